What follows belongs to an exercise in optimizing a design on an open flow for small area; a production flow would make more cautious choices.
Where RTL was checked, it was by simulation tests only, not by an equivalence proof against the original.
Runs are listed by start time; runs that overlapped did not see each other's results, and the first one shown may already differ from the original design.
The series may have gaps, and a smaller design here may also do less where the tests do not look.
No functional check of the RTL was part of runs 2, 3, 5 to 10, 17 and 18.
The clock cells of runs 14 and 16 to 19 come from the design's own scripts or RTL, not from TritonCTS.
The clock input has no modelled driver; a real chip could not lean on it and would need a root buffer or a full tree.
Power is estimated from default activity; no workload was simulated.

`design/flow/design.v`:
```
`timescale 1ns / 1ps
module ROBA(
    input [15:0] x,
    input [15:0] y,
    output [31:0] p
    );
wire [15:0] x_abs;
wire [15:0] y_abs;
wire x_sign;
wire y_sign;
assign x_sign = x[15];
assign y_sign = y[15];
sec_complement_w16 abs_X
        (
         .data_in(x),
         .sign(x[15]),
         .data_out(x_abs)
         );
sec_complement_w16 abs_Y
        (
         .data_in(y),
         .sign(y[15]),
         .data_out(y_abs)
         ); 
wire [15:0] x_round;
rounding_mod RoundX(x_abs,x_round);
wire [15:0] y_round;
rounding_mod RoundY(y_abs,y_round);
wire [3:0] x_enc;
PriorityEncoder_16 EncX(x_round,x_enc);
wire [3:0] y_enc;
PriorityEncoder_16 EncY(y_round,y_enc);
wire [31:0] xr_Y;
Barrel32L XRtimesY( y_abs, x_enc, xr_Y);
wire [31:0] yr_X;
Barrel32L YRtimesX( x_abs, y_enc, yr_X);
wire [31:0] yr_yx;
Barrel32L YRtimesXR( x_round, y_enc, yr_yx);
wire [31:0] P;
assign P = xr_Y + yr_X;
wire [31:0] prod_abs;
wire [31:0] Z;
assign Z = yr_yx;
wire [31:0] tmp;
wire [31:0] tmp1;
wire [31:0] tmp2;
assign tmp = (P ^ Z);
assign tmp1 = (P << 1);
assign tmp2 = ( P & Z) << 1;
wire zero_op;
assign zero_op = ~(|x) | ~(|y);
assign prod_abs = zero_op ? 32'd0 : (P - Z);
wire prod_sign;
assign prod_sign = x_sign ^ y_sign;
sec_complement_w32 sign_P
        (
         .data_in(prod_abs),
         .sign(prod_sign),
         .data_out(p)
         );
endmodule
module rounding_mod(
    input [15:0] data_in,
    output [15:0] data_out
);
    wire [15:0] tmp;
    genvar i;
    generate
    for (i=3; i<14; i=i+1) 
      begin
        assign tmp[i] = &(~data_in[15:i+1]);
        assign data_out[i] = ((~(data_in[i]) & data_in[i-1] & data_in[i-2]) | (data_in[i] & ~data_in[i-1])) & tmp[i];
      end
    endgenerate
    assign data_out[15] = (~data_in[15] & data_in[14] & data_in[13]) | (data_in[15] & ~data_in[14]);
    assign data_out[14] = ((~data_in[14] & data_in[13] & data_in[12]) | (data_in[14] & ~data_in[13])) & ~data_in[15];
    assign data_out[2] = data_in[2] & ~data_in[1] & (&(~data_in[15:3]));
    assign data_out[1] = data_in[1] & (&(~data_in[15:2]));
    assign data_out[0] = data_in[0] & (&(~data_in[15:1]));
endmodule
module PriorityEncoder_16(
    input [15:0] data_i,
    output reg [3:0] code_o
    );
	always @*
		case (data_i)
	     16'b0000000000000001 : code_o = 4'b0000;
         16'b0000000000000010 : code_o = 4'b0001;
         16'b0000000000000100 : code_o = 4'b0010;
         16'b0000000000001000 : code_o = 4'b0011;
         16'b0000000000010000 : code_o = 4'b0100;
         16'b0000000000100000 : code_o = 4'b0101;
         16'b0000000001000000 : code_o = 4'b0110;
         16'b0000000010000000 : code_o = 4'b0111;
		 16'b0000000100000000 : code_o = 4'b1000;
         16'b0000001000000000 : code_o = 4'b1001;
         16'b0000010000000000 : code_o = 4'b1010;
         16'b0000100000000000 : code_o = 4'b1011;
         16'b0001000000000000 : code_o = 4'b1100;
         16'b0010000000000000 : code_o = 4'b1101;
         16'b0100000000000000 : code_o = 4'b1110;
         16'b1000000000000000 : code_o = 4'b1111;
			default     : code_o = 4'b0000;
		endcase
endmodule
module Barrel32L(
    input [15:0] data_i,
    input [3:0] shift_i,
    output reg [31:0] data_o
    );
   always @*
      case (shift_i)
         4'b0000: data_o = data_i;
         4'b0001: data_o = data_i << 1;
         4'b0010: data_o = data_i << 2;
         4'b0011: data_o = data_i << 3;
         4'b0100: data_o = data_i << 4;
         4'b0101: data_o = data_i << 5;
         4'b0110: data_o = data_i << 6;
         4'b0111: data_o = data_i << 7;
         4'b1000: data_o = data_i << 8;
         4'b1001: data_o = data_i << 9;
         4'b1010: data_o = data_i << 10;
         4'b1011: data_o = data_i << 11;
         4'b1100: data_o = data_i << 12;
         4'b1101: data_o = data_i << 13;
         4'b1110: data_o = data_i << 14;
         default: data_o = data_i << 15;
      endcase
endmodule
module sec_complement_w16
  (
   input [15:0] data_in,
   input sign,
   output [15:0] data_out
   );
  wire [15:0]     w_C;
  genvar  ii;
  generate
    for (ii=1; ii<16; ii=ii+1) 
      begin: pc
         assign data_out[ii] = data_in[ii] ^ (sign & w_C[ii-1]);
      end
  endgenerate
 genvar jj;
  generate
    for (jj=1; jj<16; jj=jj+1) 
      begin: kk
        assign w_C[jj] = (data_in[jj] | w_C[jj-1]);
      end
  endgenerate
  assign w_C[0] =  data_in[0];  
  assign data_out[0] = data_in[0];    
endmodule  
module sec_complement_w32
  (
   input [31:0] data_in,
   input sign,
   output [31:0] data_out
   );
  wire [31:0]     w_C;
  genvar  ii;
  generate
    for (ii=1; ii<32; ii=ii+1) 
      begin: pc
         assign data_out[ii] = data_in[ii] ^ (sign & w_C[ii-1]);
      end
  endgenerate
 genvar jj;
  generate
    for (jj=1; jj<32; jj=jj+1) 
      begin: kk
        assign w_C[jj] = (data_in[jj] | w_C[jj-1]);
      end
  endgenerate
  assign w_C[0] =  data_in[0];  
  assign data_out[0] = data_in[0];    
endmodule  
`timescale 1ns / 1ps
module mult_top(
    input clk,
    input  [15:0] x,
    input  [15:0] y,
    output reg [31:0] p_out
    );
    wire [31:0] P_vec;
    reg [15:0] X_vec;
    reg [15:0] Y_vec;
    ROBA mult(X_vec,Y_vec,P_vec); 
    always @(posedge clk) 
    begin
        p_out <= P_vec;
        X_vec <= x;
        Y_vec <= y;
    end
endmodule 
```
`design/flow/constraint.sdc`:
```
create_clock -name core_clock -period 10.0 [get_ports {clk}]
set_input_delay 2.0000 -clock core_clock [delete_from_list [all_inputs] [get_ports {clk}]]
set_output_delay 2.0000 -clock core_clock [all_outputs]
set_load 0.01 [all_outputs]
```
`design/flow/config.mk`:
```
export PLATFORM = sky130hd
export DESIGN_NAME = mult_top
export DESIGN_NICKNAME = mult_top
export VERILOG_FILES = /design/flow/design.v
export SDC_FILE = /design/flow/constraint.sdc
export NUM_CORES = 4
export LEC_CHECK = 0
export CAP_MARGIN = 20
export CELL_PAD_IN_SITES_DETAIL_PLACEMENT = 1
export CELL_PAD_IN_SITES_GLOBAL_PLACEMENT = 2
export CORE_MARGIN = 2
export CORE_UTILIZATION = 30
export SLEW_MARGIN = 20
```
`design/flow/run.sh`:
```
#!/bin/bash
# synth_recipe.tcl (not shown) runs the flow's synth.tcl, then flattens the netlist and writes it again
# the make line also repeats each setting of config.mk as NAME=value (left out here)
make -C /OpenROAD-flow-scripts/flow DESIGN_CONFIG=/design/flow/config.mk WORK_HOME=/design/flow/orfs CLKGATE_MAP_FILE= SYNTH_SCRIPT=/design/flow/synth_recipe.tcl finish
```
==> results.py, run 1 <==
metrics = {
    "timing": {
        "worst_slew_pin_slew_ns": 1.07,
        "finalCritPeriodShare_pct": 87.1,
        "max_slew_margin_pct": 28.8,
        "hold_viol_final": 0,
        "drv_slew": 0,
        "min_period_ns": 8.71,
        "fmax_mhz": 115,
        "rsz0062_at_grt": "false",
        "hold_slack_ns": 1.14,
        "fin_skew_ns": 0.00519,
        "finalSetupViolCount": 0,
        "finalSetupTns_ns": 0,
    },
    "pwr": {
        "p_leak_nw": 4.62,
        "power_density_mw_per_mm2": 163,
        "vdd_drop_max_uv": 142,
        "power_w": 0.00201,
    },
    "synthesis": {
        "yosys.area.top_type": "dfxtp_1",
        "yosysMostFrequentCell": "o22ai_1",
        "avgSynthCellArea_um2": 7.06,
        "synthTopCellsByArea": "dfxtp_1, o22ai_1, fa_1, nor2_1, o21ai_0",
        "yosysWarnings": 3,
        "syn-num-nets": 1619,
        "synthTopCellsByCount": "o22ai_1, nor2_1, clkbuf_1, o21ai_0, nand2_1",
        "synth_area_mm2": 0.0108,
        "synth_seq_cells": 64,
        "ys_seq_area_share_pct": 11.9,
        "synth.distinct_cells": 94,
        "post-synth-top-area-fraction_pct": 11.9,
        "syn_inst": 1523,
        "synthArstFlopShare_pct": 0,
        "synth-edff-count": 0,
        "synth_flop_cell": "dfxtp_1",
    },
    "setup_path": {
        "critPathBufInv": 1,
        "required_ns": 10.27,
        "startpoint": "Y_vec[0]$_DFF_P_",
        "crit_arrival_ns": 8.98,
        "reg2reg_slack_ns": 1.29,
        "path_class": "reg -> reg",
        "startpoint_type": "flop",
        "max_stage_delay_ns": 0.81,
        "rr_startpoint": "Y_vec[0]$_DFF_P_",
        "timing.critical_path.fanout_max": 15,
        "end_kind": "flop",
        "critical-path-top-delay-family": "simple AND/OR/NAND/NOR gates",
        "path_cells": "or4_1 -> o41a_1 -> xor2_1 -> nor2_2 -> and4_1 -> nand3_1 -> or3_1 -> o22ai_1 -> a221o_1 -> or4_1 -> fa_1 -> inv_1 -> ha_1 -> a21o_1 -> a21oi_1 -> o21ai_0 -> or2_2 -> o211a_1 -> o41a_1 -> a311o_1 -> xor2_1 -> o21ai_0 -> or3_1 -> a32o_1",
        "cpMaxStageDelayCell": "or4_1",
    },
    "global_routing": {
        "grt_pass1_wl_um": 82200,
        "grt_pass1_vias": 13211,
        "overflow": 0,
        "grt_max_degree": 36,
        "antenna_found_initial": 0,
        "grt_usage_pct": 28.1,
    },
    "clock_tree": {
        "cts_root_buf": "clkbuf_16",
        "cts_sinks": 64,
        "cts.htree.levels": 3,
        "postCtsSetupBuffers": 0,
        "clockBufferDepth": 2,
        "cts_buffers": 9,
        "cts_hold_buffers": 0,
        "cts_tree": "yes",
        "clk_latency_ns": 0.37,
        "path_clk_slew_ns": 0.06,
        "cts_resized": 0,
    },
    "floorplanning": {
        "die_y_um": 193,
        "coreArea_mm2": 0.0354,
        "dieArea_mm2": 0.0374,
        "initial_core_util_pct": 30.4,
        "rows": 69,
        "fp.dieW_um": 193,
        "io_pins": 65,
    },
    "cells_and_area": {
        "fin_cells": 1987,
        "n_antenna_cell": 0,
        "area_growth_pct": 15.1,
        "drive_above_1_share_pct": 10.9,
        "nNetsFinal": 1617,
    },
    "placement": {
        "dp_cells": 1971,
        "dp_hpwl_um": 37700,
        "place_congestion": 0.864,
        "port-buffer-count": 64,
    },
    "flow_run": {
        "maxCapViolCount": 0,
    },
    "routing": {
        "postRouteWirelength_um": 53100,
        "post_drt_wl_per_cell_um": 26.7,
        "drc": 0,
        "via_per_inst": 6.56,
        "drt_iter0_markers": 1283,
        "detail_route.first_pass.iterations": 6,
        "antenna_left": 0,
        "vias": 13041,
    },
    "hold_path": {
        "min_path_type": "reg -> reg",
        "worstHoldStart": "X_vec[15]$_DFF_P_",
    },
    "outcome": {
        "status": "finished clean",
    },
}
-- path summary, 6_finish.rpt --
path	endpoint	cells past startpoint
max	p_out[31]$_DFF_P_	24
min	p_out[27]$_DFF_P_	5
max reg2reg	p_out[31]$_DFF_P_	24
min reg2reg	p_out[27]$_DFF_P_	5
-- state kept, by name (all words and copies together), names as in the netlist --
name / count
X_vec: 16
p_out: 32
Y_vec: 16
-- stage by stage --
stage	area, um2	utilization, %	worst slack, ns
finish	12400	35.0	1.29
global route	12400	35.0	0.773
CTS	12400	35.0	1.34
detailed placement	12100	34.1	1.36
global placement	12100	34.1	1.55
floorplan	10800	-	2.81
-- metal layers --
layer | GRT usage [%] | vias up | share of wire, %
li1 | - | 5813 | -
met1 | 37.3 | 6486 | 43
met2 | 43.4 | 626 | 44
met3 | 4.79 | 116 | 7.6
met4 | 15.4 | 0 | 5.5
met5 | 0 | - | 0
-- final cells by class --
type / count / area, um2
clock buffer: 11 / 253
clock inverter: 5 / 62.6
fill: 4391 / 23000
inverter: 75 / 282
multi-input combinational: 1220 / 8620
sequential: 64 / 1280
tap: 461 / 577
timing repair buffer: 151 / 1310
-- placed cells by master (no fill, tap or decap), types with 32 or more instances in the layout --
cell,n
a21oi_1,85
ha_1,32
buf_4,86
nor3_1,42
clkdlybuf4s50_1,64
xnor2_1,45
nand2_1,88
xor2_1,46
nor2_1,135
o221ai_1,39
a222oi_1,32
o21ai_0,96
inv_1,75
dfxtp_1,64
o22ai_1,153
-- tightest hold or removal path: stages, from the launching register on --
cell and delay (ns):
dfxtp_1 0.30, buf_4 0.24, xor2_1 0.20, buf_4 0.19
nand2_1 0.09, xnor2_1 0.07
-- power breakdown --
part	internal (W)	total, W	switching [W]
clock	0.000208	0.000349	0.000141
sequential	0.000317	0.000347	0.0000293
combinational	0.000538	0.00132	0.000779
-- logic make-up (layout without fill, tap and decap cells) --
family                     after synthesis  after routing  synth area share [%]
xor gates and xnor gates               101            101                  8.44
buffers and inverters                  239            242                  8.84
DFF                                     64             64                  11.9
AOI/OAI and AO/OA                      629            629                  41.0
adders and majority gates               63             63                  9.50
and+or+nand+nor                        419            419                  19.6
muxes                                    8              8                 0.756
==> inputs of run 2 (changes only) <==
==> design/flow/design.v (replaced) <==
`timescale 1ns / 1ps
module ROBA(
    input [15:0] x,
    input [15:0] y,
    output [31:0] p
    );
wire [15:0] a = x[15] ? -x : x;
wire [15:0] b = y[15] ? -y : y;
function [4:0] rexp;   
    input [15:0] v;
    integer i;
    reg [3:0] e;
    reg up;
    begin
        e = 4'd0; up = 1'b0;
        for (i = 1; i < 16; i = i + 1)
            if (v[i]) begin
                e = i;
                up = (i >= 2) ? v[i-1] : 1'b0;
            end
        rexp = {up, e + up};
    end
endfunction
wire [4:0] ra = rexp(a);
wire [4:0] rb = rexp(b);
wire [3:0] ea = ra[3:0];
wire [3:0] eb = rb[3:0];
wire [16:0] d;
genvar i;
generate
    for (i = 0; i < 15; i = i + 1) begin : g_d
        assign d[i] = (|b[15:i+1]) ? b[i] : rb[4];
    end
endgenerate
assign d[15] = rb[4];
assign d[16] = rb[4];
wire nza = |x;
wire nzb = |y;
wire [31:0] t1 = {16'd0, a & {16{nzb}}} << eb;
wire [16:0] dm = d & {17{nza}};
wire [31:0] t2 = {{15{dm[16]}}, dm} << ea;
wire [31:0] pa = t1 + t2;
assign p = (x[15] ^ y[15]) ? -pa : pa;
endmodule
`timescale 1ns / 1ps
module mult_top(
    input clk,
    input  [15:0] x,
    input  [15:0] y,
    output reg [31:0] p_out
    );
    wire [31:0] P_vec;
    reg [15:0] X_vec;
    reg [15:0] Y_vec;
    ROBA mult(X_vec,Y_vec,P_vec);
    always @(posedge clk)
    begin
        p_out <= P_vec;
        X_vec <= x;
        Y_vec <= y;
    end
endmodule
==> design/flow/flow/run.sh (new file) <==
#!/bin/bash
# Own area-oriented synthesis (flow/synth.tcl), then the standard layout
# with single-strength port buffers. Full tool output goes to flow.log here;
# ORFS's per-step logs are under orfs/logs/.
set -euo pipefail
HERE=$(pwd)
export MY_FA=0
export MY_ABC_SCRIPT=$HERE/flow/abc_area.script
bash standard.sh SYNTH_SCRIPT=$HERE/flow/synth.tcl \
  "BUFFER_PORTS_ARGS=-buffer_cell sky130_fd_sc_hd__buf_1" finish > $HERE/flow.log 2>&1
==> design/flow/flow/abc_area.script (new file) <==
strash
dch -f
amap
topo
==> design/flow/flow/synth.tcl (new file) <==
# Area-oriented synthesis: ORFS's synth.tcl without the Kogge-Stone adder map
# and (optionally) without full-adder extraction, with an area ABC script.
proc synth {args} { yosys synth -nofsm -noshare {*}$args }
source $::env(SCRIPTS_DIR)/synth_preamble.tcl
read_checkpoint $::env(RESULTS_DIR)/1_1_yosys_canonicalize.rtlil
hierarchy -check -top $::env(DESIGN_NAME)
synth -flatten -run :fine
synth -top $::env(DESIGN_NAME) -run fine:
chformal -remove
delete t:\$print
renames -wire
opt -purge
if { [env_var_equals MY_FA 1] } {
  extract_fa
  techmap -map $::env(ADDER_MAP_FILE)
  techmap
  opt -fast -purge
}
dfflibmap {*}$lib_args {*}$lib_dont_use_args
opt
setundef -zero
set my_abc_args [list -script $::env(MY_ABC_SCRIPT) {*}$lib_args {*}$lib_dont_use_args]
abc {*}$my_abc_args
splitnets
opt_clean -purge
hilomap -singleton -hicell {*}$::env(TIEHI_CELL_AND_PORT) -locell {*}$::env(TIELO_CELL_AND_PORT)
insbuf -buf {*}$::env(MIN_BUF_CELL_AND_PORTS)
tee -o $::env(REPORTS_DIR)/synth_stat.txt stat {*}$lib_args
check -assert -mapped
# left out here: clear keep_hierarchy, flatten, clean up, hide names made inside functions, write 1_2_yosys.v
log_cmd exec cp $::env(SDC_FILE) $::env(RESULTS_DIR)/1_synth.sdc
==> design/flow/standard.sh (new file) <==
#!/bin/bash
# synth_recipe.tcl (not shown) runs the flow's synth.tcl, then flattens the netlist and writes it again
# the make line also repeats each setting of config.mk as NAME=value (left out here)
make -C /OpenROAD-flow-scripts/flow DESIGN_CONFIG=/design/flow/config.mk WORK_HOME=/design/flow/orfs CLKGATE_MAP_FILE= SYNTH_SCRIPT=/design/flow/synth_recipe.tcl "${@:-finish}"
removed: design/flow/run.sh
==> results.py, run 2 <==
metrics = {
    "timing": {
        "drv_slew": 0,
        "finalCritPeriodShare_pct": 92.7,
        "hold_viol_final": 0,
        "worst_slew_pin_slew_ns": 0.644,
        "finalSetupTns_ns": 0,
        "min_period_ns": 9.27,
        "fmax_mhz": 108,
        "hold_slack_ns": 0.957,
        "finalSetupViolCount": 0,
        "fin_skew_ns": 0.00674,
        "max_slew_margin_pct": 57.1,
    },
    "pwr": {
        "power_density_mw_per_mm2": 192,
        "swShare_pct": 41.6,
        "p_leak_nw": 2.42,
        "power.internal_w": 0.000759,
        "clockPowerShare_pct": 27.1,
        "p_switching_w": 0.000540,
        "p_comb_share_pct": 48.2,
        "p_seq_share_pct": 24.7,
        "vdd_drop_max_uv": 102,
    },
    "synthesis": {
        "synth_top_family_by_area": "compound AO/OA/AOI/OAI gates",
        "yosysWarnings": 2,
        "ys_seq_area_share_pct": 24.7,
        "synth-xor-area-share_pct": 0,
        "synth-simple-area-share_pct": 26.3,
        "synth_area_mm2": 0.00519,
        "yosys.area.top_type": "dfxtp_1",
        "synth_flop_cell": "dfxtp_1",
        "synth_fa_ha_area_share_pct": 0,
        "synthMuxAreaShare_pct": 0,
        "synth_seq_cells": 64,
        "post-synth-top-area-fraction_pct": 24.7,
        "yosysMostFrequentCell": "nor2_1",
        "synthTopCellsByArea": "dfxtp_1, nor2_1, o22a_1, o21ai_0, a21oi_1",
        "avgSynthCellArea_um2": 6.32,
        "syn_inst": 821,
        "synth_compound_area_share_pct": 44.3,
        "synth.distinct_cells": 32,
        "synthArstFlopShare_pct": 0,
        "syn-num-nets": 854,
        "synth-edff-count": 0,
        "synthTopCellsByCount": "nor2_1, o21ai_0, a21oi_1, nand2_1, clkinv_1",
    },
    "flow_run": {
        "maxCapViolCount": 0,
    },
    "floorplanning": {
        "coreArea_mm2": 0.0171,
        "dieArea_mm2": 0.0184,
        "rows": 48,
        "die_y_um": 136,
        "fp.dieW_um": 136,
        "io_pins": 65,
        "initial_core_util_pct": 30.3,
    },
    "setup_path": {
        "crit_arrival_ns": 9.50,
        "end_kind": "flop",
        "timing.critical_path.fanout_max": 3,
        "startpoint_type": "flop",
        "crit_path_frequent_cell": "nor2_1",
        "max_stage_delay_ns": 0.41,
        "path_class": "reg -> reg",
        "reg2reg_slack_ns": 0.73,
        "required_ns": 10.23,
        "cpMaxStageDelayCell": "or3_1",
    },
    "global_routing": {
        "grt_pass1_vias": 6243,
        "grt_usage_pct": 20.4,
        "grt_pass1_wl_um": 30200,
        "grt_max_degree": 26,
        "antenna_found_initial": 0,
        "overflow": 0,
    },
    "cells_and_area": {
        "regArea_mm2": 0.00128,
        "drive_above_1_share_pct": 13.6,
        "final_cell_mix": "nor2_1, o21ai_0, nand2_1, a21oi_1, buf_4",
        "area_growth_pct": 30.5,
        "n_antenna_cell": 0,
        "top_register": "p_out",
        "reg_top3": "p_out: 32 flops, X_vec: 16 flops, Y_vec: 16 flops",
        "layout_commonest_cell": "nor2_1",
        "largest_reg_flops": 32,
        "multiInputGateArea_mm2": 0.00388,
        "nNetsFinal": 998,
        "fillCellCount": 2306,
        "finish.utilization_pct": 39.6,
    },
    "routing": {
        "drt_iter0_markers": 371,
        "antenna_left": 0,
        "postRouteWirelength_um": 18400,
        "post_drt_wl_per_cell_um": 15.4,
        "vias": 6393,
        "via_per_inst": 5.35,
        "detail_route.first_pass.iterations": 4,
        "drc": 0,
    },
    "clock_tree": {
        "cts_buffers": 9,
        "cts_sinks": 64,
        "cts.htree.levels": 3,
        "clk_latency_ns": 0.35,
        "clockBufferDepth": 2,
        "cts_root_buf": "clkbuf_16",
        "cts_tree": "yes",
        "path_clk_slew_ns": 0.06,
    },
    "hold_path": {
        "min_path_type": "reg -> reg",
    },
    "placement": {
        "place_congestion": 0.854,
        "port-buffer-count": 64,
        "dp_hpwl_um": 14300,
    },
    "outcome": {
        "status": "finished clean",
    },
}
-- run 2: cell type report --
class / instances / share of cell area (%)
Clock inverter: 5 / 1.18
Sequential cell: 64 / 18.9
Inverter: 66 / 3.71
Tap cell: 225 / 4.16
Multi-Input combinational cell: 691 / 57.3
Clock buffer: 11 / 3.58
Timing Repair Buffer: 133 / 11.2
-- run 2: final timing paths --
kind	startpoint	depth (start not counted)	endpoint
max	Y_vec[1]$_DFF_P_	52	p_out[30]$_DFF_P_
min	X_vec[14]$_DFF_P_	3	p_out[30]$_DFF_P_
max reg2reg	Y_vec[1]$_DFF_P_	52	p_out[30]$_DFF_P_
min reg2reg	X_vec[14]$_DFF_P_	3	p_out[30]$_DFF_P_
-- run 2: timing repair --
item                                    in CTS  in global routing
pin swaps                                    0                  9
endpoints found under the setup margin       4                 13
resized for setup                            3                 56
setup buffers                                0                 11
hold buffers                                 0                  0
gates cloned                                 0                  0
-- run 2: logic make-up (layout without fill, tap and decap cells) --
family,count (synthesis),count (layout)
AOI/OAI and AO/OA,369,369
and+or+nand+nor,322,322
buffers and inverters,66,215
DFF,64,64
-- run 2: metal layers --
metal  track usage (%)  vias up  part of all wire (%)
li1                  -     3320                     -
met1              26.7     2997                    49
met2              35.0       61                    47
met3              2.99       15                   2.4
met4              5.67        0                   1.3
met5                 0        -                     0
-- run 2: power groups by stage --
| stage | Combinational, W | Sequential (W) | Clock (W) |
|---|---|---|---|
| 2_1_floorplan | 0.000396 | 0.000347 | 0 |
| 3_3_place_gp | 0.000584 | 0.000324 | 0 |
| 3_5_place_dp | 0.000596 | 0.000325 | 0 |
| 4_1_cts | 0.000602 | 0.000321 | 0.000365 |
| 5_1_grt | 0.000710 | 0.000326 | 0.000369 |
| 6_report | 0.000625 | 0.000321 | 0.000352 |
-- run 2: critical path: cells and delay by family, from the launching register on --
family	cells	cell delay, ns
AO/OA/AOI/OAI	11	1.79
flip-flops	1	0.32
buffers and inverters	5	0.58
AND/OR/NAND/NOR	36	6.50
-- run 2: per-stage QoR --
step	instances	power (W)	instance area [um2]	setup WS, ns
after floorplan	821	0.000743	5200	0.0588
after CTS	1184	0.00129	6510	0.0185
after global placement	1168	0.000908	6160	0.172
after detailed placement	1168	0.000921	6160	-0.138
after global routing	1195	0.00140	6770	-0.0751
final	1195	0.00130	6770	0.728
==> inputs of run 3 (changes only) <==
==> design/flow/flow/run.sh (replaced) <==
#!/bin/bash
# Own area-oriented synthesis (flow/synth.tcl), then the standard layout
# with single-strength port buffers and a small clock tree. Full tool output
# goes to flow.log here; ORFS's per-step logs are under orfs/logs/.
set -euo pipefail
HERE=$(pwd)
export MY_FA=0
export MY_ABC_SCRIPT=$HERE/flow/abc_area.script
bash standard.sh SYNTH_SCRIPT=$HERE/flow/synth.tcl \
  "BUFFER_PORTS_ARGS=-buffer_cell sky130_fd_sc_hd__buf_1" \
  "CTS_ARGS=-sink_clustering_enable -repair_clock_nets -dont_use_dummy_load -root_buf sky130_fd_sc_hd__clkbuf_8 -buf_list sky130_fd_sc_hd__clkbuf_4 -sink_clustering_size 16" \
  finish > $HERE/flow.log 2>&1
==> design/flow/config.mk (replaced) <==
export PLATFORM = sky130hd
export DESIGN_NAME = mult_top
export DESIGN_NICKNAME = mult_top
export VERILOG_FILES = /design/flow/design.v
export SDC_FILE = /design/flow/constraint.sdc
export NUM_CORES = 4
export LEC_CHECK = 0
export CAP_MARGIN = 20
export CELL_PAD_IN_SITES_DETAIL_PLACEMENT = 0
export CELL_PAD_IN_SITES_GLOBAL_PLACEMENT = 0
export CORE_MARGIN = 2
export CORE_UTILIZATION = 50
export GPL_TIMING_DRIVEN = 0
export SLEW_MARGIN = 20
==> results.py, run 3 <==
metrics = {
    "clock_tree": {
        "cts_buffers": 9,
        "path_clk_slew_ns": 0.07,
        "clockBufferDepth": 2,
        "cts_tree": "yes",
        "cts_sinks": 64,
        "clk_latency_ns": 0.36,
        "cts.htree.levels": 3,
        "cts_root_buf": "clkbuf_8",
    },
    "timing": {
        "drv_slew": 0,
        "fin_skew_ns": 0.00962,
        "hold_viol_final": 0,
        "worst_slew_pin_slew_ns": 0.849,
        "hold_slack_ns": 0.932,
        "finalCritPeriodShare_pct": 93.7,
        "fmax_mhz": 107,
        "min_period_ns": 9.37,
        "max_slew_margin_pct": 42.8,
        "finalSetupViolCount": 0,
        "finalSetupTns_ns": 0,
    },
    "hold_path": {
        "worstHoldStart": "X_vec[15]$_DFF_P_",
        "hold_end": "p_out[31]$_DFF_P_",
        "hold_depth": 3,
        "min_path_type": "reg -> reg",
    },
    "synthesis": {
        "synth_area_mm2": 0.00519,
        "yosys.area.top_type": "dfxtp_1",
        "post-synth-top-area-fraction_pct": 24.7,
        "synthArstFlopShare_pct": 0,
        "yosysWarnings": 2,
        "synth.distinct_cells": 32,
        "synthTopCellsByCount": "nor2_1, o21ai_0, a21oi_1, nand2_1, clkinv_1",
        "syn_inst": 821,
        "avgSynthCellArea_um2": 6.32,
        "yosysMostFrequentCell": "nor2_1",
        "synth_flop_cell": "dfxtp_1",
        "syn-num-nets": 854,
        "synth_seq_cells": 64,
        "synthTopCellsByArea": "dfxtp_1, nor2_1, o22a_1, o21ai_0, a21oi_1",
        "ys_seq_area_share_pct": 24.7,
        "synth-edff-count": 0,
    },
    "routing": {
        "postRouteWirelength_um": 15900,
        "antenna_left": 0,
        "drc": 0,
        "drt_iter0_markers": 432,
        "vias": 6255,
        "detail_route.first_pass.iterations": 5,
        "post_drt_wl_per_cell_um": 15.1,
        "via_per_inst": 5.92,
    },
    "cells_and_area": {
        "area_growth_pct": 22.5,
        "final_area_mm2": 0.00636,
        "layout_commonest_cell": "nor2_1",
        "reg_top3": "p_out: 32 flops, X_vec: 16 flops, Y_vec: 16 flops",
        "top_register": "p_out",
        "finish.utilization_pct": 62.4,
        "nNetsFinal": 956,
        "n_antenna_cell": 0,
        "largest_reg_flops": 32,
        "drive_above_1_share_pct": 11.8,
        "final_cell_mix": "nor2_1, o21ai_0, nand2_1, a21oi_1",
    },
    "pwr": {
        "power_w": 0.00110,
        "power_density_mw_per_mm2": 174,
        "p_leak_nw": 2.17,
        "vdd_drop_max_uv": 177,
    },
    "global_routing": {
        "grt_usage_pct": 27.4,
        "grt_pass1_vias": 5410,
        "grt_max_degree": 25,
        "met2_usage_pct": 46.9,
        "use_met1_pct": 34.0,
        "grt_pass1_wl_um": 24800,
        "overflow": 0,
        "antenna_found_initial": 0,
        "met3_usage_pct": 4.76,
        "busiest_layer": "met2",
    },
    "placement": {
        "port-buffer-count": 64,
        "place_congestion": 0.902,
        "dp_hpwl_um": 11500,
        "dpl_cell_area_mm2": 0.00567,
    },
    "floorplanning": {
        "coreArea_mm2": 0.0102,
        "die_y_um": 106,
        "rows": 37,
        "initial_core_util_pct": 51.0,
        "io_pins": 65,
        "dieArea_mm2": 0.0112,
        "fp.dieW_um": 106,
    },
    "setup_path": {
        "max_stage_delay_ns": 0.40,
        "end_kind": "flop",
        "reg2reg_slack_ns": 0.63,
        "rr_worst_depth": 51,
        "rr_startpoint": "Y_vec[1]$_DFF_P_",
        "cpMaxStageDelayCell": "or3_4",
        "crit_arrival_ns": 9.60,
        "startpoint_type": "flop",
        "worstReg2RegEnd": "p_out[30]$_DFF_P_",
        "required_ns": 10.23,
        "crit_path_frequent_cell": "nor2_1",
        "timing.critical_path.fanout_max": 4,
        "path_class": "reg -> reg",
    },
    "flow_run": {
        "maxCapViolCount": 0,
    },
    "outcome": {
        "status": "finished clean",
    },
}
-- run 3: final cells by class --
cell class	instances	area [um2]
multi-input cells	694	4070
fillers	966	3830
flip-flops and latches	64	1290
repair buffers	87	420
inverters	66	279
well taps	136	170
clock buffers	9	124
repair inverters	1	5.00
-- run 3: worst max-delay path by stage --
stage | startpoint | to | slack [ns] | cells past startpoint
CTS | Y_vec[15]$_DFF_P_ | p_out[30]$_DFF_P_ | 0.02 | 54
global placement | Y_vec[15]$_DFF_P_ | p_out[30]$_DFF_P_ | -1.99 | 53
floorplan | Y_vec[15]$_DFF_P_ | p_out[30]$_DFF_P_ | 0.06 | 53
finish | Y_vec[1]$_DFF_P_ | p_out[30]$_DFF_P_ | 0.63 | 51
global route | Y_vec[0]$_DFF_P_ | p_out[30]$_DFF_P_ | -0.19 | 51
detailed placement | Y_vec[15]$_DFF_P_ | p_out[30]$_DFF_P_ | -1.91 | 54
-- run 3: what timing repair did --
item,CTS,global route
cloned,2,2
buffers inserted,2,18
pin swaps,4,17
gates resized for setup,35,68
hold buffers,0,0
endpoints found under the setup margin,16,12
hold endpoints to repair,0,0
-- run 3: through the flow --
stage,instances,worst slack (ns)
final,1057,0.628
after floorplan,821,0.0588
after CTS,1037,0.0176
after global placement,1021,-1.99
after detailed placement,1024,-1.91
after global routing,1057,-0.190
-- run 3: per-layer routing --
layer	wire length, um	share of wire (%)
met2	7660	48
met5	0	0
met4	420	2.6
met1	7100	45
met3	732	4.6
-- run 3: logic make-up after synthesis --
| logic type | Yosys count | synth area share (%) |
|---|---|---|
| and+or+nand+nor | 322 | 26.3 |
| buffers and inverters | 66 | 4.77 |
| DFF | 64 | 24.7 |
| AOI/OAI and AO/OA | 369 | 44.3 |
-- run 3: power breakdown --
| group | switching, W | total [W] | internal [W] |
|---|---|---|---|
| Clock | 0.0000927 | 0.000173 | 0.0000800 |
| Sequential | 0.0000170 | 0.000321 | 0.000304 |
| Combinational | 0.000389 | 0.000611 | 0.000222 |
| Total | 0.000498 | 0.00110 | 0.000606 |
-- run 3: critical path, delay by kind of cell (launching register included) --
kind | cells | cell delay (ns)
and+or+nand+nor | 38 | 6.98
AOI/OAI and AO/OA | 10 | 1.60
DFF | 1 | 0.31
buffers and inverters | 3 | 0.30
==> inputs of run 4 (changes only) <==
==> design/flow/design.v (replaced) <==
`timescale 1ns / 1ps
module ROBA(
    input [15:0] a,
    input [15:0] b,
    input        s,
    output [31:0] p
    );
function [4:0] rexp;
    input [15:0] v;
    integer i;
    reg [3:0] e;
    reg up;
    begin
        e = 4'd0; up = 1'b0;
        for (i = 1; i < 16; i = i + 1)
            if (v[i]) begin
                e = i;
                up = (i >= 2) ? v[i-1] : 1'b0;
            end
        rexp = {up, e + up};
    end
endfunction
wire [4:0] ra = rexp(a);
wire [4:0] rb = rexp(b);
wire [3:0] ea = ra[3:0];
wire [3:0] eb = rb[3:0];
wire nza = |a;
wire nzb = |b;
wire se = s & nza & nzb;
wire [16:0] d;
genvar i;
generate
    for (i = 0; i < 15; i = i + 1) begin : g_d
        assign d[i] = (|b[15:i+1]) ? b[i] : rb[4];
    end
endgenerate
assign d[15] = rb[4];
assign d[16] = rb[4];
wire [16:0] dm = d & {17{nza}};
wire [15:0] am = (a - se) & {16{nzb}};
wire [46:0] t1w = {16'd0, am, {15{se}}} << eb;
wire [31:0] t1 = t1w[46:15];
wire [31:0] t2 = {{15{dm[16]}}, dm} << ea;
assign p = {32{se}} ^ (t1 + t2);
endmodule
`timescale 1ns / 1ps
module mult_top(
    input clk,
    input  [15:0] x,
    input  [15:0] y,
    output reg [31:0] p_out
    );
    reg [15:0] X_abs;
    reg [15:0] Y_abs;
    reg        P_sign;
    wire [31:0] P_vec;
    ROBA mult(X_abs, Y_abs, P_sign, P_vec);
    always @(posedge clk)
    begin
        p_out  <= P_vec;
        X_abs  <= x[15] ? -x : x;
        Y_abs  <= y[15] ? -y : y;
        P_sign <= x[15] ^ y[15];
    end
endmodule
==> design/flow/flow/abc_area.script (replaced) <==
strash
dch -f
amap
topo
stime -c
upsize -c -D 8000
dnsize -c -D 8000
--- a/design/flow/flow/synth.tcl
+++ b/design/flow/flow/synth.tcl
@@ -21,4 +21,7 @@
 setundef -zero
 set my_abc_args [list -script $::env(MY_ABC_SCRIPT) {*}$lib_args {*}$lib_dont_use_args]
+if { [env_var_exists_and_non_empty MY_ABC_D] } {
+  lappend my_abc_args -D $::env(MY_ABC_D) -constr $::env(OBJECTS_DIR)/abc.constr
+}
 abc {*}$my_abc_args
 splitnets
==> results.py, run 4 <==
metrics = {
    "global_routing": {
        "overflow": 0,
        "antenna_found_initial": 0,
        "grt_pass1_wl_um": 24500,
        "grt_usage_pct": 25.9,
        "grt_pass1_vias": 5437,
        "grt_max_degree": 49,
    },
    "synthesis": {
        "yosysMostFrequentCell": "nor2_1",
        "synthArstFlopShare_pct": 0,
        "avgSynthCellArea_um2": 6.35,
        "synth_top_family_by_area": "compound AO/OA/AOI/OAI gates",
        "synth_seq_cells": 65,
        "synth-simple-area-share_pct": 25.8,
        "syn_inst": 847,
        "synth_compound_area_share_pct": 45.5,
        "synth-edff-count": 0,
        "synth-xor-area-share_pct": 0,
        "yosys.area.top_type": "dfxtp_1",
        "synthTopCellsByCount": "nor2_1, o21ai_0, nand2_1, a21oi_1, o22a_1",
        "synth_flop_cell": "dfxtp_1",
        "synth_fa_ha_area_share_pct": 0,
        "synth_area_mm2": 0.00538,
        "yosysWarnings": 2,
        "post-synth-top-area-fraction_pct": 24.2,
        "synthTopCellsByArea": "dfxtp_1, nor2_1, o21ai_0, o22a_1, a21oi_1",
        "synth.distinct_cells": 31,
        "syn-num-nets": 880,
        "ys_seq_area_share_pct": 24.2,
        "synthMuxAreaShare_pct": 0,
    },
    "clock_tree": {
        "path_clk_slew_ns": 0.07,
        "cts_root_buf": "clkbuf_8",
        "clockBufferDepth": 2,
        "cts_buffers": 9,
        "clk_latency_ns": 0.35,
        "cts_hold_buffers": 0,
        "cts_tree": "yes",
        "cts_sinks": 65,
        "cts.htree.levels": 3,
    },
    "setup_path": {
        "cpMaxStageDelayCell": "a2111oi_2",
        "timing.critical_path.fanout_max": 48,
        "path_class": "reg -> reg",
        "end_kind": "flop",
        "required_ns": 10.22,
        "crit_arrival_ns": 9.06,
        "reg2reg_slack_ns": 1.16,
        "crit_path_frequent_cell": "nand2_1",
        "max_stage_delay_ns": 0.42,
        "startpoint_type": "flop",
    },
    "cells_and_area": {
        "area_growth_pct": 12.5,
        "layout_commonest_cell": "nor2_1",
        "final_cell_mix": "nor2_1, o21ai_0, nand2_1, a21oi_1, o22a_1",
        "reg_top3": "p_out: 32 flops, X_abs: 16 flops, Y_abs: 16 flops",
        "largest_reg_flops": 32,
        "n_antenna_cell": 0,
        "drive_above_1_share_pct": 3.99,
        "finish.utilization_pct": 58.4,
        "fillCellCount": 1050,
        "top_register": "p_out",
        "nNetsFinal": 963,
    },
    "flow_run": {
        "maxCapViolCount": 0,
    },
    "placement": {
        "port-buffer-count": 64,
        "dp_hpwl_um": 11200,
        "dp_slack_ns": 0.675,
        "place_congestion": 0.980,
    },
    "floorplanning": {
        "io_pins": 65,
        "initial_core_util_pct": 51.9,
        "die_y_um": 108,
        "coreArea_mm2": 0.0104,
        "rows": 37,
        "dieArea_mm2": 0.0116,
        "fp.dieW_um": 108,
    },
    "outcome": {
        "status": "finished clean",
    },
    "routing": {
        "antenna_left": 0,
        "drc": 0,
        "post_drt_wl_per_cell_um": 13.9,
        "drt_iter0_markers": 453,
        "via_per_inst": 5.88,
        "detail_route.first_pass.iterations": 5,
        "postRouteWirelength_um": 14800,
        "vias": 6257,
    },
    "timing": {
        "drv_slew": 0,
        "min_period_ns": 8.84,
        "finalSetupTns_ns": 0,
        "fmax_mhz": 113,
        "hold_slack_ns": 0.666,
        "worst_slew_pin_slew_ns": 0.980,
        "finalSetupViolCount": 0,
        "max_slew_margin_pct": 34.3,
        "finalCritPeriodShare_pct": 88.4,
        "hold_viol_final": 0,
        "fin_ws_ns": 1.16,
        "fin_skew_ns": 0.0119,
    },
    "hold_path": {
        "min_path_type": "reg -> reg",
    },
    "pwr": {
        "power_density_mw_per_mm2": 184,
        "power_w": 0.00112,
        "vdd_drop_max_uv": 89.8,
        "p_leak_nw": 2.08,
    },
}
run 4: stage by stage:
stage          area [um2]  std cells
3_3_place_gp         5790       1047
3_5_place_dp         5880       1053
6_report             6050       1064
5_1_grt              6050       1064
4_1_cts              6000       1062
2_1_floorplan        5380        847
run 4: where the power goes:
group | leakage [nW] | total (W) | internal (W) | switching [W]
Sequential | 0.547 | 0.000340 | 0.000319 | 0.0000210
Clock | 0.0647 | 0.000175 | 0.0000802 | 0.0000952
Combinational | 1.47 | 0.000601 | 0.000223 | 0.000378
run 4: path summary, 6_finish.rpt:
path                        startpoint                end  depth (start not counted)
setup reg to reg  Y_abs[15]$_SDFF_PN0_  p_out[31]$_DFF_P_                         47
hold / removal          P_sign$_DFF_P_  p_out[30]$_DFF_P_                          4
hold reg to reg         P_sign$_DFF_P_  p_out[30]$_DFF_P_                          4
setup / recovery  Y_abs[15]$_SDFF_PN0_  p_out[31]$_DFF_P_                         47
run 4: logic make-up after synthesis:
family,after synthesis
AOI/OAI and AO/OA,391
and+or+nand+nor,326
DFF,65
buffers and inverters,65
run 4: per-layer routing:
metal / up-vias / track usage (%) / part of all wire (%)
met5: - / 0 / 0
li1: 3289 / - / -
met3: 18 / 4.90 / 6.0
met2: 168 / 44.6 / 46
met4: 0 / 6.23 / 1.1
met1: 2782 / 33.4 / 47
run 4: timing repair:
action	in CTS	in global routing
setup endpoints to repair	0	5
endpoints found under the hold margin	0	0
setup buffers	0	0
gates resized for setup	0	11
run 4: final cells by class:
type,count,area (um2),share of cell area (%)
Clock buffer,9,124,2.05
Timing Repair inverter,2,10.0,0.165
Tap cell,136,170,2.81
Multi-Input combinational cell,717,3880,64.2
Inverter,65,264,4.36
Sequential cell,65,1300,21.5
Timing Repair Buffer,70,300,4.96
run 4: worst max-delay path, delay by kind of cell, from the launching register on:
family | cells | cell delay, ns
compound gates | 13 | 2.74
buf+inv | 4 | 0.76
simple gates | 30 | 4.79
flops | 1 | 0.34
==> inputs of run 5 (changes only) <==
--- a/design/flow/design.v
+++ b/design/flow/design.v
@@ -25,7 +25,4 @@
 wire [3:0] ea = ra[3:0];
 wire [3:0] eb = rb[3:0];
-wire nza = |a;
-wire nzb = |b;
-wire se = s & nza & nzb;
 wire [16:0] d;
 genvar i;
@@ -37,10 +34,9 @@
 assign d[15] = rb[4];
 assign d[16] = rb[4];
-wire [16:0] dm = d & {17{nza}};
-wire [15:0] am = (a - se) & {16{nzb}};
-wire [46:0] t1w = {16'd0, am, {15{se}}} << eb;
-wire [31:0] t1 = t1w[46:15];
-wire [31:0] t2 = {{15{dm[16]}}, dm} << ea;
-assign p = {32{se}} ^ (t1 + t2);
+wire [15:0] am = a - s;
+wire [45:0] t1w = {15'd0, am, {15{s}}} << eb;
+wire [30:0] t1 = t1w[45:15];
+wire [30:0] t2 = {{14{d[16]}}, d} << ea;
+assign p = {s, {31{s}} ^ (t1 + t2)};
 endmodule
 `timescale 1ns / 1ps
@@ -55,11 +51,14 @@
     reg        P_sign;
     wire [31:0] P_vec;
+    wire nz = (|x) & (|y);
+    wire [15:0] xa = x[15] ? -x : x;
+    wire [15:0] ya = y[15] ? -y : y;
     ROBA mult(X_abs, Y_abs, P_sign, P_vec);
     always @(posedge clk)
     begin
         p_out  <= P_vec;
-        X_abs  <= x[15] ? -x : x;
-        Y_abs  <= y[15] ? -y : y;
-        P_sign <= x[15] ^ y[15];
+        X_abs  <= xa & {16{nz}};
+        Y_abs  <= ya & {16{nz}};
+        P_sign <= (x[15] ^ y[15]) & nz;
     end
 endmodule
--- a/design/flow/flow/run.sh
+++ b/design/flow/flow/run.sh
@@ -9,4 +9,4 @@
 bash standard.sh SYNTH_SCRIPT=$HERE/flow/synth.tcl \
   "BUFFER_PORTS_ARGS=-buffer_cell sky130_fd_sc_hd__buf_1" \
-  "CTS_ARGS=-sink_clustering_enable -repair_clock_nets -dont_use_dummy_load -root_buf sky130_fd_sc_hd__clkbuf_8 -buf_list sky130_fd_sc_hd__clkbuf_4 -sink_clustering_size 16" \
+  "CTS_ARGS=-sink_clustering_enable -repair_clock_nets -dont_use_dummy_load -root_buf sky130_fd_sc_hd__clkbuf_8 -buf_list sky130_fd_sc_hd__clkbuf_8 -sink_clustering_size 32" \
   finish > $HERE/flow.log 2>&1
--- a/design/flow/config.mk
+++ b/design/flow/config.mk
@@ -6,5 +6,5 @@
 export NUM_CORES = 4
 export LEC_CHECK = 0
-export CAP_MARGIN = 20
+export CAP_MARGIN = 0
 export CELL_PAD_IN_SITES_DETAIL_PLACEMENT = 0
 export CELL_PAD_IN_SITES_GLOBAL_PLACEMENT = 0
@@ -12,3 +12,3 @@
 export CORE_UTILIZATION = 50
 export GPL_TIMING_DRIVEN = 0
-export SLEW_MARGIN = 20
+export SLEW_MARGIN = 0
==> results.py, run 5 <==
metrics = {
    "routing": {
        "postRouteWirelength_um": 14100,
        "detail_route.first_pass.iterations": 5,
        "via_per_inst": 5.87,
        "drc": 0,
        "drt_iter0_markers": 401,
        "vias": 6073,
        "post_drt_wl_per_cell_um": 13.6,
        "antenna_left": 0,
    },
    "timing": {
        "drv_slew": 0,
        "worst_slew_pin_slew_ns": 1.23,
        "max_slew_margin_pct": 17.8,
        "hold_slack_ns": 0.711,
        "min_period_ns": 8.83,
        "finalSetupViolCount": 0,
        "fmax_mhz": 113,
        "finalCritPeriodShare_pct": 88.3,
        "hold_viol_final": 0,
        "fin_skew_ns": 0.0108,
        "finalSetupTns_ns": 0,
        "fin_ws_ns": 1.17,
    },
    "cells_and_area": {
        "layout_commonest_cell": "nor2_1",
        "area_growth_pct": 12.4,
        "largest_reg_flops": 32,
        "top_register": "p_out",
        "nNetsFinal": 933,
        "fillCellCount": 1086,
        "reg_top3": "p_out: 32 flops, X_abs: 16 flops, Y_abs: 16 flops",
        "drive_above_1_share_pct": 3.01,
        "final_area_mm2": 0.00594,
        "n_antenna_cell": 0,
        "final_cell_mix": "nor2_1, nand2_1, o21ai_0, clkinv_1, o22a_1",
    },
    "synthesis": {
        "ys_seq_area_share_pct": 24.6,
        "synthTopCellsByCount": "nor2_1, nand2_1, o21ai_0, clkinv_1, o22a_1",
        "avgSynthCellArea_um2": 6.49,
        "synth-edff-count": 0,
        "syn_inst": 815,
        "yosysMostFrequentCell": "nor2_1",
        "synth-simple-area-share_pct": 20.7,
        "yosys.area.top_type": "dfxtp_1",
        "synth_flop_cell": "dfxtp_1",
        "synth_top_family_by_area": "compound AO/OA/AOI/OAI gates",
        "post-synth-top-area-fraction_pct": 24.6,
        "synthTopCellsByArea": "dfxtp_1, o22a_1, nor2_1, o21ai_0, nand2_1",
        "synth_area_mm2": 0.00529,
        "synthArstFlopShare_pct": 0,
        "synth-xor-area-share_pct": 0,
        "synth_fa_ha_area_share_pct": 0,
        "synth_seq_cells": 65,
        "synthMuxAreaShare_pct": 0,
        "synth_compound_area_share_pct": 48.2,
        "yosysWarnings": 2,
        "synth.distinct_cells": 31,
        "syn-num-nets": 848,
    },
    "clock_tree": {
        "path_clk_slew_ns": 0.06,
        "cts_buffers": 9,
        "clk_latency_ns": 0.34,
        "cts_hold_buffers": 0,
        "cts_tree": "yes",
        "cts_sinks": 65,
        "clockBufferDepth": 2,
        "cts_root_buf": "clkbuf_8",
        "cts.htree.levels": 3,
    },
    "setup_path": {
        "crit_arrival_ns": 9.02,
        "worstReg2RegEnd": "p_out[28]$_DFF_P_",
        "end_kind": "flop",
        "rr_startpoint": "Y_abs[3]$_DFF_P_",
        "cpMaxStageDelayCell": "o21ai_2",
        "timing.critical_path.fanout_max": 24,
        "path_class": "reg -> reg",
        "critical-path-top-delay-family": "compound AO/OA/AOI/OAI gates",
        "reg2reg_slack_ns": 1.17,
        "critPathBufInv": 6,
        "max_stage_delay_ns": 0.75,
        "rr_worst_depth": 53,
        "required_ns": 10.19,
        "startpoint_type": "flop",
    },
    "pwr": {
        "power_w": 0.00108,
        "p_leak_nw": 2.02,
        "power_density_mw_per_mm2": 183,
        "vdd_drop_max_uv": 110,
    },
    "flow_run": {
        "maxCapViolCount": 0,
    },
    "floorplanning": {
        "fp.dieW_um": 107,
        "initial_core_util_pct": 51.4,
        "rows": 37,
        "coreArea_mm2": 0.0103,
        "io_pins": 65,
        "die_y_um": 107,
        "dieArea_mm2": 0.0114,
    },
    "hold_path": {
        "hold_end": "p_out[31]$_DFF_P_",
        "hold_depth": 0,
        "worstHoldStart": "P_sign$_DFF_P_",
        "min_path_type": "reg -> reg",
    },
    "placement": {
        "place_congestion": 0.941,
        "port-buffer-count": 64,
        "dpl_cell_area_mm2": 0.00573,
        "dp_slack_ns": 0.471,
        "dp_hpwl_um": 10900,
    },
    "global_routing": {
        "antenna_found_initial": 0,
        "grt_pass1_wl_um": 23500,
        "grt_usage_pct": 25.3,
        "grt_pass1_vias": 5271,
        "overflow": 0,
        "grt_max_degree": 41,
    },
    "outcome": {
        "status": "finished clean",
    },
}
==> run 5: cell families after synthesis <==
logic type,after synthesis
flops,65
buf+inv,92
simple gates,272
compound gates,386
==> run 5: power breakdown <==
group	switching (W)	internal, W
sequential	0.0000255	0.000318
combinational	0.000360	0.000214
clock	0.0000865	0.0000801
==> run 5: area by class of cell <==
class,count,area (um2),area share (%)
clock buffers,9,124,2.09
inverters,92,349,5.88
multi-input cells,658,3670,61.8
flip-flops and latches,65,1300,21.9
well taps,136,170,2.86
repair buffers,74,323,5.43
==> run 5: timing repair <==
action | CTS | global route
setup endpoints to repair | 0 | 13
resized for setup | 0 | 5
hold endpoints to repair | 0 | 0
setup buffers | 0 | 8
==> run 5: per-stage QoR <==
stage	util, %	instances
2_1_floorplan	-	815
3_3_place_gp	55.4	1015
3_5_place_dp	55.7	1017
4_1_cts	56.9	1026
5_1_grt	57.8	1034
6_report	57.8	1034
==> run 5: worst register-to-register path, delay by kind of cell, from the launching register on <==
family | cells | cell delay (ns)
buffers and inverters | 6 | 1.03
AND/OR/NAND/NOR | 21 | 2.51
AO/OA/AOI/OAI | 26 | 4.77
flip-flops | 1 | 0.40
==> run 5: layer usage <==
metal | wire length (um) | GRT usage, %
met5 | 0 | 0
met4 | 196 | 7.33
met3 | 674 | 4.44
met2 | 6500 | 42.6
met1 | 6740 | 33.1
==> run 5: how the worst max path moves through the flow <==
stage,start,to,slack [ns],cells after the start
floorplan,Y_abs[3]$_DFF_P_,p_out[28]$_DFF_P_,2.10,52
global placement,Y_abs[3]$_DFF_P_,p_out[28]$_DFF_P_,0.52,51
detailed placement,Y_abs[3]$_DFF_P_,p_out[28]$_DFF_P_,0.47,52
CTS,Y_abs[3]$_DFF_P_,p_out[28]$_DFF_P_,0.42,52
global route,Y_abs[3]$_DFF_P_,p_out[28]$_DFF_P_,-0.005,53
finish,Y_abs[3]$_DFF_P_,p_out[28]$_DFF_P_,1.17,53
==> inputs of run 6 (changes only) <==
--- a/design/flow/flow/run.sh
+++ b/design/flow/flow/run.sh
@@ -9,4 +9,4 @@
 bash standard.sh SYNTH_SCRIPT=$HERE/flow/synth.tcl \
   "BUFFER_PORTS_ARGS=-buffer_cell sky130_fd_sc_hd__buf_1" \
-  "CTS_ARGS=-sink_clustering_enable -repair_clock_nets -dont_use_dummy_load -root_buf sky130_fd_sc_hd__clkbuf_8 -buf_list sky130_fd_sc_hd__clkbuf_8 -sink_clustering_size 32" \
+  "CTS_ARGS=-sink_clustering_enable -repair_clock_nets -dont_use_dummy_load -root_buf sky130_fd_sc_hd__clkbuf_16 -buf_list sky130_fd_sc_hd__clkbuf_16 -sink_clustering_size 64" \
   finish > $HERE/flow.log 2>&1
==> results.py, run 6 <==
metrics = {
    "outcome": {
        "status": "finished clean",
    },
    "routing": {
        "antenna_left": 0,
        "postRouteWirelength_um": 14100,
        "post_drt_wl_per_cell_um": 13.6,
        "drt_iter0_markers": 421,
        "via_per_inst": 5.89,
        "vias": 6090,
        "detail_route.first_pass.iterations": 5,
        "drc": 0,
    },
    "floorplanning": {
        "die_y_um": 107,
        "fp.dieW_um": 107,
        "io_pins": 65,
        "coreArea_mm2": 0.0103,
        "rows": 37,
        "dieArea_mm2": 0.0114,
        "initial_core_util_pct": 51.4,
    },
    "clock_tree": {
        "cts_sinks": 65,
        "clk_latency_ns": 0.33,
        "cts.htree.levels": 3,
        "cts_tree": "yes",
        "clockBufferDepth": 2,
        "cts_buffers": 9,
        "path_clk_slew_ns": 0.05,
        "cts_hold_buffers": 0,
        "cts_root_buf": "clkbuf_16",
    },
    "setup_path": {
        "cpMaxStageDelayCell": "o21ai_2",
        "max_stage_delay_ns": 0.75,
        "startpoint_type": "flop",
        "path_class": "reg -> reg",
        "end_kind": "flop",
        "timing.critical_path.fanout_max": 24,
        "reg2reg_slack_ns": 1.16,
        "required_ns": 10.18,
        "crit_arrival_ns": 9.02,
    },
    "synthesis": {
        "synthTopCellsByCount": "nor2_1, nand2_1, o21ai_0, clkinv_1, o22a_1",
        "synth-edff-count": 0,
        "yosysMostFrequentCell": "nor2_1",
        "post-synth-top-area-fraction_pct": 24.6,
        "yosysWarnings": 2,
        "syn-num-nets": 848,
        "syn_inst": 815,
        "yosys.area.top_type": "dfxtp_1",
        "avgSynthCellArea_um2": 6.49,
        "synth_flop_cell": "dfxtp_1",
        "synth_area_mm2": 0.00529,
        "synthTopCellsByArea": "dfxtp_1, o22a_1, nor2_1, o21ai_0, nand2_1",
        "synthArstFlopShare_pct": 0,
        "ys_seq_area_share_pct": 24.6,
        "synth.distinct_cells": 31,
        "synth_seq_cells": 65,
    },
    "cells_and_area": {
        "area_growth_pct": 14.3,
        "nNetsFinal": 933,
        "final_area_mm2": 0.00604,
        "reg_top3": "p_out: 32 flops, X_abs: 16 flops, Y_abs: 16 flops",
        "n_antenna_cell": 0,
        "layout_commonest_cell": "nor2_1",
        "largest_reg_flops": 32,
        "drive_above_1_share_pct": 3.01,
        "top_register": "p_out",
        "final_cell_mix": "nor2_1, nand2_1, o21ai_0, clkinv_1, o22a_1",
    },
    "timing": {
        "max_slew_margin_pct": 20.0,
        "fin_skew_ns": 0.0106,
        "drv_slew": 0,
        "finalSetupTns_ns": 0,
        "min_period_ns": 8.84,
        "worst_slew_pin_slew_ns": 1.20,
        "finalCritPeriodShare_pct": 88.4,
        "fmax_mhz": 113,
        "fin_ws_ns": 1.16,
        "hold_viol_final": 0,
        "finalSetupViolCount": 0,
    },
    "placement": {
        "dp_hpwl_um": 10900,
        "place_congestion": 0.941,
        "port-buffer-count": 64,
        "dp_slack_ns": 0.471,
        "dpl_cell_area_mm2": 0.00573,
    },
    "pwr": {
        "p_leak_nw": 2.06,
        "power_density_mw_per_mm2": 194,
        "vdd_drop_max_uv": 113,
    },
    "global_routing": {
        "grt_max_degree": 41,
        "antenna_found_initial": 0,
        "grt_pass1_wl_um": 23700,
        "grt_pass1_vias": 5262,
        "overflow": 0,
        "grt_usage_pct": 25.5,
    },
    "hold_path": {
        "min_path_type": "reg -> reg",
    },
    "flow_run": {
        "maxCapViolCount": 0,
    },
}
-- run 6: changes by cell type in the layout (fill, tap and decap cells not counted) --
cell	previous run	this run
clkbuf_16	0	9
clkbuf_8	9	0
-- run 6: layer usage --
layer | GRT usage, % | share of wire [%]
met2 | 43.3 | 46
met5 | 0 | 0
met3 | 4.44 | 5.0
met4 | 7.24 | 1.2
met1 | 33.2 | 47
-- run 6: cell type report --
cell class	instances	area, um2
Clock buffer	9	225
Fill cell	1059	4240
Inverter	92	349
Multi-Input combinational cell	658	3670
Sequential cell	65	1300
Tap cell	136	170
Timing Repair Buffer	74	323
-- run 6: cells by family (layout without fill, tap and decap cells) --
family / count (synthesis) / in the layout / share of synthesized area, %
simple gates: 272 / 272 / 20.7
buf+inv: 92 / 175 / 6.53
compound gates: 386 / 386 / 48.2
flops: 65 / 65 / 24.6
-- run 6: worst paths after layout --
check	end	cells after the start	start
max	p_out[28]$_DFF_P_	53	Y_abs[3]$_DFF_P_
min	p_out[31]$_DFF_P_	0	P_sign$_DFF_P_
max reg2reg	p_out[28]$_DFF_P_	53	Y_abs[3]$_DFF_P_
min reg2reg	p_out[31]$_DFF_P_	0	P_sign$_DFF_P_
-- run 6: metrics by stage --
| step | power [W] | std cells | util (%) | hold slack (ns) |
|---|---|---|---|---|
| global route | 0.00127 | 1034 | 58.8 | 0.779 |
| finish | 0.00117 | 1034 | 58.8 | 0.713 |
| floorplan | 0.000765 | 815 | - | 0.756 |
| global placement | 0.000892 | 1015 | 55.4 | 1.07 |
| detailed placement | 0.000906 | 1017 | 55.7 | 1.06 |
| CTS | 0.00117 | 1026 | 57.9 | 1.06 |
-- run 6: report_power, final --
part | switching, W | internal (W) | total (W)
Combinational | 0.000359 | 0.000214 | 0.000573
Sequential | 0.0000255 | 0.000319 | 0.000345
Clock | 0.0000989 | 0.000157 | 0.000256
-- run 6: critical path, delay by kind of cell (launching register included) --
family	cells	cell delay [ns]
buffers and inverters	6	1.01
AND/OR/NAND/NOR	21	2.49
AO/OA/AOI/OAI	26	4.76
flip-flops	1	0.39
-- run 6: repair_timing --
item | in CTS | in global routing
setup buffers | 0 | 8
endpoints found under the setup margin | 0 | 13
gates resized for setup | 0 | 5
hold endpoints to repair | 0 | 0
==> inputs of run 7 (changes only) <==
--- a/design/flow/flow/run.sh
+++ b/design/flow/flow/run.sh
@@ -9,4 +9,4 @@
 bash standard.sh SYNTH_SCRIPT=$HERE/flow/synth.tcl \
   "BUFFER_PORTS_ARGS=-buffer_cell sky130_fd_sc_hd__buf_1" \
-  "CTS_ARGS=-sink_clustering_enable -repair_clock_nets -dont_use_dummy_load -root_buf sky130_fd_sc_hd__clkbuf_16 -buf_list sky130_fd_sc_hd__clkbuf_16 -sink_clustering_size 64" \
+  "CTS_ARGS=-sink_clustering_enable -repair_clock_nets -dont_use_dummy_load -root_buf sky130_fd_sc_hd__clkbuf_4 -buf_list sky130_fd_sc_hd__clkbuf_4" \
   finish > $HERE/flow.log 2>&1
==> design/flow/flow/abc_area.script (replaced) <==
strash
dc2
dch -f
amap
strash
dc2
dch -f
amap
topo
stime -c
upsize -c -D 9000
dnsize -c -D 9000
==> results.py, run 7 <==
metrics = {
    "outcome": {
        "status": "finished clean",
    },
    "synthesis": {
        "yosysMostFrequentCell": "nor2_1",
        "ys_seq_area_share_pct": 25.7,
        "post-synth-top-area-fraction_pct": 25.7,
        "synthTopCellsByArea": "dfxtp_1, nor2_1, o22a_1, o21ai_0, nand2_1",
        "yosysWarnings": 2,
        "synth.distinct_cells": 27,
        "yosys.area.top_type": "dfxtp_1",
        "avgSynthCellArea_um2": 6.29,
        "syn-num-nets": 839,
        "synth_seq_cells": 65,
        "synthArstFlopShare_pct": 0,
        "synthTopCellsByCount": "nor2_1, nand2_1, o21ai_0, o22a_1, a21oi_1",
        "synth_area_mm2": 0.00507,
        "syn_inst": 806,
        "synth_flop_cell": "dfxtp_1",
        "synth-edff-count": 0,
    },
    "timing": {
        "hold_slack_ns": 0.669,
        "finalSetupViolCount": 0,
        "fin_skew_ns": 0.0331,
        "worst_slew_pin_slew_ns": 0.748,
        "hold_viol_final": 0,
        "finalCritPeriodShare_pct": 89.1,
        "finalSetupTns_ns": 0,
        "max_slew_margin_pct": 49.9,
        "fmax_mhz": 112,
        "min_period_ns": 8.91,
        "drv_slew": 0,
    },
    "global_routing": {
        "overflow": 0,
        "grt_pass1_vias": 5221,
        "grt_max_degree": 40,
        "antenna_found_initial": 0,
        "grt_pass1_wl_um": 23600,
        "grt_usage_pct": 26.3,
    },
    "setup_path": {
        "crit_path_frequent_cell": "nor2_1",
        "max_stage_delay_ns": 0.35,
        "startpoint_type": "flop",
        "crit_arrival_ns": 9.27,
        "rr_startpoint": "Y_abs[5]$_DFF_P_",
        "startpoint": "Y_abs[5]$_DFF_P_",
        "timing.critical_path.fanout_max": 10,
        "cpMaxStageDelayCell": "dfxtp_1",
        "required_ns": 10.36,
        "end_kind": "flop",
        "path_class": "reg -> reg",
    },
    "floorplanning": {
        "die_y_um": 105,
        "coreArea_mm2": 0.00982,
        "rows": 36,
        "dieArea_mm2": 0.0110,
        "fp.dieW_um": 105,
        "initial_core_util_pct": 51.6,
        "io_pins": 65,
    },
    "cells_and_area": {
        "final_cell_mix": "nor2_1, nand2_1, o21ai_0, o22a_1, a21oi_1",
        "largest_reg_flops": 32,
        "area_growth_pct": 20.5,
        "top_register": "p_out",
        "nNetsFinal": 958,
        "n_antenna_cell": 0,
        "drive_above_1_share_pct": 10.1,
        "reg_top3": "p_out: 32 flops, X_abs: 16 flops, Y_abs: 16 flops",
        "layout_commonest_cell": "nor2_1",
    },
    "pwr": {
        "vdd_drop_max_uv": 122,
        "p_leak_nw": 2.25,
        "power_density_mw_per_mm2": 186,
    },
    "clock_tree": {
        "clockBufferDepth": 2,
        "cts_hold_buffers": 0,
        "cts_buffers": 9,
        "cts_root_buf": "clkbuf_4",
        "cts_tree": "yes",
        "path_clk_slew_ns": 0.11,
        "cts.htree.levels": 3,
        "cts_sinks": 65,
        "clk_latency_ns": 0.46,
    },
    "routing": {
        "antenna_left": 0,
        "postRouteWirelength_um": 15200,
        "detail_route.first_pass.iterations": 5,
        "drc": 0,
        "post_drt_wl_per_cell_um": 14.4,
        "vias": 6055,
        "drt_iter0_markers": 409,
        "via_per_inst": 5.73,
    },
    "placement": {
        "place_congestion": 0.935,
        "port-buffer-count": 64,
        "dp_hpwl_um": 11000,
    },
    "flow_run": {
        "maxCapViolCount": 0,
    },
    "hold_path": {
        "worstHoldStart": "P_sign$_DFF_P_",
        "min_path_type": "reg -> reg",
    },
}
run 7: final timing paths:
check	endpoint	slack (ns)	cells past startpoint
worst min register to register	p_out[31]$_DFF_P_	0.67	0
worst min-delay path	p_out[31]$_DFF_P_	0.67	0
worst max-delay path	p_out[30]$_DFF_P_	1.09	69
worst max register to register	p_out[30]$_DFF_P_	1.09	69
run 7: kinds of logic (layout without fill, tap and decap cells):
group / Yosys count / after routing / share of synthesized area, %
simple gates: 342 / 342 / 26.8
xor+xnor: 1 / 1 / 0.173
flops: 65 / 65 / 25.7
compound gates: 345 / 347 / 43.4
buf+inv: 53 / 168 / 3.92
run 7: metrics by stage:
stage	instances	cell area [um2]	utilization (%)	power, W	setup WS [ns]
6_report	1056	6110	62.2	0.00114	1.09
5_1_grt	1056	6110	62.2	0.00124	-0.102
4_1_cts	1014	5630	57.3	0.00108	0.0869
3_5_place_dp	1005	5510	56.1	0.000945	-1.01
3_3_place_gp	1003	5480	55.8	0.000930	-1.01
2_1_floorplan	806	5070	-	0.000793	1.30
run 7: timing repair:
item / CTS / global route
cloned: 0 / 4
setup endpoints to repair: 7 / 7
pin swaps: 0 / 9
buffers inserted: 0 / 38
gates resized for setup: 16 / 45
run 7: worst max-delay path, delay by kind of cell (launching register included):
family          cells  cell delay (ns)
buf+inv             3             0.52
flops               1             0.35
simple gates       36             3.46
compound gates     30             4.48
run 7: power breakdown:
group | internal [W] | switching [W] | total [W]
clock | 0.0000416 | 0.0000858 | 0.000127
combinational | 0.000256 | 0.000409 | 0.000665
sequential | 0.000322 | 0.0000248 | 0.000347
run 7: final cells by class:
cell class | instances | area, um2
Fill cell | 993 | 3710
Multi-Input combinational cell | 690 | 3770
Timing Repair Buffer | 104 | 548
Sequential cell | 65 | 1310
Tap cell | 133 | 166
Inverter | 53 | 240
Clock buffer | 9 | 67.6
Timing Repair inverter | 2 | 13.8
run 7: routing by layer:
layer	up-vias	wire length (um)	share of wire, %	track usage, %
met1	2656	6910	45	33.8
met5	-	0	0	0
met2	194	7050	46	44.9
met4	0	255	1.7	7.81
li1	3177	-	-	-
met3	28	1010	6.6	4.93
==> inputs of run 8 (changes only) <==
==> design/flow/flow/abc_area.script (replaced) <==
strash
dc2
dch -f
amap
strash
dc2
dch -f
amap
topo
stime -c
upsize -c -D 8000
dnsize -c -D 8000
--- a/design/flow/config.mk
+++ b/design/flow/config.mk
@@ -10,5 +10,6 @@
 export CELL_PAD_IN_SITES_GLOBAL_PLACEMENT = 0
 export CORE_MARGIN = 2
-export CORE_UTILIZATION = 50
+export CORE_UTILIZATION = 70
 export GPL_TIMING_DRIVEN = 0
+export PLACE_DENSITY = 0.75
 export SLEW_MARGIN = 0
==> results.py, run 8 <==
metrics = {
    "placement": {
        "dp_hpwl_um": 10500,
        "dpl_cell_area_mm2": 0.00554,
        "port-buffer-count": 64,
        "place_congestion": 1.04,
        "dp_slack_ns": 0.264,
    },
    "timing": {
        "min_period_ns": 9.09,
        "fin_skew_ns": 0.0307,
        "finalSetupTns_ns": 0,
        "hold_slack_ns": 0.689,
        "fin_ws_ns": 0.912,
        "finalSetupViolCount": 0,
        "fmax_mhz": 110,
        "finalCritPeriodShare_pct": 90.9,
        "max_slew_margin_pct": 48.6,
        "drv_slew": 0,
        "worst_slew_pin_slew_ns": 0.767,
        "hold_viol_final": 0,
    },
    "synthesis": {
        "yosysWarnings": 2,
        "synthTopCellsByArea": "dfxtp_1, nor2_1, o22a_1, o21ai_0, nand2_1",
        "yosysMostFrequentCell": "nor2_1",
        "synth-edff-count": 0,
        "synthArstFlopShare_pct": 0,
        "ys_seq_area_share_pct": 25.3,
        "synth_flop_cell": "dfxtp_1",
        "syn-num-nets": 839,
        "post-synth-top-area-fraction_pct": 25.3,
        "synth_seq_cells": 65,
        "synth.distinct_cells": 33,
        "syn_inst": 806,
        "avgSynthCellArea_um2": 6.38,
        "yosys.area.top_type": "dfxtp_1",
        "synth_area_mm2": 0.00514,
        "synthTopCellsByCount": "nor2_1, nand2_1, o21ai_0, o22a_1, a21oi_1",
    },
    "setup_path": {
        "critical-path-top-delay-family": "simple AND/OR/NAND/NOR gates",
        "max_stage_delay_ns": 0.38,
        "critPathBufInv": 3,
        "crit_path_frequent_cell": "nor2_1",
        "cpMaxStageDelayCell": "dfxtp_1",
        "startpoint_type": "flop",
        "timing.critical_path.fanout_max": 10,
        "required_ns": 10.37,
        "path_class": "reg -> reg",
        "crit_arrival_ns": 9.46,
        "end_kind": "flop",
    },
    "clock_tree": {
        "cts_sinks": 65,
        "clk_latency_ns": 0.45,
        "path_clk_slew_ns": 0.11,
        "cts_root_buf": "clkbuf_4",
        "clockBufferDepth": 2,
        "cts_tree": "yes",
        "cts_buffers": 9,
        "cts.htree.levels": 3,
    },
    "pwr": {
        "power_density_mw_per_mm2": 191,
        "p_leak_nw": 2.15,
        "vdd_drop_max_uv": 125,
    },
    "routing": {
        "postRouteWirelength_um": 15000,
        "detail_route.first_pass.iterations": 6,
        "drt_iter0_markers": 707,
        "via_per_inst": 6.33,
        "vias": 6368,
        "post_drt_wl_per_cell_um": 14.9,
        "drc": 0,
        "antenna_left": 0,
    },
    "floorplanning": {
        "io_pins": 65,
        "die_y_um": 89.7,
        "coreArea_mm2": 0.00718,
        "initial_core_util_pct": 71.6,
        "fp.dieW_um": 89.7,
        "dieArea_mm2": 0.00805,
        "rows": 31,
    },
    "cells_and_area": {
        "multiInputGateArea_mm2": 0.00371,
        "final_cell_mix": "nor2_1, nand2_1, o21ai_0, o22a_1, a21oi_1",
        "fillCellCount": 513,
        "reg_top3": "p_out: 32 flops, X_abs: 16 flops, Y_abs: 16 flops",
        "drive_above_1_share_pct": 7.39,
        "layout_commonest_cell": "nor2_1",
        "largest_reg_flops": 32,
        "regArea_mm2": 0.00130,
        "top_register": "p_out",
        "area_growth_pct": 14.2,
        "final_area_mm2": 0.00587,
        "n_antenna_cell": 0,
        "nNetsFinal": 942,
    },
    "global_routing": {
        "grt_max_degree": 40,
        "grt_usage_pct": 34.1,
        "overflow": 0,
        "grt_pass1_wl_um": 23100,
        "grt_pass1_vias": 5360,
        "antenna_found_initial": 0,
    },
    "flow_run": {
        "maxCapViolCount": 0,
    },
    "hold_path": {
        "min_path_type": "reg -> reg",
    },
    "outcome": {
        "status": "finished clean",
    },
}
[run 8: kinds of logic (layout without fill, tap and decap cells)]
family	Yosys count	count (layout)	synth area share, %
AOI/OAI and AO/OA	345	346	44.0
and+or+nand+nor	342	342	26.4
xor gates and xnor gates	1	1	0.170
DFF	65	65	25.3
buffers and inverters	53	153	4.14
[run 8: repair_timing]
action	in CTS	in global routing
gates resized for setup	0	18
buffers inserted	0	20
endpoints found under the setup margin	0	7
hold buffers	0	0
[run 8: final cells by class]
type	instances	share of cell area, %
timing repair inverter	4	0.341
inverter	53	3.94
sequential	65	22.2
tap	99	2.11
timing repair buffer	87	7.05
clock buffer	9	1.15
multi-input combinational	689	63.2
[run 8: final timing paths]
kind | endpoint | slack (ns) | cells after the start | startpoint
worst min-delay path | p_out[31]$_DFF_P_ | 0.69 | 0 | P_sign$_DFF_P_
worst min register to register | p_out[31]$_DFF_P_ | 0.69 | 0 | P_sign$_DFF_P_
worst max register to register | p_out[30]$_DFF_P_ | 0.91 | 73 | Y_abs[3]$_DFF_P_
worst max-delay path | p_out[30]$_DFF_P_ | 0.91 | 73 | Y_abs[3]$_DFF_P_
[run 8: per-stage QoR]
stage	power, W	cells	utilization (%)
after floorplan	0.000806	806	-
after global placement	0.000922	969	76.7
final	0.00112	1006	81.8
after global routing	0.00120	1006	81.8
after CTS	0.00107	981	78.1
after detailed placement	0.000948	972	77.1
[run 8: metal layers]
layer / vias up / global-route usage (%) / share of wire (%)
li1: 3148 / - / -
met1: 2775 / 40.9 / 40
met2: 367 / 60.7 / 47
met3: 78 / 6.45 / 9.7
met4: 0 / 12.7 / 3.5
met5: - / 0 / 0
[run 8: report_power, final]
| part | total (W) | switching, W | internal, W |
|---|---|---|---|
| logic | 0.000643 | 0.000402 | 0.000241 |
| registers | 0.000347 | 0.0000254 | 0.000322 |
| clock network | 0.000129 | 0.0000876 | 0.0000416 |
| total | 0.00112 | 0.000515 | 0.000604 |
==> inputs of run 9 (changes only) <==
==> design/flow/flow/abc_area.script (replaced) <==
strash
dch -f
amap
topo
stime -c
upsize -c -D 8000
dnsize -c -D 8000
==> results.py, run 9 <==
metrics = {
    "setup_path": {
        "timing.critical_path.fanout_max": 20,
        "cpMaxStageDelayCell": "o21ai_2",
        "critPathBufInv": 4,
        "end_kind": "flop",
        "max_stage_delay_ns": 0.65,
        "required_ns": 10.26,
        "crit_arrival_ns": 9.18,
        "critical-path-top-delay-family": "compound AO/OA/AOI/OAI gates",
        "startpoint_type": "flop",
        "path_class": "reg -> reg",
    },
    "timing": {
        "finalSetupTns_ns": 0,
        "fin_skew_ns": 0.0218,
        "hold_viol_final": 0,
        "drv_slew": 0,
        "fmax_mhz": 112,
        "fin_ws_ns": 1.08,
        "finalCritPeriodShare_pct": 89.2,
        "rsz0062_at_grt": "false",
        "finalSetupViolCount": 0,
        "max_slew_margin_pct": 14.3,
        "min_period_ns": 8.92,
        "worst_slew_pin_slew_ns": 1.28,
    },
    "routing": {
        "antenna_left": 0,
        "post_drt_wl_per_cell_um": 14.7,
        "met1Wirelength_um": 6020,
        "detail_route.first_pass.iterations": 6,
        "via_per_inst": 6.48,
        "wl_met2_um": 7020,
        "drt_iter0_markers": 495,
        "drc": 0,
        "dr_wl_met3_um": 1210,
        "vias": 6418,
        "top_layer": "met4",
        "postRouteWirelength_um": 14500,
    },
    "synthesis": {
        "yosysMostFrequentCell": "nor2_1",
        "synth-edff-count": 0,
        "synth_flop_cell": "dfxtp_1",
        "syn_inst": 815,
        "ys_seq_area_share_pct": 24.6,
        "synth_area_mm2": 0.00529,
        "synthTopCellsByCount": "nor2_1, nand2_1, o21ai_0, clkinv_1, o22a_1",
        "yosys.area.top_type": "dfxtp_1",
        "synthTopCellsByArea": "dfxtp_1, o22a_1, nor2_1, o21ai_0, nand2_1",
        "synth.distinct_cells": 31,
        "synthArstFlopShare_pct": 0,
        "yosysWarnings": 2,
        "synth_seq_cells": 65,
        "syn-num-nets": 848,
        "post-synth-top-area-fraction_pct": 24.6,
        "avgSynthCellArea_um2": 6.49,
    },
    "clock_tree": {
        "clk_latency_ns": 0.44,
        "clockBufferDepth": 2,
        "cts_tree": "yes",
        "cts_sinks": 65,
        "path_clk_slew_ns": 0.10,
        "postCtsSetupBuffers": 0,
        "cts.htree.levels": 3,
        "cts_buffers": 9,
        "cts_root_buf": "clkbuf_4",
    },
    "cells_and_area": {
        "nNetsFinal": 926,
        "top_register": "p_out",
        "drive_above_1_share_pct": 2.36,
        "largest_reg_flops": 32,
        "area_growth_pct": 10.1,
        "fin_cells": 990,
        "n_antenna_cell": 0,
        "final_cell_mix": "nor2_1, nand2_1, o21ai_0, clkinv_1, o22a_1",
        "layout_commonest_cell": "nor2_1",
        "reg_top3": "p_out: 32 flops, X_abs: 16 flops, Y_abs: 16 flops",
    },
    "outcome": {
        "status": "finished clean",
    },
    "global_routing": {
        "overflow": 0,
        "grt_pass1_vias": 5588,
        "grt_max_degree": 41,
        "antenna_found_initial": 0,
        "grt_usage_pct": 35.0,
        "grt_pass1_wl_um": 24200,
    },
    "placement": {
        "dp_hpwl_um": 10700,
        "dp_slack_ns": 0.562,
        "port-buffer-count": 64,
        "dp_cells": 980,
        "place_congestion": 0.983,
    },
    "floorplanning": {
        "initial_core_util_pct": 72.5,
        "coreArea_mm2": 0.00729,
        "dieArea_mm2": 0.00826,
        "die_y_um": 90.9,
        "rows": 31,
        "fp.dieW_um": 90.9,
        "io_pins": 65,
    },
    "pwr": {
        "vdd_drop_max_uv": 94.8,
        "power_density_mw_per_mm2": 181,
        "p_leak_nw": 1.97,
    },
    "flow_run": {
        "maxCapViolCount": 0,
    },
    "hold_path": {
        "min_path_type": "reg -> reg",
    },
}
run 9: cell families after synthesis:
kind of cell,share of synthesized area [%]
compound gates,48.2
buf+inv,6.53
flops,24.6
simple gates,20.7
run 9: area by class of cell:
class	instances	area, um2
Multi-Input combinational cell	658	3680
Fill cell	557	1470
Sequential cell	65	1300
Inverter	92	357
Timing Repair Buffer	67	290
Tap cell	99	124
Clock buffer	9	67.6
run 9: metrics by stage:
stage | hold WS, ns | utilization (%) | total power [W] | instance area (um2)
5_1_grt | 1.10 | 79.8 | 0.00113 | 5820
3_5_place_dp | 1.03 | 77.9 | 0.000904 | 5680
3_3_place_gp | 0.996 | 77.5 | 0.000878 | 5650
4_1_cts | 1.02 | 78.8 | 0.00103 | 5750
6_report | 1.00 | 79.8 | 0.00106 | 5820
2_1_floorplan | 0.756 | - | 0.000765 | 5290
run 9: metal layers:
metal | global-route usage, % | up-vias
met5 | 0 | -
met4 | 12.0 | 0
met3 | 6.93 | 35
met2 | 62.1 | 314
met1 | 42.0 | 2850
li1 | - | 3219
run 9: worst paths after layout:
kind              slack (ns)                end  cells after the start             start
setup reg to reg        1.08  p_out[28]$_DFF_P_                     50  Y_abs[3]$_DFF_P_
setup / recovery        1.08  p_out[28]$_DFF_P_                     50  Y_abs[3]$_DFF_P_
hold reg to reg         1.00  p_out[31]$_DFF_P_                      0    P_sign$_DFF_P_
hold / removal          1.00  p_out[31]$_DFF_P_                      0    P_sign$_DFF_P_
run 9: worst register-to-register path: cells and delay by family (launching register included):
| family | cells | cell delay [ns] |
|---|---|---|
| AO/OA/AOI/OAI | 27 | 5.07 |
| flip-flops | 1 | 0.42 |
| AND/OR/NAND/NOR | 19 | 2.29 |
| buffers and inverters | 4 | 0.99 |
run 9: repair_timing:
action	in CTS	in global routing
setup endpoints to repair	0	12
hold buffers	0	0
gates resized for setup	0	8
hold endpoints to repair	0	0
run 9: power by group:
part / total (W) / switching (W) / internal [W]
clock network: 0.000131 / 0.0000888 / 0.0000417
logic: 0.000582 / 0.000372 / 0.000209
registers: 0.000343 / 0.0000253 / 0.000318
==> inputs of run 10 (changes only) <==
--- a/design/flow/design.v
+++ b/design/flow/design.v
@@ -1,3 +1,15 @@
 `timescale 1ns / 1ps
+module MAGS(
+    input [15:0] x,
+    input [15:0] y,
+    output [15:0] a,
+    output [15:0] b,
+    output s
+    );
+wire nz = (|x) & (|y);
+assign a = (x[15] ? -x : x) & {16{nz}};
+assign b = (y[15] ? -y : y) & {16{nz}};
+assign s = (x[15] ^ y[15]) & nz;
+endmodule
 module ROBA(
     input [15:0] a,
@@ -38,4 +50,12 @@
 wire [30:0] t1 = t1w[45:15];
 wire [30:0] t2 = {{14{d[16]}}, d} << ea;
+SUMX sum(t1, t2, s, p);
+endmodule
+module SUMX(
+    input [30:0] t1,
+    input [30:0] t2,
+    input        s,
+    output [31:0] p
+    );
 assign p = {s, {31{s}} ^ (t1 + t2)};
 endmodule
@@ -50,15 +70,16 @@
     reg [15:0] Y_abs;
     reg        P_sign;
+    wire [15:0] xa;
+    wire [15:0] ya;
+    wire        s;
     wire [31:0] P_vec;
-    wire nz = (|x) & (|y);
-    wire [15:0] xa = x[15] ? -x : x;
-    wire [15:0] ya = y[15] ? -y : y;
+    MAGS mags(x, y, xa, ya, s);
     ROBA mult(X_abs, Y_abs, P_sign, P_vec);
     always @(posedge clk)
     begin
         p_out  <= P_vec;
-        X_abs  <= xa & {16{nz}};
-        Y_abs  <= ya & {16{nz}};
-        P_sign <= (x[15] ^ y[15]) & nz;
+        X_abs  <= xa;
+        Y_abs  <= ya;
+        P_sign <= s;
     end
 endmodule
--- a/design/flow/flow/run.sh
+++ b/design/flow/flow/run.sh
@@ -3,8 +3,9 @@
 # with single-strength port buffers and a small clock tree. Full tool output
 # goes to flow.log here; ORFS's per-step logs are under orfs/logs/.
+# The adder module keeps the structure Yosys gives it (one mapping pass);
+# the rest gets a heavier area script.
 set -euo pipefail
 HERE=$(pwd)
-export MY_FA=0
-export MY_ABC_SCRIPT=$HERE/flow/abc_area.script
+export MY_ABC_SCRIPTS="MAGS:$HERE/flow/abc_area.script ROBA:$HERE/flow/abc_area.script SUMX:$HERE/flow/abc_keep.script mult_top:$HERE/flow/abc_keep.script"
 bash standard.sh SYNTH_SCRIPT=$HERE/flow/synth.tcl \
   "BUFFER_PORTS_ARGS=-buffer_cell sky130_fd_sc_hd__buf_1" \
==> design/flow/flow/abc_area.script (replaced) <==
strash
dc2
dch -f
amap
strash
dc2
dch -f
amap
topo
==> design/flow/flow/abc_keep.script (new file) <==
strash
dch -f
amap
topo
==> design/flow/flow/synth.tcl (replaced) <==
# Area-oriented synthesis: ORFS's synth.tcl without the Kogge-Stone adder map
# and full-adder extraction. The hierarchy is kept through technology mapping
# so that each module gets its own ABC script (MY_ABC_SCRIPTS holds
# module:script pairs), then the design is flattened as the standard
# synthesis does.
proc synth {args} { yosys synth -nofsm -noshare {*}$args }
source $::env(SCRIPTS_DIR)/synth_preamble.tcl
read_checkpoint $::env(RESULTS_DIR)/1_1_yosys_canonicalize.rtlil
hierarchy -check -top $::env(DESIGN_NAME)
synth -run :fine
synth -top $::env(DESIGN_NAME) -run fine:
chformal -remove
delete t:\$print
renames -wire
opt -purge
dfflibmap {*}$lib_args {*}$lib_dont_use_args
opt
setundef -zero
foreach ms $::env(MY_ABC_SCRIPTS) {
  set m [lindex [split $ms :] 0]
  set s [lindex [split $ms :] 1]
  abc -script $s {*}$lib_args {*}$lib_dont_use_args $m
}
# left out here: clear keep_hierarchy, flatten
splitnets
opt_clean -purge
hilomap -singleton -hicell {*}$::env(TIEHI_CELL_AND_PORT) -locell {*}$::env(TIELO_CELL_AND_PORT)
insbuf -buf {*}$::env(MIN_BUF_CELL_AND_PORTS)
tee -o $::env(REPORTS_DIR)/synth_stat.txt stat {*}$lib_args
check -assert -mapped
# left out here: clean up, hide names made inside functions, write 1_2_yosys.v
log_cmd exec cp $::env(SDC_FILE) $::env(RESULTS_DIR)/1_synth.sdc
==> results.py, run 10 <==
metrics = {
    "synthesis": {
        "synth_fa_ha_area_share_pct": 0,
        "syn_inst": 820,
        "synth-xor-area-share_pct": 0.166,
        "synth-edff-count": 0,
        "synthTopCellsByCount": "nor2_1, o21ai_0, nand2_1, o22a_1",
        "synthArstFlopShare_pct": 0,
        "synth_flop_cell": "dfxtp_1",
        "synth-simple-area-share_pct": 25.5,
        "synthMuxAreaShare_pct": 0,
        "ys_seq_area_share_pct": 24.7,
        "synth_compound_area_share_pct": 45.0,
        "yosysMostFrequentCell": "nor2_1",
        "avgSynthCellArea_um2": 6.43,
        "synthTopCellsByArea": "dfxtp_1, nor2_1, o22a_1, o21ai_0, nand2_1",
        "synth.distinct_cells": 33,
        "yosys.area.top_type": "dfxtp_1",
        "yosysWarnings": 2,
        "syn-num-nets": 853,
        "synth_top_family_by_area": "compound AO/OA/AOI/OAI gates",
        "synth_area_mm2": 0.00527,
        "synth_seq_cells": 65,
        "post-synth-top-area-fraction_pct": 24.7,
    },
    "pwr": {
        "p_leak_nw": 1.93,
        "power_density_mw_per_mm2": 185,
        "power_w": 0.00106,
        "vdd_drop_max_uv": 136,
    },
    "setup_path": {
        "cpMaxStageDelayCell": "a21oi_1",
        "crit_path_frequent_cell": "nor2_1",
        "required_ns": 10.34,
        "startpoint_type": "flop",
        "rr_startpoint": "Y_abs[4]$_DFF_P_",
        "end_kind": "flop",
        "reg2reg_slack_ns": 1.48,
        "worstReg2RegEnd": "p_out[30]$_DFF_P_",
        "max_stage_delay_ns": 1.02,
        "rr_worst_depth": 36,
        "timing.critical_path.fanout_max": 20,
        "path_class": "reg -> reg",
        "crit_arrival_ns": 8.86,
    },
    "timing": {
        "fin_ws_ns": 1.48,
        "fmax_mhz": 117,
        "finalSetupViolCount": 0,
        "finalSetupTns_ns": 0,
        "finalCritPeriodShare_pct": 85.2,
        "rsz0062_at_grt": "false",
        "worst_slew_pin_slew_ns": 1.32,
        "max_slew_margin_pct": 11.8,
        "min_period_ns": 8.52,
        "drv_slew": 0,
        "hold_viol_final": 0,
        "fin_skew_ns": 0.0250,
    },
    "clock_tree": {
        "postCtsSetupBuffers": 0,
        "cts_hold_buffers": 0,
        "clockBufferDepth": 2,
        "cts_resized": 0,
        "cts_sinks": 65,
        "clk_latency_ns": 0.42,
        "cts.htree.levels": 3,
        "cts_buffers": 9,
        "path_clk_slew_ns": 0.10,
        "cts_tree": "yes",
        "cts_root_buf": "clkbuf_4",
    },
    "floorplanning": {
        "die_y_um": 90.8,
        "io_pins": 65,
        "dieArea_mm2": 0.00824,
        "initial_core_util_pct": 72.7,
        "rows": 31,
        "fp.dieW_um": 90.8,
        "coreArea_mm2": 0.00725,
    },
    "hold_path": {
        "hold_end": "p_out[31]$_DFF_P_",
        "min_path_type": "reg -> reg",
        "hold_depth": 0,
        "worstHoldStart": "P_sign$_DFF_P_",
    },
    "cells_and_area": {
        "n_antenna_cell": 0,
        "nNetsFinal": 932,
        "final_area_mm2": 0.00575,
        "reg_top3": "p_out: 32 flops, X_abs: 16 flops, Y_abs: 16 flops",
        "top_register": "p_out",
        "drive_above_1_share_pct": 1.78,
        "fin_cells": 996,
        "final_cell_mix": "nor2_1, o21ai_0, nand2_1, o22a_1",
        "fillCellCount": 578,
        "layout_commonest_cell": "nor2_1",
        "largest_reg_flops": 32,
        "area_growth_pct": 9.14,
    },
    "routing": {
        "wl_met2_um": 6870,
        "via_per_inst": 6.24,
        "top_layer": "met4",
        "antenna_left": 0,
        "dr_wl_met3_um": 1030,
        "met1Wirelength_um": 6090,
        "drt_iter0_markers": 486,
        "vias": 6211,
        "drc": 0,
        "post_drt_wl_per_cell_um": 14.4,
        "detail_route.first_pass.iterations": 6,
        "postRouteWirelength_um": 14300,
    },
    "placement": {
        "dpl_cell_area_mm2": 0.00568,
        "place_congestion": 1.07,
        "dp_slack_ns": 1.49,
        "dp_cells": 987,
        "dp_hpwl_um": 11000,
        "port-buffer-count": 64,
    },
    "global_routing": {
        "grt_pass1_vias": 5712,
        "grt_pass1_wl_um": 24400,
        "antenna_found_initial": 0,
        "grt_max_degree": 39,
        "overflow": 0,
        "grt_usage_pct": 35.2,
    },
    "outcome": {
        "status": "finished clean",
    },
    "flow_run": {
        "maxCapViolCount": 0,
    },
}
==> run 10: cell families (layout without fill, tap and decap cells) <==
family / count (synthesis) / in the layout
flops: 65 / 65
xor+xnor: 1 / 1
simple gates: 326 / 326
compound gates: 363 / 363
buf+inv: 65 / 142
==> run 10: where the power goes <==
group | total (W) | switching, W | internal [W]
Clock | 0.000127 | 0.0000851 | 0.0000417
Sequential | 0.000346 | 0.0000271 | 0.000319
Combinational | 0.000591 | 0.000379 | 0.000212
==> run 10: worst max-delay path, delay by kind of cell, from the launching register on <==
kind	cells	cell delay (ns)
buffers and inverters	5	1.69
flip-flops	1	0.35
AO/OA/AOI/OAI	15	5.02
AND/OR/NAND/NOR	16	1.35
==> run 10: per-layer routing <==
layer / global-route usage (%) / vias up
li1: - / 3213
met2: 64.0 / 235
met5: 0 / -
met4: 12.3 / 0
met1: 40.9 / 2723
met3: 6.84 / 40
==> run 10: cell type report <==
class	instances	area [um2]	share of cell area [%]
Multi-Input combinational cell	690	3740	65.0
Sequential cell	65	1300	22.6
Clock buffer	9	67.6	1.17
Tap cell	99	124	2.15
Timing Repair Buffer	68	274	4.76
Inverter	65	244	4.24
==> run 10: per-stage QoR <==
stage          hold WS [ns]  utilization, %
6_report              0.993            79.3
5_1_grt                1.01            79.3
4_1_cts               0.948            79.2
3_5_place_dp          0.943            78.3
3_3_place_gp          0.921            77.7
2_1_floorplan         0.679               -
==> run 10: worst max-delay path by stage <==
stage,startpoint,end,slack [ns],cells after the start
final,Y_abs[4]$_DFF_P_,p_out[30]$_DFF_P_,1.48,36
after floorplan,Y_abs[4]$_DFF_P_,p_out[30]$_DFF_P_,3.05,39
after CTS,Y_abs[4]$_DFF_P_,p_out[30]$_DFF_P_,1.38,36
after detailed placement,Y_abs[4]$_DFF_P_,p_out[30]$_DFF_P_,1.49,36
after global routing,Y_abs[4]$_DFF_P_,p_out[30]$_DFF_P_,0.61,36
after global placement,Y_abs[3]$_DFF_P_,p_out[30]$_DFF_P_,1.58,38
==> inputs of run 11 (changes only) <==
--- a/design/flow/design.v
+++ b/design/flow/design.v
@@ -46,17 +46,20 @@
 assign d[15] = rb[4];
 assign d[16] = rb[4];
-wire [15:0] am = a - s;
-wire [45:0] t1w = {15'd0, am, {15{s}}} << eb;
-wire [30:0] t1 = t1w[45:15];
-wire [30:0] t2 = {{14{d[16]}}, d} << ea;
-SUMX sum(t1, t2, s, p);
+wire [16:0] an = s ? -{1'b0, a} : {1'b0, a};
+wire [16:0] dn = d ^ {17{s}};
+wire [29:0] t1 = {{13{an[16]}}, an} << eb;
+wire [44:0] t2w = {{13{dn[16]}}, dn, {15{s}}} << ea;
+wire [29:0] t2 = t2w[44:15];
+wire [29:0] lo;
+SUMX sum(t1, t2, s, lo);
+assign p = {s, s | (a[15] & b[15]), lo};
 endmodule
 module SUMX(
-    input [30:0] t1,
-    input [30:0] t2,
+    input [29:0] t1,
+    input [29:0] t2,
     input        s,
-    output [31:0] p
+    output [29:0] p
     );
-assign p = {s, {31{s}} ^ (t1 + t2)};
+assign p = t1 + t2 + s;
 endmodule
 `timescale 1ns / 1ps
==> results.py, run 11 <==
metrics = {
    "cells_and_area": {
        "layout_commonest_cell": "nor2_1",
        "area_growth_pct": 9.30,
        "reg_top3": "p_out: 32 flops, X_abs: 16 flops, Y_abs: 16 flops",
        "fin_cells": 981,
        "top_register": "p_out",
        "n_antenna_cell": 0,
        "drive_above_1_share_pct": 1.81,
        "fillCellCount": 562,
        "nNetsFinal": 917,
        "largest_reg_flops": 32,
        "final_cell_mix": "nor2_1, o21ai_0, o22a_1, nand2_1, dfxtp_1",
    },
    "placement": {
        "dp_cells": 971,
        "place_congestion": 0.943,
        "dp_hpwl_um": 10900,
        "port-buffer-count": 64,
    },
    "synthesis": {
        "avgSynthCellArea_um2": 6.43,
        "ys_seq_area_share_pct": 25.1,
        "synth.distinct_cells": 30,
        "synthTopCellsByArea": "dfxtp_1, nor2_1, o22a_1, o21ai_0, o22ai_1",
        "synth_flop_cell": "dfxtp_1",
        "syn_inst": 805,
        "synthTopCellsByCount": "nor2_1, o21ai_0, nand2_1, o22a_1, dfxtp_1",
        "yosys.area.top_type": "dfxtp_1",
        "synth-edff-count": 0,
        "syn-num-nets": 838,
        "yosysWarnings": 2,
        "synth_seq_cells": 65,
        "synth_area_mm2": 0.00518,
        "synthArstFlopShare_pct": 0,
        "post-synth-top-area-fraction_pct": 25.1,
        "yosysMostFrequentCell": "nor2_1",
    },
    "floorplanning": {
        "initial_core_util_pct": 71.8,
        "rows": 31,
        "die_y_um": 90.0,
        "fp.dieW_um": 90.0,
        "dieArea_mm2": 0.00810,
        "coreArea_mm2": 0.00721,
        "io_pins": 65,
    },
    "pwr": {
        "swShare_pct": 46.1,
        "power.internal_w": 0.000566,
        "p_seq_share_pct": 33.0,
        "power_density_mw_per_mm2": 185,
        "p_comb_share_pct": 54.5,
        "power_w": 0.00105,
        "p_switching_w": 0.000483,
        "p_leak_nw": 1.87,
        "clockPowerShare_pct": 12.5,
        "vdd_drop_max_uv": 119,
    },
    "setup_path": {
        "critical-path-top-delay-family": "compound AO/OA/AOI/OAI gates",
        "startpoint_type": "flop",
        "end_kind": "flop",
        "required_ns": 10.30,
        "cpMaxStageDelayCell": "a21oi_2",
        "crit_arrival_ns": 8.29,
        "critPathBufInv": 5,
        "rr_worst_depth": 35,
        "cp.depth": 35,
        "path_class": "reg -> reg",
        "timing.critical_path.fanout_max": 20,
        "crit_path_frequent_cell": "nor2_1",
        "max_stage_delay_ns": 0.68,
    },
    "outcome": {
        "status": "finished clean",
    },
    "hold_path": {
        "min_path_type": "reg -> reg",
        "hold_depth": 2,
    },
    "routing": {
        "antenna_left": 0,
        "drt_iter0_markers": 463,
        "detail_route.first_pass.iterations": 5,
        "vias": 6292,
        "via_per_inst": 6.41,
        "drc": 0,
        "postRouteWirelength_um": 14400,
        "post_drt_wl_per_cell_um": 14.6,
    },
    "clock_tree": {
        "cts_root_buf": "clkbuf_4",
        "clk_latency_ns": 0.44,
        "postCtsSetupBuffers": 0,
        "clockBufferDepth": 2,
        "cts_resized": 0,
        "cts_hold_buffers": 0,
        "cts.htree.levels": 3,
        "cts_buffers": 9,
        "cts_tree": "yes",
        "cts_sinks": 65,
        "path_clk_slew_ns": 0.12,
    },
    "timing": {
        "finalSetupViolCount": 0,
        "hold_viol_final": 0,
        "worst_slew_pin_slew_ns": 1.14,
        "fmax_mhz": 125,
        "finalCritPeriodShare_pct": 79.8,
        "min_period_ns": 7.98,
        "rsz0062_at_grt": "false",
        "fin_skew_ns": 0.0341,
        "drv_slew": 0,
        "finalSetupTns_ns": 0,
        "max_slew_margin_pct": 24.1,
    },
    "flow_run": {
        "maxCapViolCount": 0,
    },
    "global_routing": {
        "grt_pass1_wl_um": 24300,
        "antenna_found_initial": 0,
        "grt_usage_pct": 35.5,
        "grt_max_degree": 35,
        "grt_pass1_vias": 5661,
        "overflow": 0,
    },
}
run 11: cell types whose count changed after synthesis, moves of 3 or more:
cell / before / now
or3_1: 12 / 9
a31oi_1: 11 / 6
nor2_1: 187 / 191
o21ai_0: 108 / 120
a21oi_1: 52 / 55
or2_0: 9 / 3
nand2_1: 84 / 76
nor3_1: 11 / 14
clkinv_1: 65 / 54
o32a_1: 4 / 1
run 11: power groups by stage:
stage          Sequential, W  Clock, W  Combinational (W)
2_1_floorplan       0.000374         0           0.000386
3_3_place_gp        0.000350         0           0.000528
3_5_place_dp        0.000352         0           0.000552
4_1_cts             0.000346  0.000130           0.000555
5_1_grt             0.000353  0.000142           0.000630
6_report            0.000346  0.000131           0.000572
run 11: kinds of logic (layout without fill, tap and decap cells):
kind of cell / count (synthesis) / in the layout / share of synthesized area (%)
flip-flops: 65 / 65 / 25.1
buffers and inverters: 54 / 131 / 3.91
AND/OR/NAND/NOR: 314 / 314 / 24.7
AO/OA/AOI/OAI: 372 / 372 / 46.3
run 11: cell type report:
| type | count | area (um2) | area share (%) |
|---|---|---|---|
| repair buffers | 68 | 274 | 4.84 |
| inverters | 54 | 203 | 3.58 |
| multi-input cells | 686 | 3690 | 65.2 |
| well taps | 99 | 124 | 2.19 |
| flip-flops and latches | 65 | 1300 | 23.0 |
| clock buffers | 9 | 67.6 | 1.19 |
run 11: layer usage:
layer / track usage (%) / wire length (um)
met1: 43.7 / 6010
met2: 62.0 / 6780
met3: 6.20 / 1140
met4: 13.3 / 419
met5: 0 / 0
run 11: per-stage QoR:
step	utilization (%)	hold WS, ns	instance area (um2)	setup slack [ns]
2_1_floorplan	-	0.448	5180	3.50
3_3_place_gp	76.8	0.477	5540	2.23
3_5_place_dp	77.4	0.495	5580	1.77
4_1_cts	78.3	0.539	5650	1.71
5_1_grt	78.5	0.564	5660	1.19
6_report	78.5	0.539	5660	2.02
run 11: worst paths after layout:
| check | start | to | slack, ns |
|---|---|---|---|
| max | Y_abs[3]$_DFF_P_ | p_out[29]$_DFF_P_ | 2.02 |
| max reg2reg | Y_abs[3]$_DFF_P_ | p_out[29]$_DFF_P_ | 2.02 |
| min reg2reg | Y_abs[15]$_DFF_P_ | p_out[30]$_DFF_P_ | 0.54 |
| min | Y_abs[15]$_DFF_P_ | p_out[30]$_DFF_P_ | 0.54 |
run 11: worst min-delay path: cells and delay by family, from the launching register on:
| family | cells | cell delay, ns |
|---|---|---|
| and+or+nand+nor | 2 | 0.12 |
| DFF | 1 | 0.36 |
==> inputs of run 12 (changes only) <==
--- a/design/flow/flow/run.sh
+++ b/design/flow/flow/run.sh
@@ -4,9 +4,12 @@
 # goes to flow.log here; ORFS's per-step logs are under orfs/logs/.
 # The adder module keeps the structure Yosys gives it (one mapping pass);
-# the rest gets a heavier area script.
+# the rest gets a heavier area script. After CTS, clock buffers whose sinks
+# see a slow edge are upsized (flow/post_cts.tcl).
 set -euo pipefail
 HERE=$(pwd)
 export MY_ABC_SCRIPTS="MAGS:$HERE/flow/abc_area.script ROBA:$HERE/flow/abc_area.script SUMX:$HERE/flow/abc_keep.script mult_top:$HERE/flow/abc_keep.script"
+export MY_CLK_SLEW_LIMIT=0.1
 bash standard.sh SYNTH_SCRIPT=$HERE/flow/synth.tcl \
+  POST_CTS_TCL=$HERE/flow/post_cts.tcl \
   "BUFFER_PORTS_ARGS=-buffer_cell sky130_fd_sc_hd__buf_1" \
   "CTS_ARGS=-sink_clustering_enable -repair_clock_nets -dont_use_dummy_load -root_buf sky130_fd_sc_hd__clkbuf_4 -buf_list sky130_fd_sc_hd__clkbuf_4" \
==> design/flow/flow/post_cts.tcl (new file) <==
# After CTS: upsize any clock buffer whose sinks see a slew above
# MY_CLK_SLEW_LIMIT (ns, placement parasitics) to clkbuf_8, then legalize.
estimate_parasitics -placement
set limit $::env(MY_CLK_SLEW_LIMIT)
set changed 0
foreach b [get_cells -filter "ref_name =~ sky130_fd_sc_hd__clkbuf_*"] {
  set out [get_pins -of_objects $b -filter "direction == output"]
  set net [get_nets -of_objects $out]
  set mx 0
  foreach p [get_pins -of_objects $net -filter "direction == input"] {
    foreach k {slew_max_rise slew_max_fall} {
      set v [get_property $p $k]
      if { $v > $mx } { set mx $v }
    }
  }
  puts "clock buffer [get_full_name $b] [get_property $b ref_name] sink slew $mx"
  if { $mx > $limit && [get_property $b ref_name] != "sky130_fd_sc_hd__clkbuf_8" } {
    replace_cell $b sky130_fd_sc_hd__clkbuf_8
    incr changed
  }
}
puts "upsized $changed clock buffers"
if { $changed > 0 } {
  detailed_placement
  check_placement -verbose
  estimate_parasitics -placement
  foreach b [get_cells -filter "ref_name =~ sky130_fd_sc_hd__clkbuf_*"] {
    puts "clock buffer [get_full_name $b] [get_property $b ref_name]"
  }
}
==> results.py, run 12 <==
metrics = {
    "setup_path": {
        "critical-path-top-delay-family": "compound AO/OA/AOI/OAI gates",
        "timing.critical_path.fanout_max": 20,
        "critPathBufInv": 5,
        "cp.depth": 35,
        "max_stage_delay_ns": 0.68,
        "path_class": "reg -> reg",
        "cpMaxStageDelayCell": "a21oi_2",
        "crit_path_frequent_cell": "nor2_1",
        "end_kind": "flop",
        "crit_arrival_ns": 8.17,
        "startpoint_type": "flop",
        "startpoint": "Y_abs[3]$_DFF_P_",
        "rr_startpoint": "Y_abs[3]$_DFF_P_",
        "rr_worst_depth": 35,
        "required_ns": 10.24,
    },
    "clock_tree": {
        "cts_tree": "yes",
        "clk_latency_ns": 0.36,
        "path_clk_slew_ns": 0.09,
        "cts_sinks": 65,
    },
    "timing": {
        "worst_slew_pin_slew_ns": 1.14,
        "fin_skew_ns": 0.0255,
        "max_slew_margin_pct": 23.7,
        "min_period_ns": 7.93,
        "finalCritPeriodShare_pct": 79.3,
        "rsz0062_at_grt": "false",
        "drv_slew": 0,
        "fmax_mhz": 126,
        "hold_slack_ns": 0.485,
        "finalSetupViolCount": 0,
        "finalSetupTns_ns": 0,
        "hold_viol_final": 0,
        "fin_ws_ns": 2.07,
    },
    "synthesis": {
        "yosysMostFrequentCell": "nor2_1",
        "yosys.area.top_type": "dfxtp_1",
        "avgSynthCellArea_um2": 6.43,
        "synthTopCellsByArea": "dfxtp_1, nor2_1, o22a_1, o21ai_0, o22ai_1",
        "syn-num-nets": 838,
        "synth_seq_cells": 65,
        "synthArstFlopShare_pct": 0,
        "synth.distinct_cells": 30,
        "synthTopCellsByCount": "nor2_1, o21ai_0, nand2_1, o22a_1, dfxtp_1",
        "synth_flop_cell": "dfxtp_1",
        "yosysWarnings": 2,
        "synth_area_mm2": 0.00518,
        "post-synth-top-area-fraction_pct": 25.1,
        "ys_seq_area_share_pct": 25.1,
        "synth-edff-count": 0,
        "syn_inst": 805,
    },
    "pwr": {
        "vdd_drop_max_uv": 119,
        "p_leak_nw": 1.88,
        "power_density_mw_per_mm2": 188,
    },
    "cells_and_area": {
        "nNetsFinal": 917,
        "top_register": "p_out",
        "largest_reg_flops": 32,
        "area_growth_pct": 9.78,
        "finish.utilization_pct": 78.8,
        "drive_above_1_share_pct": 1.81,
        "final_cell_mix": "nor2_1, o21ai_0, o22a_1, nand2_1, dfxtp_1",
        "reg_top3": "p_out: 32 flops, X_abs: 16 flops, Y_abs: 16 flops",
        "final_area_mm2": 0.00569,
        "n_antenna_cell": 0,
        "layout_commonest_cell": "nor2_1",
    },
    "global_routing": {
        "grt_usage_pct": 35.6,
        "overflow": 0,
        "grt_pass1_wl_um": 24300,
        "antenna_found_initial": 0,
        "grt_max_degree": 35,
        "grt_pass1_vias": 5674,
    },
    "routing": {
        "via_per_inst": 6.40,
        "postRouteWirelength_um": 14400,
        "drc": 0,
        "drt_iter0_markers": 438,
        "vias": 6281,
        "post_drt_wl_per_cell_um": 14.7,
        "antenna_left": 0,
        "detail_route.first_pass.iterations": 6,
    },
    "floorplanning": {
        "initial_core_util_pct": 71.8,
        "dieArea_mm2": 0.00810,
        "io_pins": 65,
        "coreArea_mm2": 0.00721,
        "rows": 31,
        "die_y_um": 90.0,
        "fp.dieW_um": 90.0,
    },
    "hold_path": {
        "min_path_type": "reg -> reg",
        "worstHoldStart": "Y_abs[15]$_DFF_P_",
        "hold_depth": 2,
    },
    "placement": {
        "dp_slack_ns": 1.77,
        "dpl_cell_area_mm2": 0.00558,
        "port-buffer-count": 64,
        "dp_hpwl_um": 10900,
        "place_congestion": 0.943,
    },
    "outcome": {
        "status": "finished clean",
    },
    "flow_run": {
        "maxCapViolCount": 0,
    },
}
[run 12: logic make-up after synthesis]
family	count (synthesis)	share of synthesized area (%)
DFF	65	25.1
buffers and inverters	54	3.91
and+or+nand+nor	314	24.7
AOI/OAI and AO/OA	372	46.3
[run 12: worst reg2reg max path, delay by kind of cell (launching register included)]
kind	cells	cell delay, ns
buffers and inverters	5	1.65
and+or+nand+nor	17	2.08
DFF	1	0.44
AOI/OAI and AO/OA	13	3.64
[run 12: cell type report]
type,instances,area (um2)
sequential,65,1300
timing repair buffer,68,274
multi-input combinational,686,3690
inverter,54,203
clock buffer,9,92.6
tap,99,124
fill,554,1530
[run 12: worst paths after layout]
kind | endpoint | slack (ns)
setup reg to reg | p_out[29]$_DFF_P_ | 2.07
setup / recovery | p_out[29]$_DFF_P_ | 2.07
hold / removal | p_out[30]$_DFF_P_ | 0.48
hold reg to reg | p_out[30]$_DFF_P_ | 0.48
[run 12: per-stage QoR]
stage / power (W) / std cells
global route: 0.00114 / 981
finish: 0.00107 / 981
detailed placement: 0.000903 / 971
floorplan: 0.000760 / 805
global placement: 0.000877 / 968
[run 12: where the power goes]
group | internal (W) | switching, W | leakage, nW
sequential | 0.000319 | 0.0000269 | 0.548
clock | 0.0000593 | 0.0000927 | 0.0518
combinational | 0.000205 | 0.000368 | 1.28
[run 12: layer usage]
layer | up-vias | global-route usage [%] | share of wire [%]
li1 | 3160 | - | -
met1 | 2782 | 43.0 | 42
met2 | 279 | 61.8 | 47
met3 | 60 | 7.12 | 8.2
met4 | 0 | 14.1 | 3.1
met5 | - | 0 | 0
==> inputs of run 13 (changes only) <==
--- a/design/flow/flow/run.sh
+++ b/design/flow/flow/run.sh
@@ -4,9 +4,10 @@
 # goes to flow.log here; ORFS's per-step logs are under orfs/logs/.
 # The adder module keeps the structure Yosys gives it (one mapping pass);
-# the rest gets a heavier area script. After CTS, clock buffers whose sinks
+# the rounding and shifting module gets LUT mapping with don't-care
+# resynthesis (mfs) before cell mapping; the rest a plain area script. After CTS, clock buffers whose sinks
 # see a slow edge are upsized (flow/post_cts.tcl).
 set -euo pipefail
 HERE=$(pwd)
-export MY_ABC_SCRIPTS="MAGS:$HERE/flow/abc_area.script ROBA:$HERE/flow/abc_area.script SUMX:$HERE/flow/abc_keep.script mult_top:$HERE/flow/abc_keep.script"
+export MY_ABC_SCRIPTS="MAGS:$HERE/flow/abc_area.script ROBA:$HERE/flow/abc_mfs.script SUMX:$HERE/flow/abc_keep.script mult_top:$HERE/flow/abc_keep.script"
 export MY_CLK_SLEW_LIMIT=0.1
 bash standard.sh SYNTH_SCRIPT=$HERE/flow/synth.tcl \
==> design/flow/flow/abc_mfs.script (new file) <==
strash
&get -n
&dch -f
&if -K 4 -a
&mfs
&st
&put
dc2
dch -f
amap
strash
dc2
dch -f
amap
topo
==> results.py, run 13 <==
metrics = {
    "global_routing": {
        "antenna_found_initial": 0,
        "grt_max_degree": 32,
        "grt_pass1_vias": 5367,
        "grt_pass1_wl_um": 22800,
        "overflow": 0,
        "grt_usage_pct": 35.9,
    },
    "timing": {
        "finalSetupViolCount": 0,
        "fin_skew_ns": 0.0303,
        "hold_slack_ns": 0.544,
        "finalCritPeriodShare_pct": 77.4,
        "drv_slew": 0,
        "min_period_ns": 7.74,
        "max_slew_margin_pct": 28.5,
        "fmax_mhz": 129,
        "worst_slew_pin_slew_ns": 1.06,
        "rsz0062_at_grt": "false",
        "hold_viol_final": 0,
        "finalSetupTns_ns": 0,
    },
    "cells_and_area": {
        "reg_top3": "p_out: 32 flops, X_abs: 16 flops, Y_abs: 16 flops",
        "fillCellCount": 536,
        "n_antenna_cell": 0,
        "drive_above_1_share_pct": 1.82,
        "nNetsFinal": 916,
        "final_cell_mix": "nor2_1, o21ai_0, o22ai_1, nand2_1, dfxtp_1",
        "layout_commonest_cell": "nor2_1",
        "largest_reg_flops": 32,
        "area_growth_pct": 10.1,
        "finish.utilization_pct": 80.1,
        "fin_cells": 977,
        "top_register": "p_out",
    },
    "hold_path": {
        "worstHoldStart": "X_abs[15]$_DFF_P_",
        "min_path_type": "reg -> reg",
    },
    "synthesis": {
        "ys_seq_area_share_pct": 26.2,
        "synth_top_family_by_area": "compound AO/OA/AOI/OAI gates",
        "yosysMostFrequentCell": "nor2_1",
        "synth_flop_cell": "dfxtp_1",
        "synth_seq_cells": 65,
        "syn-num-nets": 835,
        "synth_fa_ha_area_share_pct": 0,
        "yosys.area.top_type": "dfxtp_1",
        "synth-simple-area-share_pct": 24.5,
        "synthArstFlopShare_pct": 0,
        "synthTopCellsByCount": "nor2_1, o21ai_0, o22ai_1, nand2_1, dfxtp_1",
        "syn_inst": 802,
        "synth_area_mm2": 0.00497,
        "synth-edff-count": 0,
        "synth.distinct_cells": 32,
        "yosysWarnings": 2,
        "avgSynthCellArea_um2": 6.20,
        "post-synth-top-area-fraction_pct": 26.2,
        "synthMuxAreaShare_pct": 0,
        "synthTopCellsByArea": "dfxtp_1, o21ai_0, o22ai_1, nor2_1, nand2_1",
        "synth_compound_area_share_pct": 45.0,
        "synth-xor-area-share_pct": 0,
    },
    "setup_path": {
        "crit_path_frequent_cell": "nor2_1",
        "required_ns": 10.25,
        "critPathBufInv": 4,
        "end_kind": "flop",
        "cpMaxStageDelayCell": "a21oi_1",
        "critical-path-top-delay-family": "compound AO/OA/AOI/OAI gates",
        "startpoint": "Y_abs[4]$_DFF_P_",
        "rr_startpoint": "Y_abs[4]$_DFF_P_",
        "max_stage_delay_ns": 0.83,
        "startpoint_type": "flop",
        "timing.critical_path.fanout_max": 20,
        "crit_arrival_ns": 7.98,
        "path_class": "reg -> reg",
    },
    "routing": {
        "via_per_inst": 6.41,
        "vias": 6263,
        "antenna_left": 0,
        "detail_route.first_pass.iterations": 5,
        "drc": 0,
        "postRouteWirelength_um": 13600,
        "post_drt_wl_per_cell_um": 13.9,
        "drt_iter0_markers": 602,
    },
    "floorplanning": {
        "die_y_um": 88.3,
        "fp.dieW_um": 88.3,
        "io_pins": 65,
        "rows": 30,
        "coreArea_mm2": 0.00683,
        "initial_core_util_pct": 72.8,
        "dieArea_mm2": 0.00780,
    },
    "placement": {
        "dp_cells": 968,
        "port-buffer-count": 64,
        "dp_hpwl_um": 10500,
        "place_congestion": 1.03,
    },
    "pwr": {
        "p_leak_nw": 1.80,
        "power_w": 0.00107,
        "vdd_drop_max_uv": 80.0,
        "power_density_mw_per_mm2": 196,
    },
    "clock_tree": {
        "path_clk_slew_ns": 0.09,
        "clk_latency_ns": 0.36,
        "cts_sinks": 65,
        "cts_tree": "yes",
    },
    "flow_run": {
        "maxCapViolCount": 0,
    },
    "outcome": {
        "status": "finished clean",
    },
}
==> run 13: path summary, 6_finish.rpt <==
path	end	slack [ns]	depth (start not counted)
min reg2reg	p_out[30]$_DFF_P_	0.54	2
max	p_out[29]$_DFF_P_	2.26	32
min	p_out[30]$_DFF_P_	0.54	2
max reg2reg	p_out[29]$_DFF_P_	2.26	32
==> run 13: cell families after synthesis <==
kind of cell           after synthesis
AO/OA/AOI/OAI                      383
AND/OR/NAND/NOR                    296
flip-flops                          65
buffers and inverters               58
==> run 13: worst reg2reg max path: cells and delay by family, from the launching register on <==
family	cells	cell delay [ns]
buffers and inverters	4	1.46
and+or+nand+nor	13	1.78
AOI/OAI and AO/OA	15	4.06
DFF	1	0.35
==> run 13: layout make-up <==
class	instances	area, um2	share of cell area [%]
flip-flops and latches	65	1300	23.8
multi-input cells	679	3460	63.2
repair buffers	70	289	5.28
clock buffers	9	86.3	1.58
well taps	96	120	2.19
inverters	58	218	3.98
==> run 13: per-layer routing <==
layer  global-route usage, %  up-vias  routed length [um]
met5                       0        -                   0
met4                    16.9        0                 639
met3                    6.06       73                 962
met2                    62.5      350                6340
met1                    43.0     2664                5640
li1                        -     3176                   -
==> run 13: through the flow <==
| stage | area [um2] | worst slack (ns) |
|---|---|---|
| 2_1_floorplan | 4970 | 3.13 |
| 3_3_place_gp | 5330 | 1.78 |
| 6_report | 5480 | 2.26 |
| 5_1_grt | 5480 | 1.45 |
| 3_5_place_dp | 5390 | 2.40 |
==> run 13: power breakdown <==
group          internal [W]  leakage [nW]  switching [W]
Clock             0.0000550        0.0492      0.0000843
Combinational      0.000194          1.20       0.000394
Sequential         0.000322         0.548      0.0000252
==> inputs of run 14 (changes only) <==
==> design/flow/flow/run.sh (replaced) <==
#!/bin/bash
# Own area-oriented synthesis (flow/synth.tcl), then the standard layout
# with single-strength port buffers and a small clock tree. Full tool output
# goes to flow.log here; ORFS's per-step logs are under orfs/logs/.
# The adder module keeps the structure Yosys gives it (one mapping pass);
# the rounding and shifting module gets LUT mapping with don't-care
# resynthesis (mfs) before cell mapping; the rest a plain area script. 
# After CTS, flow/clock_tree.tcl replaces TritonCTS's two-level tree with
# four clkbuf_8 leaves driven from the clock port, one per register cluster.
set -euo pipefail
HERE=$(pwd)
export MY_ABC_SCRIPTS="MAGS:$HERE/flow/abc_area.script ROBA:$HERE/flow/abc_mfs.script SUMX:$HERE/flow/abc_keep.script mult_top:$HERE/flow/abc_keep.script"
export MY_CTS_N=4 MY_CTS_CELL=sky130_fd_sc_hd__clkbuf_8 MY_CTS_PORT=clk
export MY_CTS_SLACKCAP=1 MY_CTS_SLEW_LIMIT=0.115
bash standard.sh SYNTH_SCRIPT=$HERE/flow/synth.tcl \
  POST_CTS_TCL=$HERE/flow/clock_tree.tcl \
  "BUFFER_PORTS_ARGS=-buffer_cell sky130_fd_sc_hd__buf_1" \
  "CTS_ARGS=-sink_clustering_enable -repair_clock_nets -dont_use_dummy_load -root_buf sky130_fd_sc_hd__clkbuf_4 -buf_list sky130_fd_sc_hd__clkbuf_4" \
  finish > $HERE/flow.log 2>&1
==> design/flow/flow/clock_tree.tcl (new file) <==
# After CTS: replace TritonCTS's tree (a root buffer and eight leaf buffers
# for 65 registers) with MY_CTS_N leaf buffers of type MY_CTS_CELL, each
# driving one cluster of registers, all driven straight from the clock port.
# Clusters come from k-means on the registers' positions; each buffer sits at
# its cluster's centroid and is then legalized.
set n_leaf $::env(MY_CTS_N)
set cell $::env(MY_CTS_CELL)
set block [ord::get_db_block]

# registers and their clock pins
set regs {}
foreach inst [$block getInsts] {
  set m [$inst getMaster]
  if { [$m isSequential] } { lappend regs $inst }
}
proc inst_xy { inst } {
  set bb [$inst getBBox]
  return [list [expr {([$bb xMin] + [$bb xMax]) / 2.0}] [expr {([$bb yMin] + [$bb yMax]) / 2.0}]]
}

# k-means, seeded by sorting on angle around the centroid
set cx 0; set cy 0
foreach r $regs { lassign [inst_xy $r] x y; set cx [expr {$cx + $x}]; set cy [expr {$cy + $y}] }
set cx [expr {$cx / [llength $regs]}]; set cy [expr {$cy / [llength $regs]}]
set ang {}
foreach r $regs { lassign [inst_xy $r] x y; lappend ang [list $r [expr {atan2($y - $cy, $x - $cx)}]] }
set ang [lsort -real -index 1 $ang]
set per [expr {int(ceil([llength $regs] / double($n_leaf)))}]
set assign [dict create]
set i 0
foreach e $ang { dict set assign [lindex $e 0] [expr {min($i / $per, $n_leaf - 1)}]; incr i }
for {set it 0} {$it < 20} {incr it} {
  for {set k 0} {$k < $n_leaf} {incr k} { set sx($k) 0.0; set sy($k) 0.0; set sn($k) 0 }
  dict for {r k} $assign { lassign [inst_xy $r] x y; set sx($k) [expr {$sx($k) + $x}]; set sy($k) [expr {$sy($k) + $y}]; incr sn($k) }
  for {set k 0} {$k < $n_leaf} {incr k} {
    if { $sn($k) > 0 } { set mx($k) [expr {$sx($k) / $sn($k)}]; set my($k) [expr {$sy($k) / $sn($k)}] }
  }
  # balanced reassignment: each register to the nearest centroid with room
  set cap [expr {int(ceil([llength $regs] / double($n_leaf))) + $::env(MY_CTS_SLACKCAP)}]
  for {set k 0} {$k < $n_leaf} {incr k} { set cnt($k) 0 }
  set pairs {}
  foreach r $regs {
    lassign [inst_xy $r] x y
    for {set k 0} {$k < $n_leaf} {incr k} { lappend pairs [list $r $k [expr {abs($x - $mx($k)) + abs($y - $my($k))}]] }
  }
  set pairs [lsort -real -index 2 $pairs]
  set new [dict create]
  foreach p $pairs {
    lassign $p r k d
    if { [dict exists $new $r] } continue
    if { $cnt($k) >= $cap } continue
    dict set new $r $k; incr cnt($k)
  }
  set assign $new
}

# the clock port's net
set clk_net [[$block findBTerm $::env(MY_CTS_PORT)] getNet]

# remove TritonCTS's buffers and nets: the buffers reached from the clock
# port through buffers only
set old_bufs {}
set old_nets {}
set todo [list $clk_net]
while { [llength $todo] > 0 } {
  set net [lindex $todo 0]
  set todo [lrange $todo 1 end]
  foreach it [$net getITerms] {
    set inst [$it getInst]
    set mname [[$inst getMaster] getName]
    if { [$it isInputSignal] && [string match "sky130_fd_sc_hd__clkbuf_*" $mname] && [lsearch -exact $old_bufs $inst] < 0 } {
      lappend old_bufs $inst
      set onet [[$inst findITerm X] getNet]
      if { $onet != "NULL" } { lappend old_nets $onet; lappend todo $onet }
    }
  }
}
puts "removing [llength $old_bufs] clock buffers"
foreach b $old_bufs {
  foreach it [$b getITerms] {
    if { [$it getNet] != "NULL" } { $it disconnect }
  }
}
foreach b $old_bufs { odb::dbInst_destroy $b }
foreach net $old_nets { odb::dbNet_destroy $net }

# new leaf buffers and nets
set master [[ord::get_db] findMaster $cell]
for {set k 0} {$k < $n_leaf} {incr k} {
  set b [odb::dbInst_create $block $master "clkleaf_$k"]
  set net [odb::dbNet_create $block "clknet_leaf_$k"]
  $net setSigType CLOCK
  [$b findITerm A] connect $clk_net
  [$b findITerm X] connect $net
  $b setLocation [expr {int($mx($k))}] [expr {int($my($k))}]
  $b setPlacementStatus PLACED
  set leafnet($k) $net
}
dict for {r k} $assign {
  foreach it [$r getITerms] {
    if { [[$it getMTerm] getSigType] == "CLOCK" || [[$it getMTerm] getName] == "CLK" } {
      if { [$it getNet] != "NULL" } { $it disconnect }
      $it connect $leafnet($k)
    }
  }
}
for {set k 0} {$k < $n_leaf} {incr k} { puts "clock leaf $k: $cnt($k) registers" }
detailed_placement
estimate_parasitics -placement
# a leaf whose registers see a slew above MY_CTS_SLEW_LIMIT (ns, placement
# parasitics) gets the next larger buffer
set bigger [dict create sky130_fd_sc_hd__clkbuf_4 sky130_fd_sc_hd__clkbuf_8 sky130_fd_sc_hd__clkbuf_8 sky130_fd_sc_hd__clkbuf_16]
set up 0
for {set k 0} {$k < $n_leaf} {incr k} {
  set b [get_cells clkleaf_$k]
  set mxk 0
  foreach p [get_pins -of_objects [get_nets clknet_leaf_$k] -filter "direction == input"] {
    foreach q {slew_max_rise slew_max_fall} { set v [get_property $p $q]; if { $v > $mxk } { set mxk $v } }
  }
  set c [get_property $b ref_name]
  puts "clock leaf $k: $c, register clock slew $mxk"
  if { $mxk > $::env(MY_CTS_SLEW_LIMIT) && [dict exists $bigger $c] } {
    replace_cell $b [dict get $bigger $c]
    incr up
  }
}
if { $up > 0 } {
  detailed_placement
  estimate_parasitics -placement
}
check_placement -verbose
set mxs 0
foreach r $regs {
  foreach it [$r getITerms] {
    if { [[$it getMTerm] getName] == "CLK" } {
      set p [get_pins [$r getName]/CLK]
      foreach k {slew_max_rise slew_max_fall} { set v [get_property $p $k]; if { $v > $mxs } { set mxs $v } }
    }
  }
}
puts "largest register clock slew (placement parasitics): $mxs"
removed: design/flow/flow/post_cts.tcl
==> results.py, run 14 <==
metrics = {
    "synthesis": {
        "syn_inst": 802,
        "synthTopCellsByArea": "dfxtp_1, o21ai_0, o22ai_1, nor2_1, nand2_1",
        "post-synth-top-area-fraction_pct": 26.2,
        "syn-num-nets": 835,
        "synth-edff-count": 0,
        "synth.distinct_cells": 32,
        "synth_area_mm2": 0.00497,
        "synthArstFlopShare_pct": 0,
        "synthTopCellsByCount": "nor2_1, o21ai_0, o22ai_1, nand2_1, dfxtp_1",
        "yosys.area.top_type": "dfxtp_1",
        "yosysMostFrequentCell": "nor2_1",
        "synth_flop_cell": "dfxtp_1",
        "synth_seq_cells": 65,
        "ys_seq_area_share_pct": 26.2,
        "yosysWarnings": 2,
        "avgSynthCellArea_um2": 6.20,
    },
    "setup_path": {
        "timing.critical_path.fanout_max": 20,
        "end_kind": "flop",
        "startpoint_type": "flop",
        "crit_arrival_ns": 7.84,
        "crit_path_frequent_cell": "nor2_1",
        "max_stage_delay_ns": 0.86,
        "critical-path-top-delay-family": "compound AO/OA/AOI/OAI gates",
        "path_class": "reg -> reg",
        "cpMaxStageDelayCell": "a21oi_1",
        "required_ns": 10.04,
        "critPathBufInv": 4,
    },
    "global_routing": {
        "grt_pass1_vias": 5297,
        "antenna_found_initial": 0,
        "overflow": 0,
        "grt_usage_pct": 35.7,
        "grt_max_degree": 32,
        "grt_pass1_wl_um": 22800,
    },
    "clock_tree": {
        "clk_latency_ns": 0.15,
        "cts_sinks": 65,
        "path_clk_slew_ns": 0.10,
    },
    "timing": {
        "hold_slack_ns": 0.547,
        "rsz0062_at_grt": "false",
        "max_slew_margin_pct": 26.4,
        "finalSetupTns_ns": 0,
        "fin_skew_ns": 0.00799,
        "worst_slew_pin_slew_ns": 1.10,
        "hold_viol_final": 0,
        "min_period_ns": 7.80,
        "fmax_mhz": 128,
        "drv_slew": 0,
        "finalSetupViolCount": 0,
        "finalCritPeriodShare_pct": 78.0,
    },
    "cells_and_area": {
        "top_register": "p_out",
        "area_growth_pct": 9.46,
        "final_cell_mix": "nor2_1, o21ai_0, o22ai_1, nand2_1, dfxtp_1",
        "nNetsFinal": 911,
        "fillCellCount": 535,
        "n_antenna_cell": 0,
        "reg_top3": "p_out: 32 flops, X_abs: 16 flops, Y_abs: 16 flops",
        "layout_commonest_cell": "nor2_1",
        "drive_above_1_share_pct": 1.26,
        "largest_reg_flops": 32,
    },
    "routing": {
        "post_drt_wl_per_cell_um": 14.0,
        "vias": 6251,
        "detail_route.first_pass.iterations": 6,
        "postRouteWirelength_um": 13600,
        "dr_wl_met3_um": 816,
        "via_per_inst": 6.43,
        "met1Wirelength_um": 5750,
        "top_layer": "met4",
        "wl_met2_um": 6480,
        "drt_iter0_markers": 478,
        "antenna_left": 0,
        "drc": 0,
    },
    "hold_path": {
        "min_path_type": "reg -> reg",
    },
    "floorplanning": {
        "rows": 30,
        "fp.dieW_um": 88.3,
        "initial_core_util_pct": 72.8,
        "io_pins": 65,
        "dieArea_mm2": 0.00780,
        "die_y_um": 88.3,
        "coreArea_mm2": 0.00683,
    },
    "placement": {
        "dp_hpwl_um": 10500,
        "port-buffer-count": 64,
        "place_congestion": 1.03,
    },
    "pwr": {
        "vdd_drop_max_uv": 96.7,
        "p_leak_nw": 1.78,
        "power_density_mw_per_mm2": 190,
    },
    "flow_run": {
        "maxCapViolCount": 0,
    },
    "outcome": {
        "status": "finished clean",
    },
}
[run 14: path summary, 6_finish.rpt]
check	from	to	slack, ns	cells past startpoint
setup / recovery	Y_abs[4]$_DFF_P_	p_out[29]$_DFF_P_	2.20	32
hold / removal	X_abs[15]$_DFF_P_	p_out[30]$_DFF_P_	0.55	2
setup reg to reg	Y_abs[4]$_DFF_P_	p_out[29]$_DFF_P_	2.20	32
hold reg to reg	X_abs[15]$_DFF_P_	p_out[30]$_DFF_P_	0.55	2
[run 14: final cells by class]
| cell class | instances | area [um2] | share of cell area (%) |
|---|---|---|---|
| timing repair buffer | 70 | 289 | 5.31 |
| tap | 96 | 120 | 2.21 |
| sequential | 65 | 1300 | 23.9 |
| buffer | 4 | 55.1 | 1.01 |
| inverter | 58 | 218 | 4.00 |
| multi-input combinational | 679 | 3460 | 63.6 |
[run 14: routing by layer]
layer,up-vias,global-route usage (%)
met5,-,0
met2,303,62.6
li1,3171,-
met3,62,4.66
met4,0,16.9
met1,2715,43.1
[run 14: kinds of logic (layout without fill, tap and decap cells)]
family	count (synthesis)	count (layout)	synth area share, %
buffers and inverters	58	132	4.38
and+or+nand+nor	296	296	24.5
DFF	65	65	26.2
AOI/OAI and AO/OA	383	383	45.0
[run 14: worst register-to-register path, delay by kind of cell (launching register included)]
family	cells	cell delay, ns
simple gates	13	1.79
buf+inv	4	1.44
compound gates	15	4.08
flops	1	0.36
[run 14: stage by stage]
stage                     setup slack [ns]  area (um2)  std cells  power [W]  utilization, %
final                                 2.20        5440        972    0.00104            79.7
after global routing                  1.40        5440        972    0.00112            79.7
after detailed placement              2.40        5390        968   0.000920            78.9
after global placement                1.78        5330        962   0.000890            78.1
after floorplan                       3.13        4970        802   0.000774               -
[run 14: where the power goes]
part	leakage (nW)	total (W)	internal, W	switching (W)
Combinational	1.20	0.000589	0.000194	0.000394
Clock	0.0288	0.0000990	0.0000370	0.0000620
Sequential	0.548	0.000347	0.000322	0.0000255
==> inputs of run 15 (changes only) <==
--- a/design/flow/config.mk
+++ b/design/flow/config.mk
@@ -10,6 +10,6 @@
 export CELL_PAD_IN_SITES_GLOBAL_PLACEMENT = 0
 export CORE_MARGIN = 2
-export CORE_UTILIZATION = 70
+export CORE_UTILIZATION = 80
 export GPL_TIMING_DRIVEN = 0
-export PLACE_DENSITY = 0.75
+export PLACE_DENSITY = 0.85
 export SLEW_MARGIN = 0
==> results.py, run 15 <==
metrics = {
    "outcome": {
        "failed_stage": "3_3_place_gp",
        "firstError": "[ERROR GPL-0301] Utilization 104.251 % exceeds 100%.",
        "status": "stopped before the end",
    },
    "synthesis": {
        "synth_seq_cells": 65,
        "synthArstFlopShare_pct": 0,
        "synthMuxAreaShare_pct": 0,
        "synth.distinct_cells": 32,
        "synth_area_mm2": 0.00497,
        "synth-xor-area-share_pct": 0,
        "synth-simple-area-share_pct": 24.5,
        "synth_fa_ha_area_share_pct": 0,
        "yosysMostFrequentCell": "nor2_1",
        "syn_inst": 802,
        "avgSynthCellArea_um2": 6.20,
        "ys_seq_area_share_pct": 26.2,
        "synthTopCellsByCount": "nor2_1, o21ai_0, o22ai_1, nand2_1, dfxtp_1",
        "synth_flop_cell": "dfxtp_1",
        "yosys.area.top_type": "dfxtp_1",
        "syn-num-nets": 835,
        "synth_top_family_by_area": "compound AO/OA/AOI/OAI gates",
        "synth-edff-count": 0,
        "post-synth-top-area-fraction_pct": 26.2,
        "yosysWarnings": 2,
        "synthTopCellsByArea": "dfxtp_1, o21ai_0, o22ai_1, nor2_1, nand2_1",
        "synth_compound_area_share_pct": 45.0,
    },
    "floorplanning": {
        "rows": 28,
        "initial_core_util_pct": 83.5,
        "fp.dieW_um": 82.8,
        "die_y_um": 82.8,
        "io_pins": 65,
    },
    "placement": {
        "port-buffer-count": 64,
    },
}
run 15: cells by family after synthesis:
kind of cell           after synthesis
buffers and inverters               58
and+or+nand+nor                    296
AOI/OAI and AO/OA                  383
DFF                                 65
==> inputs of run 16 (changes only) <==
--- a/design/flow/design.v
+++ b/design/flow/design.v
@@ -21,13 +21,16 @@
     input [15:0] v;
     integer i;
+    reg [15:0] h;      
     reg [3:0] e;
     reg up;
     begin
+        h[15] = 1'b1;
+        for (i = 14; i >= 0; i = i - 1)
+            h[i] = h[i+1] & ~v[i+1];
         e = 4'd0; up = 1'b0;
-        for (i = 1; i < 16; i = i + 1)
-            if (v[i]) begin
-                e = i;
-                up = (i >= 2) ? v[i-1] : 1'b0;
-            end
+        for (i = 0; i < 16; i = i + 1)
+            if (v[i] & h[i]) e = e | i;
+        for (i = 2; i < 16; i = i + 1)
+            up = up | (v[i] & h[i] & v[i-1]);
         rexp = {up, e + up};
     end
--- a/design/flow/config.mk
+++ b/design/flow/config.mk
@@ -10,6 +10,6 @@
 export CELL_PAD_IN_SITES_GLOBAL_PLACEMENT = 0
 export CORE_MARGIN = 2
-export CORE_UTILIZATION = 80
+export CORE_UTILIZATION = 70
 export GPL_TIMING_DRIVEN = 0
-export PLACE_DENSITY = 0.85
+export PLACE_DENSITY = 0.75
 export SLEW_MARGIN = 0
==> results.py, run 16 <==
metrics = {
    "outcome": {
        "status": "finished clean",
    },
    "cells_and_area": {
        "largest_reg_flops": 32,
        "fin_cells": 964,
        "top_register": "p_out",
        "n_antenna_cell": 0,
        "layout_commonest_cell": "nor2_1",
        "fillCellCount": 548,
        "reg_top3": "p_out: 32 flops, X_abs: 16 flops, Y_abs: 16 flops",
        "area_growth_pct": 9.14,
        "final_cell_mix": "nor2_1, o21ai_0, o22ai_1, nand2_1, dfxtp_1",
        "drive_above_1_share_pct": 1.04,
        "nNetsFinal": 903,
    },
    "floorplanning": {
        "initial_core_util_pct": 72.4,
        "die_y_um": 88.0,
        "rows": 30,
        "dieArea_mm2": 0.00775,
        "coreArea_mm2": 0.00683,
        "io_pins": 65,
        "fp.dieW_um": 88.0,
    },
    "pwr": {
        "p_seq_share_pct": 33.8,
        "p_comb_share_pct": 56.5,
        "p_leak_nw": 1.76,
        "power_w": 0.00102,
        "clockPowerShare_pct": 9.7,
        "swShare_pct": 46.2,
        "p_switching_w": 0.000471,
        "vdd_drop_max_uv": 88.5,
        "power.internal_w": 0.000548,
        "power_density_mw_per_mm2": 189,
    },
    "routing": {
        "detail_route.first_pass.iterations": 8,
        "postRouteWirelength_um": 13000,
        "post_drt_wl_per_cell_um": 13.5,
        "drt_iter0_markers": 525,
        "vias": 6086,
        "via_per_inst": 6.31,
        "antenna_left": 0,
        "drc": 0,
    },
    "setup_path": {
        "crit_arrival_ns": 8.77,
        "required_ns": 10.04,
        "path_class": "reg -> reg",
        "rr_startpoint": "Y_abs[15]$_DFF_P_",
        "timing.critical_path.fanout_max": 21,
        "max_stage_delay_ns": 1.06,
        "critical-path-top-delay-family": "compound AO/OA/AOI/OAI gates",
        "cpMaxStageDelayCell": "a21oi_1",
        "crit_path_frequent_cell": "nor2_1",
        "startpoint": "Y_abs[15]$_DFF_P_",
        "end_kind": "flop",
        "startpoint_type": "flop",
        "critPathBufInv": 7,
    },
    "timing": {
        "min_period_ns": 8.73,
        "finalSetupViolCount": 0,
        "max_slew_margin_pct": 9.25,
        "rsz0062_at_grt": "false",
        "worst_slew_pin_slew_ns": 1.36,
        "hold_viol_final": 0,
        "fmax_mhz": 115,
        "finalCritPeriodShare_pct": 87.3,
        "drv_slew": 0,
        "finalSetupTns_ns": 0,
        "fin_skew_ns": 0.00999,
    },
    "synthesis": {
        "ys_seq_area_share_pct": 26.3,
        "yosys.area.top_type": "dfxtp_1",
        "synthTopCellsByArea": "dfxtp_1, o22ai_1, o21ai_0, nor2_1, nand2_1",
        "syn-num-nets": 830,
        "synth-edff-count": 0,
        "avgSynthCellArea_um2": 6.20,
        "synthTopCellsByCount": "nor2_1, o21ai_0, o22ai_1, nand2_1, dfxtp_1",
        "synth_area_mm2": 0.00494,
        "yosysMostFrequentCell": "nor2_1",
        "synthArstFlopShare_pct": 0,
        "syn_inst": 797,
        "synth_flop_cell": "dfxtp_1",
        "yosysWarnings": 2,
        "synth_seq_cells": 65,
        "synth.distinct_cells": 33,
        "post-synth-top-area-fraction_pct": 26.3,
    },
    "global_routing": {
        "antenna_found_initial": 0,
        "grt_pass1_vias": 5104,
        "overflow": 0,
        "grt_pass1_wl_um": 21400,
        "grt_usage_pct": 33.5,
        "grt_max_degree": 30,
    },
    "placement": {
        "dp_cells": 959,
        "port-buffer-count": 64,
        "place_congestion": 1.16,
        "dp_hpwl_um": 9970,
    },
    "clock_tree": {
        "clk_latency_ns": 0.16,
        "path_clk_slew_ns": 0.10,
        "cts_sinks": 65,
    },
    "hold_path": {
        "min_path_type": "reg -> reg",
        "worstHoldStart": "Y_abs[15]$_DFF_P_",
    },
    "flow_run": {
        "maxCapViolCount": 0,
    },
}
run 16: changes by cell type after synthesis, sizes merged, moves of 3 or more:
cell    before  now
o21a         5    1
o22ai      117  120
o32ai        0    3
a31oi        9    4
clkinv      58   61
nor4         5    8
a21oi       49   52
o21ai      150  140
or2          4    1
nor3        14   11
run 16: metal layers:
metal / GRT usage [%] / vias to the layer above / wire length [um]
li1: - / 3128 / -
met1: 40.4 / 2558 / 5490
met2: 58.4 / 352 / 6070
met3: 4.43 / 48 / 926
met4: 16.9 / 0 / 528
met5: 0 / - / 0
run 16: power by group through the flow:
| stage | logic (W) | clock network, W | registers, W |
|---|---|---|---|
| detailed placement | 0.000554 | 0 | 0.000351 |
| global route | 0.000645 | 0.000107 | 0.000354 |
| floorplan | 0.000395 | 0 | 0.000375 |
| global placement | 0.000534 | 0 | 0.000348 |
| finish | 0.000576 | 0.0000988 | 0.000344 |
run 16: path summary, 6_finish.rpt:
check / to / cells past startpoint / slack, ns
min: p_out[30]$_DFF_P_ / 2 / 0.55
max: p_out[29]$_DFF_P_ / 37 / 1.27
min reg2reg: p_out[30]$_DFF_P_ / 2 / 0.55
max reg2reg: p_out[29]$_DFF_P_ / 37 / 1.27
run 16: tightest hold or removal path, stage by stage, from the launching register on:
cell	delay [ns]
dfxtp_1	0.37
nand2_1	0.07
nand2_1	0.06
run 16: cell families after synthesis:
kind of cell / share of synthesized area (%)
compound gates: 44.0
xor+xnor: 0.177
buf+inv: 4.63
flops: 26.3
simple gates: 24.9
run 16: layout make-up:
class / count / area, um2 / share of cell area (%)
well taps: 96 / 120 / 2.23
inverters: 61 / 229 / 4.24
repair buffers: 66 / 259 / 4.80
plain buffers: 4 / 55.1 / 1.02
repair inverters: 1 / 5.00 / 0.0928
multi-input cells: 671 / 3430 / 63.5
flip-flops and latches: 65 / 1300 / 24.1
run 16: stage by stage:
stage	setup slack, ns	utilization [%]	hold WS, ns	instance area (um2)
after floorplan	2.93	-	0.461	4940
after global placement	1.75	77.6	0.527	5300
after detailed placement	1.36	78.0	0.538	5330
after global routing	0.0927	79.0	0.606	5400
final	1.27	79.0	0.548	5400
==> inputs of run 17 (changes only) <==
--- a/design/flow/design.v
+++ b/design/flow/design.v
@@ -40,9 +40,16 @@
 wire [3:0] ea = ra[3:0];
 wire [3:0] eb = rb[3:0];
-wire [16:0] d;
+wire [15:0] hb;      
+assign hb[15] = 1'b1;
 genvar i;
 generate
+    for (i = 14; i >= 0; i = i - 1) begin : g_h
+        assign hb[i] = hb[i+1] & ~b[i+1];
+    end
+endgenerate
+wire [16:0] d;
+generate
     for (i = 0; i < 15; i = i + 1) begin : g_d
-        assign d[i] = (|b[15:i+1]) ? b[i] : rb[4];
+        assign d[i] = hb[i] ? rb[4] : b[i];
     end
 endgenerate
@@ -64,5 +71,15 @@
     output [29:0] p
     );
-assign p = t1 + t2 + s;
+wire [6:0] lo = {1'b0, t1[5:0]} + {1'b0, t2[5:0]} + s;
+ADDHI hi(t1[29:6], t2[29:6], lo[6], p[29:6]);
+assign p[5:0] = lo[5:0];
+endmodule
+module ADDHI(
+    input [23:0] a,
+    input [23:0] b,
+    input        c,
+    output [23:0] s
+    );
+assign s = a + b + c;
 endmodule
 `timescale 1ns / 1ps
--- a/design/flow/flow/run.sh
+++ b/design/flow/flow/run.sh
@@ -3,5 +3,6 @@
 # with single-strength port buffers and a small clock tree. Full tool output
 # goes to flow.log here; ORFS's per-step logs are under orfs/logs/.
-# The adder module keeps the structure Yosys gives it (one mapping pass);
+# The adder's low bits ripple (mapped like the rounding logic); its high
+# bits (ADDHI) keep the structure Yosys gives them (one mapping pass);
 # the rounding and shifting module gets LUT mapping with don't-care
 # resynthesis (mfs) before cell mapping; the rest a plain area script. 
@@ -10,5 +11,5 @@
 set -euo pipefail
 HERE=$(pwd)
-export MY_ABC_SCRIPTS="MAGS:$HERE/flow/abc_area.script ROBA:$HERE/flow/abc_mfs.script SUMX:$HERE/flow/abc_keep.script mult_top:$HERE/flow/abc_keep.script"
+export MY_ABC_SCRIPTS="MAGS:$HERE/flow/abc_area.script ROBA:$HERE/flow/abc_mfs.script SUMX:$HERE/flow/abc_mfs.script ADDHI:$HERE/flow/abc_keep.script mult_top:$HERE/flow/abc_keep.script"
 export MY_CTS_N=4 MY_CTS_CELL=sky130_fd_sc_hd__clkbuf_8 MY_CTS_PORT=clk
 export MY_CTS_SLACKCAP=1 MY_CTS_SLEW_LIMIT=0.115
==> results.py, run 17 <==
metrics = {
    "outcome": {
        "status": "finished clean",
    },
    "routing": {
        "drc": 0,
        "detail_route.first_pass.iterations": 7,
        "postRouteWirelength_um": 13700,
        "via_per_inst": 6.46,
        "post_drt_wl_per_cell_um": 14.2,
        "vias": 6211,
        "drt_iter0_markers": 592,
        "antenna_left": 0,
    },
    "setup_path": {
        "critical-path-top-delay-family": "simple AND/OR/NAND/NOR gates",
        "timing.critical_path.fanout_max": 24,
        "crit_arrival_ns": 9.07,
        "startpoint_type": "flop",
        "required_ns": 10.05,
        "reg2reg_slack_ns": 0.98,
        "max_stage_delay_ns": 0.36,
        "critPathBufInv": 10,
        "path_class": "reg -> reg",
        "end_kind": "flop",
        "crit_path_frequent_cell": "nor2_1",
        "cpMaxStageDelayCell": "nor2_1",
    },
    "synthesis": {
        "avgSynthCellArea_um2": 6.23,
        "synthMuxAreaShare_pct": 0,
        "synth-simple-area-share_pct": 25.9,
        "synth_seq_cells": 65,
        "synth_compound_area_share_pct": 43.4,
        "synth_fa_ha_area_share_pct": 0,
        "ys_seq_area_share_pct": 26.4,
        "yosysMostFrequentCell": "nor2_1",
        "synth-edff-count": 0,
        "syn-num-nets": 823,
        "synth-xor-area-share_pct": 0,
        "synth_top_family_by_area": "compound AO/OA/AOI/OAI gates",
        "syn_inst": 790,
        "yosysWarnings": 2,
        "synth_flop_cell": "dfxtp_1",
        "yosys.area.top_type": "dfxtp_1",
        "post-synth-top-area-fraction_pct": 26.4,
        "synth_area_mm2": 0.00492,
        "synthArstFlopShare_pct": 0,
        "synth.distinct_cells": 31,
        "synthTopCellsByCount": "nor2_1, o21ai_0, o22ai_1, nand2_1, dfxtp_1",
        "synthTopCellsByArea": "dfxtp_1, o22ai_1, o21ai_0, nor2_1, a21oi_1",
    },
    "cells_and_area": {
        "fillCellCount": 536,
        "n_antenna_cell": 0,
        "drive_above_1_share_pct": 2.66,
        "top_register": "p_out",
        "final_cell_mix": "nor2_1, o21ai_0, o22ai_1, nand2_1, dfxtp_1",
        "fin_cells": 961,
        "area_growth_pct": 11.0,
        "nNetsFinal": 900,
        "reg_top3": "p_out: 32 flops, X_abs: 16 flops, Y_abs: 16 flops",
        "layout_commonest_cell": "nor2_1",
        "finish.utilization_pct": 80.4,
        "largest_reg_flops": 32,
    },
    "timing": {
        "min_period_ns": 9.02,
        "finalSetupTns_ns": 0,
        "max_slew_margin_pct": 14.8,
        "finalCritPeriodShare_pct": 90.2,
        "fmax_mhz": 111,
        "rsz0062_at_grt": "false",
        "worst_slew_pin_slew_ns": 1.28,
        "hold_viol_final": 0,
        "drv_slew": 0,
        "fin_skew_ns": 0.00783,
        "finalSetupViolCount": 0,
    },
    "floorplanning": {
        "die_y_um": 87.8,
        "rows": 30,
        "initial_core_util_pct": 72.4,
        "io_pins": 65,
        "coreArea_mm2": 0.00679,
        "dieArea_mm2": 0.00772,
        "fp.dieW_um": 87.8,
    },
    "clock_tree": {
        "cts_sinks": 65,
        "path_clk_slew_ns": 0.10,
        "clk_latency_ns": 0.16,
    },
    "flow_run": {
        "maxCapViolCount": 0,
    },
    "pwr": {
        "power_density_mw_per_mm2": 191,
        "vdd_drop_max_uv": 97.1,
        "p_leak_nw": 1.80,
    },
    "placement": {
        "port-buffer-count": 64,
        "dp_cells": 952,
        "dp_hpwl_um": 10200,
        "place_congestion": 1.28,
    },
    "global_routing": {
        "grt_pass1_wl_um": 22500,
        "antenna_found_initial": 0,
        "grt_usage_pct": 35.3,
        "overflow": 0,
        "grt_max_degree": 34,
        "grt_pass1_vias": 5278,
    },
    "hold_path": {
        "min_path_type": "reg -> reg",
    },
}
## run 17: changes by cell type after synthesis, moves of 5 or more
cell	before	now
nor2_1	153	166
o21ai_0	140	125
a21oi_1	52	60
o31ai_1	1	6
nand2_1	95	79
clkinv_1	61	56
and2_0	0	5
## run 17: where the power goes
| part | internal (W) | leakage [nW] | switching, W |
|---|---|---|---|
| registers | 0.000322 | 0.548 | 0.0000249 |
| clock network | 0.0000371 | 0.0288 | 0.0000639 |
| logic | 0.000194 | 1.22 | 0.000401 |
| total | 0.000552 | 1.80 | 0.000489 |
## run 17: worst paths after layout
| kind | end | start | cells after the start |
|---|---|---|---|
| hold / removal | p_out[30]$_DFF_P_ | X_abs[15]$_DFF_P_ | 2 |
| hold reg to reg | p_out[30]$_DFF_P_ | X_abs[15]$_DFF_P_ | 2 |
| setup / recovery | p_out[29]$_DFF_P_ | Y_abs[14]$_DFF_P_ | 49 |
| setup reg to reg | p_out[29]$_DFF_P_ | Y_abs[14]$_DFF_P_ | 49 |
## run 17: layout make-up
class,instances,area (um2),area share [%]
timing repair inverter,2,10.0,0.183
timing repair buffer,69,282,5.15
multi-input combinational,669,3480,63.6
buffer,4,55.1,1.01
inverter,56,218,3.99
tap,96,120,2.20
sequential,65,1300,23.8
## run 17: cells by family after synthesis
family                 count (synthesis)
AO/OA/AOI/OAI                        365
buffers and inverters                 56
flip-flops                            65
AND/OR/NAND/NOR                      304
## run 17: metal layers
| layer | part of all wire (%) | GRT usage (%) | up-vias |
|---|---|---|---|
| met5 | 0 | 0 | - |
| met3 | 6.6 | 4.34 | 72 |
| met4 | 5.3 | 19.2 | 0 |
| li1 | - | - | 3131 |
| met1 | 42 | 42.1 | 2660 |
| met2 | 46 | 61.6 | 348 |
## run 17: worst reg2reg max path, delay by kind of cell (launching register included)
| family | cells | cell delay (ns) |
|---|---|---|
| compound gates | 16 | 3.19 |
| simple gates | 23 | 3.70 |
| buf+inv | 10 | 1.64 |
| flops | 1 | 0.35 |
## run 17: stage by stage
step | area, um2 | hold WS, ns | worst slack (ns) | power [W]
global route | 5460 | 0.611 | 0.0188 | 0.00113
global placement | 5280 | 0.541 | 0.720 | 0.000884
detailed placement | 5310 | 0.545 | 0.362 | 0.000909
finish | 5460 | 0.577 | 0.982 | 0.00104
floorplan | 4920 | 0.488 | 1.91 | 0.000769
==> inputs of run 18 (changes only) <==
--- a/design/flow/design.v
+++ b/design/flow/design.v
@@ -71,15 +71,5 @@
     output [29:0] p
     );
-wire [6:0] lo = {1'b0, t1[5:0]} + {1'b0, t2[5:0]} + s;
-ADDHI hi(t1[29:6], t2[29:6], lo[6], p[29:6]);
-assign p[5:0] = lo[5:0];
-endmodule
-module ADDHI(
-    input [23:0] a,
-    input [23:0] b,
-    input        c,
-    output [23:0] s
-    );
-assign s = a + b + c;
+assign p = t1 + t2 + s;
 endmodule
 `timescale 1ns / 1ps
--- a/design/flow/flow/run.sh
+++ b/design/flow/flow/run.sh
@@ -3,6 +3,5 @@
 # with single-strength port buffers and a small clock tree. Full tool output
 # goes to flow.log here; ORFS's per-step logs are under orfs/logs/.
-# The adder's low bits ripple (mapped like the rounding logic); its high
-# bits (ADDHI) keep the structure Yosys gives them (one mapping pass);
+# The adder module keeps the structure Yosys gives it (one mapping pass);
 # the rounding and shifting module gets LUT mapping with don't-care
 # resynthesis (mfs) before cell mapping; the rest a plain area script. 
@@ -11,5 +10,5 @@
 set -euo pipefail
 HERE=$(pwd)
-export MY_ABC_SCRIPTS="MAGS:$HERE/flow/abc_area.script ROBA:$HERE/flow/abc_mfs.script SUMX:$HERE/flow/abc_mfs.script ADDHI:$HERE/flow/abc_keep.script mult_top:$HERE/flow/abc_keep.script"
+export MY_ABC_SCRIPTS="MAGS:$HERE/flow/abc_area.script ROBA:$HERE/flow/abc_mfs.script SUMX:$HERE/flow/abc_keep.script mult_top:$HERE/flow/abc_keep.script"
 export MY_CTS_N=4 MY_CTS_CELL=sky130_fd_sc_hd__clkbuf_8 MY_CTS_PORT=clk
 export MY_CTS_SLACKCAP=1 MY_CTS_SLEW_LIMIT=0.115
==> results.py, run 18 <==
metrics = {
    "cells_and_area": {
        "final_cell_mix": "nor2_1, o21ai_0, o22ai_1, nand2_1, dfxtp_1",
        "drive_above_1_share_pct": 1.39,
        "largest_reg_flops": 32,
        "reg_top3": "p_out: 32 flops, X_abs: 16 flops, Y_abs: 16 flops",
        "nNetsFinal": 897,
        "finish.utilization_pct": 79.5,
        "n_antenna_cell": 0,
        "area_growth_pct": 9.35,
        "fin_cells": 958,
        "layout_commonest_cell": "nor2_1",
        "top_register": "p_out",
    },
    "setup_path": {
        "critPathBufInv": 9,
        "critical-path-top-delay-family": "compound AO/OA/AOI/OAI gates",
        "worstReg2RegEnd": "p_out[29]$_DFF_P_",
        "startpoint_type": "flop",
        "required_ns": 10.05,
        "cp.depth": 36,
        "startpoint": "Y_abs[14]$_DFF_P_",
        "end_kind": "flop",
        "reg2reg_slack_ns": 0.77,
        "rr_startpoint": "Y_abs[14]$_DFF_P_",
        "critPathCapture": "p_out[29]$_DFF_P_",
        "path_class": "reg -> reg",
        "rr_worst_depth": 36,
        "max_stage_delay_ns": 0.58,
        "crit_arrival_ns": 9.28,
        "timing.critical_path.fanout_max": 24,
        "cpMaxStageDelayCell": "a21oi_2",
    },
    "pwr": {
        "p_switching_w": 0.000491,
        "p_seq_share_pct": 33.2,
        "vdd_drop_max_uv": 119,
        "p_comb_share_pct": 57.6,
        "clockPowerShare_pct": 9.2,
        "power_density_mw_per_mm2": 193,
        "power.internal_w": 0.000550,
        "swShare_pct": 47.2,
        "p_leak_nw": 1.77,
    },
    "placement": {
        "place_congestion": 1.19,
        "dp_hpwl_um": 10400,
        "dp_slack_ns": 0.809,
        "dp_cells": 954,
        "port-buffer-count": 64,
    },
    "clock_tree": {
        "clk_latency_ns": 0.15,
        "path_clk_slew_ns": 0.09,
        "cts_sinks": 65,
    },
    "synthesis": {
        "yosysWarnings": 2,
        "synth_area_mm2": 0.00494,
        "synth-edff-count": 0,
        "yosys.area.top_type": "dfxtp_1",
        "synth_flop_cell": "dfxtp_1",
        "avgSynthCellArea_um2": 6.24,
        "yosysMostFrequentCell": "nor2_1",
        "synthTopCellsByArea": "dfxtp_1, o22ai_1, o21ai_0, nor2_1, nand2_1",
        "post-synth-top-area-fraction_pct": 26.3,
        "syn-num-nets": 825,
        "syn_inst": 792,
        "ys_seq_area_share_pct": 26.3,
        "synthArstFlopShare_pct": 0,
        "synthTopCellsByCount": "nor2_1, o21ai_0, o22ai_1, nand2_1, dfxtp_1",
        "synth.distinct_cells": 31,
        "synth_seq_cells": 65,
    },
    "floorplanning": {
        "dieArea_mm2": 0.00774,
        "rows": 30,
        "die_y_um": 88.0,
        "io_pins": 65,
        "fp.dieW_um": 88.0,
        "coreArea_mm2": 0.00679,
        "initial_core_util_pct": 72.7,
    },
    "outcome": {
        "status": "finished clean",
    },
    "timing": {
        "finalSetupViolCount": 0,
        "hold_viol_final": 0,
        "fin_skew_ns": 0.00415,
        "fin_ws_ns": 0.768,
        "worst_slew_pin_slew_ns": 1.25,
        "finalSetupTns_ns": 0,
        "min_period_ns": 9.23,
        "hold_slack_ns": 0.589,
        "fmax_mhz": 108,
        "drv_slew": 0,
        "finalCritPeriodShare_pct": 92.3,
        "max_slew_margin_pct": 16.8,
    },
    "routing": {
        "drt_iter0_markers": 476,
        "vias": 6164,
        "via_per_inst": 6.43,
        "post_drt_wl_per_cell_um": 14.2,
        "detail_route.first_pass.iterations": 5,
        "antenna_left": 0,
        "postRouteWirelength_um": 13600,
        "drc": 0,
    },
    "hold_path": {
        "hold_depth": 2,
        "min_path_type": "reg -> reg",
    },
    "flow_run": {
        "maxCapViolCount": 0,
    },
    "global_routing": {
        "antenna_found_initial": 0,
        "grt_pass1_vias": 5106,
        "grt_max_degree": 33,
        "grt_pass1_wl_um": 22100,
        "overflow": 0,
        "grt_usage_pct": 34.9,
    },
}
[run 18: changes by cell type after synthesis, moves of 5 or more]
cell / before / now
nor2_1: 166 / 153
o21ai_0: 125 / 136
nand2_1: 79 / 88
and2_0: 5 / 0
[run 18: power groups by stage]
stage / sequential (W) / clock, W / combinational [W]
3_3_place_gp: 0.000350 / 0 / 0.000542
3_5_place_dp: 0.000351 / 0 / 0.000570
6_report: 0.000345 / 0.0000963 / 0.000600
2_1_floorplan: 0.000376 / 0 / 0.000399
5_1_grt: 0.000355 / 0.000106 / 0.000664
[run 18: worst min-delay path, cell delays in order (launching register included)]
cell and delay (ns):
dfxtp_1 0.35, clkinv_1 0.10, o21ai_0 0.09
[run 18: worst min-delay path by stage]
stage,start,to,slack (ns)
after global placement,Y_abs[15]$_DFF_P_,p_out[30]$_DFF_P_,0.56
final,Y_abs[15]$_DFF_P_,p_out[30]$_DFF_P_,0.59
after global routing,Y_abs[15]$_DFF_P_,p_out[30]$_DFF_P_,0.64
after detailed placement,Y_abs[15]$_DFF_P_,p_out[30]$_DFF_P_,0.55
after floorplan,Y_abs[15]$_DFF_P_,p_out[30]$_DFF_P_,0.49
[run 18: per-stage QoR]
step	cell area (um2)	power, W
detailed placement	5320	0.000922
floorplan	4940	0.000775
finish	5400	0.00104
global placement	5300	0.000892
global route	5400	0.00113
[run 18: layout make-up]
class	count	area, um2
inverter	55	210
fill	512	1390
sequential	65	1300
tap	96	120
buffer	4	55.1
multi-input combinational	672	3450
timing repair buffer	66	259
[run 18: cells by family after synthesis]
group	after synthesis	synth area share [%]
AOI/OAI and AO/OA	375	44.4
and+or+nand+nor	297	25.1
DFF	65	26.3
buffers and inverters	55	4.18
[run 18: layer usage]
metal / share of wire [%] / vias to the layer above / wire (um) / GRT usage (%)
met4: 4.2 / 0 / 570 / 11.9
met1: 41 / 2647 / 5600 / 40.7
met2: 48 / 321 / 6470 / 64.3
met5: 0 / - / 0 / 0
li1: - / 3133 / - / -
met3: 6.8 / 63 / 923 / 5.66
==> inputs of run 19 (changes only) <==
--- a/design/flow/design.v
+++ b/design/flow/design.v
@@ -40,16 +40,9 @@
 wire [3:0] ea = ra[3:0];
 wire [3:0] eb = rb[3:0];
-wire [15:0] hb;      
-assign hb[15] = 1'b1;
+wire [16:0] d;
 genvar i;
 generate
-    for (i = 14; i >= 0; i = i - 1) begin : g_h
-        assign hb[i] = hb[i+1] & ~b[i+1];
-    end
-endgenerate
-wire [16:0] d;
-generate
     for (i = 0; i < 15; i = i + 1) begin : g_d
-        assign d[i] = hb[i] ? rb[4] : b[i];
+        assign d[i] = (|b[15:i+1]) ? b[i] : rb[4];
     end
 endgenerate
--- a/design/flow/config.mk
+++ b/design/flow/config.mk
@@ -10,6 +10,6 @@
 export CELL_PAD_IN_SITES_GLOBAL_PLACEMENT = 0
 export CORE_MARGIN = 2
-export CORE_UTILIZATION = 70
+export CORE_UTILIZATION = 75
 export GPL_TIMING_DRIVEN = 0
-export PLACE_DENSITY = 0.75
+export PLACE_DENSITY = 0.8
 export SLEW_MARGIN = 0
==> results.py, run 19 <==
metrics = {
    "outcome": {
        "status": "finished clean",
    },
    "floorplanning": {
        "coreArea_mm2": 0.00635,
        "io_pins": 65,
        "die_y_um": 85.2,
        "rows": 29,
        "dieArea_mm2": 0.00726,
        "fp.dieW_um": 85.2,
        "initial_core_util_pct": 77.9,
    },
    "synthesis": {
        "yosys.area.top_type": "dfxtp_1",
        "synth-edff-count": 0,
        "synthTopCellsByArea": "dfxtp_1, o22ai_1, o21ai_0, nor2_1, nand2_1",
        "synth_area_mm2": 0.00494,
        "syn-num-nets": 830,
        "post-synth-top-area-fraction_pct": 26.3,
        "avgSynthCellArea_um2": 6.20,
        "synth_seq_cells": 65,
        "synthArstFlopShare_pct": 0,
        "syn_inst": 797,
        "synth.distinct_cells": 33,
        "yosysWarnings": 2,
        "synthTopCellsByCount": "nor2_1, o21ai_0, o22ai_1, nand2_1, dfxtp_1",
        "yosysMostFrequentCell": "nor2_1",
        "synth_flop_cell": "dfxtp_1",
        "ys_seq_area_share_pct": 26.3,
    },
    "global_routing": {
        "grt_pass1_vias": 5336,
        "overflow": 0,
        "grt_pass1_wl_um": 22600,
        "antenna_found_initial": 0,
        "grt_usage_pct": 37.3,
        "grt_max_degree": 30,
    },
    "timing": {
        "finalCritPeriodShare_pct": 86.9,
        "rsz0062_at_grt": "false",
        "finalSetupViolCount": 0,
        "fmax_mhz": 115,
        "hold_slack_ns": 0.565,
        "worst_slew_pin_slew_ns": 1.16,
        "drv_slew": 0,
        "fin_skew_ns": 0.0155,
        "hold_viol_final": 0,
        "min_period_ns": 8.69,
        "finalSetupTns_ns": 0,
        "max_slew_margin_pct": 22.7,
    },
    "cells_and_area": {
        "fillCellCount": 431,
        "final_cell_mix": "nor2_1, o21ai_0, o22ai_1, nand2_1, dfxtp_1",
        "nNetsFinal": 902,
        "finish.utilization_pct": 84.6,
        "area_growth_pct": 8.63,
        "drive_above_1_share_pct": 1.04,
        "largest_reg_flops": 32,
        "top_register": "p_out",
        "layout_commonest_cell": "nor2_1",
        "reg_top3": "p_out: 32 flops, X_abs: 16 flops, Y_abs: 16 flops",
        "fin_cells": 944,
        "n_antenna_cell": 0,
    },
    "routing": {
        "postRouteWirelength_um": 13900,
        "drt_iter0_markers": 680,
        "drc": 0,
        "antenna_left": 0,
        "detail_route.first_pass.iterations": 10,
        "post_drt_wl_per_cell_um": 14.7,
        "vias": 6350,
        "via_per_inst": 6.73,
    },
    "setup_path": {
        "end_kind": "flop",
        "path_class": "reg -> reg",
        "timing.critical_path.fanout_max": 17,
        "rr_worst_depth": 32,
        "startpoint_type": "flop",
        "cpMaxStageDelayCell": "a21oi_1",
        "worstReg2RegEnd": "p_out[29]$_DFF_P_",
        "rr_startpoint": "Y_abs[15]$_DFF_P_",
        "crit_arrival_ns": 8.74,
        "reg2reg_slack_ns": 1.31,
        "max_stage_delay_ns": 0.93,
        "required_ns": 10.05,
    },
    "placement": {
        "place_congestion": 1.14,
        "port-buffer-count": 64,
        "dp_hpwl_um": 10100,
        "dp_cells": 940,
    },
    "pwr": {
        "p_comb_share_pct": 56.8,
        "p_seq_share_pct": 33.6,
        "p_leak_nw": 1.76,
        "swShare_pct": 46.7,
        "vdd_drop_max_uv": 207,
        "p_switching_w": 0.000480,
        "clockPowerShare_pct": 9.6,
        "power_density_mw_per_mm2": 192,
        "power.internal_w": 0.000548,
    },
    "hold_path": {
        "hold_depth": 2,
        "min_path_type": "reg -> reg",
        "worstHoldStart": "Y_abs[15]$_DFF_P_",
        "hold_end": "p_out[30]$_DFF_P_",
    },
    "clock_tree": {
        "path_clk_slew_ns": 0.10,
        "clk_latency_ns": 0.16,
        "cts_sinks": 65,
    },
    "flow_run": {
        "maxCapViolCount": 0,
    },
}
## run 19: cell count changes after synthesis, moves of 4 or more
| cell | previous run | this run |
|---|---|---|
| a21oi_1 | 58 | 52 |
| o21ai_0 | 136 | 140 |
| o31ai_1 | 5 | 1 |
| nand2_1 | 88 | 95 |
| clkinv_1 | 55 | 61 |
## run 19: metal layers
metal | up-vias | track usage, % | part of all wire [%]
met4 | 0 | 24.1 | 6.3
met5 | - | 0 | 0
met3 | 95 | 4.28 | 8.1
met2 | 415 | 63.1 | 46
met1 | 2697 | 44.8 | 40
li1 | 3143 | - | -
## run 19: cell type report
cell class	count	area (um2)	share of cell area, %
multi-input cells	671	3430	63.9
flip-flops and latches	65	1300	24.2
repair buffers	66	259	4.82
inverters	61	229	4.26
well taps	77	96.3	1.79
plain buffers	4	55.1	1.03
## run 19: critical path: cells and delay by family, from the launching register on
| kind | cells | cell delay, ns |
|---|---|---|
| simple gates | 10 | 1.98 |
| buf+inv | 6 | 1.45 |
| flops | 1 | 0.38 |
| compound gates | 16 | 4.75 |
## run 19: per-stage QoR
step           area (um2)  power [W]  setup WS, ns
2_1_floorplan        4940   0.000769          2.93
3_3_place_gp         5280   0.000879          1.77
3_5_place_dp         5310   0.000905          1.32
5_1_grt              5370    0.00110         0.497
6_report             5370    0.00103          1.31
## run 19: power groups by stage
| stage | combinational [W] | sequential, W | clock [W] |
|---|---|---|---|
| 3_3_place_gp | 0.000531 | 0.000348 | 0 |
| 3_5_place_dp | 0.000554 | 0.000351 | 0 |
| 6_report | 0.000585 | 0.000346 | 0.0000983 |
| 5_1_grt | 0.000644 | 0.000351 | 0.000107 |
| 2_1_floorplan | 0.000395 | 0.000375 | 0 |
## run 19: worst max-delay path by stage
stage / from / to / slack [ns] / cells past startpoint
3_5_place_dp: Y_abs[15]$_DFF_P_ / p_out[29]$_DFF_P_ / 1.32 / 37
5_1_grt: Y_abs[15]$_DFF_P_ / p_out[29]$_DFF_P_ / 0.50 / 37
2_1_floorplan: Y_abs[14]$_DFF_P_ / p_out[29]$_DFF_P_ / 2.93 / 37
3_3_place_gp: Y_abs[15]$_DFF_P_ / p_out[29]$_DFF_P_ / 1.77 / 37
6_report: Y_abs[15]$_DFF_P_ / p_out[29]$_DFF_P_ / 1.31 / 32
## run 19: logic make-up (layout without fill, tap and decap cells)
logic type      count (synthesis)  in the layout  share of synthesized area [%]
buf+inv                        61            131                           4.63
flops                          65             65                           26.3
xor+xnor                        1              1                          0.177
simple gates                  299            299                           24.9
compound gates                371            371                           44.0

-- static timing again, ports no longer ideal --
The results above use ideal ports. As a check the final layouts listed here were re-extracted and re-timed, cells and wires unchanged.
Step 1 (the two cells are an assumption about what drives the block):
set clk [get_ports {clk}]
set_driving_cell -lib_cell sky130_fd_sc_hd__clkbuf_16 $clk
set_driving_cell -lib_cell sky130_fd_sc_hd__buf_2 [delete_from_list [all_inputs] $clk]
Step 2 adds t to the input delays and takes it off the output delays; t is the mean of the earliest and latest rising clock arrival at the registers after step 1. Input paths then give back, and output paths get back, about the clock's delay inside the block.
a / b / c = ideal / step 1 / step 2; a / b = the first two.
| run | shift t [ns] | slack for setup (ns) | worst setup path after step 2 | worst register clock-pin slew, ns |
|---|---|---|---|---|
| run 1 | 0.425 | 1.286 / 1.286 / 1.286 | register to register | 0.06 / 0.06 |
| run 2 | 0.392 | 0.728 / 0.728 / 0.728 | register to register | 0.06 / 0.06 |
| run 3 | 0.396 | 0.628 / 0.628 / 0.628 | register to register | 0.07 / 0.07 |
| run 4 | 0.381 | 1.164 / 1.164 / 1.164 | register to register | 0.07 / 0.07 |
| run 5 | 0.370 | 1.165 / 1.165 / 1.165 | register to register | 0.07 / 0.07 |
| run 6 | 0.369 | 1.164 / 1.164 / 1.164 | register to register | 0.05 / 0.05 |
| run 7 | 0.472 | 1.089 / 1.089 / 1.089 | register to register | 0.11 / 0.11 |
| run 8 | 0.466 | 0.912 / 0.912 / 0.912 | register to register | 0.12 / 0.12 |
| run 9 | 0.458 | 1.077 / 1.077 / 1.077 | register to register | 0.11 / 0.11 |
| run 10 | 0.440 | 1.480 / 1.480 / 1.480 | register to register | 0.10 / 0.10 |
| run 11 | 0.454 | 2.015 / 2.015 / 2.015 | register to register | 0.12 / 0.12 |
| run 12 | 0.383 | 2.071 / 2.071 / 2.071 | register to register | 0.09 / 0.09 |
| run 13 | 0.373 | 2.264 / 2.264 / 2.264 | register to register | 0.10 / 0.10 |
| run 14 | 0.224 | 2.199 / 2.199 / 2.199 | register to register | 0.10 / 0.10 |
| run 16 | 0.223 | 1.272 / 1.272 / 1.272 | register to register | 0.10 / 0.10 |
| run 17 | 0.220 | 0.982 / 0.982 / 0.982 | register to register | 0.10 / 0.10 |
| run 18 | 0.222 | 0.768 / 0.768 / 0.768 | register to register | 0.09 / 0.09 |
| run 19 | 0.216 | 1.310 / 1.310 / 1.310 | register to register | 0.10 / 0.10 |
After both steps setup and hold are still met in every run listed.
